This design comes from an exercise in tuning for small area on the open sky130 flow, not from production work. The RTL was checked by simulation tests, not by an equivalence proof against the original design. Runs are listed by start time; runs that overlapped did not see each other's results, and the first one shown may already differ from the original design. The series may have gaps, and a smaller design here may also do less where the tests do not look. In runs 7 to 18 the design's own scripts or RTL, not TritonCTS, make the clock network. The clock input has no modelled driver; a real chip could not lean on it and would need a root buffer or a full tree.

--- flow/constraint.sdc ---
create_clock -name core_clock -period 10.0 [get_ports {sys_clk}]
set_input_delay 2.0000 -clock core_clock [delete_from_list [all_inputs] [get_ports {sys_clk}]]
set_output_delay 2.0000 -clock core_clock [all_outputs]
set_load 0.01 [all_outputs]
--- flow/design.v ---
`timescale 1ns / 1ps
module cs42448_adc #(
	parameter startup_frames = 76800,
	parameter startup_frames2 = 2000
)(
	input					sys_clk,
	input					sys_nrst,
	input					init_done,
	output		[15 : 0]	adc_dout_l0,
	output		[15 : 0]	adc_dout_r0,
	output		[15 : 0]	adc_dout_l1,
	output		[15 : 0]	adc_dout_r1,
	output		[15 : 0]	adc_dout_l2,
	output		[15 : 0]	adc_dout_r2,
	input					ADC_SDIN_CH0,
	input					ADC_SDIN_CH1,
	input					ADC_SDIN_CH2,
	output					ADC_SCLK,
	output					ADC_LRCK
);
	reg		[5 : 0]			adc_divider;
	wire	[3 : 0]			shift_bit;
	reg						sclk_r;
	reg						lrck_r;
	reg		[19 : 0]	startup_delay;
	reg		[15 : 0]	startup_delay2;
	reg					all_ready;
	reg					all_ready2;
	always@(posedge sys_clk)begin
		if(!sys_nrst)begin
			startup_delay <= 'd0;
			all_ready <= 1'b0;
		end else if(init_done)begin
			if(adc_divider == 'd63 && startup_delay < startup_frames)
				startup_delay <= startup_delay + 'd1;
			if(startup_delay >= startup_frames)
				all_ready <= 1'b1;
		end
	end
	always@(posedge sys_clk)begin
		if(!sys_nrst)begin
			startup_delay2 <= 'd0;
			all_ready2 <= 1'b0;
		end else if(all_ready)begin
			if(adc_divider == 'd63 && startup_delay2 < startup_frames2)
				startup_delay2 <= startup_delay2 + 'd1;
			if(startup_delay2 >= startup_frames2)
				all_ready2 <= 1'b1;
		end
	end
	always@(posedge sys_clk)begin
		if(!sys_nrst)begin
			adc_divider <= 'd0;
		end else begin
			adc_divider <= adc_divider + 'd1;
		end
	end
	always@(posedge sys_clk)begin
		if(!sys_nrst)begin
			lrck_r <= 1'b0;
		end else begin
			if(adc_divider == 'd29)
				lrck_r <= 1'b1;
			else if(adc_divider == 'd61)
				lrck_r <= 1'b0;
		end
	end
	always@(posedge sys_clk)begin
		if(!sys_nrst)begin
			sclk_r <= 1'b0;
		end else begin
			if(!adc_divider[0])
				sclk_r <= 1'b1;
			else
				sclk_r <= 1'b0;
		end
	end
	assign shift_bit = 'd15 - adc_divider[4 : 1];
	reg		[15 : 0]	adc_l_d0;
	reg		[15 : 0]	adc_r_d0;
	reg		[15 : 0]	adc_l_d1;
	reg		[15 : 0]	adc_r_d1;
	reg		[15 : 0]	adc_l_d2;
	reg		[15 : 0]	adc_r_d2;
	always@(posedge sys_clk)begin
		if(!sys_nrst)begin
			adc_l_d0 <= 'd0;
			adc_r_d0 <= 'd0;
			adc_l_d1 <= 'd0;
			adc_r_d1 <= 'd0;
			adc_l_d2 <= 'd0;
			adc_r_d2 <= 'd0;
		end else if(!adc_divider[0])begin
			if(adc_divider[5])begin
				adc_r_d0[shift_bit] <= ADC_SDIN_CH0;
				adc_r_d1[shift_bit] <= ADC_SDIN_CH1;
				adc_r_d2[shift_bit] <= ADC_SDIN_CH2;
			end else begin
				adc_l_d0[shift_bit] <= ADC_SDIN_CH0;
				adc_l_d1[shift_bit] <= ADC_SDIN_CH1;
				adc_l_d2[shift_bit] <= ADC_SDIN_CH2;
			end
		end
	end
	assign ADC_SCLK = (all_ready) ? sclk_r : 1'b0;
	assign ADC_LRCK = (all_ready) ? lrck_r : 1'b0;
	assign adc_dout_l0 = adc_l_d0;
	assign adc_dout_r0 = adc_r_d0;
	assign adc_dout_l1 = adc_l_d1;
	assign adc_dout_r1 = adc_r_d1;
	assign adc_dout_l2 = adc_l_d2;
	assign adc_dout_r2 = adc_r_d2;
endmodule
`timescale 1ns / 1ps
module cs42448_dac #(
	parameter startup_frames = 76800,
	parameter startup_frames2 = 2000
)(
	input				sys_clk,
	input				sys_nrst,
	input				init_done,
	input	[15 : 0]	dac_din_l0,
	input	[15 : 0]	dac_din_r0,
	input	[15 : 0]	dac_din_l1,
	input	[15 : 0]	dac_din_r1,
	input	[15 : 0]	dac_din_l2,
	input	[15 : 0]	dac_din_r2,
	input	[15 : 0]	dac_din_l3,
	input	[15 : 0]	dac_din_r3,
	output				DAC_SDOUT_CH0,
	output				DAC_SDOUT_CH1,
	output				DAC_SDOUT_CH2,
	output				DAC_SDOUT_CH3,
	output				DAC_SCLK,
	output				DAC_LRCK
);
	reg		[5 : 0]			dac_divider;
	wire	[3 : 0]			shift_bit;
	reg						sclk_r;
	reg						lrck_r;
	reg						sdin_r0;
	reg						sdin_r1;
	reg						sdin_r2;
	reg						sdin_r3;
	reg		[19 : 0]	startup_delay;
	reg		[15 : 0]	startup_delay2;
	reg					all_ready;
	reg					all_ready2;
	always@(posedge sys_clk)begin
		if(!sys_nrst)begin
			startup_delay <= 'd0;
			all_ready <= 1'b0;
		end else if(init_done)begin
			if(dac_divider == 'd63 && startup_delay < startup_frames)
				startup_delay <= startup_delay + 'd1;
			if(startup_delay >= startup_frames)
				all_ready <= 1'b1;
		end
	end
	always@(posedge sys_clk)begin
		if(!sys_nrst)begin
			startup_delay2 <= 'd0;
			all_ready2 <= 1'b0;
		end else if(all_ready)begin
			if(dac_divider == 'd63 && startup_delay2 < startup_frames2)
				startup_delay2 <= startup_delay2 + 'd1;
			if(startup_delay2 >= startup_frames2)
				all_ready2 <= 1'b1;
		end
	end
	always@(posedge sys_clk)begin
		if(!sys_nrst)begin
			dac_divider <= 'd0;
		end else begin
			dac_divider <= dac_divider + 'd1;
		end
	end
	always@(posedge sys_clk)begin
		if(!sys_nrst)begin
			lrck_r <= 1'b0;
		end else begin
			if(dac_divider == 'd29)
				lrck_r <= 1'b1;
			else if(dac_divider == 'd61)
				lrck_r <= 1'b0;
		end
	end
	always@(posedge sys_clk)begin
		if(!sys_nrst)begin
			sclk_r <= 1'b0;
		end else begin
			if(!dac_divider[0])
				sclk_r <= 1'b1;
			else
				sclk_r <= 1'b0;
		end
	end
	reg		[15 : 0]	dac_din_l0_r;
	reg		[15 : 0]	dac_din_r0_r;
	reg		[15 : 0]	dac_din_l1_r;
	reg		[15 : 0]	dac_din_r1_r;
	reg		[15 : 0]	dac_din_l2_r;
	reg		[15 : 0]	dac_din_r2_r;
	reg		[15 : 0]	dac_din_l3_r;
	reg		[15 : 0]	dac_din_r3_r;
	always@(posedge sys_clk)begin
		if(!sys_nrst)begin
			dac_din_l0_r <= 'd0;
			dac_din_r0_r <= 'd0;
			dac_din_l1_r <= 'd0;
			dac_din_r1_r <= 'd0;
			dac_din_l2_r <= 'd0;
			dac_din_r2_r <= 'd0;
			dac_din_l3_r <= 'd0;
			dac_din_r3_r <= 'd0;
		end else if(dac_divider == 'd61)begin
			dac_din_l0_r <= dac_din_l0;
			dac_din_r0_r <= dac_din_r0;
			dac_din_l1_r <= dac_din_l1;
			dac_din_r1_r <= dac_din_r1;
			dac_din_l2_r <= dac_din_l2;
			dac_din_r2_r <= dac_din_r2;
			dac_din_l3_r <= dac_din_l3;
			dac_din_r3_r <= dac_din_r3;
		end
	end
	assign shift_bit = 'd14 - dac_divider[4 : 1];
	always@(posedge sys_clk)begin
		if(!sys_nrst)begin
			sdin_r0 <= 1'b0;
			sdin_r1 <= 1'b0;
			sdin_r2 <= 1'b0;
			sdin_r3 <= 1'b0;
		end else if(dac_divider[0])begin
			if(dac_divider[5 : 1] >= 'd15 && dac_divider[5 : 1] < 'd31)begin
				sdin_r0 <= dac_din_r0_r[shift_bit];
				sdin_r1 <= dac_din_r1_r[shift_bit];
				sdin_r2 <= dac_din_r2_r[shift_bit];
				sdin_r3 <= dac_din_r3_r[shift_bit];
			end else begin
				sdin_r0 <= dac_din_l0_r[shift_bit];
				sdin_r1 <= dac_din_l1_r[shift_bit];
				sdin_r2 <= dac_din_l2_r[shift_bit];
				sdin_r3 <= dac_din_l3_r[shift_bit];
			end
		end
	end
	assign DAC_SCLK = (all_ready) ? sclk_r : 1'b0;
	assign DAC_LRCK = (all_ready) ? lrck_r : 1'b0;
	assign DAC_SDOUT_CH0 = (all_ready2) ? sdin_r0 : 1'b0;
	assign DAC_SDOUT_CH1 = (all_ready2) ? sdin_r1 : 1'b0;
	assign DAC_SDOUT_CH2 = (all_ready2) ? sdin_r2 : 1'b0;
	assign DAC_SDOUT_CH3 = (all_ready2) ? sdin_r3 : 1'b0;
endmodule
module cs42448_iic #(
	parameter system_clk_freq = 200000,
	parameter i2c_clk_bps = 100000,
	parameter	[0 : 0]	cs42448_a0 = 1'b1,
	parameter	[0 : 0]	cs42448_a1 = 1'b1,
	parameter	[0 : 0]	cs42448_dac0 = 1'b0,
	parameter	[0 : 0]	cs42448_dac1 = 1'b0,
	parameter	[0 : 0]	cs42448_dac2 = 1'b0,
	parameter	[0 : 0]	cs42448_dac3 = 1'b0,
	parameter	[0 : 0]	cs42448_adc0 = 1'b0,
	parameter	[0 : 0]	cs42448_adc1 = 1'b0,
	parameter	[0 : 0]	cs42448_adc2 = 1'b0
)(
	input			sys_clk,
	input 			sys_nrst,
	input			i2c_rw,
	input			i2c_start,
	output			ready,
	output			done,
	output			init_done,
	input	[6 : 0]		i2c_ptr,
	input	[7 : 0]		i2c_wr_byte,
	output	[7 : 0]		i2c_rd_byte,
	output			scl,
	input			sda_i,
	output			sda_o,
	output			sda_oe,
	output			cs_nrst,
	output			cs_mclk_rdy
);
	localparam clock_cnt_setup = (system_clk_freq * 1000) / i2c_clk_bps / 5;
	localparam limit_setup1 = clock_cnt_setup;
	localparam limit_setup2 = clock_cnt_setup*2;
	localparam limit_setup3 = clock_cnt_setup*3;
	localparam limit_setup4 = clock_cnt_setup*4;
	localparam limit_setup5 = (clock_cnt_setup*5) - 1;
	localparam cs42448_saddr = {5'b1001_0, cs42448_a1, cs42448_a0};
	localparam	wr_start			= 0,
				rd_restart			= wr_start + 1,
				wr_slave_addr		= rd_restart + 1,
				wr_pointer			= wr_slave_addr + 1,
				w_byte				= wr_pointer + 1,
				r_byte				= w_byte + 1,
				r_latch				= r_byte + 1,
				wr_stop_bit			= r_latch + 1,
				wr_end_pulse		= wr_stop_bit + 1,
				wr_end_return		= wr_end_pulse + 1,
				wr_data_bit0		= wr_end_return + 1,
				wr_data_bit1		= wr_data_bit0 + 1,
				wr_data_bit2		= wr_data_bit1 + 1,
				wr_data_bit3		= wr_data_bit2 + 1,
				wr_data_bit4		= wr_data_bit3 + 1,
				wr_data_bit5		= wr_data_bit4 + 1,
				wr_data_bit6		= wr_data_bit5 + 1,
				wr_data_bit7		= wr_data_bit6 + 1,
				r_ack_set			= wr_data_bit7 + 1,
				w_ack_get			= r_ack_set + 1,
				w_ack_check			= w_ack_get + 1;
	reg		[5 : 0]		next_stage;
	reg		[5 : 0]		store_stage;
	reg		[19 : 0]	sclk_cnt;
	reg		[19 : 0]	sclk_limit1;
	reg		[19 : 0]	sclk_limit2;
	reg		[19 : 0]	sclk_limit3;
	reg		[19 : 0]	sclk_limit4;
	reg		[19 : 0]	sclk_limit5;
	reg		[7 : 0]		tmp_r;
	reg					scl_r;
	reg					sda_r;
	wire				sda_in;
	reg					ack_r;
	reg					done_r;
	reg					io_sel_r;
	reg					ready_r;
	reg					wr_latch;
	reg					rd_latch;
	reg					addr_w;
	reg		[7 : 0]		mem_load	[21 : 0];
	initial begin
		mem_load[0] = {	cs42448_adc2, cs42448_adc1, cs42448_adc0, 
						cs42448_dac3, cs42448_dac2, cs42448_dac1, cs42448_dac0 ,1'b1};
		mem_load[1] = 8'b11_11_000_0;
		mem_load[2] = 8'b0_1_001_001;
		mem_load[3] = 8'b0_0_0_000_0_0;
		mem_load[4] = 8'b0_00_0_0_0_00;
		mem_load[5] = 8'h00;
		mem_load[6] = 8'h00;
		mem_load[7] = 8'h00;
		mem_load[8] = 8'h00;
		mem_load[9] = 8'h00;
		mem_load[10] = 8'h00;
		mem_load[11] = 8'h00;
		mem_load[12] = 8'h00;
		mem_load[13] = 8'h00;
		mem_load[14] = 8'h00;
		mem_load[15] = 8'h00;
		mem_load[16] = 8'h00;
		mem_load[17] = 8'h00;
		mem_load[18] = 8'h00;
		mem_load[19] = 8'h00;
		mem_load[20] = 8'h00;
		mem_load[21] = 8'h00;
	end
	assign sda_in = sda_i;
	assign sda_o = sda_r;
	assign sda_oe = !io_sel_r;
	assign scl = scl_r;
	reg		[3 : 0]		startup_fsm;
	reg					startup_ld;
	reg					startup_rw;
	reg					cs_nrst_r;
	reg					cs_mclk_r;
	assign cs_nrst = cs_nrst_r;
	assign cs_mclk_rdy = cs_mclk_r;
	reg		[6 : 0]		ptr_ld;
	reg		[7 : 0]		byte_ld;
	reg		[4 : 0]		mem_ptr;
	reg		[11 : 0]	stable_cnt;
	always@(posedge sys_clk)begin
		if(!sys_nrst)begin
			cs_nrst_r <= 1'b0;
			cs_mclk_r <= 1'b0;
			stable_cnt <= 'd0;
			startup_ld <= 1'b0;
			startup_rw <= 1'b0;
			startup_fsm <= 'd0;
			ptr_ld <= 7'd0;
			byte_ld <= 8'd0;
			mem_ptr <= 5'd0;
		end else begin
			case(startup_fsm)
				0: begin
					cs_nrst_r <= 1'b0;
					stable_cnt <= stable_cnt + 'd1;
					if(stable_cnt == {12{1'b1}})begin
						cs_nrst_r <= 1'b1;
						stable_cnt <= 'd0;
						startup_fsm <= startup_fsm + 'd1;
					end
				end
				1: begin
					startup_rw <= 1'b1;
					ptr_ld <= 7'd1;
					startup_ld <= 1'b1;
					if(!ready_r)
						startup_fsm <= startup_fsm + 'd1;
				end
				2: begin
					startup_ld <= 1'b0;
					if(ready_r)begin
						ptr_ld <= ptr_ld + 'd1;
						startup_fsm <= startup_fsm + 'd1;
					end
				end
				3: begin
					byte_ld <= mem_load[mem_ptr];
					startup_ld <= 1'b1;
					startup_rw <= 1'b0;
					if(!ready_r)
						startup_fsm <= startup_fsm + 'd1;
				end
				4: begin
					startup_ld <= 1'b0;
					if(ready_r)begin
						if(mem_ptr == 'd21)begin
							startup_fsm <= startup_fsm + 'd1;
							startup_rw <= 1'b0;
							ptr_ld <= 7'd1;
						end else begin
							mem_ptr <= mem_ptr + 'd1;
							ptr_ld <= ptr_ld + 'd1;
							startup_fsm <= startup_fsm - 'd1;
						end
					end
				end
				5: begin
					startup_rw <= 1'b1;
					startup_ld <= 1'b1;
					if(!ready_r)
						startup_fsm <= startup_fsm + 'd1;
				end
				6: begin
					startup_ld <= 1'b0;
					if(ready_r)begin
						if(ptr_ld == 'd21)begin
							startup_fsm <= startup_fsm + 'd1;
						end else begin
							ptr_ld <= ptr_ld + 'd1;
							startup_fsm <= startup_fsm - 'd1;
						end
					end
				end
				7: begin
					ptr_ld <= 7'd2;
					byte_ld <= {cs42448_adc2, cs42448_adc1, cs42448_adc0, 
								cs42448_dac3, cs42448_dac2, cs42448_dac1, cs42448_dac0 ,1'b0};
					stable_cnt <= stable_cnt + 'd1;
					if(stable_cnt == {6{1'b1}})begin
						startup_ld <= 1'b1;
						cs_mclk_r <= 1'b1;
					end
					startup_rw <= 1'b0;
					if(!ready_r)
						startup_fsm <= startup_fsm + 'd1;
				end
				8: begin
					startup_ld <= 1'b0;
					if(ready_r)begin
						startup_fsm <= startup_fsm + 'd1;
					end
				end
				9: begin
					mem_ptr <= i2c_ptr;
					byte_ld <= i2c_wr_byte;
				end
			endcase
		end
	end
	assign init_done = (startup_fsm == 'd9);
	reg		[7 : 0]		byte_latch;
	assign done			= done_r & init_done;
	assign ready		= ready_r & init_done;
	assign i2c_rd_byte	= byte_latch;
	reg		rd_flag;
	reg		rd_last;
	always@(posedge sys_clk)begin
		if(!sys_nrst)begin
			next_stage <= 'd0;
			store_stage <= 'd0;
			sclk_cnt <= 'd0;
			sclk_limit1 <= limit_setup1;
			sclk_limit2 <= limit_setup2;
			sclk_limit3 <= limit_setup3;
			sclk_limit4 <= limit_setup4;
			sclk_limit5 <= limit_setup5;
			tmp_r <= 8'd0;
			byte_latch <= 8'd0;
			rd_flag <= 1'b0;
			scl_r <= 1'b1;
			sda_r <= 1'b1;
			ack_r <= 1'b1;
			done_r <= 1'b0;
			io_sel_r <= 1'b0;
			ready_r <= 1'b1;
			wr_latch <= 1'b0;
			rd_latch <= 1'b0;
			addr_w <= 1'b0;
			rd_last <= 1'b0;
		end else begin
			if(i2c_start | startup_ld | (wr_latch ^ rd_latch))begin
				case(next_stage)
					wr_start: begin
						if(sclk_cnt == 0)
							if(!(wr_latch | rd_latch))begin
								rd_flag <= 1'b0;
								if(startup_ld)begin
									wr_latch <= !startup_rw;
									rd_latch <= startup_rw;
								end else begin
									wr_latch <= !i2c_rw;
									rd_latch <= i2c_rw;
								end
							end
							ready_r <= 1'b0;
						io_sel_r <= 1'b0;
						if(sclk_cnt == 0)
							scl_r <= 1'b1;
						if(sclk_cnt == sclk_limit4)
							scl_r <= 1'b0;
						if(sclk_cnt == 0)
							sda_r <= 1'b1;
						if(sclk_cnt == sclk_limit1)
							sda_r <= 1'b0;
						if(sclk_cnt == sclk_limit5)begin
							sclk_cnt <= 'd0;
							next_stage <= wr_slave_addr;
						end else begin
							sclk_cnt <= sclk_cnt + 1'b1;
						end
					end
					wr_slave_addr: begin
						if(rd_latch & rd_flag)
							tmp_r <= {cs42448_saddr, 1'b1};
						else
							tmp_r <= {cs42448_saddr, 1'b0};
						if(sclk_cnt == sclk_limit1)begin
							sclk_cnt <= 'd0;
							next_stage <= wr_data_bit0;
						end else begin
							sclk_cnt <= sclk_cnt + 1'b1;
						end
						if(rd_flag)begin
							store_stage <= r_byte;
						end else begin
							store_stage <= wr_pointer;
						end
						addr_w <= 1'b1;
						io_sel_r <= 1'b0;
					end
					wr_pointer: begin
						tmp_r <= {1'b0, ptr_ld};
						next_stage <= wr_data_bit0;
						if(rd_latch)
							store_stage <= wr_stop_bit;
						else
							store_stage <= w_byte;
						io_sel_r <= 1'b0;
					end
					w_byte: begin
						tmp_r <= byte_ld;
						next_stage <= wr_data_bit0;
						store_stage <= wr_stop_bit;
						io_sel_r <= 1'b0;
					end
					r_byte: begin
						next_stage <= wr_data_bit0;
						store_stage <= r_latch;
						rd_last <= 1'b1;
						io_sel_r <= 1'b1;
					end
					r_latch: begin
						byte_latch <= tmp_r;
						next_stage <= wr_stop_bit;
					end
					wr_stop_bit: begin
						io_sel_r <= 1'b0;
						if(sclk_cnt == 0)
							scl_r <= 1'b0;
						if(sclk_cnt == sclk_limit1)
							scl_r <= 1'b1;
						if(sclk_cnt == 0)
							sda_r <= 1'b0;
						if(sclk_cnt == sclk_limit4)
							sda_r <= 1'b1;
						if(sclk_cnt == sclk_limit5)begin
							sclk_cnt <= 'd0;
							sclk_limit1 <= limit_setup1;
							sclk_limit2 <= clock_cnt_setup << 1;
							sclk_limit3 <= (clock_cnt_setup << 1) + clock_cnt_setup;
							sclk_limit4 <= clock_cnt_setup << 2;
							sclk_limit5 <= (clock_cnt_setup << 2) + clock_cnt_setup;
							next_stage <= wr_end_pulse;
						end else
							sclk_cnt <= sclk_cnt + 1'b1;
					end
					wr_end_pulse: begin
						if(sclk_cnt == sclk_limit1)begin
							sclk_cnt <= 'd0;
							if(rd_latch & !rd_flag)begin
								next_stage <= wr_start;
								rd_flag <= 1'b1;
							end else begin
								done_r <= 1'b1;
								next_stage <= wr_end_return;
							end
						end else begin
							sclk_cnt <= sclk_cnt + 1'b1;
						end
					end
					wr_end_return: begin
						rd_flag <= 1'b0;
						done_r <= 1'b0;
						ready_r <= 1'b1;
						next_stage <= 'd0;
						wr_latch <= 1'b0;
						rd_latch <= 1'b0;
					end
					wr_data_bit0, wr_data_bit1,
					wr_data_bit2, wr_data_bit3,
					wr_data_bit4, wr_data_bit5,
					wr_data_bit6, wr_data_bit7: begin
						if(wr_latch | addr_w | (rd_latch & !rd_flag))
							sda_r <= tmp_r[wr_data_bit7-next_stage];
						else
							sda_r <= 1'b1;
						if( (sclk_cnt == sclk_limit2) && (rd_latch & rd_flag))begin
							tmp_r[wr_data_bit7-next_stage] <= sda_in;
						end
						if(sclk_cnt == 0)
							scl_r <= 1'b0;
						if(sclk_cnt == sclk_limit1)
							scl_r <= 1'b1;
						if(sclk_cnt == sclk_limit3)
							scl_r <= 1'b0;
						if(sclk_cnt == sclk_limit5)begin
							sclk_cnt <= 'd0;
							if(next_stage == wr_data_bit7)
								if(wr_latch | addr_w | (rd_latch & !rd_flag))
									next_stage <= w_ack_get;
								else
									next_stage <= r_ack_set;
							else
								next_stage <= next_stage + 1;
						end else begin
							sclk_cnt <= sclk_cnt + 1'b1;
						end
					end
					r_ack_set: begin
						io_sel_r <= 1'b0;
						sda_r <= rd_last;
						if(sclk_cnt == 0)
							scl_r <= 1'b0;
						if(sclk_cnt == sclk_limit1)
							scl_r <= 1'b1;
						if(sclk_cnt == sclk_limit3)
							scl_r <= 1'b0;
						if(sclk_cnt == sclk_limit5)begin
							sclk_cnt <= 'd0;
							rd_last <= 1'b0;
							next_stage <= store_stage;
						end else begin
							sclk_cnt <= sclk_cnt + 1'b1;
						end
					end
					w_ack_get: begin
						io_sel_r <= 1'b1;
						addr_w <= 1'b0;
						if(sclk_cnt == sclk_limit2)begin
							ack_r <= sda_in;
						end
						if(sclk_cnt == 0)
							scl_r <= 1'b0;
						if(sclk_cnt == sclk_limit1)
							scl_r <= 1'b1;
						if(sclk_cnt == sclk_limit3)
							scl_r <= 1'b0;
						if(sclk_cnt == sclk_limit5)begin
							sclk_cnt <= 'd0;
							next_stage <= w_ack_check;
						end else begin
							sclk_cnt <= sclk_cnt + 1'b1;
						end
					end
					w_ack_check: begin
						if(ack_r != 0)begin
							next_stage <= 'd0;
							ready_r <= 1'b1;
						end else begin
							next_stage <= store_stage;
						end
					end
				endcase
			end
		end
	end
endmodule
`timescale 1ns / 1ps
module cs42448 #(
	parameter clk_freq = 12288,
	parameter i2c_bps = 400000,
	parameter startup_frames = 512,
	parameter startup_frames2 = 32
)(
	input				sys_clk,
	input				sys_nrst,
	output				CS42xx8_DAC_SDOUT0,
	output				CS42xx8_DAC_SDOUT1,
	output				CS42xx8_DAC_SDOUT2,
	output				CS42xx8_DAC_SDOUT3,
	output				CS42xx8_DAC_SCLK,
	output				CS42xx8_DAC_LRCK,
	input				CS42xx8_ADC_SDIN0,
	input				CS42xx8_ADC_SDIN1,
	input				CS42xx8_ADC_SDIN2,
	output				CS42xx8_ADC_SCLK,
	output				CS42xx8_ADC_LRCK,
	output				CS42xx8_MCLK_EN,
	output				CS42xx8_SCL,
	input				CS42xx8_SDA_I,
	output				CS42xx8_SDA_O,
	output				CS42xx8_SDA_OE,
	output				CS42xx8_nRST
);
	wire	[15 : 0]	forward_w	[5 : 0];
	wire	init_done;
	wire	cs_mclk_rdy;
	assign CS42xx8_MCLK_EN = cs_mclk_rdy;
	cs42448_dac #(
		.startup_frames		(startup_frames),
		.startup_frames2	(startup_frames2)
	)cs42448_dac_u0(
		.sys_clk		(sys_clk),
		.sys_nrst		(sys_nrst),
		.init_done		(init_done),
		.dac_din_l0		(forward_w[0]),
		.dac_din_r0		(forward_w[1]),
		.dac_din_l1		(forward_w[2]),
		.dac_din_r1		(forward_w[3]),
		.dac_din_l2		(forward_w[4]),
		.dac_din_r2		(forward_w[5]),
		.dac_din_l3		(forward_w[0]),
		.dac_din_r3		(forward_w[1]),
		.DAC_SDOUT_CH0	(CS42xx8_DAC_SDOUT0),
		.DAC_SDOUT_CH1	(CS42xx8_DAC_SDOUT1),
		.DAC_SDOUT_CH2	(CS42xx8_DAC_SDOUT2),
		.DAC_SDOUT_CH3	(CS42xx8_DAC_SDOUT3),
		.DAC_LRCK		(CS42xx8_DAC_LRCK),
		.DAC_SCLK		(CS42xx8_DAC_SCLK)
	);
	cs42448_adc #(
		.startup_frames		(startup_frames),
		.startup_frames2	(startup_frames2)
	)cs42448_adc_u0(
		.sys_clk		(sys_clk),
		.sys_nrst		(sys_nrst),
		.init_done		(init_done),
		.adc_dout_l0	(forward_w[0]),
		.adc_dout_r0	(forward_w[1]),
		.adc_dout_l1	(forward_w[2]),
		.adc_dout_r1	(forward_w[3]),
		.adc_dout_l2	(forward_w[4]),
		.adc_dout_r2	(forward_w[5]),
		.ADC_SDIN_CH0	(CS42xx8_ADC_SDIN0),
		.ADC_SDIN_CH1	(CS42xx8_ADC_SDIN1),
		.ADC_SDIN_CH2	(CS42xx8_ADC_SDIN2),
		.ADC_LRCK		(CS42xx8_ADC_LRCK),
		.ADC_SCLK		(CS42xx8_ADC_SCLK)
	);
	cs42448_iic #(
		.system_clk_freq	(clk_freq),
		.i2c_clk_bps		(i2c_bps),
		.cs42448_a0			(1'b1),
		.cs42448_a1			(1'b1)
	)cs42448_u0(
		.sys_clk			(sys_clk),
		.sys_nrst			(sys_nrst),
		.i2c_rw				(1'b0),
		.i2c_start			(1'b0),
		.ready				(),
		.done				(),
		.init_done			(init_done),
		.i2c_ptr			('d0),
		.i2c_wr_byte		('d0),
		.i2c_rd_byte		(),
		.cs_mclk_rdy		(cs_mclk_rdy),
		.cs_nrst			(CS42xx8_nRST),
		.scl				(CS42xx8_SCL),
		.sda_i				(CS42xx8_SDA_I),
		.sda_o				(CS42xx8_SDA_O),
		.sda_oe				(CS42xx8_SDA_OE)
	);
endmodule
--- flow/run.sh ---
#!/bin/bash
# synth_recipe.tcl (not shown) runs the flow's synth.tcl, then flattens the netlist and writes it again
# the make line also repeats each setting of config.mk as NAME=value (left out here)
make -C /OpenROAD-flow-scripts/flow DESIGN_CONFIG=/design/flow/config.mk WORK_HOME=/design/flow/orfs CLKGATE_MAP_FILE= SYNTH_SCRIPT=/design/flow/synth_recipe.tcl finish
--- flow/config.mk ---
export PLATFORM = sky130hd
export DESIGN_NAME = cs42448
export DESIGN_NICKNAME = cs42448
export VERILOG_FILES = /design/flow/design.v
export SDC_FILE = /design/flow/constraint.sdc
export NUM_CORES = 4
export LEC_CHECK = 0
export CAP_MARGIN = 20
export CORE_MARGIN = 2
export CORE_UTILIZATION = 40
export SLEW_MARGIN = 20
==> results of run 1 <==
-- logic make-up after synthesis --
| family | Yosys count | share of synthesized area |
|---|---|---|
| multiplexers | 69 | 0.05860 |
| AO/OA/AOI/OAI | 408 | 0.1613 |
| adder cells (fa/ha/maj) | 45 | 0.03377 |
| AND/OR/NAND/NOR | 873 | 0.2460 |
| XOR/XNOR | 56 | 0.02941 |
| flip-flops | 357 | 0.4286 |
| buffers and inverters | 170 | 0.04240 |
-- layer usage --
| metal | GRT usage | part of all wire |
|---|---|---|
| met5 | 0 | 0 |
| met4 | 0.06152 | 0.026 |
| met3 | 0.03592 | 0.053 |
| met2 | 0.3011 | 0.45 |
| met1 | 0.2464 | 0.47 |
-- cell type report --
cell class	instances	area, um^2
Multi-Input combinational cell	1451	8846
Inverter	41	166.4
Timing Repair Buffer	27	262.8
Sequential cell	357	7147
Clock buffer	57	1135
Fill cell	4021	22600
Tap cell	532	665.6
Clock inverter	13	198.9
-- cell usage in the layout, fill, tap and decap left out, types with 8 or more instances in the layout --
master           Yosys  layout
mux2i_1             38      38
nor4_1              10      10
nand2_1            327     327
nor2b_1             15      15
xor2_1              35      35
nand3_1             48      47
o22ai_1             10      10
nor3_1              29      29
dfxtp_1            357     357
nand2b_1            13      13
clkdlybuf4s50_1      0      17
mux4_2              22      22
a21oi_1            158     158
and3_1              24      23
o21ai_0             49      49
a31oi_1             19      19
and2_1              55      55
or3_1               16      16
a22oi_1             74      74
clkbuf_1            96      10
a211oi_1            10      10
inv_1               39      39
mux2_2               9       9
xnor2_1             21      21
nand4_1             27      27
clkbuf_16            0      40
ha_1                45      45
nand3b_1            12      12
nor2_1             238     238
buf_4                5       8
-- through the flow --
stage | setup WS [ns] | area [um^2] | hold WS, ns | instances
detailed placement | 5.496 | 17080 | 0.4431 | 2408
global route | 5.128 | 18420 | 0.4663 | 2478
finish | 5.430 | 18420 | 0.4501 | 2478
floorplan | 6.134 | 16670 | 0.4302 | 1978
global placement | 5.535 | 17060 | 0.4357 | 2407
CTS | 5.524 | 18420 | 0.4527 | 2478
-- final timing paths --
check | end | slack, ns | depth (start not counted)
setup / recovery | cs42448_u0.tmp_r[2] | 5.43 | 14
setup reg to reg | cs42448_u0.tmp_r[2] | 5.43 | 14
hold reg to reg | cs42448_dac_u0.dac_din_r1_r[9] | 0.45 | 2
hold / removal | cs42448_dac_u0.dac_din_r1_r[9] | 0.45 | 2
-- Yosys cell counts (22+ instances only) --
library cell / n
and3_1: 24
nand4_1: 27
nor2_1: 238
mux4_2: 22
nor3_1: 29
ha_1: 45
dfxtp_1: 357
o21ai_0: 49
inv_1: 39
clkbuf_1: 96
nand2_1: 327
and2_1: 55
xor2_1: 35
a21oi_1: 158
nand3_1: 48
mux2i_1: 38
a22oi_1: 74
-- worst min-delay path, delay by kind of cell, from the launching register on --
kind	cells	cell delay (ns)
DFF	1	0.30
and+or+nand+nor	1	0.05
AOI/OAI and AO/OA	1	0.05
==> results.toml, run 1 <==
[setup_path]
path_class = "flop to flop"
crit_path_start_kind = "flop"
cp_slowest_stage_delay_ns = 0.84
cp_max_fo = 23
worstSetupStartpoint = "cs42448_u0.next_stage[2]"
crit_slowest_cell = "dfxtp_1"
critPathTopFamily = "simple AND/OR/NAND/NOR gates"
crit_buf_inv = 1
crit_required_ns = 10.48
crit_chain = "inv_1 > ha_1 > nor3_1 > a31oi_1 > nor2_1 > nand3_1 > ha_1 > or4b_1 > nor4_2 > nand3_1 > nor2_2 > nand2_1 > or4_1 > a41oi_1"
endpoint_kind = "flop"
cp_data_arrival_time_ns = 5.05
reg2reg_from = "cs42448_u0.next_stage[2]"

[clock_tree]
cts_max_path_buffers = 3
cts_tree = "yes"
cts_buffers = 40
holdBufCountCts = 0
htreeDepth = 2
cts.sinks = 357
clk_pin_slew_ns = 0.06
root_buffer = "clkbuf_16"
clk_latency_ns = 0.56
cts_setup_buffers = 0
post_cts_resized = 0

[logic_synthesis]
yosysTopAreaCellShare = 0.4286
synth_top_area_cell = "dfxtp_1"
synthArstFlopShare = 0
syn_area_mm2 = 0.01667
ys_types = 101
syn_nets = 2029
synth-edff-count = 0
ys.warnings.count = 4
ys_seq_area_frac = 0.4286
synth_ff_type = "dfxtp_1"
synth-seq-cells = 357
yosys-top-cells-area = "dfxtp_1 43%, nand2_1 7.4%, nor2_1 5.4%"
syn_avg_cell_area_um2 = 8.430
synth_cells = 1978

[worst_hold_path]
min_from = "cs42448_dac_u0.dac_din_r1_r[9]"
hp-class = "flop to flop"

[timing]
max-slew-margin-rel = 0.2515
finClkSkew_ns = 0.01516
hold_viol_final = 0
tns_ns = 0
tightest_slew_ns = 1.095
slew_violations = 0
setup_viol = 0
fmax_mhz = 218.8
post-route-period-util = 0.4570
period_needed_ns = 4.570
rsz0062_at_grt = "false"

[layout]
post-route-util = 0.4491
drive_gt1_frac = 0.07862
reg.largest.list = "cs42448_adc_u0.startup_delay x20, cs42448_dac_u0.startup_delay x20, cs42448_u0.sclk_cnt x20"
nets = 1969
syn2layout_area_growth_pct = 10.47
antenna_cells = 0

[drt]
wl_per_cell_um = 16.38
antenna_left = 0
routed_via_density = 5.511
dr.pass1.iters = 5
vias = 13660
drtIter0Drc = 1095
finalWirelength_um = 40600
drc = 0

[die]
rows = 74
io-pin-count = 19
core_mm2 = 0.04102
die_area_mm2 = 0.04334
dieHeight_um = 208.2
die_w_um = 208.2
initial_core_util = 0.4065

[run_status]
status = "finished clean"

[global_routing]
grt_max_degree = 194
grtUsageTotal = 0.1850
grt_overflow_total = 0
antenna_found_initial = 0
grt_pass1_wl_um = 66780
grt_pass1_vias = 13060

[placed_design]
io_buffers = 18
dp_hpwl_um = 26330
gp_congestion = 0.8686

[flow_run]
cap_violations = 0
Power of run 1 is not shown: the default activity estimate is doubtful for this run.
==> inputs of run 2 (changes only) <==
==> flow/design.v (replaced) <==
`timescale 1ns / 1ps
module cs42448_adc (
	input				sys_clk,
	input	[5 : 0]		ph,
	input				ADC_SDIN_CH0,
	input				ADC_SDIN_CH1,
	input				ADC_SDIN_CH2,
	output				dout0,
	output				dout1,
	output				dout2
);
	reg					hold1;
	reg		[64 : 0]	sr01;
	reg		[32 : 0]	ring2;
	reg					last0, last1, last2;
	wire	frame_end = (ph == 6'd33);
	wire	tail = (ph[5 : 1] == 5'b10000);
	always@(posedge sys_clk)begin
		hold1 <= ADC_SDIN_CH1;
		sr01 <= {sr01[63 : 0], ph[0] ? hold1 : ADC_SDIN_CH0};
		ring2 <= {ring2[31 : 0], ph[0] ? ring2[32] : ADC_SDIN_CH2};
		if(frame_end)begin
			last0 <= sr01[64];
			last1 <= sr01[63];
			last2 <= ring2[31];
		end
	end
	assign dout0 = tail ? last0 : (ph[0] ? sr01[64] : sr01[63]);
	assign dout1 = tail ? last1 : (ph[0] ? sr01[63] : sr01[62]);
	assign dout2 = tail ? last2 : (ph[0] ? ring2[31] : ring2[30]);
endmodule
`timescale 1ns / 1ps
module cs42448_dac (
	input	[5 : 0]		ph,
	input				all_ready,
	input				all_ready2,
	input				dout0,
	input				dout1,
	input				dout2,
	output				DAC_SDOUT_CH0,
	output				DAC_SDOUT_CH1,
	output				DAC_SDOUT_CH2,
	output				DAC_SDOUT_CH3,
	output				DAC_SCLK,
	output				DAC_LRCK,
	output				ADC_SCLK,
	output				ADC_LRCK
);
	wire	sclk = all_ready & ph[0];
	wire	lrck = all_ready & !ph[5];
	assign DAC_SCLK = sclk;
	assign DAC_LRCK = lrck;
	assign ADC_SCLK = sclk;
	assign ADC_LRCK = lrck;
	assign DAC_SDOUT_CH0 = all_ready2 & dout0;
	assign DAC_SDOUT_CH1 = all_ready2 & dout1;
	assign DAC_SDOUT_CH2 = all_ready2 & dout2;
	assign DAC_SDOUT_CH3 = all_ready2 & dout0;
endmodule
`timescale 1ns / 1ps
module cs42448_iic #(
	parameter startup_frames = 512,
	parameter startup_frames2 = 32
)(
	input				sys_clk,
	input				sys_nrst,
	output	[5 : 0]		ph,
	output				all_ready,
	output				all_ready2,
	output				cs_mclk_rdy,
	output				cs_nrst,
	output				scl,
	input				sda_i,
	output				sda_o,
	output				sda_oe
);
	reg		[5 : 0]		ph_r;
	always@(posedge sys_clk)begin
		if(!sys_nrst)
			ph_r <= 6'd34;
		else
			ph_r <= ph_r + 6'd1;
	end
	assign ph = ph_r;
	wire	frame_end = (ph_r == 6'd33);
	reg		[3 : 0]		fsm;
	reg		[4 : 0]		ptr;
	reg					ld;
	reg					mclk_r;
	wire				ready;
	reg		[9 : 0]		cnt;
	reg					rdy1;
	reg					rdy2;
	wire	st0 = (fsm == 4'd0);
	wire	st7 = (fsm == 4'd7);
	wire	st9 = (fsm == 4'd9);
	always@(posedge sys_clk)begin
		if(!sys_nrst)
			cnt <= 10'd0;
		else if(!(st0 | st7 | st9))
			cnt <= 10'd0;
		else if(st7 | (frame_end & !rdy2))
			cnt <= cnt + 10'd1;
	end
	always@(posedge sys_clk)begin
		if(!sys_nrst)begin
			rdy1 <= 1'b0;
			rdy2 <= 1'b0;
		end else begin
			rdy1 <= cnt[9];
			rdy2 <= cnt[9] & cnt[5];
		end
	end
	assign all_ready = rdy1;
	assign all_ready2 = rdy2;
	always@(posedge sys_clk)begin
		if(!sys_nrst)begin
			fsm <= 4'd0;
			ptr <= 5'd0;
			ld <= 1'b0;
			mclk_r <= 1'b0;
		end else begin
			case(fsm)
				4'd0: begin
					if(frame_end && cnt[5 : 0] == 6'd63)
						fsm <= 4'd1;
				end
				4'd1: begin
					ptr <= 5'd1;
					ld <= 1'b1;
					if(!ready)
						fsm <= 4'd2;
				end
				4'd2: begin
					ld <= 1'b0;
					if(ready)begin
						ptr <= ptr + 5'd1;
						fsm <= 4'd3;
					end
				end
				4'd3: begin
					ld <= 1'b1;
					if(!ready)
						fsm <= 4'd4;
				end
				4'd4: begin
					ld <= 1'b0;
					if(ready)begin
						if(ptr == 5'd23)begin
							ptr <= 5'd1;
							fsm <= 4'd5;
						end else begin
							ptr <= ptr + 5'd1;
							fsm <= 4'd3;
						end
					end
				end
				4'd5: begin
					ld <= 1'b1;
					if(!ready)
						fsm <= 4'd6;
				end
				4'd6: begin
					ld <= 1'b0;
					if(ready)begin
						if(ptr == 5'd21)
							fsm <= 4'd7;
						else begin
							ptr <= ptr + 5'd1;
							fsm <= 4'd5;
						end
					end
				end
				4'd7: begin
					ptr <= 5'd2;
					if(cnt[5 : 0] == 6'd63)begin
						ld <= 1'b1;
						mclk_r <= 1'b1;
					end
					if(!ready)
						fsm <= 4'd8;
				end
				4'd8: begin
					ld <= 1'b0;
					if(ready)
						fsm <= 4'd9;
				end
				default: ;
			endcase
		end
	end
	assign cs_nrst = !st0;
	assign cs_mclk_rdy = mclk_r;
	wire	rw = (fsm == 4'd1) | (fsm == 4'd2) | (fsm == 4'd5) | (fsm == 4'd6);
	reg		[7 : 0]		cfg_byte;
	always@(*)begin
		cfg_byte = 8'h00;
		if(fsm == 4'd3 || fsm == 4'd4)begin
			case(ptr)
				5'd2: cfg_byte = 8'h01;
				5'd3: cfg_byte = 8'hF0;
				5'd4: cfg_byte = 8'h49;
				default: cfg_byte = 8'h00;
			endcase
		end
	end
	localparam	S_START		= 5'd0,
				S_ADDR		= 5'd1,
				S_PTR		= 5'd2,
				S_WB		= 5'd3,
				S_RB		= 5'd4,
				S_RL		= 5'd5,
				S_STOP		= 5'd6,
				S_EP		= 5'd7,
				S_BIT0		= 5'd8,		 
				S_ER		= 5'd16,
				S_RACK		= 5'd17,
				S_WACK		= 5'd18,
				S_ACHK		= 5'd19;
	reg		[4 : 0]		stg;
	reg		[2 : 0]		store;		 
	reg		[4 : 0]		scnt;
	reg					first;
	reg					rdf;
	reg					wrl;
	reg					rdl;
	reg					ackr;
	reg					iosel;
	reg					scl_r;
	reg					sda_r;
	reg					ready_r;
	assign ready = ready_r;
	assign scl = scl_r;
	assign sda_o = sda_r;
	assign sda_oe = !iosel;
	wire	act = ld | wrl | rdl;
	wire	wrap5 = (scnt == (first ? 5'd29 : 5'd30));
	wire	[2 : 0]	bi = stg[2 : 0];
	reg		txbit;
	always@(*)begin
		if(store == S_PTR[2 : 0] || store == S_RB[2 : 0])begin
			case(bi)
				3'd0: txbit = 1'b1;
				3'd1: txbit = 1'b0;
				3'd2: txbit = 1'b0;
				3'd3: txbit = 1'b1;
				3'd4: txbit = 1'b0;
				3'd5: txbit = 1'b1;
				3'd6: txbit = 1'b1;
				default: txbit = rdl & rdf;
			endcase
		end else if(store == S_WB[2 : 0] || rdl)begin
			txbit = bi[2] | (bi == 3'd3) ? ptr[3'd7 - bi] : 1'b0;
		end else begin
			txbit = cfg_byte[3'd7 - bi];
		end
	end
	wire	scl_pat0 = (scnt == 5'd0) | (scnt == 5'd18);
	always@(posedge sys_clk)begin
		if(!sys_nrst)begin
			stg <= S_START;
			store <= 3'd0;
			scnt <= 5'd0;
			first <= 1'b1;
			rdf <= 1'b0;
			wrl <= 1'b0;
			rdl <= 1'b0;
			ackr <= 1'b1;
			iosel <= 1'b0;
			scl_r <= 1'b1;
			sda_r <= 1'b1;
			ready_r <= 1'b1;
		end else if(act)begin
			if(stg[3])begin
				sda_r <= txbit;
				if(scl_pat0)
					scl_r <= 1'b0;
				if(scnt == 5'd6)
					scl_r <= 1'b1;
				if(wrap5)begin
					scnt <= 5'd0;
					if(bi == 3'd7)
						stg <= (store == S_RL[2 : 0]) ? S_RACK : S_WACK;
					else
						stg <= stg + 5'd1;
				end else
					scnt <= scnt + 5'd1;
			end else begin
				case(stg)
					S_START: begin
						if(scnt == 5'd0 && !(wrl | rdl))begin
							rdf <= 1'b0;
							wrl <= !rw;
							rdl <= rw;
						end
						ready_r <= 1'b0;
						iosel <= 1'b0;
						if(scnt == 5'd0)begin
							scl_r <= 1'b1;
							sda_r <= 1'b1;
						end
						if(scnt == 5'd24)
							scl_r <= 1'b0;
						if(scnt == 5'd6)
							sda_r <= 1'b0;
						if(wrap5)begin
							scnt <= 5'd0;
							stg <= S_ADDR;
						end else
							scnt <= scnt + 5'd1;
					end
					S_ADDR: begin
						if(scnt == 5'd6)begin
							scnt <= 5'd0;
							stg <= S_BIT0;
						end else
							scnt <= scnt + 5'd1;
						store <= rdf ? S_RB[2 : 0] : S_PTR[2 : 0];
						iosel <= 1'b0;
					end
					S_PTR: begin
						stg <= S_BIT0;
						store <= rdl ? S_STOP[2 : 0] : S_WB[2 : 0];
						iosel <= 1'b0;
					end
					S_WB: begin
						stg <= S_BIT0;
						store <= S_STOP[2 : 0];
						iosel <= 1'b0;
					end
					S_RB: begin
						stg <= S_BIT0;
						store <= S_RL[2 : 0];
						iosel <= 1'b1;
					end
					S_RL: begin
						stg <= S_STOP;
					end
					S_STOP: begin
						iosel <= 1'b0;
						if(scnt == 5'd0)begin
							scl_r <= 1'b0;
							sda_r <= 1'b0;
						end
						if(scnt == 5'd6)
							scl_r <= 1'b1;
						if(scnt == 5'd24)
							sda_r <= 1'b1;
						if(wrap5)begin
							scnt <= 5'd0;
							first <= 1'b0;
							stg <= S_EP;
						end else
							scnt <= scnt + 5'd1;
					end
					S_EP: begin
						if(scnt == 5'd6)begin
							scnt <= 5'd0;
							if(rdl & !rdf)begin
								stg <= S_START;
								rdf <= 1'b1;
							end else
								stg <= S_ER;
						end else
							scnt <= scnt + 5'd1;
					end
					S_ER: begin
						rdf <= 1'b0;
						ready_r <= 1'b1;
						stg <= S_START;
						wrl <= 1'b0;
						rdl <= 1'b0;
					end
					S_RACK: begin
						iosel <= 1'b0;
						sda_r <= 1'b1;
						if(scl_pat0)
							scl_r <= 1'b0;
						if(scnt == 5'd6)
							scl_r <= 1'b1;
						if(wrap5)begin
							scnt <= 5'd0;
							stg <= {2'b00, store};
						end else
							scnt <= scnt + 5'd1;
					end
					S_WACK: begin
						iosel <= 1'b1;
						if(scnt == 5'd12)
							ackr <= sda_i;
						if(scl_pat0)
							scl_r <= 1'b0;
						if(scnt == 5'd6)
							scl_r <= 1'b1;
						if(wrap5)begin
							scnt <= 5'd0;
							stg <= S_ACHK;
						end else
							scnt <= scnt + 5'd1;
					end
					S_ACHK: begin
						if(ackr)begin
							stg <= S_START;
							ready_r <= 1'b1;
						end else
							stg <= {2'b00, store};
					end
					default: ;
				endcase
			end
		end
	end
endmodule
`timescale 1ns / 1ps
module cs42448 #(
	parameter clk_freq = 12288,
	parameter i2c_bps = 400000,
	parameter startup_frames = 512,
	parameter startup_frames2 = 32
)(
	input				sys_clk,
	input				sys_nrst,
	output				CS42xx8_DAC_SDOUT0,
	output				CS42xx8_DAC_SDOUT1,
	output				CS42xx8_DAC_SDOUT2,
	output				CS42xx8_DAC_SDOUT3,
	output				CS42xx8_DAC_SCLK,
	output				CS42xx8_DAC_LRCK,
	input				CS42xx8_ADC_SDIN0,
	input				CS42xx8_ADC_SDIN1,
	input				CS42xx8_ADC_SDIN2,
	output				CS42xx8_ADC_SCLK,
	output				CS42xx8_ADC_LRCK,
	output				CS42xx8_MCLK_EN,
	output				CS42xx8_SCL,
	input				CS42xx8_SDA_I,
	output				CS42xx8_SDA_O,
	output				CS42xx8_SDA_OE,
	output				CS42xx8_nRST
);
	wire	[5 : 0]		ph;
	wire				all_ready;
	wire				all_ready2;
	cs42448_iic #(
		.startup_frames		(startup_frames),
		.startup_frames2	(startup_frames2)
	) cs42448_u0 (
		.sys_clk		(sys_clk),
		.sys_nrst		(sys_nrst),
		.ph				(ph),
		.all_ready		(all_ready),
		.all_ready2		(all_ready2),
		.cs_mclk_rdy	(CS42xx8_MCLK_EN),
		.cs_nrst		(CS42xx8_nRST),
		.scl			(CS42xx8_SCL),
		.sda_i			(CS42xx8_SDA_I),
		.sda_o			(CS42xx8_SDA_O),
		.sda_oe			(CS42xx8_SDA_OE)
	);
	wire	dout0, dout1, dout2;
	cs42448_adc cs42448_adc_u0 (
		.sys_clk		(sys_clk),
		.ph				(ph),
		.ADC_SDIN_CH0	(CS42xx8_ADC_SDIN0),
		.ADC_SDIN_CH1	(CS42xx8_ADC_SDIN1),
		.ADC_SDIN_CH2	(CS42xx8_ADC_SDIN2),
		.dout0			(dout0),
		.dout1			(dout1),
		.dout2			(dout2)
	);
	cs42448_dac cs42448_dac_u0 (
		.ph				(ph),
		.all_ready		(all_ready),
		.all_ready2		(all_ready2),
		.dout0			(dout0),
		.dout1			(dout1),
		.dout2			(dout2),
		.DAC_SDOUT_CH0	(CS42xx8_DAC_SDOUT0),
		.DAC_SDOUT_CH1	(CS42xx8_DAC_SDOUT1),
		.DAC_SDOUT_CH2	(CS42xx8_DAC_SDOUT2),
		.DAC_SDOUT_CH3	(CS42xx8_DAC_SDOUT3),
		.DAC_SCLK		(CS42xx8_DAC_SCLK),
		.DAC_LRCK		(CS42xx8_DAC_LRCK),
		.ADC_SCLK		(CS42xx8_ADC_SCLK),
		.ADC_LRCK		(CS42xx8_ADC_LRCK)
	);
endmodule
==> run 2 against run 1 <==
Effect of this change:
- fmax up 1.3%
- hold slack worse by 0.13 ns
- synthesized area down 66%
- final cell count down 70%
- synthesized cell count down 72%
- wire length down 74%
==> results.toml, run 2 <==
[clock_tree]
root_buffer = "clkbuf_16"
cts.sinks = 153
cts_setup_buffers = 0
clk_pin_slew_ns = 0.07
cts_max_path_buffers = 2
cts_buffers = 17
htreeDepth = 4
clk_latency_ns = 0.41
post_cts_resized = 0
holdBufCountCts = 0
cts_tree = "yes"

[logic_synthesis]
synthArstFlopShare = 0
synth-seq-cells = 153
synth_top_area_cell = "dfxtp_1"
yosysTopAreaCellShare = 0.5367
yosys-top-cells-area = "dfxtp_1 54%, mux2i_1 3.8%, ha_1 3.6%"
ys_top_cells_by_count = "150 x dfxtp_1, 49 x nor2_1, 42 x nand2_1"
yosysMostFrequentCell = "dfxtp_1"
syn_area_mm2 = 0.005595
synth_cells = 551
ys.warnings.count = 2
synth_ff_type = "dfxtp_1"
ys_types = 67
ys_seq_area_frac = 0.5528
syn_nets = 573
synth-edff-count = 3
syn_avg_cell_area_um2 = 10.15

[setup_path]
endpoint_kind = "output port"
path_class = "flop to output port"
cp_max_fo = 6
crit_path_start_kind = "flop"
cp_data_arrival_time_ns = 2.51
crit_required_ns = 8.00

[drt]
routed_via_density = 5.078
vias = 3819
finalWirelength_um = 10500
drc = 0
dr.pass1.iters = 4
antenna_left = 0
wl_per_cell_um = 13.96
drtIter0Drc = 217

[die]
die_area_mm2 = 0.01495
io-pin-count = 19
core_mm2 = 0.01377
initial_core_util = 0.4062
die_w_um = 122.3
rows = 43
dieHeight_um = 122.3

[timing]
finClkSkew_ns = 0.008534
post-route-period-util = 0.4513
tns_ns = 0
fmax_mhz = 221.6
rsz0062_at_grt = "false"
hold_viol_final = 0
setup_viol = 0
period_needed_ns = 4.513
slew_violations = 0
tightest_slew_ns = 0.8706
max-slew-margin-rel = 0.4188

[layout]
regMostFlops = "cs42448_adc_u0.sr01"
mostFrequentLayoutCells = "150 x dfxtp_1, 49 x nor2_1, 42 x nand2_1"
reg.largest.list = "cs42448_adc_u0.sr01 x65, cs42448_adc_u0.ring2 x33, cs42448_u0.cnt x10"
drive_gt1_frac = 0.08042
antenna_cells = 0
nets = 581
largest_reg_flops = 65
final_common_cell = "dfxtp_1"
syn2layout_area_growth_pct = 15.97

[global_routing]
grtUsageTotal = 0.1541
grt_overflow_total = 0
grt_max_degree = 29
grt_pass1_vias = 3719
antenna_found_initial = 0
grt_pass1_wl_um = 18030

[worst_hold_path]
hp-class = "flop to flop"

[placed_design]
io_buffers = 18
dp_hpwl_um = 6873
gp_congestion = 0.8516

[flow_run]
cap_violations = 0

[run_status]
status = "finished clean"
==> run 2: final timing paths <==
kind	startpoint	end	slack [ns]	cells after the start
max	cs42448_u0.ph_r[3]	CS42xx8_DAC_SDOUT2	5.49	6
min	cs42448_adc_u0.sr01[37]	cs42448_adc_u0.sr01[38]	0.32	0
max reg2reg	cs42448_u0.stg[2]	cs42448_u0.store[2]	7.08	6
min reg2reg	cs42448_adc_u0.sr01[37]	cs42448_adc_u0.sr01[38]	0.32	0
==> run 2: layout make-up <==
class | instances | area [um^2]
clock inverter | 13 | 151.4
timing repair buffer | 19 | 187.7
fill | 1318 | 7284
inverter | 20 | 75.07
multi-input combinational | 348 | 2302
sequential | 153 | 3093
tap | 180 | 225.2
clock buffer | 19 | 454.2
==> run 2: per-stage QoR <==
stage / util / cells / cell area [um^2] / hold slack [ns] / worst slack, ns
floorplan: - / 551 / 5595 / 0.3096 / 6.410
global placement: 0.4271 / 720 / 5883 / 0.3127 / 5.984
detailed placement: 0.4271 / 720 / 5883 / 0.3121 / 5.929
CTS: 0.4711 / 752 / 6489 / 0.3238 / 5.454
global route: 0.4711 / 752 / 6489 / 0.3292 / 5.284
finish: 0.4711 / 752 / 6489 / 0.3204 / 5.487
==> run 2: critical path, cell delays in order, from the launching register on <==
cell and delay [ns]:
dfxtp_1 0.34, or4b_4 0.60, nor2_1 0.29, nand2_1 0.08, o21ai_0 0.09, and2_1 0.17, clkdlybuf4s50_1 0.54
==> run 2: metal layers <==
metal,vias up,GRT usage,routed length (um)
met3,19,0.03578,366
met4,0,0.06753,201
met2,71,0.2330,4720
met1,1792,0.2104,5207
li1,1937,-,-
met5,-,0,0
==> run 2: logic make-up (layout without fill, tap and decap cells) <==
logic type | Yosys count | after routing | share of synthesized area
simple gates | 186 | 186 | 0.1782
flops | 153 | 153 | 0.5528
compound gates | 105 | 105 | 0.1272
buf+inv | 50 | 71 | 0.03578
mux | 24 | 24 | 0.04360
xor+xnor | 17 | 17 | 0.02661
fa+ha+maj | 16 | 16 | 0.03578
Power of run 2 is not shown: the default activity estimate is doubtful for this run.
==> inputs of run 3 (changes only) <==
--- a/flow/config.mk
+++ b/flow/config.mk
@@ -9,3 +9,6 @@
 export CORE_MARGIN = 2
 export CORE_UTILIZATION = 40
+export CTS_BUF_LIST = sky130_fd_sc_hd__clkbuf_8
+export CTS_CLUSTER_DIAMETER = 100
+export CTS_CLUSTER_SIZE = 30
 export SLEW_MARGIN = 20
==> run 3 against run 2 <==
Effect of this change:
- global-route usage shrank 0.27 points
- worst setup slack lost 0.048 ns
- fmax shrank 1.0%
- count of clock-buffer cells in the layout shrank 2
- final cell count is the same
- critical path depth is the same
- via count shrank 0.47%
- utilization shrank 1.4 points
- critical path type unchanged
==> results.toml, run 3 <==
[global_routing]
grt_pass1_vias = 3651
grtUsageTotal = 0.1514
antenna_found_initial = 0
grt_max_degree = 29
grt_overflow_total = 0
grt_pass1_wl_um = 17750

[clock_tree]
cts.sinks = 153
clk_latency_ns = 0.44
holdBufCountCts = 0
root_buffer = "clkbuf_8"
clk_pin_slew_ns = 0.09
cts_max_path_buffers = 2
cts_tree = "yes"
cts_buffers = 17
post_cts_resized = 0
htreeDepth = 4
cts_setup_buffers = 0

[logic_synthesis]
syn_avg_cell_area_um2 = 10.15
ys_top_cells_by_count = "150 x dfxtp_1, 49 x nor2_1, 42 x nand2_1"
syn_nets = 573
synth-edff-count = 3
synthArstFlopShare = 0
yosysMostFrequentCell = "dfxtp_1"
yosys-top-cells-area = "dfxtp_1 54%, mux2i_1 3.8%, ha_1 3.6%"
synth-seq-cells = 153
syn_area_mm2 = 0.005595
ys.warnings.count = 2
yosysTopAreaCellShare = 0.5367
ys_seq_area_frac = 0.5528
synth_cells = 551
synth_top_area_cell = "dfxtp_1"
synth_ff_type = "dfxtp_1"
ys_types = 67

[timing]
rsz0062_at_grt = "false"
slew_violations = 0
fmax_mhz = 219.3
hold_viol_final = 0
setup_viol = 0
max-slew-margin-rel = 0.4144
tns_ns = 0
period_needed_ns = 4.561
finClkSkew_ns = 0.01870
post-route-period-util = 0.4561
tightest_slew_ns = 0.8772
fin_ws_ns = 5.439

[layout]
drive_gt1_frac = 0.08042
regMostFlops = "cs42448_adc_u0.sr01"
fillCellCount = 1344
fin_cells = 752
nets = 581
reg.largest.list = "cs42448_adc_u0.sr01 x65, cs42448_adc_u0.ring2 x33, cs42448_u0.cnt x10"
largest_reg_flops = 65
final_common_cell = "dfxtp_1"
antenna_cells = 0
mostFrequentLayoutCells = "150 x dfxtp_1, 49 x nor2_1, 42 x nand2_1"
syn2layout_area_growth_pct = 12.63

[setup_path]
reg2reg_from = "cs42448_u0.stg[2]"
endpoint_kind = "output port"
crit_chain = "or4b_4 > nor2_1 > nand2_1 > o21ai_0 > and2_1 > clkdlybuf4s50_1"
crit_required_ns = 8.00
path_class = "flop to output port"
crit_path_start_kind = "flop"
cp_max_fo = 6
reg2regPathDepth = 6
worstSetupStartpoint = "cs42448_u0.ph_r[3]"
crit_slowest_cell = "or4b_4"
cp_slowest_stage_delay_ns = 0.60
cp_data_arrival_time_ns = 2.56

[die]
io-pin-count = 19
core_mm2 = 0.01377
die_area_mm2 = 0.01495
die_w_um = 122.3
initial_core_util = 0.4062
rows = 43
dieHeight_um = 122.3

[drt]
routed_via_density = 5.055
drtIter0Drc = 240
antenna_left = 0
vias = 3801
wl_per_cell_um = 13.77
finalWirelength_um = 10350
drc = 0
dr.pass1.iters = 5

[placed_design]
gp_congestion = 0.8516
dp_slack_ns = 5.929
io_buffers = 18
dp_hpwl_um = 6873
place_inst = 720

[worst_hold_path]
hold_depth = 0
min_from = "cs42448_adc_u0.sr01[45]"
hp-class = "flop to flop"

[run_status]
status = "finished clean"

[flow_run]
cap_violations = 0
[run 3: cell families (layout without fill, tap and decap cells)]
family,after synthesis,count (layout),share of synthesized area
simple gates,186,186,0.1782
fa+ha+maj,16,16,0.03578
flops,153,153,0.5528
mux,24,24,0.04360
xor+xnor,17,17,0.02661
buf+inv,50,71,0.03578
compound gates,105,105,0.1272
[run 3: stage by stage]
| stage | utilization | cell area [um^2] | hold slack, ns |
|---|---|---|---|
| finish | 0.4576 | 6302 | 0.3253 |
| global route | 0.4576 | 6302 | 0.3301 |
| CTS | 0.4576 | 6302 | 0.3270 |
| detailed placement | 0.4271 | 5883 | 0.3121 |
| global placement | 0.4271 | 5883 | 0.3127 |
| floorplan | - | 5595 | 0.3096 |
[run 3: per-layer routing]
metal  share of wire  up-vias  global-route usage  wire length, um
met4           0.012        0             0.06609              121
met5               0        -                   0                0
met1            0.51     1808              0.2096             5261
met2            0.45       49              0.2247             4709
met3           0.025        9             0.03671              260
li1                -     1935                   -                -
[run 3: worst max-delay path: cells and delay by family, from the launching register on]
family	cells	cell delay, ns
simple gates	4	1.16
buf+inv	1	0.53
flops	1	0.34
compound gates	1	0.10
[run 3: final timing paths]
check,slack [ns],end
setup / recovery,5.44,CS42xx8_DAC_SDOUT2
hold / removal,0.33,cs42448_adc_u0.sr01[46]
setup reg to reg,7.08,cs42448_u0.store[2]
hold reg to reg,0.33,cs42448_adc_u0.sr01[46]
[run 3: cell type report]
class	count	area, um^2	share of cell area
flip-flops and latches	153	3093	0.4908
multi-input cells	348	2302	0.3653
clock buffers	17	234.0	0.03713
well taps	180	225.2	0.03574
repair buffers	19	187.7	0.02978
clock inverters	15	185.2	0.02938
inverters	20	75.07	0.01191
Power of run 3 is not shown: the default activity estimate is doubtful for this run.
==> inputs of run 4 (changes only) <==
--- a/flow/design.v
+++ b/flow/design.v
@@ -85,5 +85,4 @@
 	wire	frame_end = (ph_r == 6'd33);
 	reg		[3 : 0]		fsm;
-	reg		[4 : 0]		ptr;
 	reg					ld;
 	reg					mclk_r;
@@ -95,12 +94,24 @@
 	wire	st7 = (fsm == 4'd7);
 	wire	st9 = (fsm == 4'd9);
+	wire	last_wr = (cnt[4 : 0] == 5'd23);
+	wire	last_rd = (cnt[4 : 0] == 5'd21);
 	always@(posedge sys_clk)begin
 		if(!sys_nrst)
 			cnt <= 10'd0;
-		else if(!(st0 | st7 | st9))
-			cnt <= 10'd0;
-		else if(st7 | (frame_end & !rdy2))
-			cnt <= cnt + 10'd1;
+		else begin
+			case(fsm)
+				4'd0: if(frame_end) cnt <= cnt + 10'd1;
+				4'd1: cnt <= 10'd1;
+				4'd2: if(ready) cnt <= cnt + 10'd1;
+				4'd4: if(ready) cnt <= last_wr ? 10'd1 : cnt + 10'd1;
+				4'd6: if(ready) cnt <= last_rd ? 10'd0 : cnt + 10'd1;
+				4'd7: cnt <= cnt + 10'd1;
+				4'd8: cnt <= 10'd0;
+				4'd9: if(frame_end & !rdy2) cnt <= cnt + 10'd1;
+				default: ;
+			endcase
+		end
 	end
+	wire	[4 : 0]		ptr = (fsm[3] | st7) ? 5'd2 : cnt[4 : 0];
 	always@(posedge sys_clk)begin
 		if(!sys_nrst)begin
@@ -117,5 +128,4 @@
 		if(!sys_nrst)begin
 			fsm <= 4'd0;
-			ptr <= 5'd0;
 			ld <= 1'b0;
 			mclk_r <= 1'b0;
@@ -127,5 +137,4 @@
 				end
 				4'd1: begin
-					ptr <= 5'd1;
 					ld <= 1'b1;
 					if(!ready)
@@ -134,8 +143,6 @@
 				4'd2: begin
 					ld <= 1'b0;
-					if(ready)begin
-						ptr <= ptr + 5'd1;
+					if(ready)
 						fsm <= 4'd3;
-					end
 				end
 				4'd3: begin
@@ -146,13 +153,6 @@
 				4'd4: begin
 					ld <= 1'b0;
-					if(ready)begin
-						if(ptr == 5'd23)begin
-							ptr <= 5'd1;
-							fsm <= 4'd5;
-						end else begin
-							ptr <= ptr + 5'd1;
-							fsm <= 4'd3;
-						end
-					end
+					if(ready)
+						fsm <= last_wr ? 4'd5 : 4'd3;
 				end
 				4'd5: begin
@@ -163,15 +163,8 @@
 				4'd6: begin
 					ld <= 1'b0;
-					if(ready)begin
-						if(ptr == 5'd21)
-							fsm <= 4'd7;
-						else begin
-							ptr <= ptr + 5'd1;
-							fsm <= 4'd5;
-						end
-					end
+					if(ready)
+						fsm <= last_rd ? 4'd7 : 4'd5;
 				end
 				4'd7: begin
-					ptr <= 5'd2;
 					if(cnt[5 : 0] == 6'd63)begin
 						ld <= 1'b1;
@@ -205,4 +198,31 @@
 		end
 	end
+	cs42448_i2cm i2cm_u0 (
+		.sys_clk	(sys_clk),
+		.sys_nrst	(sys_nrst),
+		.ld			(ld),
+		.rw			(rw),
+		.ptr		(ptr),
+		.cfg_byte	(cfg_byte),
+		.ready		(ready),
+		.scl		(scl),
+		.sda_i		(sda_i),
+		.sda_o		(sda_o),
+		.sda_oe		(sda_oe)
+	);
+endmodule
+module cs42448_i2cm (
+	input				sys_clk,
+	input				sys_nrst,
+	input				ld,
+	input				rw,
+	input	[4 : 0]		ptr,
+	input	[7 : 0]		cfg_byte,
+	output				ready,
+	output				scl,
+	input				sda_i,
+	output				sda_o,
+	output				sda_oe
+);
 	localparam	S_START		= 5'd0,
 				S_ADDR		= 5'd1,
@@ -260,16 +280,13 @@
 		if(!sys_nrst)begin
 			stg <= S_START;
-			store <= 3'd0;
 			scnt <= 5'd0;
 			first <= 1'b1;
-			rdf <= 1'b0;
 			wrl <= 1'b0;
 			rdl <= 1'b0;
-			ackr <= 1'b1;
 			iosel <= 1'b0;
 			scl_r <= 1'b1;
 			sda_r <= 1'b1;
 			ready_r <= 1'b1;
-		end else if(act)begin
+		end else begin
 			if(stg[3])begin
 				sda_r <= txbit;
@@ -291,8 +308,9 @@
 						if(scnt == 5'd0 && !(wrl | rdl))begin
 							rdf <= 1'b0;
-							wrl <= !rw;
-							rdl <= rw;
+							wrl <= ld & !rw;
+							rdl <= ld & rw;
 						end
-						ready_r <= 1'b0;
+						if(act)
+							ready_r <= 1'b0;
 						iosel <= 1'b0;
 						if(scnt == 5'd0)begin
@@ -307,5 +325,5 @@
 							scnt <= 5'd0;
 							stg <= S_ADDR;
-						end else
+						end else if(act)
 							scnt <= scnt + 5'd1;
 					end
==> run 4 against run 3 <==
Effect of this change:
- worst setup slack better by 0.0097 ns
- first-iteration DRC count up 5.0%
- via count up 4.3%
- synthesized cell count down 1.3%
- die area down 1.2%
- critical path depth down 2
- non-clock buffer count unchanged
- sequential cell count down 5
- utilization up 0.50 points
- count of clock-buffer cells in the layout up 1
- global-route usage up 0.87 points
- fmax up 0.21%
==> results.toml, run 4 <==
[placed_design]
dp_hpwl_um = 7102
io_buffers = 18
gp_congestion = 0.8427
dpl_cell_area_mm2 = 0.005768

[setup_path]
path_class = "input pin to flop"
crit_path_start_kind = "input pin"
cp_data_arrival_time_ns = 4.91
endpoint_kind = "flop"
cp_slowest_stage_delay_ns = 1.07
crit_slowest_cell = "clkdlybuf4s50_1"
crit_chain = "clkdlybuf4s50_1 > clkinv_1 > or4_1 > o21ai_1"
cp_max_fo = 27
crit_required_ns = 10.36

[logic_synthesis]
yosys-top-cells-area = "dfxtp_1 51%, edfxtp_1 4.3%, a21oi_1 3.3%"
yosysTopAreaCellShare = 0.5070
synth-edff-count = 8
syn_area_mm2 = 0.005528
synth_top_area_cell = "dfxtp_1"
synth-seq-cells = 148
synth_ff_type = "dfxtp_1"
ys.warnings.count = 3
ys_top_cells_by_count = "140 x dfxtp_1, 47 x nand2_1, 37 x a21oi_1"
ys_types = 81
syn_avg_cell_area_um2 = 10.16
yosysMostFrequentCell = "dfxtp_1"
synth_cells = 544
synthArstFlopShare = 0
ys_seq_area_frac = 0.5505
syn_nets = 563

[die]
die_area_mm2 = 0.01478
dieHeight_um = 121.6
rows = 42
core_mm2 = 0.01335
die_w_um = 121.6
io-pin-count = 19
initial_core_util = 0.4141

[worst_hold_path]
hp-class = "flop to flop"

[layout]
mostFrequentLayoutCells = "140 x dfxtp_1, 47 x nand2_1, 37 x a21oi_1"
syn2layout_area_growth_pct = 11.70
final_common_cell = "dfxtp_1"
antenna_cells = 0
fillCellCount = 1287
drive_gt1_frac = 0.09464
multiInputGateArea_mm2 = 0.002242
final_area_mm2 = 0.006175
seqCellArea_mm2 = 0.003043
reg.largest.list = "cs42448_adc_u0.sr01 x65, cs42448_adc_u0.ring2 x33, cs42448_u0.cnt x10"
largest_reg_flops = 65
regMostFlops = "cs42448_adc_u0.sr01"
nets = 567

[run_status]
status = "finished clean"

[clock_tree]
cts_buffers = 17
clk_pin_slew_ns = 0.08
root_buffer = "clkbuf_8"
htreeDepth = 4
clk_latency_ns = 0.44
cts_max_path_buffers = 2
cts.sinks = 148
holdBufCountCts = 0
cts_setup_buffers = 0
post_cts_resized = 0
cts_tree = "yes"

[timing]
hold_viol_final = 0
post-route-period-util = 0.4551
max-slew-margin-rel = 0.3875
tns_ns = 0
rsz0062_at_grt = "false"
slew_violations = 0
period_needed_ns = 4.551
finClkSkew_ns = 0.01482
setup_viol = 0
fmax_mhz = 219.7
tightest_slew_ns = 0.9158

[drt]
routed_via_density = 5.387
drc = 0
wl_per_cell_um = 15.02
antenna_left = 0
finalWirelength_um = 11060
vias = 3965
drtIter0Drc = 252
dr.pass1.iters = 6

[global_routing]
grt_overflow_total = 0
grt_pass1_vias = 3827
grtUsageTotal = 0.1601
grt_max_degree = 32
antenna_found_initial = 0
grt_pass1_wl_um = 18650

[flow_run]
cap_violations = 0
## run 4: changes by cell type after synthesis, sizes merged, moves of 7 or more
cell | previous run | this run
buf | 7 | 19
nor2b | 10 | 1
a21oi | 27 | 38
nor2 | 49 | 37
clkbuf | 23 | 15
dfxtp | 150 | 140
nor3 | 17 | 7
mux2i | 21 | 6
a31oi | 2 | 9
or4 | 0 | 7
## run 4: path summary, 6_finish.rpt
| path | from | end | slack, ns | depth (start not counted) |
|---|---|---|---|---|
| max | sys_nrst | cs42448_u0.cnt[7] | 5.45 | 4 |
| min reg2reg | cs42448_adc_u0.sr01[61] | cs42448_adc_u0.sr01[62] | 0.32 | 0 |
| min | cs42448_adc_u0.sr01[61] | cs42448_adc_u0.sr01[62] | 0.32 | 0 |
| max reg2reg | cs42448_u0.i2cm_u0.stg[0] | cs42448_u0.i2cm_u0.scnt[0] | 7.30 | 7 |
## run 4: logic make-up after synthesis
family,Yosys count,synth area share
AO/OA/AOI/OAI,135,0.1680
XOR/XNOR,9,0.01426
adder cells (fa/ha/maj),13,0.02943
buffers and inverters,54,0.04391
flip-flops,148,0.5505
multiplexers,11,0.02173
AND/OR/NAND/NOR,174,0.1723
## run 4: area by class of cell
cell class	count	share of cell area
repair buffers	19	0.03040
clock buffers	18	0.04012
inverters	20	0.01216
well taps	176	0.03566
flip-flops and latches	148	0.4928
multi-input cells	342	0.3631
clock inverters	13	0.02573
## run 4: per-layer routing
| layer | up-vias | part of all wire | track usage |
|---|---|---|---|
| met5 | - | 0 | 0 |
| met4 | 0 | 0.013 | 0.07112 |
| met3 | 10 | 0.040 | 0.04635 |
| met2 | 97 | 0.46 | 0.2388 |
| met1 | 1896 | 0.49 | 0.2162 |
| li1 | 1962 | - | - |
## run 4: worst max-delay path: cells and delay by family
kind | cells | cell delay [ns]
AOI/OAI and AO/OA | 1 | 0.08
and+or+nand+nor | 1 | 0.76
buffers and inverters | 2 | 2.06
## run 4: stage by stage
step	instances	hold slack [ns]	setup slack (ns)	utilization
after global placement	705	0.3125	5.006	0.4321
after floorplan	544	0.3096	6.536	-
after CTS	736	0.3180	5.457	0.4626
after global routing	736	0.3209	5.231	0.4626
final	736	0.3193	5.449	0.4626
after detailed placement	705	0.3121	5.015	0.4321
Power of run 4 is not shown: the default activity estimate is doubtful for this run.
==> inputs of run 5 (changes only) <==
==> flow/flow/run.sh (new file) <==
#!/bin/bash
# Standard ORFS layout; only the clock tree synthesis arguments differ
# (larger sink clusters, no dummy loads).
set -euo pipefail
export CTS_ARGS="-sink_clustering_enable -repair_clock_nets -sink_clustering_size 40 -sink_clustering_max_diameter 300 -buf_list sky130_fd_sc_hd__clkbuf_16 -dont_use_dummy_load"
bash standard.sh > standard.log 2>&1
==> flow/standard.sh (new file) <==
#!/bin/bash
# synth_recipe.tcl (not shown) runs the flow's synth.tcl, then flattens the netlist and writes it again
# the make line also repeats each setting of config.mk as NAME=value (left out here)
make -C /OpenROAD-flow-scripts/flow DESIGN_CONFIG=/design/flow/config.mk WORK_HOME=/design/flow/orfs CLKGATE_MAP_FILE= SYNTH_SCRIPT=/design/flow/synth_recipe.tcl "${@:-finish}"
--- a/flow/config.mk
+++ b/flow/config.mk
@@ -9,6 +9,3 @@
 export CORE_MARGIN = 2
 export CORE_UTILIZATION = 40
-export CTS_BUF_LIST = sky130_fd_sc_hd__clkbuf_8
-export CTS_CLUSTER_DIAMETER = 100
-export CTS_CLUSTER_SIZE = 30
 export SLEW_MARGIN = 20
removed: flow/run.sh
==> run 5 against run 4 <==
Effect of this change:
- global-route usage fell by 0.080 points
- wire length is 0.95% lower
- via count decreased by 1.0%
- utilization rose by 0.14 points
- sequential share of layout area shrank 0.15 points
- die area stayed put
- non-clock buffer count is the same
- synthesized area is the same
- critical endpoint unchanged
==> results.toml, run 5 <==
[logic_synthesis]
yosysTopAreaCellShare = 0.5070
ys.warnings.count = 3
syn_nets = 563
yosysMostFrequentCell = "dfxtp_1"
synth_top_area_cell = "dfxtp_1"
syn_avg_cell_area_um2 = 10.16
synth-seq-cells = 148
synth_ff_type = "dfxtp_1"
ys_types = 81
synth_cells = 544
ys_seq_area_frac = 0.5505
yosys-top-cells-area = "dfxtp_1 51%, edfxtp_1 4.3%, a21oi_1 3.3%"
ys_top_cells_by_count = "140 x dfxtp_1, 47 x nand2_1, 37 x a21oi_1"
synthArstFlopShare = 0
syn_area_mm2 = 0.005528
synth-edff-count = 8

[setup_path]
reg2regPathDepth = 7
reg2reg_to = "cs42448_u0.i2cm_u0.scnt[0]"
path_class = "input pin to flop"
endpoint_kind = "flop"
crit_chain = "clkdlybuf4s50_1 > clkinv_1 > or4_1 > o21ai_1"
crit_slowest_cell = "clkdlybuf4s50_1"
critPathTopFamily = "buffers and inverters"
crit_path_start_kind = "input pin"
cp_slowest_stage_delay_ns = 1.07
cp_max_fo = 27
reg2reg_from = "cs42448_u0.i2cm_u0.stg[0]"
ff2ff_setup_slack_ns = 7.32
crit_required_ns = 10.33
crit_buf_inv = 2
cp_data_arrival_time_ns = 4.90
worstSetupStartpoint = "sys_nrst"

[timing]
hold_viol_final = 0
setup_viol = 0
post-route-period-util = 0.4575
tightest_slew_ns = 0.9193
max-slew-margin-rel = 0.3852
fmax_mhz = 218.6
rsz0062_at_grt = "false"
tns_ns = 0
finClkSkew_ns = 0.02132
period_needed_ns = 4.575
slew_violations = 0

[run_status]
status = "finished clean"

[placed_design]
gp_congestion = 0.8427
io_buffers = 18
dp_hpwl_um = 7102
place_inst = 705

[layout]
mostFrequentLayoutCells = "140 x dfxtp_1, 47 x nand2_1, 37 x a21oi_1"
antenna_cells = 0
nets = 567
fin_cells = 722
final_common_cell = "dfxtp_1"
multiInputGateArea_mm2 = 0.002242
reg.largest.list = "cs42448_adc_u0.sr01 x65, cs42448_adc_u0.ring2 x33, cs42448_u0.cnt x10"
syn2layout_area_growth_pct = 12.04
fillCellCount = 1282
seqCellArea_mm2 = 0.003043
regMostFlops = "cs42448_adc_u0.sr01"
largest_reg_flops = 65
drive_gt1_frac = 0.07692

[global_routing]
grt_overflow_total = 0
antenna_found_initial = 0
grt_pass1_wl_um = 18540
grt_pass1_vias = 3789
grtUsageTotal = 0.1593
grt_max_degree = 32

[clock_tree]
cts_max_path_buffers = 2
holdBufCountCts = 0
root_buffer = "clkbuf_16"
clk_latency_ns = 0.41
cts.sinks = 148
clk_pin_slew_ns = 0.06
post_cts_resized = 0
cts_tree = "yes"
cts_buffers = 17
cts_setup_buffers = 0
htreeDepth = 4

[drt]
drt-met1-wl_um = 5448
wl_per_cell_um = 15.17
drtIter0Drc = 249
highest_layer = "met4"
vias = 3925
drc = 0
dr.pass1.iters = 5
finalWirelength_um = 10950
dr_wl_met2_um = 5058
dr_wl_met3_um = 345
antenna_left = 0
routed_via_density = 5.436

[worst_hold_path]
min_from = "cs42448_adc_u0.sr01[40]"
hold_depth = 0
holdPathEnd = "cs42448_adc_u0.sr01[41]"
hp-class = "flop to flop"

[die]
initial_core_util = 0.4141
io-pin-count = 19
die_w_um = 121.6
core_mm2 = 0.01335
dieHeight_um = 121.6
rows = 42
die_area_mm2 = 0.01478

[flow_run]
cap_violations = 0
run 5: changes by cell type in the layout (fill, tap and decap cells not counted), sizes merged:
cell,change
clkinvlp,-2
bufinv,-3
clkbuf,-1
inv,-7
clkinv,-1
run 5: worst max path at each step:
stage | endpoint | slack, ns | cells past startpoint
3_3_place_gp | cs42448_u0.cnt[8] | 5.01 | 4
2_1_floorplan | CS42xx8_DAC_SDOUT3 | 6.54 | 4
4_1_cts | cs42448_u0.cnt[7] | 5.40 | 4
5_1_grt | cs42448_u0.cnt[7] | 5.17 | 4
6_report | cs42448_u0.cnt[7] | 5.43 | 4
3_5_place_dp | cs42448_u0.cnt[7] | 5.01 | 4
run 5: kinds of logic after synthesis:
group	synth area share
DFF	0.5505
AOI/OAI and AO/OA	0.1680
xor gates and xnor gates	0.01426
and+or+nand+nor	0.1723
muxes	0.02173
buffers and inverters	0.04391
adders and majority gates	0.02943
run 5: through the flow:
stage | area [um^2] | worst slack [ns] | hold WS, ns | utilization
2_1_floorplan | 5528 | 6.536 | 0.3096 | -
6_report | 6193 | 5.425 | 0.3152 | 0.4640
5_1_grt | 6193 | 5.170 | 0.3192 | 0.4640
4_1_cts | 6193 | 5.398 | 0.3127 | 0.4640
3_3_place_gp | 5768 | 5.006 | 0.3125 | 0.4321
3_5_place_dp | 5768 | 5.015 | 0.3121 | 0.4321
run 5: layer usage:
metal / track usage / up-vias
met1: 0.2162 / 1901
met2: 0.2391 / 64
li1: - / 1950
met4: 0.07615 / 0
met3: 0.03886 / 10
met5: 0 / -
run 5: area by class of cell:
class                      instances  share of cell area
tap                              176             0.03556
inverter                          20             0.01212
timing repair buffer              19             0.03030
clock buffer                      17             0.06869
sequential                       148              0.4913
multi-input combinational        342              0.3620
run 5: worst reg2reg max path: stages, from the launching register on:
cell     delay (ns)
dfxtp_1        0.43
inv_1          0.17
ha_1           0.48
nor4b_2        0.69
nand2_1        0.18
o32ai_1        0.34
nor3_1         0.11
o21a_1         0.19
Power of run 5 is not shown: the default activity estimate is doubtful for this run.
==> inputs of run 6 (changes only) <==
==> flow/flow/run.sh (replaced) <==
#!/bin/bash
# Standard ORFS layout with different knobs: clock tree without dummy
# loads, single-drive port buffers, power (area) recovery after global route.
set -euo pipefail
export CTS_ARGS="-sink_clustering_enable -repair_clock_nets -buf_list sky130_fd_sc_hd__clkbuf_8 -dont_use_dummy_load"
export BUFFER_PORTS_ARGS="-buffer_cell sky130_fd_sc_hd__buf_1"
export RECOVER_POWER=100
bash standard.sh > standard.log 2>&1
==> run 6 against run 5 <==
Effect of this change:
- wire length decreased by 1.6%
- count of clock-buffer cells in the layout did not move
- global-route usage down 0.17 points
- synthesized cell count did not move
- final cell count is 0.14% higher
- cell area decreased by 4.8%
- highest routed layer unchanged
- clock skew down 0.0012 ns
- sequential cell count is the same
- worst setup slack improved by 0.075 ns
- via count grew 0.13%
==> results.toml, run 6 <==
[logic_synthesis]
synthArstFlopShare = 0
ys_types = 81
ys_seq_area_frac = 0.5505
syn_nets = 563
synth-edff-count = 8
syn_avg_cell_area_um2 = 10.16
syn_area_mm2 = 0.005528
synth-seq-cells = 148
ys_top_cells_by_count = "140 x dfxtp_1, 47 x nand2_1, 37 x a21oi_1"
yosys-top-cells-area = "dfxtp_1 51%, edfxtp_1 4.3%, a21oi_1 3.3%"
yosysTopAreaCellShare = 0.5070
yosysMostFrequentCell = "dfxtp_1"
synth_top_area_cell = "dfxtp_1"
synth_cells = 544
synth_ff_type = "dfxtp_1"
ys.warnings.count = 3

[placed_design]
dp_hpwl_um = 7125
dpl_cell_area_mm2 = 0.005663
io_buffers = 18
gp_congestion = 0.8759
place_inst = 706
dp_slack_ns = 6.044

[die]
die_w_um = 121.6
rows = 42
initial_core_util = 0.4141
io-pin-count = 19
dieHeight_um = 121.6
core_mm2 = 0.01335
die_area_mm2 = 0.01478

[clock_tree]
holdBufCountCts = 0
post_cts_resized = 0
cts_setup_buffers = 0
cts_buffers = 17
htreeDepth = 4
cts_max_path_buffers = 2
root_buffer = "clkbuf_8"
clk_latency_ns = 0.42
clk_pin_slew_ns = 0.07
cts_tree = "yes"
cts.sinks = 148

[layout]
largest_reg_flops = 65
drive_gt1_frac = 0.07678
reg.largest.list = "cs42448_adc_u0.sr01 x65, cs42448_adc_u0.ring2 x33, cs42448_u0.cnt x10"
antenna_cells = 0
nets = 568
regMostFlops = "cs42448_adc_u0.sr01"
final_common_cell = "dfxtp_1"
final_area_mm2 = 0.005893
fin_cells = 723
mostFrequentLayoutCells = "140 x dfxtp_1, 47 x nand2_1, 37 x a21oi_1"
syn2layout_area_growth_pct = 6.609

[setup_path]
cp_max_fo = 27
cp_slowest_stage_delay_ns = 1.05
cp_data_arrival_time_ns = 4.83
critPathTopFamily = "buffers and inverters"
crit_chain = "buf_1 > clkbuf_1 > clkinv_1 > or4_1 > o21ai_0"
cp.depth = 5
crit_buf_inv = 3
ff2ff_setup_slack_ns = 7.32
crit_path_start_kind = "input pin"
crit_required_ns = 10.33
endpoint_kind = "flop"
path_class = "input pin to flop"
crit_slowest_cell = "clkinv_1"
reg2regPathDepth = 8

[global_routing]
antenna_found_initial = 0
grtUsageTotal = 0.1576
grt_overflow_total = 0
grt_pass1_vias = 3720
grt_pass1_wl_um = 18410
grt_max_degree = 28

[drt]
drc = 0
routed_via_density = 5.436
dr.pass1.iters = 5
wl_per_cell_um = 14.91
drtIter0Drc = 316
finalWirelength_um = 10780
vias = 3930
antenna_left = 0

[timing]
setup_viol = 0
rsz0062_at_grt = "false"
tightest_slew_ns = 1.188
post-route-period-util = 0.4500
hold_viol_final = 0
max-slew-margin-rel = 0.2082
slew_violations = 0
fin_ws_ns = 5.500
fmax_mhz = 222.2
finClkSkew_ns = 0.02011
period_needed_ns = 4.500
tns_ns = 0

[run_status]
status = "finished clean"

[worst_hold_path]
hp-class = "flop to flop"
hold_depth = 0

[flow_run]
cap_violations = 0
## run 6: cell families (layout without fill, tap and decap cells)
| family | after synthesis | count (layout) | share of synthesized area |
|---|---|---|---|
| and+or+nand+nor | 174 | 174 | 0.1723 |
| DFF | 148 | 148 | 0.5505 |
| adders and majority gates | 13 | 13 | 0.02943 |
| xor gates and xnor gates | 9 | 9 | 0.01426 |
| AOI/OAI and AO/OA | 135 | 135 | 0.1680 |
| buffers and inverters | 54 | 57 | 0.04391 |
| muxes | 11 | 11 | 0.02173 |
## run 6: final timing paths
| path | from | endpoint |
|---|---|---|
| worst max-delay path | sys_nrst | cs42448_u0.cnt[9] |
| worst min-delay path | cs42448_adc_u0.ring2[5] | cs42448_adc_u0.ring2[6] |
| worst min register to register | cs42448_adc_u0.ring2[5] | cs42448_adc_u0.ring2[6] |
| worst max register to register | cs42448_u0.i2cm_u0.stg[0] | cs42448_u0.i2cm_u0.scnt[4] |
## run 6: worst reg2reg max path: stages (launching register included)
cell and delay, ns:
dfxtp_1 0.59, inv_1 0.17, ha_1 0.41, nor2_1 0.21, a22oi_1 0.12, and2_4 0.22
o32ai_1 0.57, o21ai_1 0.14, a21oi_1 0.15
## run 6: metal layers
metal | track usage | routed length [um] | share of wire | vias to the layer above
met2 | 0.2374 | 4972 | 0.46 | 103
met4 | 0.06466 | 176 | 0.016 | 0
met5 | 0 | 0 | 0 | -
li1 | - | - | - | 1944
met3 | 0.04541 | 454 | 0.042 | 15
met1 | 0.2134 | 5180 | 0.48 | 1868
## run 6: area by class of cell
cell class / count / area (um^2)
fillers: 1274 / 7455
multi-input cells: 342 / 2242
clock buffers: 17 / 234.0
well taps: 176 / 220.2
flip-flops and latches: 148 / 3043
inverters: 20 / 75.07
repair buffers: 20 / 78.83
## run 6: through the flow
stage	hold slack (ns)	utilization
after global routing	0.3127	0.4415
final	0.3116	0.4415
after CTS	0.3119	0.4418
after floorplan	0.3096	-
after detailed placement	0.3121	0.4243
after global placement	0.3137	0.4243
Power of run 6 is not shown: the default activity estimate is doubtful for this run.
==> inputs of run 7 (changes only) <==
==> flow/flow/run.sh (replaced) <==
#!/bin/bash
# Own layout flow: the standard ORFS flow (standard.sh) with
#  - an area-oriented ABC mapping script in synthesis (registers unchanged),
#  - single-drive port buffers,
#  - a one-level clock tree built in the CTS step's PRE hook (optional).
set -euo pipefail
here=$(pwd)
flowdir=$here/flow

# ORFS scripts with the ABC area script replaced
rm -rf "$here/orfs_scripts"
cp -r "$FLOW_HOME/scripts" "$here/orfs_scripts"
cat > "$here/orfs_scripts/abc_area.script" <<'ABC'
strash
dc2
dch -f
map -a
topo
dnsize
ABC
export SCRIPTS_DIR=$here/orfs_scripts
export ABC_AREA=1
export BUFFER_PORTS_ARGS="-buffer_cell sky130_fd_sc_hd__buf_1"

MODE=manual
if [[ $MODE == manual ]]; then
  export MTREE_TCL=$flowdir/mtree.tcl
  export MTREE_K=${MTREE_K:-5}
  export MTREE_BUF=${MTREE_BUF:-sky130_fd_sc_hd__clkbuf_16}
  export MTREE_ROOT=${MTREE_ROOT:-sky130_fd_sc_hd__clkbuf_8}
  export PRE_CTS_TCL=$flowdir/pre_cts.tcl
else
  export CTS_ARGS="-sink_clustering_enable -repair_clock_nets -buf_list sky130_fd_sc_hd__clkbuf_8 -dont_use_dummy_load"
fi

bash standard.sh > standard.log 2>&1
==> flow/flow/mtree.tcl (new file) <==
# Manual clock tree: the clock port drives K clock buffers, each driving
# the flip-flops of one placement cluster (k-means on sink locations).
proc manual_clock_tree { K bufname {rootname ""} } {
  set block [ord::get_db_block]
  set db [ord::get_db]
  set clknet [$block findNet sys_clk]
  set sinks {}
  foreach it [$clknet getITerms] {
    set inst [$it getInst]
    set bb [$inst getBBox]
    lappend sinks [list $it [expr {([$bb xMin] + [$bb xMax]) / 2.0}] [expr {([$bb yMin] + [$bb yMax]) / 2.0}]]
  }
  set n [llength $sinks]
  # initial centers: spread along sorted x+y
  set sorted [lsort -real -index 1 $sinks]
  set cx {}; set cy {}
  for {set k 0} {$k < $K} {incr k} {
    set s [lindex $sorted [expr {int(($k + 0.5) * $n / $K)}]]
    lappend cx [lindex $s 1]; lappend cy [lindex $s 2]
  }
  set cap [expr {int(ceil(double($n) / $K)) + 2}]
  for {set iter 0} {$iter < 30} {incr iter} {
    # balanced assignment: greedy by distance with capacity
    set pairs {}
    set i 0
    foreach s $sinks {
      for {set k 0} {$k < $K} {incr k} {
        set d [expr {abs([lindex $s 1] - [lindex $cx $k]) + abs([lindex $s 2] - [lindex $cy $k])}]
        lappend pairs [list $d $i $k]
      }
      incr i
    }
    set pairs [lsort -real -index 0 $pairs]
    set assign [lrepeat $n -1]
    set cnt [lrepeat $K 0]
    foreach p $pairs {
      lassign $p d i k
      if {[lindex $assign $i] >= 0} continue
      if {[lindex $cnt $k] >= $cap} continue
      lset assign $i $k
      lset cnt $k [expr {[lindex $cnt $k] + 1}]
    }
    set sx [lrepeat $K 0.0]; set sy [lrepeat $K 0.0]
    set i 0
    foreach s $sinks {
      set k [lindex $assign $i]
      lset sx $k [expr {[lindex $sx $k] + [lindex $s 1]}]
      lset sy $k [expr {[lindex $sy $k] + [lindex $s 2]}]
      incr i
    }
    for {set k 0} {$k < $K} {incr k} {
      if {[lindex $cnt $k] > 0} {
        lset cx $k [expr {[lindex $sx $k] / [lindex $cnt $k]}]
        lset cy $k [expr {[lindex $sy $k] / [lindex $cnt $k]}]
      }
    }
  }
  set master [$db findMaster $bufname]
  set src $clknet
  if {$rootname ne ""} {
    # one root buffer between the clock port and the cluster buffers
    set rinst [odb::dbInst_create $block [$db findMaster $rootname] "clkbuf_manual_root"]
    set rnet [odb::dbNet_create $block "clknet_manual_root"]
    $rnet setSigType CLOCK
    [$rinst findITerm A] connect $clknet
    [$rinst findITerm X] connect $rnet
    set mx 0.0; set my 0.0
    foreach x $cx y $cy { set mx [expr {$mx + $x}]; set my [expr {$my + $y}] }
    $rinst setLocation [expr {int($mx / $K)}] [expr {int($my / $K)}]
    $rinst setPlacementStatus PLACED
    set src $rnet
  }
  for {set k 0} {$k < $K} {incr k} {
    set inst [odb::dbInst_create $block $master "clkbuf_manual_$k"]
    set net [odb::dbNet_create $block "clknet_manual_$k"]
    $net setSigType CLOCK
    [$inst findITerm A] connect $src
    [$inst findITerm X] connect $net
    $inst setLocation [expr {int([lindex $cx $k])}] [expr {int([lindex $cy $k])}]
    $inst setPlacementStatus PLACED
    set i 0
    foreach s $sinks {
      if {[lindex $assign $i] == $k} {
        set it [lindex $s 0]
        $it disconnect
        $it connect $net
      }
      incr i
    }
    puts "manual clock tree: buffer $k drives [lindex $cnt $k] sinks"
  }
}
==> flow/flow/pre_cts.tcl (new file) <==
# Replaces TritonCTS with a one-level clock tree: the clock port drives
# a few large clock buffers, each driving the flip-flops of one
# placement cluster (see mtree.tcl). The rest of the CTS step (legalizing,
# timing repair) runs as usual.
source $::env(MTREE_TCL)
manual_clock_tree $::env(MTREE_K) $::env(MTREE_BUF) $::env(MTREE_ROOT)
rename clock_tree_synthesis tritoncts_unused
proc clock_tree_synthesis { args } {
  puts "clock tree built by pre_cts.tcl; clock_tree_synthesis $args skipped"
}
--- a/flow/config.mk
+++ b/flow/config.mk
@@ -8,4 +8,4 @@
 export CAP_MARGIN = 20
 export CORE_MARGIN = 2
-export CORE_UTILIZATION = 40
+export CORE_UTILIZATION = 60
 export SLEW_MARGIN = 20
==> run 7 against run 6 <==
Effect of this change:
- sequential cell count did not move
- clock skew rose by 0.013 ns
- wire length fell by 16%
- utilization rose by 21 points
- register-to-register slack got worse by 0.28 ns
- critical endpoint is now CS42xx8_DAC_SDOUT1
- via count fell by 9.4%
- hold slack improved by 0.019 ns
- still clean on timing, DRC and antenna
- final cell count fell by 8.3%
- global-route usage rose by 4.7 points
- critical path depth did not move
- worst setup slack improved by 0.86 ns
- synthesized area fell by 11%
==> results.toml, run 7 <==
[setup_path]
cp_max_fo = 11
endpoint_kind = "output port"
reg2reg_from = "cs42448_u0.i2cm_u0.stg[0]"
cp_common_cell = "a21oi_1"
crit_slowest_cell = "dfxtp_1"
crit_chain = "clkinv_1 > nor2_1 > a21oi_1 > a21oi_1 > buf_1"
path_class = "flop to output port"
cp_slowest_stage_delay_ns = 0.54
crit_path_start_kind = "flop"
crit_required_ns = 8.00
cp_data_arrival_time_ns = 1.64
worstSetupStartpoint = "cs42448_u0.ph_r[0]"

[logic_synthesis]
syn_avg_cell_area_um2 = 9.214
yosysMostFrequentCell = "dfxtp_1"
ys_top_cells_by_count = "140 x dfxtp_1, 74 x nor2_1, 73 x clkinv_1"
ys_seq_area_frac = 0.6162
ys_types = 29
synth-seq-cells = 148
syn_nets = 555
synthArstFlopShare = 0
yosys-top-cells-area = "dfxtp_1 57%, nor2_1 5.6%, clkinv_1 5.5%"
synth_top_area_cell = "dfxtp_1"
synth_cells = 536
synth-edff-count = 8
yosysTopAreaCellShare = 0.5675
ys.warnings.count = 3
syn_area_mm2 = 0.004938
synth_ff_type = "dfxtp_1"

[layout]
nets = 579
regMostFlops = "cs42448_adc_u0.sr01"
fillCellCount = 676
fin_cells = 663
syn2layout_area_growth_pct = 6.537
mostFrequentLayoutCells = "140 x dfxtp_1, 74 x nor2_1, 73 x clkinv_1"
reg.largest.list = "cs42448_adc_u0.sr01 x65, cs42448_adc_u0.ring2 x33, cs42448_u0.cnt x10"
final_common_cell = "dfxtp_1"
drive_gt1_frac = 0.01254
antenna_cells = 0
post-route-util = 0.6501
largest_reg_flops = 65

[die]
io-pin-count = 19
die_w_um = 94.73
dieHeight_um = 94.73
core_mm2 = 0.008093
initial_core_util = 0.6102
rows = 33
die_area_mm2 = 0.008973

[global_routing]
antenna_found_initial = 0
grt_pass1_vias = 3273
grtUsageTotal = 0.2046
grt_max_degree = 33
grt_pass1_wl_um = 15060
grt_overflow_total = 0

[timing]
rsz0062_at_grt = "false"
tns_ns = 0
post-route-period-util = 0.3643
fin_ws_ns = 6.357
tightest_slew_ns = 0.9224
fmax_mhz = 274.5
max-slew-margin-rel = 0.3786
period_needed_ns = 3.643
slew_violations = 0
setup_viol = 0
finClkSkew_ns = 0.03325
hold_viol_final = 0

[placed_design]
gp_congestion = 0.9124
place_inst = 657
io_buffers = 18
dp_slack_ns = 6.680
dp_hpwl_um = 6326

[drt]
dr_wl_met2_um = 4008
dr_wl_met3_um = 363
finalWirelength_um = 9004
drt-met1-wl_um = 4486
drtIter0Drc = 221
wl_per_cell_um = 13.58
routed_via_density = 5.368
dr.pass1.iters = 5
drc = 0
antenna_left = 0
vias = 3559
highest_layer = "met4"

[clock_tree]
clk_pin_slew_ns = 0.12
holdBufCountCts = 0
clk_latency_ns = 0.39
cts_setup_buffers = 0
post_cts_resized = 0

[run_status]
status = "finished clean"

[flow_run]
cap_violations = 0

[worst_hold_path]
hp-class = "flop to flop"
min_from = "cs42448_adc_u0.ring2[14]"
==> run 7: cell families after synthesis <==
kind of cell	synth area share
compound gates	0.1272
xor+xnor	0.001774
fa+ha+maj	0.03294
buf+inv	0.06004
flops	0.6162
simple gates	0.1619
==> run 7: final cells by class <==
| type | instances | area [um^2] | area share |
|---|---|---|---|
| sequential | 148 | 3043 | 0.5784 |
| multi-input combinational | 312 | 1599 | 0.3039 |
| timing repair buffer | 19 | 75.07 | 0.01427 |
| tap | 105 | 131.4 | 0.02497 |
| buffer | 6 | 138.9 | 0.02640 |
| inverter | 73 | 274.0 | 0.05208 |
==> run 7: critical path: cells and delay by family, from the launching register on <==
kind | cells | cell delay [ns]
compound gates | 2 | 0.19
simple gates | 1 | 0.14
flops | 1 | 0.54
buf+inv | 2 | 0.39
==> run 7: final timing paths <==
check	to	slack [ns]	cells after the start
worst max-delay path	CS42xx8_DAC_SDOUT1	6.36	5
worst min-delay path	cs42448_adc_u0.ring2[15]	0.33	0
worst max register to register	cs42448_u0.i2cm_u0.scnt[4]	7.04	16
worst min register to register	cs42448_adc_u0.ring2[15]	0.33	0
==> run 7: through the flow <==
stage	hold WS, ns	cell area [um^2]
after CTS	0.3121	5261
after detailed placement	0.3128	5122
after global routing	0.3320	5261
after floorplan	0.3096	4938
final	0.3303	5261
after global placement	0.3116	5122
==> run 7: per-layer routing <==
layer  vias up  track usage
li1       1841            -
met1      1620       0.3006
met2        84       0.3387
met3        14      0.01676
met4         0      0.03261
met5         -            0
Power of run 7 is not shown: the default activity estimate is doubtful for this run.
==> inputs of run 8 (changes only) <==
--- a/flow/flow/run.sh
+++ b/flow/flow/run.sh
@@ -28,5 +28,5 @@
   export MTREE_K=${MTREE_K:-5}
   export MTREE_BUF=${MTREE_BUF:-sky130_fd_sc_hd__clkbuf_16}
-  export MTREE_ROOT=${MTREE_ROOT:-sky130_fd_sc_hd__clkbuf_8}
+  export MTREE_ROOT=${MTREE_ROOT:-sky130_fd_sc_hd__clkbuf_2}
   export PRE_CTS_TCL=$flowdir/pre_cts.tcl
 else
==> run 8 against run 7 <==
Effect of this change:
- still clean on timing, DRC and antenna
- synthesized cell count did not move
- critical path depth did not move
- register-to-register slack barely moved
- global-route usage did not move
- clock skew rose by 0.0030 ns
- hold slack got worse by 0.0013 ns
- fmax fell by 4.8%
- final cell count did not move
- synthesized area did not move
- die area did not move
==> results.toml, run 8 <==
[run_status]
status = "finished clean"

[logic_synthesis]
synth_cells = 536
synth_compound_area_frac = 0.1272
synthSimpleGateAreaFrac = 0.1619
muxShareOfSynthArea = 0
synthArstFlopShare = 0
synth-edff-count = 8
synth_top_family_by_area = "simple AND/OR/NAND/NOR gates"
synthAdderAreaFrac = 0.03294
synth_ff_type = "dfxtp_1"
syn_nets = 555
synth_top_area_cell = "dfxtp_1"
ys_seq_area_frac = 0.6162
yosys-top-cells-area = "dfxtp_1 57%, nor2_1 5.6%, clkinv_1 5.5%"
ys.warnings.count = 3
yosysMostFrequentCell = "dfxtp_1"
syn_avg_cell_area_um2 = 9.214
syn_area_mm2 = 0.004938
yosysTopAreaCellShare = 0.5675
synth-xor-area-share = 0.001773
ys_types = 29
synth-seq-cells = 148
ys_top_cells_by_count = "140 x dfxtp_1, 74 x nor2_1, 73 x clkinv_1"

[timing]
tightest_slew_ns = 0.9239
rsz0062_at_grt = "false"
holdWs_ns = 0.3290
fmax_mhz = 261.2
period_needed_ns = 3.829
post-route-period-util = 0.3829
fin_ws_ns = 6.171
setup_viol = 0
max-slew-margin-rel = 0.3775
slew_violations = 0
hold_viol_final = 0
tns_ns = 0
finClkSkew_ns = 0.03630

[placed_design]
place_inst = 657
io_buffers = 18
dp_hpwl_um = 6326
gp_congestion = 0.9124
dp_slack_ns = 6.680

[layout]
regMostFlops = "cs42448_adc_u0.sr01"
fillCellCount = 676
multiInputGateArea_mm2 = 0.001599
final_common_cell = "dfxtp_1"
fin_cells = 663
reg.largest.list = "cs42448_adc_u0.sr01 x65, cs42448_adc_u0.ring2 x33, cs42448_u0.cnt x10"
largest_reg_flops = 65
mostFrequentLayoutCells = "140 x dfxtp_1, 74 x nor2_1, 73 x clkinv_1"
seqCellArea_mm2 = 0.003043
drive_gt1_frac = 0.01254
antenna_cells = 0
syn2layout_area_growth_pct = 6.359
nets = 579

[setup_path]
crit_chain = "clkinv_1 > nor2_1 > a21oi_1 > a21oi_1 > buf_1"
worstSetupStartpoint = "cs42448_u0.ph_r[0]"
crit_path_start_kind = "flop"
cp_common_cell = "a21oi_1"
path_class = "flop to output port"
reg2regPathDepth = 16
crit_required_ns = 8.00
endpoint_kind = "output port"
cp_max_fo = 11
cp_slowest_stage_delay_ns = 0.54
ff2ff_setup_slack_ns = 7.03
cp_data_arrival_time_ns = 1.83
reg2reg_from = "cs42448_u0.i2cm_u0.stg[0]"
crit_slowest_cell = "dfxtp_1"

[die]
die_w_um = 94.73
dieHeight_um = 94.73
io-pin-count = 19
rows = 33
initial_core_util = 0.6102
die_area_mm2 = 0.008973
core_mm2 = 0.008093

[drt]
dr.pass1.iters = 5
wl_per_cell_um = 13.60
routed_via_density = 5.395
antenna_left = 0
vias = 3577
drc = 0
finalWirelength_um = 9014
drtIter0Drc = 212

[clock_tree]
clk_pin_slew_ns = 0.12
holdBufCountCts = 0
post_cts_resized = 0
cts_setup_buffers = 0
clk_latency_ns = 0.58

[global_routing]
grt_pass1_wl_um = 15060
grt_overflow_total = 0
grt_util_met3 = 0.01756
grt_pass1_vias = 3273
met2_usage = 0.3387
busiest_layer = "met2"
antenna_found_initial = 0
grt_max_degree = 33
grtUsageTotal = 0.2046
met1_usage = 0.3006

[flow_run]
cap_violations = 0

[worst_hold_path]
hp-class = "flop to flop"
min_from = "cs42448_adc_u0.ring2[14]"
hold_depth = 0
## run 8: cell counts after synthesis
Identical to the previous run, type by type.
## run 8: routing by layer
metal,part of all wire,routed length (um),up-vias
met1,0.50,4528,1620
met5,0,0,-
met3,0.039,352,17
met4,0.016,144,0
met2,0.44,3990,97
li1,-,-,1843
## run 8: worst paths after layout
check	end
max	CS42xx8_DAC_SDOUT1
min	cs42448_adc_u0.ring2[15]
max reg2reg	cs42448_u0.i2cm_u0.scnt[4]
min reg2reg	cs42448_adc_u0.ring2[15]
## run 8: cell type report
type                       instances  area share
buffer                             6     0.02477
inverter                          73     0.05217
multi-input combinational        312      0.3044
sequential                       148      0.5793
tap                              105     0.02501
timing repair buffer              19     0.01429
## run 8: cells by family after synthesis
family,Yosys count
XOR/XNOR,1
AND/OR/NAND/NOR,189
buffers and inverters,76
AO/OA/AOI/OAI,109
flip-flops,148
adder cells (fa/ha/maj),13
## run 8: critical path: cells and delay by family (launching register included)
family,cells,cell delay [ns]
flops,1,0.54
buf+inv,2,0.39
compound gates,2,0.19
simple gates,1,0.14
## run 8: per-stage QoR
stage                       util  cell area (um^2)
after detailed placement  0.6330              5122
final                     0.6490              5253
after floorplan                -              4938
after global placement    0.6330              5122
after CTS                 0.6490              5253
after global routing      0.6490              5253
Power of run 8 is not shown: the default activity estimate is doubtful for this run.
==> inputs of run 9 (changes only) <==
--- a/flow/design.v
+++ b/flow/design.v
@@ -84,4 +84,6 @@
 	assign ph = ph_r;
 	wire	frame_end = (ph_r == 6'd33);
+	localparam	[3 : 0]	F0 = 4'd0, F1 = 4'd1, F2 = 4'd2, F3 = 4'd3, F4 = 4'd4,
+					F5 = 4'd5, F6 = 4'd6, F7 = 4'd7, F8 = 4'd8, F9 = 4'd9;
 	reg		[3 : 0]		fsm;
 	reg					ld;
@@ -91,27 +93,26 @@
 	reg					rdy1;
 	reg					rdy2;
-	wire	st0 = (fsm == 4'd0);
-	wire	st7 = (fsm == 4'd7);
-	wire	st9 = (fsm == 4'd9);
+	wire	st0 = (fsm == F0);
+	wire	st7 = (fsm == F7);
+	wire	st9 = (fsm == F9);
 	wire	last_wr = (cnt[4 : 0] == 5'd23);
 	wire	last_rd = (cnt[4 : 0] == 5'd21);
 	always@(posedge sys_clk)begin
 		if(!sys_nrst)
-			cnt <= 10'd0;
+			cnt <= 10'd1;
 		else begin
 			case(fsm)
-				4'd0: if(frame_end) cnt <= cnt + 10'd1;
-				4'd1: cnt <= 10'd1;
-				4'd2: if(ready) cnt <= cnt + 10'd1;
-				4'd4: if(ready) cnt <= last_wr ? 10'd1 : cnt + 10'd1;
-				4'd6: if(ready) cnt <= last_rd ? 10'd0 : cnt + 10'd1;
-				4'd7: cnt <= cnt + 10'd1;
-				4'd8: cnt <= 10'd0;
-				4'd9: if(frame_end & !rdy2) cnt <= cnt + 10'd1;
+				F0: if(frame_end) cnt <= cnt + 10'd1;
+				F2: if(ready) cnt <= cnt + 10'd1;
+				F4: if(ready) cnt <= last_wr ? 10'd1 : cnt + 10'd1;
+				F6: if(ready) cnt <= last_rd ? 10'd1 : cnt + 10'd1;
+				F7: cnt <= cnt + 10'd1;
+				F8: cnt <= 10'd0;
+				F9: if(frame_end) cnt <= cnt + 10'd1;
 				default: ;
 			endcase
 		end
 	end
-	wire	[4 : 0]		ptr = (fsm[3] | st7) ? 5'd2 : cnt[4 : 0];
+	wire	[4 : 0]		ptr = (st7 | (fsm == F8) | st9) ? 5'd2 : cnt[4 : 0];
 	always@(posedge sys_clk)begin
 		if(!sys_nrst)begin
@@ -119,6 +120,6 @@
 			rdy2 <= 1'b0;
 		end else begin
-			rdy1 <= cnt[9];
-			rdy2 <= cnt[9] & cnt[5];
+			rdy1 <= rdy1 | cnt[9];
+			rdy2 <= rdy2 | (cnt[9] & cnt[5]);
 		end
 	end
@@ -127,55 +128,55 @@
 	always@(posedge sys_clk)begin
 		if(!sys_nrst)begin
-			fsm <= 4'd0;
+			fsm <= F0;
 			ld <= 1'b0;
 			mclk_r <= 1'b0;
 		end else begin
 			case(fsm)
-				4'd0: begin
-					if(frame_end && cnt[5 : 0] == 6'd63)
-						fsm <= 4'd1;
+				F0: begin
+					if(frame_end && cnt[6])
+						fsm <= F1;
 				end
-				4'd1: begin
+				F1: begin
 					ld <= 1'b1;
 					if(!ready)
-						fsm <= 4'd2;
+						fsm <= F2;
 				end
-				4'd2: begin
+				F2: begin
 					ld <= 1'b0;
 					if(ready)
-						fsm <= 4'd3;
+						fsm <= F3;
 				end
-				4'd3: begin
+				F3: begin
 					ld <= 1'b1;
 					if(!ready)
-						fsm <= 4'd4;
+						fsm <= F4;
 				end
-				4'd4: begin
+				F4: begin
 					ld <= 1'b0;
 					if(ready)
-						fsm <= last_wr ? 4'd5 : 4'd3;
+						fsm <= last_wr ? F5 : F3;
 				end
-				4'd5: begin
+				F5: begin
 					ld <= 1'b1;
 					if(!ready)
-						fsm <= 4'd6;
+						fsm <= F6;
 				end
-				4'd6: begin
+				F6: begin
 					ld <= 1'b0;
 					if(ready)
-						fsm <= last_rd ? 4'd7 : 4'd5;
+						fsm <= last_rd ? F7 : F5;
 				end
-				4'd7: begin
-					if(cnt[5 : 0] == 6'd63)begin
+				F7: begin
+					if(cnt[6])begin
 						ld <= 1'b1;
 						mclk_r <= 1'b1;
 					end
 					if(!ready)
-						fsm <= 4'd8;
+						fsm <= F8;
 				end
-				4'd8: begin
+				F8: begin
 					ld <= 1'b0;
 					if(ready)
-						fsm <= 4'd9;
+						fsm <= F9;
 				end
 				default: ;
@@ -185,9 +186,9 @@
 	assign cs_nrst = !st0;
 	assign cs_mclk_rdy = mclk_r;
-	wire	rw = (fsm == 4'd1) | (fsm == 4'd2) | (fsm == 4'd5) | (fsm == 4'd6);
+	wire	rw = (fsm == F1) | (fsm == F2) | (fsm == F5) | (fsm == F6);
 	reg		[7 : 0]		cfg_byte;
 	always@(*)begin
 		cfg_byte = 8'h00;
-		if(fsm == 4'd3 || fsm == 4'd4)begin
+		if(fsm == F3 || fsm == F4)begin
 			case(ptr)
 				5'd2: cfg_byte = 8'h01;
@@ -227,7 +228,5 @@
 	localparam	S_START		= 5'd0,
 				S_ADDR		= 5'd1,
-				S_PTR		= 5'd2,
-				S_WB		= 5'd3,
-				S_RB		= 5'd4,
+				S_NB		= 5'd2,
 				S_RL		= 5'd5,
 				S_STOP		= 5'd6,
@@ -239,5 +238,5 @@
 				S_ACHK		= 5'd19;
 	reg		[4 : 0]		stg;
-	reg		[2 : 0]		store;		 
+	reg		[1 : 0]		byt;		 
 	reg		[4 : 0]		scnt;
 	reg					first;
@@ -246,18 +245,34 @@
 	reg					rdl;
 	reg					ackr;
-	reg					iosel;
-	reg					scl_r;
 	reg					sda_r;
-	reg					ready_r;
-	assign ready = ready_r;
-	assign scl = scl_r;
-	assign sda_o = sda_r;
-	assign sda_oe = !iosel;
-	wire	act = ld | wrl | rdl;
+	wire	busy = wrl | rdl;
+	wire	act = ld | busy;
 	wire	wrap5 = (scnt == (first ? 5'd29 : 5'd30));
 	wire	[2 : 0]	bi = stg[2 : 0];
+	wire	c0 = (scnt == 5'd0);
+	wire	s_bits = stg[3];
+	wire	s_start = (stg == S_START);
+	wire	s_nb = (stg == S_NB);
+	wire	s_stop = (stg == S_STOP);
+	wire	s_ep = (stg == S_EP);
+	wire	s_er = (stg == S_ER);
+	wire	s_rack = (stg == S_RACK);
+	wire	s_wack = (stg == S_WACK);
+	wire	s_achk = (stg == S_ACHK);
+	wire	nack_restart = s_start & c0 & busy & ackr;
+	assign ready = s_start & c0 & (!busy | ackr);
+	wire	iosel = (s_wack & !c0) | s_achk | s_nb |
+					(s_bits & (byt == 2'd3)) | (s_rack & c0) |
+					nack_restart | (s_stop & c0 & (byt != 2'd3));
+	wire	scl_hi = (scnt > 5'd6) & (scnt < 5'd19);
+	assign scl = s_start ? ((scnt < 5'd25) & !nack_restart) :
+				 (s_bits | s_wack | s_rack) ? scl_hi :
+				 s_stop ? (scnt > 5'd6) :
+				 (s_ep | s_er);
+	assign sda_o = sda_r;
+	assign sda_oe = !iosel;
 	reg		txbit;
 	always@(*)begin
-		if(store == S_PTR[2 : 0] || store == S_RB[2 : 0])begin
+		if(byt == 2'd0)begin
 			case(bi)
 				3'd0: txbit = 1'b1;
@@ -270,5 +285,5 @@
 				default: txbit = rdl & rdf;
 			endcase
-		end else if(store == S_WB[2 : 0] || rdl)begin
+		end else if(byt[0])begin
 			txbit = bi[2] | (bi == 3'd3) ? ptr[3'd7 - bi] : 1'b0;
 		end else begin
@@ -276,5 +291,4 @@
 		end
 	end
-	wire	scl_pat0 = (scnt == 5'd0) | (scnt == 5'd18);
 	always@(posedge sys_clk)begin
 		if(!sys_nrst)begin
@@ -284,19 +298,12 @@
 			wrl <= 1'b0;
 			rdl <= 1'b0;
-			iosel <= 1'b0;
-			scl_r <= 1'b1;
 			sda_r <= 1'b1;
-			ready_r <= 1'b1;
 		end else begin
-			if(stg[3])begin
+			if(s_bits)begin
 				sda_r <= txbit;
-				if(scl_pat0)
-					scl_r <= 1'b0;
-				if(scnt == 5'd6)
-					scl_r <= 1'b1;
 				if(wrap5)begin
 					scnt <= 5'd0;
 					if(bi == 3'd7)
-						stg <= (store == S_RL[2 : 0]) ? S_RACK : S_WACK;
+						stg <= (byt == 2'd3) ? S_RACK : S_WACK;
 					else
 						stg <= stg + 5'd1;
@@ -306,18 +313,11 @@
 				case(stg)
 					S_START: begin
-						if(scnt == 5'd0 && !(wrl | rdl))begin
+						if(c0 && !busy)begin
 							rdf <= 1'b0;
 							wrl <= ld & !rw;
 							rdl <= ld & rw;
 						end
-						if(act)
-							ready_r <= 1'b0;
-						iosel <= 1'b0;
-						if(scnt == 5'd0)begin
-							scl_r <= 1'b1;
+						if(c0)
 							sda_r <= 1'b1;
-						end
-						if(scnt == 5'd24)
-							scl_r <= 1'b0;
 						if(scnt == 5'd6)
 							sda_r <= 1'b0;
@@ -334,21 +334,9 @@
 						end else
 							scnt <= scnt + 5'd1;
-						store <= rdf ? S_RB[2 : 0] : S_PTR[2 : 0];
-						iosel <= 1'b0;
-					end
-					S_PTR: begin
-						stg <= S_BIT0;
-						store <= rdl ? S_STOP[2 : 0] : S_WB[2 : 0];
-						iosel <= 1'b0;
+						byt <= 2'd0;
 					end
-					S_WB: begin
+					S_NB: begin
 						stg <= S_BIT0;
-						store <= S_STOP[2 : 0];
-						iosel <= 1'b0;
-					end
-					S_RB: begin
-						stg <= S_BIT0;
-						store <= S_RL[2 : 0];
-						iosel <= 1'b1;
+						byt <= (byt == 2'd0) ? {rdf, 1'b1} : 2'd2;
 					end
 					S_RL: begin
@@ -356,11 +344,6 @@
 					end
 					S_STOP: begin
-						iosel <= 1'b0;
-						if(scnt == 5'd0)begin
-							scl_r <= 1'b0;
+						if(c0)
 							sda_r <= 1'b0;
-						end
-						if(scnt == 5'd6)
-							scl_r <= 1'b1;
 						if(scnt == 5'd24)
 							sda_r <= 1'b1;
@@ -385,5 +368,4 @@
 					S_ER: begin
 						rdf <= 1'b0;
-						ready_r <= 1'b1;
 						stg <= S_START;
 						wrl <= 1'b0;
@@ -391,24 +373,14 @@
 					end
 					S_RACK: begin
-						iosel <= 1'b0;
 						sda_r <= 1'b1;
-						if(scl_pat0)
-							scl_r <= 1'b0;
-						if(scnt == 5'd6)
-							scl_r <= 1'b1;
 						if(wrap5)begin
 							scnt <= 5'd0;
-							stg <= {2'b00, store};
+							stg <= S_RL;
 						end else
 							scnt <= scnt + 5'd1;
 					end
 					S_WACK: begin
-						iosel <= 1'b1;
 						if(scnt == 5'd12)
 							ackr <= sda_i;
-						if(scl_pat0)
-							scl_r <= 1'b0;
-						if(scnt == 5'd6)
-							scl_r <= 1'b1;
 						if(wrap5)begin
 							scnt <= 5'd0;
@@ -418,9 +390,10 @@
 					end
 					S_ACHK: begin
-						if(ackr)begin
+						if(ackr)
 							stg <= S_START;
-							ready_r <= 1'b1;
-						end else
-							stg <= {2'b00, store};
+						else if(byt[1] | (byt[0] & rdl))
+							stg <= S_STOP;
+						else
+							stg <= S_NB;
 					end
 					default: ;
--- a/flow/flow/run.sh
+++ b/flow/flow/run.sh
@@ -15,5 +15,11 @@
 dc2
 dch -f
-map -a
+amap
+topo
+dnsize
+strash
+dc2
+dch -f
+amap
 topo
 dnsize
@@ -28,5 +34,5 @@
   export MTREE_K=${MTREE_K:-5}
   export MTREE_BUF=${MTREE_BUF:-sky130_fd_sc_hd__clkbuf_16}
-  export MTREE_ROOT=${MTREE_ROOT:-sky130_fd_sc_hd__clkbuf_2}
+  export MTREE_ROOT=${MTREE_ROOT:-sky130_fd_sc_hd__clkbuf_4}
   export PRE_CTS_TCL=$flowdir/pre_cts.tcl
 else
==> flow/flow/mtree.tcl (replaced) <==
# Manual clock tree: the clock port drives an optional root buffer and K
# clock buffers, each driving the flip-flops of one placement cluster.
# Clusters come from capacity-limited k-means; of several random starts
# the one with the smallest largest estimated load (pin + wire) is kept.
proc mt_cluster { sinks K seed } {
  expr {srand($seed)}
  set n [llength $sinks]
  set cx {}; set cy {}
  for {set k 0} {$k < $K} {incr k} {
    set s [lindex $sinks [expr {int(rand() * $n)}]]
    lappend cx [lindex $s 1]; lappend cy [lindex $s 2]
  }
  set cap [expr {int(ceil(double($n) / $K)) + 3}]
  for {set iter 0} {$iter < 25} {incr iter} {
    set pairs {}
    set i 0
    foreach s $sinks {
      for {set k 0} {$k < $K} {incr k} {
        lappend pairs [list [expr {abs([lindex $s 1] - [lindex $cx $k]) + abs([lindex $s 2] - [lindex $cy $k])}] $i $k]
      }
      incr i
    }
    set assign [lrepeat $n -1]
    set cnt [lrepeat $K 0]
    foreach p [lsort -real -index 0 $pairs] {
      lassign $p d i k
      if {[lindex $assign $i] >= 0 || [lindex $cnt $k] >= $cap} continue
      lset assign $i $k
      lset cnt $k [expr {[lindex $cnt $k] + 1}]
    }
    set sx [lrepeat $K 0.0]; set sy [lrepeat $K 0.0]
    set i 0
    foreach s $sinks {
      set k [lindex $assign $i]
      lset sx $k [expr {[lindex $sx $k] + [lindex $s 1]}]
      lset sy $k [expr {[lindex $sy $k] + [lindex $s 2]}]
      incr i
    }
    for {set k 0} {$k < $K} {incr k} {
      if {[lindex $cnt $k] > 0} {
        lset cx $k [expr {[lindex $sx $k] / [lindex $cnt $k]}]
        lset cy $k [expr {[lindex $sy $k] / [lindex $cnt $k]}]
      }
    }
  }
  # estimated load per cluster, fF: pins plus wire (distances in dbu)
  set load [lrepeat $K 0.0]
  set i 0
  foreach s $sinks {
    set k [lindex $assign $i]
    set d [expr {(abs([lindex $s 1] - [lindex $cx $k]) + abs([lindex $s 2] - [lindex $cy $k])) / 1000.0}]
    lset load $k [expr {[lindex $load $k] + 1.8 + 0.12 * $d}]
    incr i
  }
  set worst 0.0
  foreach l $load { if {$l > $worst} { set worst $l } }
  return [list $worst $assign $cx $cy $cnt]
}

proc manual_clock_tree { K bufname {rootname ""} {tries 40} } {
  set block [ord::get_db_block]
  set db [ord::get_db]
  set clknet [$block findNet sys_clk]
  set sinks {}
  foreach it [$clknet getITerms] {
    set bb [[$it getInst] getBBox]
    lappend sinks [list $it [expr {([$bb xMin] + [$bb xMax]) / 2.0}] [expr {([$bb yMin] + [$bb yMax]) / 2.0}]]
  }
  set best {}
  for {set t 1} {$t <= $tries} {incr t} {
    set r [mt_cluster $sinks $K $t]
    if {$best eq {} || [lindex $r 0] < [lindex $best 0]} { set best $r }
  }
  lassign $best worst assign cx cy cnt
  puts "manual clock tree: largest estimated cluster load $worst fF"
  set src $clknet
  if {$rootname ne ""} {
    set rinst [odb::dbInst_create $block [$db findMaster $rootname] "clkbuf_manual_root"]
    set rnet [odb::dbNet_create $block "clknet_manual_root"]
    $rnet setSigType CLOCK
    [$rinst findITerm A] connect $clknet
    [$rinst findITerm X] connect $rnet
    set mx 0.0; set my 0.0
    foreach x $cx y $cy { set mx [expr {$mx + $x}]; set my [expr {$my + $y}] }
    $rinst setLocation [expr {int($mx / $K)}] [expr {int($my / $K)}]
    $rinst setPlacementStatus PLACED
    set src $rnet
  }
  set master [$db findMaster $bufname]
  for {set k 0} {$k < $K} {incr k} {
    set inst [odb::dbInst_create $block $master "clkbuf_manual_$k"]
    set net [odb::dbNet_create $block "clknet_manual_$k"]
    $net setSigType CLOCK
    [$inst findITerm A] connect $src
    [$inst findITerm X] connect $net
    $inst setLocation [expr {int([lindex $cx $k])}] [expr {int([lindex $cy $k])}]
    $inst setPlacementStatus PLACED
    set i 0
    foreach s $sinks {
      if {[lindex $assign $i] == $k} {
        set it [lindex $s 0]
        $it disconnect
        $it connect $net
      }
      incr i
    }
    puts "manual clock tree: buffer $k drives [lindex $cnt $k] sinks"
  }
}
==> run 9 against run 8 <==
Effect of this change:
- sequential cell count fell by 4
- global-route usage is 0.40 points higher
- cell area decreased by 4.4%
- critical path type unchanged
- still clean on timing, DRC and antenna
- first-iteration DRC count down 34%
- fmax decreased by 15%
- clock skew down 0.026 ns
- critical path depth is 3 higher
- highest routed layer unchanged
- final cell count is 8.9% lower
==> results.toml, run 9 <==
[layout]
final_common_cell = "dfxtp_1"
regMostFlops = "cs42448_adc_u0.sr01"
nets = 523
syn2layout_area_growth_pct = 6.472
largest_reg_flops = 65
antenna_cells = 0
drive_gt1_frac = 0.01195
mostFrequentLayoutCells = "137 x dfxtp_1, 69 x nor2_1, 58 x clkinv_1"
seqCellArea_mm2 = 0.002953
fillCellCount = 602
reg.largest.list = "cs42448_adc_u0.sr01 x65, cs42448_adc_u0.ring2 x33, cs42448_u0.cnt x10"
multiInputGateArea_mm2 = 0.001524

[logic_synthesis]
synth-seq-cells = 144
synth_compound_area_frac = 0.1448
syn_avg_cell_area_um2 = 9.807
muxShareOfSynthArea = 0
ys_top_cells_by_count = "137 x dfxtp_1, 69 x nor2_1, 58 x clkinv_1"
synth-xor-area-share = 0
ys_seq_area_frac = 0.6260
synth-edff-count = 7
ys_types = 34
synthSimpleGateAreaFrac = 0.1438
synth_top_family_by_area = "compound AO/OA/AOI/OAI gates"
yosysMostFrequentCell = "dfxtp_1"
synth_cells = 481
syn_nets = 500
yosys-top-cells-area = "dfxtp_1 58%, nor2_1 5.5%, clkinv_1 4.6%"
yosysTopAreaCellShare = 0.5814
synth_ff_type = "dfxtp_1"
synthArstFlopShare = 0
synthAdderAreaFrac = 0.03448
syn_area_mm2 = 0.004717
ys.warnings.count = 3
synth_top_area_cell = "dfxtp_1"

[timing]
fmax_mhz = 220.9
setup_viol = 0
rsz0062_at_grt = "false"
post-route-period-util = 0.4526
tns_ns = 0
finClkSkew_ns = 0.009966
slew_violations = 0
period_needed_ns = 4.526
max-slew-margin-rel = 0.4099
tightest_slew_ns = 0.8760
hold_viol_final = 0

[die]
core_mm2 = 0.007687
initial_core_util = 0.6136
rows = 32
die_area_mm2 = 0.008587
dieHeight_um = 92.67
io-pin-count = 19
die_w_um = 92.67

[drt]
vias = 3368
finalWirelength_um = 8948
routed_via_density = 5.576
drtIter0Drc = 140
wl_per_cell_um = 14.81
dr.pass1.iters = 5
antenna_left = 0
drc = 0

[worst_hold_path]
hp-class = "flop to flop"

[setup_path]
crit_buf_inv = 3
crit_path_start_kind = "flop"
crit_slowest_cell = "nor4_1"
cp_max_fo = 7
crit_chain = "clkinv_1 > ha_1 > nand3_1 > nor2_1 > clkinv_1 > nor4_1 > nor4_1 > buf_1"
critPathTopFamily = "simple AND/OR/NAND/NOR gates"
crit_required_ns = 8.00
endpoint_kind = "output port"
cp_data_arrival_time_ns = 2.53
cp_slowest_stage_delay_ns = 0.41
path_class = "flop to output port"

[global_routing]
antenna_found_initial = 0
grt_overflow_total = 0
grt_pass1_vias = 3167
grt_max_degree = 32
grtUsageTotal = 0.2087
grt_pass1_wl_um = 14790

[placed_design]
gp_congestion = 0.9508
io_buffers = 18
dp_hpwl_um = 6185

[clock_tree]
clk_pin_slew_ns = 0.11
holdBufCountCts = 0
clk_latency_ns = 0.43
post_cts_resized = 0
cts_setup_buffers = 0

[run_status]
status = "finished clean"

[flow_run]
cap_violations = 0
run 9: cell types whose count changed in the layout (fill, tap and decap cells not counted), sizes merged, moves of 4 or more:
cell | previous run | this run
a211oi | 4 | 10
a21oi | 39 | 32
a31oi | 13 | 6
clkinv | 73 | 58
nand2 | 54 | 28
nand3 | 21 | 13
nor2 | 74 | 69
nor4 | 1 | 10
o21ai | 35 | 28
o221ai | 1 | 5
run 9: worst register-to-register path: stages (launching register included):
cell and delay (ns):
dfxtp_1 0.38, clkinv_1 0.14, ha_1 0.21, nand3_1 0.13, nor2_1 0.34, a32oi_1 0.24
clkinv_1 0.09, o221ai_1 0.24, a311o_1 0.40, o21ai_0 0.69, clkinv_1 0.19, o21ai_0 0.12
a21oi_1 0.05
run 9: per-stage QoR:
stage | cell area, um^2 | util | hold WS, ns | worst slack [ns] | instances
global route | 5022 | 0.6533 | 0.3344 | 5.182 | 604
detailed placement | 4890 | 0.6361 | 0.3121 | 5.922 | 598
finish | 5022 | 0.6533 | 0.3303 | 5.474 | 604
CTS | 5022 | 0.6533 | 0.3121 | 5.924 | 604
floorplan | 4717 | - | 0.3096 | 6.332 | 481
global placement | 4890 | 0.6361 | 0.3117 | 6.015 | 598
run 9: path summary, 6_finish.rpt:
kind | from | end | slack, ns | cells past startpoint
worst max-delay path | cs42448_u0.i2cm_u0.stg[1] | CS42xx8_SDA_OE | 5.47 | 8
worst min register to register | cs42448_adc_u0.sr01[55] | cs42448_adc_u0.sr01[56] | 0.33 | 0
worst max register to register | cs42448_u0.i2cm_u0.stg[1] | cs42448_u0.cnt[4] | 6.66 | 12
worst min-delay path | cs42448_adc_u0.sr01[55] | cs42448_adc_u0.sr01[56] | 0.33 | 0
run 9: final cells by class:
cell class / instances / area share
multi-input combinational: 276 / 0.3034
buffer: 6 / 0.02641
tap: 102 / 0.02541
sequential: 144 / 0.5879
timing repair buffer: 18 / 0.01345
inverter: 58 / 0.04335
run 9: routing by layer:
metal  track usage  vias up  routed length [um]
met3       0.01221       10                 392
met5             0        -                   0
li1              -     1722                   -
met2        0.3522       80                4157
met1        0.3072     1556                4296
met4       0.02941        0                 102
run 9: logic make-up after synthesis:
logic type | count (synthesis)
compound gates | 108
simple gates | 155
fa+ha+maj | 13
flops | 144
buf+inv | 61
Power of run 9 is not shown: the default activity estimate is doubtful for this run.
==> inputs of run 10 (changes only) <==
--- a/flow/design.v
+++ b/flow/design.v
@@ -242,9 +242,8 @@
 	reg					first;
 	reg					rdf;
-	reg					wrl;
-	reg					rdl;
+	reg					busy;		 
+	reg					rdl;		 
 	reg					ackr;
 	reg					sda_r;
-	wire	busy = wrl | rdl;
 	wire	act = ld | busy;
 	wire	wrap5 = (scnt == (first ? 5'd29 : 5'd30));
@@ -283,5 +282,5 @@
 				3'd5: txbit = 1'b1;
 				3'd6: txbit = 1'b1;
-				default: txbit = rdl & rdf;
+				default: txbit = rdf;
 			endcase
 		end else if(byt[0])begin
@@ -296,6 +295,5 @@
 			scnt <= 5'd0;
 			first <= 1'b1;
-			wrl <= 1'b0;
-			rdl <= 1'b0;
+			busy <= 1'b0;
 			sda_r <= 1'b1;
 		end else begin
@@ -313,8 +311,8 @@
 				case(stg)
 					S_START: begin
-						if(c0 && !busy)begin
+						if(!busy)begin
 							rdf <= 1'b0;
-							wrl <= ld & !rw;
-							rdl <= ld & rw;
+							busy <= ld;
+							rdl <= rw;
 						end
 						if(c0)
@@ -369,6 +367,5 @@
 						rdf <= 1'b0;
 						stg <= S_START;
-						wrl <= 1'b0;
-						rdl <= 1'b0;
+						busy <= 1'b0;
 					end
 					S_RACK: begin
==> run 10 against run 9 <==
Effect of this change:
- clock skew rose by 0.0024 ns
- cell area shrank 0.25%
- global-route usage down 0.50 points
- synthesized cell count fell by 0.42%
- still clean
==> results.toml, run 10 <==
[clock_tree]
holdBufCountCts = 0
clk_latency_ns = 0.44
cts_setup_buffers = 0
clk_pin_slew_ns = 0.11
post_cts_resized = 0

[timing]
tightest_slew_ns = 0.8721
finClkSkew_ns = 0.01240
tns_ns = 0
setup_viol = 0
hold_viol_final = 0
period_needed_ns = 4.666
max-slew-margin-rel = 0.4186
fmax_mhz = 214.3
rsz0062_at_grt = "false"
post-route-period-util = 0.4666
slew_violations = 0

[logic_synthesis]
synth_top_area_cell = "dfxtp_1"
ys_types = 35
yosysMostFrequentCell = "dfxtp_1"
synth_cells = 479
synthArstFlopShare = 0
ys.warnings.count = 3
yosysTopAreaCellShare = 0.5787
syn_nets = 498
ys_seq_area_frac = 0.6298
yosys-top-cells-area = "dfxtp_1 58%, nor2_1 5.8%, edfxtp_1 5.1%"
syn_area_mm2 = 0.004705
synth_ff_type = "dfxtp_1"
synth-seq-cells = 144
syn_avg_cell_area_um2 = 9.822
ys_top_cells_by_count = "136 x dfxtp_1, 73 x nor2_1, 61 x clkinv_1"
synth-edff-count = 8

[global_routing]
grt_max_degree = 33
grtUsageTotal = 0.2036
grt_pass1_vias = 3158
met2_usage = 0.3321
grt_util_met3 = 0.01709
antenna_found_initial = 0
grt_overflow_total = 0
met1_usage = 0.2977
grt_pass1_wl_um = 14520
busiest_layer = "met2"

[layout]
antenna_cells = 0
drive_gt1_frac = 0.01200
reg.largest.list = "cs42448_adc_u0.sr01 x65, cs42448_adc_u0.ring2 x33, cs42448_u0.cnt x10"
syn2layout_area_growth_pct = 6.489
final_area_mm2 = 0.005010
nets = 521
final_common_cell = "dfxtp_1"
regMostFlops = "cs42448_adc_u0.sr01"
fin_cells = 602
mostFrequentLayoutCells = "136 x dfxtp_1, 73 x nor2_1, 61 x clkinv_1"
largest_reg_flops = 65

[setup_path]
cp_data_arrival_time_ns = 2.67
crit_chain = "clkinv_1 > nand3_1 > nor2_1 > nor3_1 > clkinv_1 > o311ai_0 > o31ai_1 > buf_1"
cp_max_fo = 10
crit_required_ns = 8.00
crit_path_start_kind = "flop"
critPathTopFamily = "simple AND/OR/NAND/NOR gates"
cp_slowest_stage_delay_ns = 0.53
path_class = "flop to output port"
endpoint_kind = "output port"
crit_buf_inv = 3
crit_slowest_cell = "dfxtp_1"
cp_common_cell = "clkinv_1"

[die]
dieHeight_um = 92.55
initial_core_util = 0.6152
die_w_um = 92.55
rows = 32
io-pin-count = 19
core_mm2 = 0.007647
die_area_mm2 = 0.008566

[drt]
vias = 3339
wl_per_cell_um = 14.39
finalWirelength_um = 8663
drtIter0Drc = 164
dr.pass1.iters = 5
drc = 0
antenna_left = 0
routed_via_density = 5.547

[placed_design]
dpl_cell_area_mm2 = 0.004877
place_inst = 596
io_buffers = 18
gp_congestion = 0.9553
dp_hpwl_um = 6070

[flow_run]
cap_violations = 0

[worst_hold_path]
hp-class = "flop to flop"

[run_status]
status = "finished clean"
[run 10: area by class of cell]
class	count	area, um^2
Buffer	6	132.6
Timing Repair Buffer	18	67.56
Fill cell	620	2638
Multi-Input combinational cell	271	1490
Inverter	61	229.0
Sequential cell	144	2963
Tap cell	102	127.6
[run 10: worst paths after layout]
| path | start | endpoint | slack (ns) | cells after the start |
|---|---|---|---|---|
| min reg2reg | cs42448_adc_u0.sr01[12] | cs42448_adc_u0.sr01[13] | 0.32 | 0 |
| max reg2reg | cs42448_u0.i2cm_u0.stg[0] | cs42448_u0.cnt[6] | 6.04 | 16 |
| min | cs42448_adc_u0.sr01[12] | cs42448_adc_u0.sr01[13] | 0.32 | 0 |
| max | cs42448_u0.i2cm_u0.stg[2] | CS42xx8_SCL | 5.33 | 8 |
[run 10: worst reg2reg max path: stages, from the launching register on]
cell	delay, ns
dfxtp_1	0.38
clkinv_1	0.15
ha_1	0.21
nand3_1	0.15
nor2_1	0.21
clkinv_1	0.18
nor2_1	0.15
o21ai_0	0.20
clkinv_1	0.11
nor3_1	0.05
a221oi_1	0.52
clkinv_1	0.25
a221o_1	0.32
o21ai_0	0.58
clkinv_1	0.21
o21ai_0	0.12
a21oi_1	0.06
[run 10: per-layer routing]
metal / part of all wire / vias to the layer above
met5: 0 / -
met4: 0.021 / 0
met3: 0.043 / 13
met2: 0.45 / 88
met1: 0.49 / 1536
li1: - / 1702
[run 10: cells by family after synthesis]
family / Yosys count / share of synthesized area
AO/OA/AOI/OAI: 111 / 0.1481
adder cells (fa/ha/maj): 13 / 0.03458
buffers and inverters: 64 / 0.05346
flip-flops: 144 / 0.6298
AND/OR/NAND/NOR: 147 / 0.1340
[run 10: through the flow]
step           setup slack (ns)  hold slack (ns)  utilization
5_1_grt                   5.026           0.3380       0.6551
6_report                  5.334           0.3218       0.6551
3_5_place_dp              5.824           0.3121       0.6378
4_1_cts                   5.823           0.3121       0.6551
2_1_floorplan             6.003           0.3096            -
3_3_place_gp              5.919           0.3118       0.6378
Power of run 10 is not shown: the default activity estimate is doubtful for this run.
==> inputs of run 11 (changes only) <==
--- a/flow/design.v
+++ b/flow/design.v
@@ -85,5 +85,6 @@
 	wire	frame_end = (ph_r == 6'd33);
 	localparam	[3 : 0]	F0 = 4'd0, F1 = 4'd1, F2 = 4'd2, F3 = 4'd3, F4 = 4'd4,
-					F5 = 4'd5, F6 = 4'd6, F7 = 4'd7, F8 = 4'd8, F9 = 4'd9;
+					F5 = 4'd5, F6 = 4'd6, F7 = 4'd7, F8 = 4'd8, F9 = 4'd12,
+					F10 = 4'd13, F11 = 4'd15;
 	reg		[3 : 0]		fsm;
 	reg					ld;
@@ -91,9 +92,7 @@
 	wire				ready;
 	reg		[9 : 0]		cnt;
-	reg					rdy1;
-	reg					rdy2;
 	wire	st0 = (fsm == F0);
 	wire	st7 = (fsm == F7);
-	wire	st9 = (fsm == F9);
+	wire	st9 = fsm[3] & fsm[2];
 	wire	last_wr = (cnt[4 : 0] == 5'd23);
 	wire	last_rd = (cnt[4 : 0] == 5'd21);
@@ -109,21 +108,12 @@
 				F7: cnt <= cnt + 10'd1;
 				F8: cnt <= 10'd0;
-				F9: if(frame_end) cnt <= cnt + 10'd1;
+				F9, F10, F11: if(frame_end) cnt <= cnt + 10'd1;
 				default: ;
 			endcase
 		end
 	end
-	wire	[4 : 0]		ptr = (st7 | (fsm == F8) | st9) ? 5'd2 : cnt[4 : 0];
-	always@(posedge sys_clk)begin
-		if(!sys_nrst)begin
-			rdy1 <= 1'b0;
-			rdy2 <= 1'b0;
-		end else begin
-			rdy1 <= rdy1 | cnt[9];
-			rdy2 <= rdy2 | (cnt[9] & cnt[5]);
-		end
-	end
-	assign all_ready = rdy1;
-	assign all_ready2 = rdy2;
+	wire	[4 : 0]		ptr = (st7 | fsm[3]) ? 5'd2 : cnt[4 : 0];
+	assign all_ready = (fsm == F10) | (fsm == F11);
+	assign all_ready2 = (fsm == F11);
 	always@(posedge sys_clk)begin
 		if(!sys_nrst)begin
@@ -180,4 +170,12 @@
 						fsm <= F9;
 				end
+				F9: begin
+					if(cnt[9])
+						fsm <= F10;
+				end
+				F10: begin
+					if(cnt[5])
+						fsm <= F11;
+				end
 				default: ;
 			endcase
==> run 11 against run 10 <==
Effect of this change:
- hold slack worse by 0.0027 ns
- cell area shrank 0.57%
- via count up 2.2%
- worst setup slack got worse by 0.072 ns
- wire length down 0.69%
- global-route usage grew 0.22 points
- fmax fell by 1.5%
- synthesized area decreased by 0.61%
- sequential share of layout area fell by 0.46 points
- final cell count is 1.0% lower
- highest routed layer unchanged
- critical path type unchanged
- synthesized cell count decreased by 1.3%
- die area down 0.59%
==> results.toml, run 11 <==
[setup_path]
endpoint_kind = "output port"
path_class = "flop to output port"
crit_buf_inv = 4
crit_chain = "clkinv_1 > ha_1 > nand3_1 > nor2_1 > clkinv_1 > nor2_1 > nand3_1 > a222oi_1 > clkinv_1 > buf_1"
cp_data_arrival_time_ns = 2.74
crit_slowest_cell = "dfxtp_1"
crit_required_ns = 8.00
cp_max_fo = 9
cp_common_cell = "clkinv_1"
cp_slowest_stage_delay_ns = 0.41
crit_path_start_kind = "flop"
critPathTopFamily = "simple AND/OR/NAND/NOR gates"

[logic_synthesis]
synthAdderAreaFrac = 0.03479
synth-xor-area-share = 0
syn_nets = 492
synthSimpleGateAreaFrac = 0.1397
muxShareOfSynthArea = 0
synth_top_family_by_area = "compound AO/OA/AOI/OAI gates"
ys_seq_area_frac = 0.6251
ys.warnings.count = 3
yosys-top-cells-area = "dfxtp_1 57%, edfxtp_1 5.1%, nor2_1 5.0%"
synth-seq-cells = 142
syn_avg_cell_area_um2 = 9.885
synth_cells = 473
synthArstFlopShare = 0
yosysTopAreaCellShare = 0.5737
syn_area_mm2 = 0.004676
yosysMostFrequentCell = "dfxtp_1"
synth-edff-count = 8
ys_top_cells_by_count = "134 x dfxtp_1, 62 x nor2_1, 54 x clkinv_1"
synth_ff_type = "dfxtp_1"
synth_compound_area_frac = 0.1523
ys_types = 37
synth_top_area_cell = "dfxtp_1"

[timing]
tns_ns = 0
hold_viol_final = 0
period_needed_ns = 4.738
fmax_mhz = 211.1
setup_viol = 0
finClkSkew_ns = 0.01386
rsz0062_at_grt = "false"
fin_ws_ns = 5.262
post-route-period-util = 0.4738
max-slew-margin-rel = 0.4747
slew_violations = 0
tightest_slew_ns = 0.7798

[global_routing]
grt_pass1_wl_um = 14760
grt_overflow_total = 0
grt_pass1_vias = 3121
grtUsageTotal = 0.2058
antenna_found_initial = 0
grt_max_degree = 33

[drt]
antenna_left = 0
wl_per_cell_um = 14.43
vias = 3411
finalWirelength_um = 8603
drtIter0Drc = 208
drc = 0
routed_via_density = 5.723
dr.pass1.iters = 5

[run_status]
status = "finished clean"

[clock_tree]
clk_latency_ns = 0.45
clk_pin_slew_ns = 0.10
post_cts_resized = 0
cts_setup_buffers = 0
holdBufCountCts = 0

[layout]
post-route-util = 0.6513
largest_reg_flops = 65
fillCellCount = 618
syn2layout_area_growth_pct = 6.529
antenna_cells = 0
reg.largest.list = "cs42448_adc_u0.sr01 x65, cs42448_adc_u0.ring2 x33, cs42448_u0.cnt x10"
drive_gt1_frac = 0.01215
nets = 515
mostFrequentLayoutCells = "134 x dfxtp_1, 62 x nor2_1, 54 x clkinv_1"
final_common_cell = "dfxtp_1"
final_area_mm2 = 0.004981
regMostFlops = "cs42448_adc_u0.sr01"

[flow_run]
cap_violations = 0

[worst_hold_path]
hp-class = "flop to flop"

[placed_design]
gp_congestion = 1.037
dp_slack_ns = 5.791
dpl_cell_area_mm2 = 0.004848
dp_hpwl_um = 6127
io_buffers = 18

[die]
rows = 32
io-pin-count = 19
die_area_mm2 = 0.008515
dieHeight_um = 92.28
die_w_um = 92.28
core_mm2 = 0.007647
initial_core_util = 0.6114
[run 11: cell count changes in the layout (fill, tap and decap cells not counted), moves of 6 or more]
cell	before	now
a211oi_1	12	5
o21ai_0	34	28
nor2_1	73	62
a21oi_1	25	35
clkinv_1	61	54
[run 11: cell type report]
type                    instances  area [um^2]  share of cell area
flip-flops and latches        142         2923              0.5868
inverters                      54        202.7             0.04069
plain buffers                   6        132.6             0.02663
well taps                     102        127.6             0.02562
repair buffers                 18        67.56             0.01356
multi-input cells             274         1528              0.3067
[run 11: cells by family after synthesis]
logic type | count (synthesis)
buffers and inverters | 57
AND/OR/NAND/NOR | 147
AO/OA/AOI/OAI | 114
adder cells (fa/ha/maj) | 13
flip-flops | 142
[run 11: routing by layer]
metal / vias to the layer above / routed length [um] / GRT usage
li1: 1707 / - / -
met1: 1566 / 3957 / 0.3036
met2: 122 / 3977 / 0.3444
met3: 16 / 476 / 0.01150
met4: 0 / 192 / 0.03234
met5: - / 0 / 0
[run 11: through the flow]
stage	instances	hold WS [ns]
2_1_floorplan	473	0.3096
3_3_place_gp	590	0.3117
3_5_place_dp	590	0.3128
4_1_cts	596	0.3132
5_1_grt	596	0.3260
6_report	596	0.3191
[run 11: worst reg2reg max path: stages, from the launching register on]
cell      delay, ns
dfxtp_1        0.41
clkinv_1       0.16
ha_1           0.21
nand3_1        0.16
nor2_1         0.28
o211ai_1       0.26
a221oi_1       0.59
clkinv_1       0.26
nor2_1         0.24
nand2_1        0.10
nor3_1         0.31
and3_1         0.26
a21oi_1        0.08
a311oi_1       0.19
[run 11: path summary, 6_finish.rpt]
kind	slack, ns	startpoint	endpoint	depth (start not counted)
max	5.26	cs42448_u0.i2cm_u0.stg[0]	CS42xx8_SCL	10
min	0.32	cs42448_adc_u0.sr01[2]	cs42448_adc_u0.sr01[3]	0
max reg2reg	6.40	cs42448_u0.i2cm_u0.stg[0]	cs42448_u0.cnt[8]	13
min reg2reg	0.32	cs42448_adc_u0.sr01[2]	cs42448_adc_u0.sr01[3]	0
Power of run 11 is not shown: the default activity estimate is doubtful for this run.
==> inputs of run 12 (changes only) <==
--- a/flow/design.v
+++ b/flow/design.v
@@ -363,5 +363,4 @@
 					end
 					S_ER: begin
-						rdf <= 1'b0;
 						stg <= S_START;
 						busy <= 1'b0;
==> run 12 against run 11 <==
Effect of this change:
- critical path depth decreased by 4
- clock skew increased by 0.0085 ns
- utilization decreased by 0.16 points
- via count decreased by 1.8%
- cell area decreased by 0.25%
- first-iteration DRC count increased by 31%
==> results.toml, run 12 <==
[setup_path]
reg2reg_to = "cs42448_u0.cnt[4]"
crit_required_ns = 8.00
path_class = "flop to output port"
ff2ff_setup_slack_ns = 5.89
reg2reg_from = "cs42448_u0.i2cm_u0.stg[0]"
reg2regPathDepth = 15
cp_data_arrival_time_ns = 2.61
cp_max_fo = 11
endpoint_kind = "output port"
crit_path_start_kind = "flop"

[die]
io-pin-count = 19
die_area_mm2 = 0.008493
rows = 32
die_w_um = 92.16
initial_core_util = 0.6098
core_mm2 = 0.007647
dieHeight_um = 92.16

[layout]
syn2layout_area_growth_pct = 6.547
mostFrequentLayoutCells = "134 x dfxtp_1, 70 x nor2_1, 55 x clkinv_1"
drive_gt1_frac = 0.01222
regMostFlops = "cs42448_adc_u0.sr01"
reg.largest.list = "cs42448_adc_u0.sr01 x65, cs42448_adc_u0.ring2 x33, cs42448_u0.cnt x10"
post-route-util = 0.6497
nets = 512
final_common_cell = "dfxtp_1"
largest_reg_flops = 65
antenna_cells = 0

[logic_synthesis]
synthArstFlopShare = 0
synth-edff-count = 8
ys.warnings.count = 3
synth_cells = 470
synth-seq-cells = 142
ys_top_cells_by_count = "134 x dfxtp_1, 70 x nor2_1, 55 x clkinv_1"
syn_nets = 489
synth_ff_type = "dfxtp_1"
yosysTopAreaCellShare = 0.5753
yosysMostFrequentCell = "dfxtp_1"
syn_area_mm2 = 0.004663
syn_avg_cell_area_um2 = 9.922
ys_types = 34
yosys-top-cells-area = "dfxtp_1 58%, nor2_1 5.6%, edfxtp_1 5.2%"
ys_seq_area_frac = 0.6268
synth_top_area_cell = "dfxtp_1"

[run_status]
status = "finished clean"

[timing]
setup_viol = 0
hold_viol_final = 0
fmax_mhz = 217.0
finClkSkew_ns = 0.02233
period_needed_ns = 4.609
tns_ns = 0
slew_violations = 0
post-route-period-util = 0.4609
rsz0062_at_grt = "false"
tightest_slew_ns = 0.9660
max-slew-margin-rel = 0.3560

[global_routing]
antenna_found_initial = 0
grt_max_degree = 33
grt_pass1_wl_um = 14380
grt_overflow_total = 0
grtUsageTotal = 0.2030
grt_pass1_vias = 2984

[clock_tree]
post_cts_resized = 0
clk_latency_ns = 0.47
holdBufCountCts = 0
clk_pin_slew_ns = 0.10
cts_setup_buffers = 0

[flow_run]
cap_violations = 0

[placed_design]
gp_congestion = 0.9428
dp_hpwl_um = 6285
io_buffers = 18

[worst_hold_path]
min_from = "cs42448_adc_u0.sr01[61]"
hp-class = "flop to flop"
holdPathEnd = "cs42448_adc_u0.sr01[62]"
hold_depth = 0

[drt]
drc = 0
routed_via_density = 5.646
dr.pass1.iters = 5
wl_per_cell_um = 14.63
antenna_left = 0
vias = 3348
finalWirelength_um = 8678
drtIter0Drc = 273
run 12: cell types whose count changed in the layout (fill, tap and decap cells not counted), moves of 4 or more:
cell,change
a211oi_1,+6
nand3_1,-7
o21ai_0,-7
nor3_1,+4
a21oi_1,-6
nor2_1,+8
a31oi_1,-5
a22oi_1,+4
run 12: cells by family after synthesis:
logic type,count (synthesis),share of synthesized area
simple gates,156,0.1492
buf+inv,58,0.04910
fa+ha+maj,13,0.03488
flops,142,0.6268
compound gates,101,0.1401
run 12: worst max path at each step:
stage | endpoint | slack [ns] | from
final | CS42xx8_SCL | 5.39 | cs42448_u0.i2cm_u0.stg[2]
after global routing | CS42xx8_SDA_OE | 5.11 | cs42448_u0.i2cm_u0.stg[2]
after CTS | CS42xx8_SCL | 5.96 | cs42448_u0.i2cm_u0.stg[2]
after detailed placement | CS42xx8_SDA_OE | 5.96 | cs42448_u0.i2cm_u0.stg[2]
after global placement | CS42xx8_SDA_OE | 6.03 | cs42448_u0.i2cm_u0.stg[2]
after floorplan | CS42xx8_SCL | 6.38 | cs42448_u0.i2cm_u0.stg[1]
run 12: per-stage QoR:
step	hold WS (ns)	worst slack, ns	cell area, um^2	cells
after global placement	0.3095	6.034	4836	587
after global routing	0.3407	5.110	4969	593
after floorplan	0.3096	6.383	4663	470
after detailed placement	0.3121	5.961	4836	587
after CTS	0.3121	5.957	4969	593
final	0.3355	5.391	4969	593
run 12: worst max-delay path, cell delays in order (launching register included):
cell      delay [ns]
dfxtp_1         0.52
clkinv_1        0.35
nor3_1          0.64
clkinv_1        0.21
a31oi_1         0.18
o31ai_1         0.11
buf_1           0.14
run 12: layout make-up:
type                            instances  area (um^2)
Sequential cell                       142         2923
Fill cell                             610         2679
Multi-Input combinational cell        270         1511
Inverter                               55        206.4
Buffer                                  6        132.6
Tap cell                              102        127.6
Timing Repair Buffer                   18        67.56
run 12: routing by layer:
layer	GRT usage	up-vias	share of wire
met5	0	-	0
met4	0.02488	0	0.012
met1	0.3189	1549	0.51
met2	0.3168	101	0.43
met3	0.01643	12	0.052
li1	-	1686	-
Power of run 12 is not shown: the default activity estimate is doubtful for this run.
==> inputs of run 13 (changes only) <==
--- a/flow/design.v
+++ b/flow/design.v
@@ -288,22 +288,44 @@
 		end
 	end
+	wire	s_addr = (stg == S_ADDR);
+	wire	s_rl = (stg == S_RL);
+	wire	c6 = (scnt == 5'd6);
+	wire	seg_end = ((s_bits | s_start | s_stop | s_rack | s_wack) & wrap5) |
+					  ((s_addr | s_ep) & c6);
+	wire	counting = s_bits | (s_start & act) | s_addr | s_stop | s_ep |
+					   s_rack | s_wack;
+	always@(posedge sys_clk)begin
+		if(!sys_nrst || seg_end || !counting)
+			scnt <= 5'd0;
+		else
+			scnt <= scnt + 5'd1;
+	end
+	always@(posedge sys_clk)begin
+		if(!sys_nrst)
+			sda_r <= 1'b1;
+		else if(s_bits)
+			sda_r <= txbit;
+		else if(s_start)
+			sda_r <= (scnt < 5'd6);
+		else if(s_stop)
+			sda_r <= (scnt > 5'd23);
+		else if(s_rack | s_rl | s_ep | s_er)
+			sda_r <= 1'b1;
+		else if(s_addr)
+			sda_r <= 1'b0;
+	end
 	always@(posedge sys_clk)begin
 		if(!sys_nrst)begin
 			stg <= S_START;
-			scnt <= 5'd0;
 			first <= 1'b1;
 			busy <= 1'b0;
-			sda_r <= 1'b1;
 		end else begin
 			if(s_bits)begin
-				sda_r <= txbit;
 				if(wrap5)begin
-					scnt <= 5'd0;
 					if(bi == 3'd7)
 						stg <= (byt == 2'd3) ? S_RACK : S_WACK;
 					else
 						stg <= stg + 5'd1;
-				end else
-					scnt <= scnt + 5'd1;
+				end
 			end else begin
 				case(stg)
@@ -314,20 +336,10 @@
 							rdl <= rw;
 						end
-						if(c0)
-							sda_r <= 1'b1;
-						if(scnt == 5'd6)
-							sda_r <= 1'b0;
-						if(wrap5)begin
-							scnt <= 5'd0;
+						if(wrap5)
 							stg <= S_ADDR;
-						end else if(act)
-							scnt <= scnt + 5'd1;
 					end
 					S_ADDR: begin
-						if(scnt == 5'd6)begin
-							scnt <= 5'd0;
+						if(c6)
 							stg <= S_BIT0;
-						end else
-							scnt <= scnt + 5'd1;
 						byt <= 2'd0;
 					end
@@ -340,18 +352,11 @@
 					end
 					S_STOP: begin
-						if(c0)
-							sda_r <= 1'b0;
-						if(scnt == 5'd24)
-							sda_r <= 1'b1;
 						if(wrap5)begin
-							scnt <= 5'd0;
 							first <= 1'b0;
 							stg <= S_EP;
-						end else
-							scnt <= scnt + 5'd1;
+						end
 					end
 					S_EP: begin
-						if(scnt == 5'd6)begin
-							scnt <= 5'd0;
+						if(c6)begin
 							if(rdl & !rdf)begin
 								stg <= S_START;
@@ -359,6 +364,5 @@
 							end else
 								stg <= S_ER;
-						end else
-							scnt <= scnt + 5'd1;
+						end
 					end
 					S_ER: begin
@@ -367,19 +371,12 @@
 					end
 					S_RACK: begin
-						sda_r <= 1'b1;
-						if(wrap5)begin
-							scnt <= 5'd0;
+						if(wrap5)
 							stg <= S_RL;
-						end else
-							scnt <= scnt + 5'd1;
 					end
 					S_WACK: begin
 						if(scnt == 5'd12)
 							ackr <= sda_i;
-						if(wrap5)begin
-							scnt <= 5'd0;
+						if(wrap5)
 							stg <= S_ACHK;
-						end else
-							scnt <= scnt + 5'd1;
 					end
 					S_ACHK: begin
==> run 13 against run 12 <==
Effect of this change:
- utilization is 0.23 points higher
- critical path depth is 2 higher
- critical path type unchanged
- via count is 0.45% lower
- critical endpoint unchanged
- die area is 0.21% higher
- final cell count is 0.34% higher
- wire length is 6.0% higher
- highest routed layer unchanged
- largest cell class unchanged
- clock skew is 0.0019 ns lower
- synthesized area is 0.21% higher
- first-iteration DRC count is 14% lower
==> results.toml, run 13 <==
[run_status]
status = "finished clean"

[drt]
finalWirelength_um = 9198
antenna_left = 0
vias = 3333
wl_per_cell_um = 15.46
routed_via_density = 5.602
dr.pass1.iters = 5
drc = 0
drtIter0Drc = 236

[logic_synthesis]
synth_cells = 471
ys_top_cells_by_count = "134 x dfxtp_1, 73 x nor2_1, 53 x clkinv_1"
syn_area_mm2 = 0.004673
ys_types = 40
yosysTopAreaCellShare = 0.5740
synth_ff_type = "dfxtp_1"
synth_top_area_cell = "dfxtp_1"
yosys-top-cells-area = "dfxtp_1 57%, nor2_1 5.9%, edfxtp_1 5.1%"
synth-edff-count = 8
syn_nets = 490
yosysMostFrequentCell = "dfxtp_1"
ys_seq_area_frac = 0.6254
syn_avg_cell_area_um2 = 9.922
synthArstFlopShare = 0
ys.warnings.count = 3
synth-seq-cells = 142

[layout]
reg.largest.list = "cs42448_adc_u0.sr01 x65, cs42448_adc_u0.ring2 x33, cs42448_u0.cnt x10"
regMostFlops = "cs42448_adc_u0.sr01"
drive_gt1_frac = 0.01420
final_common_cell = "dfxtp_1"
mostFrequentLayoutCells = "134 x dfxtp_1, 73 x nor2_1, 53 x clkinv_1"
syn2layout_area_growth_pct = 6.693
nets = 514
largest_reg_flops = 65
antenna_cells = 0

[global_routing]
grt_pass1_wl_um = 15480
grt_pass1_vias = 3089
grt_overflow_total = 0
grtUsageTotal = 0.2217
antenna_found_initial = 0
grt_max_degree = 33

[die]
die_area_mm2 = 0.008511
dieHeight_um = 92.26
rows = 32
io-pin-count = 19
core_mm2 = 0.007647
initial_core_util = 0.6111
die_w_um = 92.26

[clock_tree]
clk_latency_ns = 0.47
clk_pin_slew_ns = 0.11
post_cts_resized = 0
holdBufCountCts = 0
cts_setup_buffers = 0

[placed_design]
gp_congestion = 0.9184
dp_hpwl_um = 6672
io_buffers = 18
dp_slack_ns = 5.777

[timing]
finClkSkew_ns = 0.02042
hold_viol_final = 0
slew_violations = 0
fmax_mhz = 210.2
post-route-period-util = 0.4758
max-slew-margin-rel = 0.4066
period_needed_ns = 4.758
rsz0062_at_grt = "false"
fin_ws_ns = 5.242
setup_viol = 0
tightest_slew_ns = 0.8786
tns_ns = 0

[flow_run]
cap_violations = 0

[setup_path]
crit_chain = "ha_1 > clkinv_1 > nor3_1 > clkinv_1 > o21ai_0 > nor2_1 > o32ai_1 > buf_1"
cp_common_cell = "clkinv_1"
crit_required_ns = 8.00
endpoint_kind = "output port"
path_class = "flop to output port"
cp_data_arrival_time_ns = 2.76
crit_slowest_cell = "dfxtp_1"
cp_slowest_stage_delay_ns = 0.53
crit_path_start_kind = "flop"
cp_max_fo = 10

[worst_hold_path]
hp-class = "flop to flop"
==> run 13: worst max-delay path, delay by kind of cell, from the launching register on <==
family	cells	cell delay, ns
and+or+nand+nor	2	0.60
buffers and inverters	3	0.59
DFF	1	0.53
AOI/OAI and AO/OA	2	0.34
adders and majority gates	1	0.25
==> run 13: routing by layer <==
metal | GRT usage | vias to the layer above | part of all wire
met5 | 0 | - | 0
met4 | 0.04478 | 0 | 0.024
met3 | 0.01808 | 24 | 0.048
met2 | 0.3548 | 107 | 0.45
met1 | 0.3328 | 1514 | 0.48
li1 | - | 1688 | -
==> run 13: cell families (layout without fill, tap and decap cells) <==
group | after synthesis | count (layout) | share of synthesized area
and+or+nand+nor | 158 | 158 | 0.1502
DFF | 142 | 142 | 0.6254
AOI/OAI and AO/OA | 102 | 102 | 0.1422
buffers and inverters | 56 | 78 | 0.04739
adders and majority gates | 13 | 13 | 0.03481
==> run 13: metrics by stage <==
stage / util / hold slack [ns] / cell area (um^2) / std cells
2_1_floorplan: - / 0.3096 / 4673 / 471
3_3_place_gp: 0.6347 / 0.3095 / 4853 / 589
3_5_place_dp: 0.6347 / 0.3121 / 4853 / 589
4_1_cts: 0.6520 / 0.3121 / 4986 / 595
5_1_grt: 0.6520 / 0.3346 / 4986 / 595
6_report: 0.6520 / 0.3246 / 4986 / 595
==> run 13: layout make-up <==
cell class / instances / area [um^2]
fillers: 630 / 2661
flip-flops and latches: 142 / 2923
well taps: 102 / 127.6
multi-input cells: 273 / 1529
inverters: 53 / 198.9
plain buffers: 6 / 132.6
repair buffers: 19 / 75.07
==> run 13: final timing paths <==
path	startpoint	endpoint	slack [ns]	cells past startpoint
setup / recovery	cs42448_u0.i2cm_u0.stg[0]	CS42xx8_SCL	5.24	8
hold / removal	cs42448_adc_u0.sr01[30]	cs42448_adc_u0.sr01[31]	0.32	0
setup reg to reg	cs42448_u0.i2cm_u0.stg[0]	cs42448_u0.cnt[6]	5.68	15
hold reg to reg	cs42448_adc_u0.sr01[30]	cs42448_adc_u0.sr01[31]	0.32	0
Power of run 13 is not shown: the default activity estimate is doubtful for this run.
==> inputs of run 14 (changes only) <==
==> flow/design.v: back to that of run 12 <==
==> flow/flow/run.sh (replaced) <==
#!/bin/bash
# Own layout flow: the standard ORFS flow (standard.sh) with
#  - an area-oriented ABC mapping script in synthesis (registers unchanged),
#  - single-drive port buffers,
#  - a one-level clock tree built in the CTS step's PRE hook.
set -euo pipefail
here=$(pwd)
flowdir=$here/flow

# ORFS scripts with the ABC area script replaced
rm -rf "$here/orfs_scripts"
cp -r "$FLOW_HOME/scripts" "$here/orfs_scripts"
cat > "$here/orfs_scripts/abc_area.script" <<'ABC'
strash
dc2
dch -f
amap
topo
dnsize
strash
dc2
dch -f
amap
topo
dnsize
ABC
export SCRIPTS_DIR=$here/orfs_scripts
export ABC_AREA=1
export BUFFER_PORTS_ARGS="-buffer_cell sky130_fd_sc_hd__buf_1"

export MTREE_TCL=$flowdir/mtree.tcl
export MTREE_K=4
export MTREE_BUF=sky130_fd_sc_hd__clkbuf_16
export MTREE_ROOT=""
export PRE_CTS_TCL=$flowdir/pre_cts.tcl

bash standard.sh > standard.log 2>&1
==> run 14 against run 13 <==
Effect of this change:
- final cell count fell by 0.67%
- largest cell class unchanged
- global-route usage fell by 1.7 points
- synthesized cell count fell by 0.21%
- die area fell by 0.21%
==> results.toml, run 14 <==
[run_status]
status = "finished clean"

[clock_tree]
cts_setup_buffers = 0
post_cts_resized = 0
clk_latency_ns = 0.18
holdBufCountCts = 0
clk_pin_slew_ns = 0.12

[layout]
antenna_cells = 0
final_common_cell = "dfxtp_1"
reg.largest.list = "cs42448_adc_u0.sr01 x65, cs42448_adc_u0.ring2 x33, cs42448_u0.cnt x10"
mostFrequentLayoutCells = "134 x dfxtp_1, 70 x nor2_1, 55 x clkinv_1"
multiInputGateArea_mm2 = 0.001511
drive_gt1_frac = 0.008180
fillCellCount = 615
syn2layout_area_growth_pct = 5.849
nets = 510
regMostFlops = "cs42448_adc_u0.sr01"
largest_reg_flops = 65
seqCellArea_mm2 = 0.002923

[timing]
rsz0062_at_grt = "false"
holdWs_ns = 0.3383
setup_viol = 0
post-route-period-util = 0.4314
tightest_slew_ns = 0.9771
period_needed_ns = 4.314
hold_viol_final = 0
max-slew-margin-rel = 0.3486
finClkSkew_ns = 0.01062
fmax_mhz = 231.8
slew_violations = 0
tns_ns = 0

[die]
die_w_um = 92.16
rows = 32
die_area_mm2 = 0.008493
core_mm2 = 0.007647
dieHeight_um = 92.16
initial_core_util = 0.6098
io-pin-count = 19

[drt]
vias = 3319
routed_via_density = 5.616
dr.pass1.iters = 7
antenna_left = 0
wl_per_cell_um = 14.78
drtIter0Drc = 309
drc = 0
finalWirelength_um = 8736

[global_routing]
grt_max_degree = 40
antenna_found_initial = 0
grt_overflow_total = 0
grt_pass1_vias = 3009
grt_pass1_wl_um = 14480
grtUsageTotal = 0.2051

[setup_path]
crit_required_ns = 8.00
crit_path_start_kind = "flop"
crit_slowest_cell = "nor3_1"
cp_slowest_stage_delay_ns = 0.63
cp_data_arrival_time_ns = 2.31
cp_max_fo = 11
path_class = "flop to output port"
cp_common_cell = "clkinv_1"
endpoint_kind = "output port"
crit_chain = "clkinv_1 > nor3_1 > clkinv_1 > a31oi_1 > o31ai_1 > buf_1"

[logic_synthesis]
ys_top_cells_by_count = "134 x dfxtp_1, 70 x nor2_1, 55 x clkinv_1"
syn_nets = 489
muxShareOfSynthArea = 0
ys_seq_area_frac = 0.6268
syn_area_mm2 = 0.004663
synthArstFlopShare = 0
synth-edff-count = 8
synth-xor-area-share = 0
synth_compound_area_frac = 0.1401
synth-seq-cells = 142
yosysMostFrequentCell = "dfxtp_1"
ys.warnings.count = 3
ys_types = 34
yosys-top-cells-area = "dfxtp_1 58%, nor2_1 5.6%, edfxtp_1 5.2%"
synth_cells = 470
synth_ff_type = "dfxtp_1"
synth_top_family_by_area = "simple AND/OR/NAND/NOR gates"
syn_avg_cell_area_um2 = 9.922
synthAdderAreaFrac = 0.03488
synth_top_area_cell = "dfxtp_1"
yosysTopAreaCellShare = 0.5753
synthSimpleGateAreaFrac = 0.1492

[placed_design]
dp_hpwl_um = 6285
gp_congestion = 0.9428
io_buffers = 18

[worst_hold_path]
hp-class = "flop to flop"

[flow_run]
cap_violations = 0
-- run 14: cell count changes after synthesis, sizes merged, moves of 3 or more --
cell and change:
a22oi +4, a31oi -3, nand4 +3, nor2 -3
-- run 14: kinds of logic (layout without fill, tap and decap cells) --
family / count (synthesis) / count (layout)
adder cells (fa/ha/maj): 13 / 13
AND/OR/NAND/NOR: 156 / 156
AO/OA/AOI/OAI: 101 / 101
flip-flops: 142 / 142
buffers and inverters: 58 / 77
-- run 14: final cells by class --
cell class / count / area share
Tap cell: 102 / 0.02586
Timing Repair Buffer: 18 / 0.01369
Sequential cell: 142 / 0.5921
Inverter: 55 / 0.04183
Buffer: 4 / 0.02028
Multi-Input combinational cell: 270 / 0.3062
-- run 14: metrics by stage --
step,std cells,setup WS [ns],instance area (um^2),util
5_1_grt,591,5.416,4936,0.6455
3_3_place_gp,587,6.034,4836,0.6324
6_report,591,5.686,4936,0.6455
2_1_floorplan,470,6.383,4663,-
4_1_cts,591,5.957,4936,0.6455
3_5_place_dp,587,5.961,4836,0.6324
-- run 14: worst paths after layout --
check	end	cells past startpoint	slack (ns)	from
worst max-delay path	CS42xx8_SCL	6	5.69	cs42448_u0.i2cm_u0.stg[2]
worst min-delay path	cs42448_adc_u0.ring2[6]	0	0.34	cs42448_adc_u0.ring2[5]
worst max register to register	cs42448_u0.cnt[4]	15	5.94	cs42448_u0.i2cm_u0.stg[0]
worst min register to register	cs42448_adc_u0.ring2[6]	0	0.34	cs42448_adc_u0.ring2[5]
-- run 14: per-layer routing --
metal / global-route usage / vias to the layer above / wire length (um)
li1: - / 1672 / -
met2: 0.3352 / 100 / 3858
met1: 0.3163 / 1541 / 4389
met4: 0.01866 / 0 / 63
met3: 0.009860 / 6 / 424
met5: 0 / - / 0
-- run 14: critical path: cells and delay by family, from the launching register on --
kind            cells  cell delay, ns
flops               1            0.52
compound gates      2            0.28
buf+inv             3            0.69
simple gates        1            0.63
Power of run 14 is not shown: the default activity estimate is doubtful for this run.
==> inputs of run 15 (changes only) <==
--- a/flow/config.mk
+++ b/flow/config.mk
@@ -9,3 +9,4 @@
 export CORE_MARGIN = 2
 export CORE_UTILIZATION = 60
+export PLACE_DENSITY = 0.75
 export SLEW_MARGIN = 20
==> run 15 against run 14 <==
Effect of this change:
- still clean
- via count decreased by 0.15%
- global-route usage increased by 1.3 points
- sequential cell count unchanged
- register-to-register slack got worse by 0.02 ns
==> results.toml, run 15 <==
[placed_design]
gp_congestion = 0.9169
io_buffers = 18
dp_hpwl_um = 6628

[setup_path]
worstSetupEndpoint = "CS42xx8_SCL"
path_class = "flop to output port"
worstSetupStartpoint = "cs42448_u0.i2cm_u0.stg[2]"
crit_required_ns = 8.00
reg2reg_from = "cs42448_u0.i2cm_u0.stg[1]"
crit_path_start_kind = "flop"
endpoint_kind = "output port"
reg2reg_to = "cs42448_u0.cnt[7]"
ff2ff_setup_slack_ns = 5.92
reg2regPathDepth = 15
cp_data_arrival_time_ns = 2.25
cp_max_fo = 11

[layout]
nets = 510
drive_gt1_frac = 0.008180
syn2layout_area_growth_pct = 5.849
final_common_cell = "dfxtp_1"
regMostFlops = "cs42448_adc_u0.sr01"
largest_reg_flops = 65
seqCellArea_mm2 = 0.002923
reg.largest.list = "cs42448_adc_u0.sr01 x65, cs42448_adc_u0.ring2 x33, cs42448_u0.cnt x10"
multiInputGateArea_mm2 = 0.001511
fillCellCount = 616
mostFrequentLayoutCells = "134 x dfxtp_1, 70 x nor2_1, 55 x clkinv_1"
antenna_cells = 0

[die]
initial_core_util = 0.6098
core_mm2 = 0.007647
die_area_mm2 = 0.008493
dieHeight_um = 92.16
die_w_um = 92.16
io-pin-count = 19
rows = 32

[logic_synthesis]
ys.warnings.count = 3
syn_avg_cell_area_um2 = 9.922
synth_ff_type = "dfxtp_1"
synth_cells = 470
ys_seq_area_frac = 0.6268
syn_area_mm2 = 0.004663
synthArstFlopShare = 0
ys_types = 34
synth-edff-count = 8
yosysMostFrequentCell = "dfxtp_1"
yosys-top-cells-area = "dfxtp_1 58%, nor2_1 5.6%, edfxtp_1 5.2%"
syn_nets = 489
ys_top_cells_by_count = "134 x dfxtp_1, 70 x nor2_1, 55 x clkinv_1"
synth-seq-cells = 142
yosysTopAreaCellShare = 0.5753
synth_top_area_cell = "dfxtp_1"

[worst_hold_path]
hp-class = "flop to flop"

[clock_tree]
post_cts_resized = 0
clk_latency_ns = 0.18
cts_setup_buffers = 0
clk_pin_slew_ns = 0.12
holdBufCountCts = 0

[drt]
drt-met1-wl_um = 4574
drc = 0
routed_via_density = 5.607
wl_per_cell_um = 15.43
drtIter0Drc = 204
vias = 3314
finalWirelength_um = 9117
highest_layer = "met4"
antenna_left = 0
dr_wl_met3_um = 465
dr.pass1.iters = 6
dr_wl_met2_um = 3973

[global_routing]
grt_overflow_total = 0
grt_pass1_vias = 3121
grtUsageTotal = 0.2181
grt_pass1_wl_um = 15160
grt_max_degree = 40
antenna_found_initial = 0

[timing]
period_needed_ns = 4.250
rsz0062_at_grt = "false"
slew_violations = 0
setup_viol = 0
tns_ns = 0
max-slew-margin-rel = 0.4713
post-route-period-util = 0.4250
fmax_mhz = 235.3
tightest_slew_ns = 0.7930
hold_viol_final = 0
finClkSkew_ns = 0.01969

[flow_run]
cap_violations = 0

[run_status]
status = "finished clean"
==> run 15: cell counts in the layout (fill, tap and decap cells not counted) <==
No cell type changed its count.
==> run 15: layer usage <==
layer,global-route usage,vias to the layer above
met5,0,-
met2,0.3431,111
met1,0.3389,1507
met3,0.01561,10
met4,0.03358,0
li1,-,1686
==> run 15: worst min-delay path by stage <==
stage / startpoint / end / slack, ns / cells past startpoint
2_1_floorplan: cs42448_adc_u0.ring2[9] / cs42448_adc_u0.ring2[10] / 0.31 / 0
3_3_place_gp: cs42448_adc_u0.ring2[29] / cs42448_adc_u0.ring2[30] / 0.31 / 0
3_5_place_dp: cs42448_adc_u0.sr01[0] / cs42448_adc_u0.sr01[1] / 0.31 / 0
4_1_cts: cs42448_adc_u0.sr01[9] / cs42448_adc_u0.sr01[10] / 0.31 / 0
5_1_grt: cs42448_adc_u0.sr01[61] / cs42448_adc_u0.sr01[62] / 0.34 / 0
6_report: cs42448_adc_u0.sr01[61] / cs42448_adc_u0.sr01[62] / 0.33 / 0
==> run 15: worst max-delay path: stages, from the launching register on <==
cell and delay (ns):
dfxtp_1 0.52, clkinv_1 0.33, nor3_1 0.63, or2_0 0.25, a31oi_1 0.11, o31ai_1 0.07
buf_1 0.17
==> run 15: cell families (layout without fill, tap and decap cells) <==
family / after synthesis / count (layout) / synth area share
fa+ha+maj: 13 / 13 / 0.03488
buf+inv: 58 / 77 / 0.04910
simple gates: 156 / 156 / 0.1492
flops: 142 / 142 / 0.6268
compound gates: 101 / 101 / 0.1401
==> run 15: cell type report <==
class                      count  share of cell area
buffer                         4             0.02028
timing repair buffer          18             0.01369
multi-input combinational    270              0.3062
tap                          102             0.02586
inverter                      55             0.04183
sequential                   142              0.5921
==> run 15: metrics by stage <==
stage	std cells	setup WS (ns)	utilization	hold WS, ns	cell area (um^2)
finish	591	5.750	0.6455	0.3271	4936
global route	591	5.516	0.6455	0.3414	4936
CTS	591	5.968	0.6455	0.3121	4936
detailed placement	587	6.008	0.6324	0.3121	4836
global placement	587	6.062	0.6324	0.3102	4836
floorplan	470	6.383	-	0.3096	4663
Power of run 15 is not shown: the default activity estimate is doubtful for this run.
==> inputs of run 16 (changes only) <==
--- a/flow/config.mk
+++ b/flow/config.mk
@@ -8,5 +8,5 @@
 export CAP_MARGIN = 20
 export CORE_MARGIN = 2
-export CORE_UTILIZATION = 60
-export PLACE_DENSITY = 0.75
+export CORE_UTILIZATION = 70
+export PLACE_DENSITY = 0.8
 export SLEW_MARGIN = 20
==> run 16 against run 15 <==
Effect of this change:
- register-to-register slack got worse by 0.57 ns
- via count increased by 7.5%
- global-route usage increased by 5.9 points
- sequential share of layout area increased by 0.38 points
- sequential cell count unchanged
- die area decreased by 14%
- wire length increased by 11%
- clock skew decreased by 0.0063 ns
- hold slack improved by 0.0083 ns
- fmax decreased by 8.5%
- largest cell class unchanged
- highest routed layer unchanged
==> results.toml, run 16 <==
[global_routing]
grt_pass1_vias = 3248
grt_overflow_total = 0
grt_max_degree = 40
antenna_found_initial = 0
grtUsageTotal = 0.2774
grt_pass1_wl_um = 16340

[logic_synthesis]
synth_ff_type = "dfxtp_1"
yosys-top-cells-area = "dfxtp_1 58%, nor2_1 5.6%, edfxtp_1 5.2%"
yosysMostFrequentCell = "dfxtp_1"
syn_nets = 489
yosysTopAreaCellShare = 0.5753
ys.warnings.count = 3
ys_seq_area_frac = 0.6268
synth-edff-count = 8
ys_types = 34
syn_avg_cell_area_um2 = 9.922
synth-seq-cells = 142
synth_top_area_cell = "dfxtp_1"
synth_cells = 470
ys_top_cells_by_count = "134 x dfxtp_1, 70 x nor2_1, 55 x clkinv_1"
synthArstFlopShare = 0
syn_area_mm2 = 0.004663

[setup_path]
reg2regPathDepth = 15
cp.depth = 15
reg2reg_from = "cs42448_u0.i2cm_u0.stg[1]"
cp_data_arrival_time_ns = 4.71
cp_slowest_stage_delay_ns = 0.76
crit_path_start_kind = "flop"
critPathTopFamily = "compound AO/OA/AOI/OAI gates"
ff2ff_setup_slack_ns = 5.35
cp_max_fo = 7
crit_buf_inv = 4
path_class = "flop to flop"
worstSetupStartpoint = "cs42448_u0.i2cm_u0.stg[1]"
worstSetupEndpoint = "cs42448_u0.cnt[4]"
reg2reg_to = "cs42448_u0.cnt[4]"
crit_chain = "clkinv_1 > ha_1 > clkinv_1 > nor3_1 > nand2_1 > nor2_1 > o21ai_0 > a221oi_1 > clkinv_1 > a31oi_1 > o21ai_0 > o21ai_0 > clkinv_1 > o21ai_0 > a21oi_1"
crit_slowest_cell = "o21ai_0"
crit_required_ns = 10.06
endpoint_kind = "flop"

[layout]
seqCellArea_mm2 = 0.002923
final_area_mm2 = 0.004905
drive_gt1_frac = 0.008180
mostFrequentLayoutCells = "134 x dfxtp_1, 70 x nor2_1, 55 x clkinv_1"
antenna_cells = 0
fillCellCount = 410
reg.largest.list = "cs42448_adc_u0.sr01 x65, cs42448_adc_u0.ring2 x33, cs42448_u0.cnt x10"
largest_reg_flops = 65
syn2layout_area_growth_pct = 5.178
fin_cells = 566
regMostFlops = "cs42448_adc_u0.sr01"
nets = 510
multiInputGateArea_mm2 = 0.001511
final_common_cell = "dfxtp_1"

[run_status]
status = "finished clean"

[drt]
dr.pass1.iters = 6
wl_per_cell_um = 17.94
antenna_left = 0
drc = 0
drtIter0Drc = 331
routed_via_density = 6.297
finalWirelength_um = 10150
vias = 3564

[worst_hold_path]
hp-class = "flop to flop"
hold_depth = 0

[placed_design]
gp_congestion = 0.8950
io_buffers = 18
dpl_cell_area_mm2 = 0.004805
place_inst = 562
dp_hpwl_um = 7047

[clock_tree]
post_cts_resized = 0
holdBufCountCts = 0
clk_pin_slew_ns = 0.12
cts_setup_buffers = 0
clk_latency_ns = 0.18

[timing]
slew_violations = 0
tightest_slew_ns = 1.006
setup_viol = 0
hold_viol_final = 0
rsz0062_at_grt = "false"
fmax_mhz = 215.2
finClkSkew_ns = 0.01337
max-slew-margin-rel = 0.3294
post-route-period-util = 0.4646
tns_ns = 0
period_needed_ns = 4.646

[die]
initial_core_util = 0.7302
io-pin-count = 19
die_w_um = 85.62
rows = 29
die_area_mm2 = 0.007331
core_mm2 = 0.006386
dieHeight_um = 85.62

[flow_run]
cap_violations = 0
## run 16: cell counts after synthesis
No cell type changed its count.
## run 16: cells by family (layout without fill, tap and decap cells)
group / Yosys count / in the layout / share of synthesized area
simple gates: 156 / 156 / 0.1492
fa+ha+maj: 13 / 13 / 0.03488
flops: 142 / 142 / 0.6268
buf+inv: 58 / 77 / 0.04910
compound gates: 101 / 101 / 0.1401
## run 16: layout make-up
class / count / area share
flip-flops and latches: 142 / 0.5959
multi-input cells: 270 / 0.3082
repair buffers: 18 / 0.01378
plain buffers: 4 / 0.02041
inverters: 55 / 0.04209
well taps: 77 / 0.01964
## run 16: metrics by stage
stage,hold WS (ns),util,setup WS (ns)
after floorplan,0.3096,-,6.383
after global placement,0.3096,0.7524,5.991
after detailed placement,0.3121,0.7524,5.790
after CTS,0.3121,0.7680,5.624
after global routing,0.3390,0.7680,5.094
final,0.3354,0.7680,5.354
## run 16: how the worst min path moves through the flow
stage / start / to / slack (ns)
floorplan: cs42448_adc_u0.ring2[9] / cs42448_adc_u0.ring2[10] / 0.31
global placement: cs42448_adc_u0.ring2[20] / cs42448_adc_u0.ring2[21] / 0.31
detailed placement: cs42448_adc_u0.sr01[41] / cs42448_adc_u0.sr01[42] / 0.31
CTS: cs42448_adc_u0.sr01[34] / cs42448_adc_u0.sr01[35] / 0.31
global route: cs42448_adc_u0.sr01[61] / cs42448_adc_u0.sr01[62] / 0.34
finish: cs42448_adc_u0.sr01[61] / cs42448_adc_u0.sr01[62] / 0.34
## run 16: worst register-to-register path, stage by stage (launching register included)
cell	delay (ns)
dfxtp_1	0.42
clkinv_1	0.14
ha_1	0.19
clkinv_1	0.11
nor3_1	0.27
nand2_1	0.21
nor2_1	0.20
o21ai_0	0.21
a221oi_1	0.74
clkinv_1	0.38
a31oi_1	0.22
o21ai_0	0.14
o21ai_0	0.76
clkinv_1	0.30
o21ai_0	0.18
a21oi_1	0.07
## run 16: routing by layer
| layer | up-vias | global-route usage | wire length [um] |
|---|---|---|---|
| met4 | 0 | 0.04618 | 147 |
| met5 | - | 0 | 0 |
| li1 | 1684 | - | - |
| met2 | 213 | 0.4659 | 4871 |
| met3 | 17 | 0.03561 | 892 |
| met1 | 1650 | 0.3954 | 4240 |
Power of run 16 is not shown: the default activity estimate is doubtful for this run.
==> inputs of run 17 (changes only) <==
--- a/flow/design.v
+++ b/flow/design.v
@@ -224,15 +224,15 @@
 	output				sda_oe
 );
-	localparam	S_START		= 5'd0,
-				S_ADDR		= 5'd1,
-				S_NB		= 5'd2,
-				S_RL		= 5'd5,
-				S_STOP		= 5'd6,
-				S_EP		= 5'd7,
-				S_BIT0		= 5'd8,		 
+	localparam	S_START		= 5'd18,
+				S_ADDR		= 5'd2,
+				S_NB		= 5'd6,
+				S_RL		= 5'd23,
+				S_STOP		= 5'd0,
+				S_EP		= 5'd1,
 				S_ER		= 5'd16,
-				S_RACK		= 5'd17,
-				S_WACK		= 5'd18,
-				S_ACHK		= 5'd19;
+				S_RACK		= 5'd20,
+				S_WACK		= 5'd5,
+				S_ACHK		= 5'd4,
+				S_BIT0		= 5'd8;		 
 	reg		[4 : 0]		stg;
 	reg		[1 : 0]		byt;		 
--- a/flow/flow/run.sh
+++ b/flow/flow/run.sh
@@ -30,7 +30,7 @@
 
 export MTREE_TCL=$flowdir/mtree.tcl
-export MTREE_K=4
 export MTREE_BUF=sky130_fd_sc_hd__clkbuf_16
-export MTREE_ROOT=""
+export MTREE_ROOT=sky130_fd_sc_hd__clkbuf_4
+export MTREE_MAX_SLEW=0.122
 export PRE_CTS_TCL=$flowdir/pre_cts.tcl
 
--- a/flow/flow/mtree.tcl
+++ b/flow/flow/mtree.tcl
@@ -108,2 +108,39 @@
   }
 }
+
+# Undo manual_clock_tree: flip-flops back on the clock port's net, the
+# buffers and their nets removed.
+proc manual_clock_tree_undo { } {
+  set block [ord::get_db_block]
+  set clknet [$block findNet sys_clk]
+  foreach inst [$block getInsts] {
+    if {![string match "clkbuf_manual_*" [$inst getName]]} continue
+    set onet [[$inst findITerm X] getNet]
+    foreach it [$onet getITerms] {
+      if {[$it getInst] eq $inst} continue
+      if {[string match "clkbuf_manual_*" [[$it getInst] getName]]} {
+        $it disconnect
+        continue
+      }
+      $it disconnect
+      $it connect $clknet
+    }
+  }
+  foreach inst [$block getInsts] {
+    if {![string match "clkbuf_manual_*" [$inst getName]]} continue
+    set onet [[$inst findITerm X] getNet]
+    odb::dbInst_destroy $inst
+    odb::dbNet_destroy $onet
+  }
+}
+
+# Worst slew at a flip-flop clock pin, from placement parasitics.
+proc manual_clock_tree_worst_slew { } {
+  estimate_parasitics -placement
+  set worst 0.0
+  foreach pin [get_pins -hier */CLK] {
+    set s [get_property $pin slew_max]
+    if {$s > $worst} { set worst $s }
+  }
+  return $worst
+}
==> flow/flow/pre_cts.tcl (replaced) <==
source $::env(MTREE_TCL)
manual_clock_tree 4 $::env(MTREE_BUF) ""
detailed_placement
set_propagated_clock [all_clocks]
set mt_worst [manual_clock_tree_worst_slew]
puts "manual clock tree: 4 buffers, worst estimated clock-pin slew $mt_worst"
if {$mt_worst > $::env(MTREE_MAX_SLEW)} {
  manual_clock_tree_undo
  manual_clock_tree 5 $::env(MTREE_BUF) $::env(MTREE_ROOT)
  detailed_placement
  set mt_worst [manual_clock_tree_worst_slew]
  puts "manual clock tree: 5 buffers and a root, worst estimated clock-pin slew $mt_worst"
}
unset_propagated_clock [all_clocks]
rename clock_tree_synthesis tritoncts_unused
proc clock_tree_synthesis { args } {
  puts "clock tree built by pre_cts.tcl; clock_tree_synthesis $args skipped"
}
--- a/flow/config.mk
+++ b/flow/config.mk
@@ -8,5 +8,4 @@
 export CAP_MARGIN = 20
 export CORE_MARGIN = 2
-export CORE_UTILIZATION = 70
-export PLACE_DENSITY = 0.8
+export CORE_UTILIZATION = 60
 export SLEW_MARGIN = 20
==> run 17 against run 16 <==
Effect of this change:
- critical path depth decreased by 7
- synthesized area decreased by 0.38%
- fmax decreased by 2.0%
- final cell count increased by 5.1%
- sequential share of layout area decreased by 0.56 points
- cell area increased by 0.94%
- register-to-register slack improved by 0.54 ns
- utilization decreased by 12 points
- first-iteration DRC count decreased by 55%
- clock skew decreased by 0.0016 ns
- synthesized cell count increased by 0.43%
- global-route usage decreased by 5.2 points
- largest cell class unchanged
==> results.toml, run 17 <==
[run_status]
status = "finished clean"

[logic_synthesis]
synth-seq-cells = 142
synthArstFlopShare = 0
synth_top_area_cell = "dfxtp_1"
ys.warnings.count = 3
ys_seq_area_frac = 0.6291
ys_types = 34
synth-edff-count = 8
ys_top_cells_by_count = "134 x dfxtp_1, 72 x nor2_1, 56 x clkinv_1"
yosysTopAreaCellShare = 0.5774
yosysMostFrequentCell = "dfxtp_1"
synth_cells = 472
syn_area_mm2 = 0.004646
synth_ff_type = "dfxtp_1"
syn_nets = 489
syn_avg_cell_area_um2 = 9.843
yosys-top-cells-area = "dfxtp_1 58%, nor2_1 5.8%, edfxtp_1 5.2%"

[timing]
fmax_mhz = 211.0
fin_ws_ns = 5.261
period_needed_ns = 4.739
setup_viol = 0
post-route-period-util = 0.4739
hold_viol_final = 0
tightest_slew_ns = 0.8307
slew_violations = 0
tns_ns = 0
finClkSkew_ns = 0.01181
max-slew-margin-rel = 0.4404
rsz0062_at_grt = "false"
holdWs_ns = 0.3352

[clock_tree]
holdBufCountCts = 0
clk_pin_slew_ns = 0.10
clk_latency_ns = 0.45
post_cts_resized = 0
cts_setup_buffers = 0

[setup_path]
crit_path_start_kind = "flop"
reg2regPathDepth = 13
reg2reg_to = "cs42448_u0.cnt[6]"
cp_data_arrival_time_ns = 2.74
cp_slowest_stage_delay_ns = 0.50
path_class = "flop to output port"
endpoint_kind = "output port"
worstSetupStartpoint = "cs42448_u0.i2cm_u0.stg[0]"
crit_chain = "clkinv_1 > ha_1 > clkinv_1 > nor3_1 > clkinv_1 > nor3_1 > a2111oi_0 > buf_1"
crit_required_ns = 8.00
critPathTopFamily = "simple AND/OR/NAND/NOR gates"
crit_slowest_cell = "nor3_1"
crit_buf_inv = 4
cp_common_cell = "clkinv_1"
ff2ff_setup_slack_ns = 5.89
cp_max_fo = 7
reg2reg_from = "cs42448_u0.i2cm_u0.stg[0]"

[drt]
antenna_left = 0
drc = 0
finalWirelength_um = 9509
wl_per_cell_um = 15.98
vias = 3368
drtIter0Drc = 150
routed_via_density = 5.661
dr.pass1.iters = 5

[global_routing]
grt_pass1_wl_um = 15570
grt_overflow_total = 0
antenna_found_initial = 0
grt_pass1_vias = 3176
grt_max_degree = 33
grtUsageTotal = 0.2252

[layout]
regMostFlops = "cs42448_adc_u0.sr01"
mostFrequentLayoutCells = "134 x dfxtp_1, 72 x nor2_1, 56 x clkinv_1"
antenna_cells = 0
seqCellArea_mm2 = 0.002923
nets = 512
reg.largest.list = "cs42448_adc_u0.sr01 x65, cs42448_adc_u0.ring2 x33, cs42448_u0.cnt x10"
final_common_cell = "dfxtp_1"
fillCellCount = 595
multiInputGateArea_mm2 = 0.001490
largest_reg_flops = 65
drive_gt1_frac = 0.01217
syn2layout_area_growth_pct = 6.572

[die]
die_w_um = 92.00
die_area_mm2 = 0.008463
dieHeight_um = 92.00
initial_core_util = 0.6107
rows = 32
core_mm2 = 0.007607
io-pin-count = 19

[placed_design]
gp_congestion = 0.8882
dp_slack_ns = 5.805
io_buffers = 18
dp_hpwl_um = 6596

[worst_hold_path]
holdPathEnd = "cs42448_adc_u0.ring2[4]"
min_from = "cs42448_adc_u0.ring2[3]"
hold_depth = 0
hp-class = "flop to flop"

[flow_run]
cap_violations = 0
run 17: changes by cell type in the layout (fill, tap and decap cells not counted), moves of 3 or more:
| cell | delta |
|---|---|
| a31oi_1 | +5 |
| a21oi_1 | -8 |
| o21ai_0 | +6 |
| or3_1 | -3 |
| a311oi_1 | -3 |
| a221oi_1 | -3 |
| a22oi_1 | -3 |
| nand2_1 | +6 |
run 17: kinds of logic after synthesis:
logic type | Yosys count | synth area share
and+or+nand+nor | 157 | 0.1468
DFF | 142 | 0.6291
AOI/OAI and AO/OA | 103 | 0.1444
buffers and inverters | 59 | 0.05009
adders and majority gates | 11 | 0.02963
run 17: worst max-delay path by stage:
stage	cells past startpoint	slack, ns	endpoint
floorplan	9	5.99	CS42xx8_SDA_OE
global placement	8	5.85	CS42xx8_SCL
detailed placement	8	5.81	CS42xx8_SDA_OE
CTS	8	5.79	CS42xx8_SDA_OE
global route	8	5.02	CS42xx8_SDA_OE
finish	8	5.26	CS42xx8_SDA_OE
run 17: cell type report:
type / instances / share of cell area
Buffer: 6 / 0.02679
Inverter: 56 / 0.04246
Multi-Input combinational cell: 271 / 0.3010
Sequential cell: 142 / 0.5903
Tap cell: 102 / 0.02578
Timing Repair Buffer: 18 / 0.01365
run 17: metal layers:
metal,vias to the layer above,global-route usage,routed length (um)
met5,-,0,0
met4,0,0.03483,155
met3,16,0.01315,294
met2,95,0.3891,4539
met1,1564,0.3216,4520
li1,1693,-,-
run 17: worst reg2reg max path, stage by stage, from the launching register on:
cell	delay (ns)
dfxtp_1	0.40
clkinv_1	0.14
ha_1	0.21
clkinv_1	0.12
nor3_1	0.50
clkinv_1	0.35
a211oi_1	0.47
o21ai_0	0.38
a31oi_1	0.25
o21ai_0	0.12
o21ai_0	0.66
clkinv_1	0.22
o21ai_0	0.13
a21oi_1	0.05
run 17: per-stage QoR:
stage | utilization | instances | instance area [um^2]
floorplan | - | 472 | 4646
global placement | 0.6334 | 589 | 4818
detailed placement | 0.6334 | 589 | 4818
CTS | 0.6508 | 595 | 4951
global route | 0.6508 | 595 | 4951
finish | 0.6508 | 595 | 4951
Power of run 17 is not shown: the default activity estimate is doubtful for this run.
==> inputs of run 18 (changes only) <==
--- a/flow/design.v
+++ b/flow/design.v
@@ -224,15 +224,15 @@
 	output				sda_oe
 );
-	localparam	S_START		= 5'd18,
-				S_ADDR		= 5'd2,
-				S_NB		= 5'd6,
-				S_RL		= 5'd23,
-				S_STOP		= 5'd0,
-				S_EP		= 5'd1,
+	localparam	S_START		= 5'd0,
+				S_ADDR		= 5'd1,
+				S_NB		= 5'd2,
+				S_RL		= 5'd5,
+				S_STOP		= 5'd6,
+				S_EP		= 5'd7,
+				S_BIT0		= 5'd8,		 
 				S_ER		= 5'd16,
-				S_RACK		= 5'd20,
-				S_WACK		= 5'd5,
-				S_ACHK		= 5'd4,
-				S_BIT0		= 5'd8;		 
+				S_RACK		= 5'd17,
+				S_WACK		= 5'd18,
+				S_ACHK		= 5'd19;
 	reg		[4 : 0]		stg;
 	reg		[1 : 0]		byt;		 
==> run 18 against run 17 <==
Effect of this change:
- still clean on timing, DRC and antenna
- fmax up 9.8%
- wire length is 8.1% lower
- final cell count decreased by 0.67%
- synthesized area up 0.38%
- critical path depth down 2
- register-to-register slack better by 0.05 ns
- die area rose by 0.36%
- cell area down 0.30%
- synthesized cell count is 0.42% lower
- worst setup slack improved by 0.42 ns
- hold slack better by 0.0032 ns
==> results.toml, run 18 <==
[logic_synthesis]
synth_cells = 470
syn_nets = 489
synth_top_area_cell = "dfxtp_1"
synth_ff_type = "dfxtp_1"
synth-seq-cells = 142
yosysMostFrequentCell = "dfxtp_1"
ys.warnings.count = 3
ys_top_cells_by_count = "134 x dfxtp_1, 70 x nor2_1, 55 x clkinv_1"
synthArstFlopShare = 0
yosys-top-cells-area = "dfxtp_1 58%, nor2_1 5.6%, edfxtp_1 5.2%"
syn_avg_cell_area_um2 = 9.922
ys_seq_area_frac = 0.6268
synth-edff-count = 8
ys_types = 34
syn_area_mm2 = 0.004663
yosysTopAreaCellShare = 0.5753

[timing]
fmax_mhz = 231.8
slew_violations = 0
setup_viol = 0
period_needed_ns = 4.314
hold_viol_final = 0
finClkSkew_ns = 0.01062
tns_ns = 0
post-route-period-util = 0.4314
max-slew-margin-rel = 0.3486
rsz0062_at_grt = "false"
tightest_slew_ns = 0.9771

[die]
initial_core_util = 0.6098
core_mm2 = 0.007647
die_w_um = 92.16
die_area_mm2 = 0.008493
dieHeight_um = 92.16
io-pin-count = 19
rows = 32

[setup_path]
reg2reg_from = "cs42448_u0.i2cm_u0.stg[0]"
crit_chain = "clkinv_1 > nor3_1 > clkinv_1 > a31oi_1 > o31ai_1 > buf_1"
cp_common_cell = "clkinv_1"
crit_buf_inv = 3
cp_slowest_stage_delay_ns = 0.63
critPathTopFamily = "buffers and inverters"
crit_path_start_kind = "flop"
cp_data_arrival_time_ns = 2.31
crit_slowest_cell = "nor3_1"
endpoint_kind = "output port"
cp_max_fo = 11
reg2reg_to = "cs42448_u0.cnt[4]"
crit_required_ns = 8.00
ff2ff_setup_slack_ns = 5.94
path_class = "flop to output port"
reg2regPathDepth = 15

[layout]
regMostFlops = "cs42448_adc_u0.sr01"
post-route-util = 0.6455
final_area_mm2 = 0.004936
nets = 510
syn2layout_area_growth_pct = 5.849
mostFrequentLayoutCells = "134 x dfxtp_1, 70 x nor2_1, 55 x clkinv_1"
final_common_cell = "dfxtp_1"
drive_gt1_frac = 0.008180
antenna_cells = 0
fillCellCount = 615
reg.largest.list = "cs42448_adc_u0.sr01 x65, cs42448_adc_u0.ring2 x33, cs42448_u0.cnt x10"
largest_reg_flops = 65

[drt]
drc = 0
routed_via_density = 5.616
vias = 3319
antenna_left = 0
finalWirelength_um = 8736
dr.pass1.iters = 7
drtIter0Drc = 309
wl_per_cell_um = 14.78

[global_routing]
grtUsageTotal = 0.2051
grt_pass1_wl_um = 14480
grt_pass1_vias = 3009
grt_overflow_total = 0
antenna_found_initial = 0
grt_max_degree = 40

[placed_design]
gp_congestion = 0.9428
dp_hpwl_um = 6285
io_buffers = 18
dpl_cell_area_mm2 = 0.004836

[clock_tree]
clk_pin_slew_ns = 0.12
holdBufCountCts = 0
clk_latency_ns = 0.18
post_cts_resized = 0
cts_setup_buffers = 0

[worst_hold_path]
hold_depth = 0
hp-class = "flop to flop"
min_from = "cs42448_adc_u0.ring2[5]"
holdPathEnd = "cs42448_adc_u0.ring2[6]"

[flow_run]
cap_violations = 0

[run_status]
status = "finished clean"
## run 18: worst max path at each step
stage	endpoint	depth (start not counted)	slack [ns]	startpoint
final	CS42xx8_SCL	6	5.69	cs42448_u0.i2cm_u0.stg[2]
after floorplan	CS42xx8_SCL	8	6.38	cs42448_u0.i2cm_u0.stg[1]
after detailed placement	CS42xx8_SDA_OE	6	5.96	cs42448_u0.i2cm_u0.stg[2]
after global placement	CS42xx8_SDA_OE	6	6.03	cs42448_u0.i2cm_u0.stg[2]
after CTS	CS42xx8_SCL	6	5.96	cs42448_u0.i2cm_u0.stg[2]
after global routing	CS42xx8_SDA_OE	7	5.42	cs42448_u0.i2cm_u0.stg[2]
## run 18: through the flow
stage	hold slack (ns)	cells	worst slack, ns
after floorplan	0.3096	470	6.383
after global placement	0.3095	587	6.034
after detailed placement	0.3121	587	5.961
after CTS	0.3121	591	5.957
after global routing	0.3423	591	5.416
final	0.3383	591	5.686
## run 18: cell families (layout without fill, tap and decap cells)
family | after synthesis | after routing | share of synthesized area
buffers and inverters | 58 | 77 | 0.04910
adder cells (fa/ha/maj) | 13 | 13 | 0.03488
flip-flops | 142 | 142 | 0.6268
AND/OR/NAND/NOR | 156 | 156 | 0.1492
AO/OA/AOI/OAI | 101 | 101 | 0.1401
## run 18: area by class of cell
type / instances / area (um^2) / share of cell area
multi-input cells: 270 / 1511 / 0.3062
plain buffers: 4 / 100.1 / 0.02028
well taps: 102 / 127.6 / 0.02586
repair buffers: 18 / 67.56 / 0.01369
inverters: 55 / 206.4 / 0.04183
flip-flops and latches: 142 / 2923 / 0.5921
## run 18: layer usage
metal / vias up / track usage / wire, um / part of all wire
met1: 1541 / 0.3163 / 4389 / 0.50
li1: 1672 / - / - / -
met3: 6 / 0.009860 / 424 / 0.049
met4: 0 / 0.01866 / 63 / 0.0072
met5: - / 0 / 0 / 0
met2: 100 / 0.3352 / 3858 / 0.44
Power of run 18 is not shown: the default activity estimate is doubtful for this run.

[static timing again, ports no longer ideal]
The flow's constraints put no driver on any port. The routed layouts listed below were extracted and timed again, unchanged, in two steps.
Step 1 sets driving cells, clkbuf_16 on the clock port and buf_2 on the other inputs (assumed; they add their load-dependent delay and slew).
Step 2 adds t to the input delays and takes it off the output delays; t is the mean of the earliest and latest rising clock arrival at the registers after step 1. Input paths then give back, and output paths get back, about the clock's delay inside the block.
a / b / c = ideal / step 1 / step 2; a / b = the first two.
run | t (ns) | setup slack, ns | hold WS [ns]
run 1 | 0.604 | 5.430 / 5.430 / 5.430 | 0.450 / 0.450 / 0.450
run 2 | 0.446 | 5.487 / 5.450 / 5.895 | 0.320 / 0.320 / 0.320
run 3 | 0.463 | 5.439 / 5.405 / 5.868 | 0.325 / 0.325 / 0.325
run 4 | 0.464 | 5.449 / 5.455 / 4.991 | 0.319 / 0.319 / 0.319
run 5 | 0.432 | 5.425 / 5.433 / 5.001 | 0.315 / 0.315 / 0.315
run 6 | 0.440 | 5.500 / 5.509 / 5.070 | 0.312 / 0.312 / 0.312
run 7 | 0.407 | 6.357 / 6.328 / 6.707 | 0.330 / 0.330 / 0.330
run 8 | 0.589 | 6.171 / 6.146 / 6.706 | 0.329 / 0.329 / 0.329
run 9 | 0.458 | 5.474 / 5.446 / 5.904 | 0.330 / 0.330 / 0.330
run 10 | 0.464 | 5.334 / 5.309 / 5.772 | 0.322 / 0.322 / 0.322
run 11 | 0.473 | 5.262 / 5.233 / 5.706 | 0.319 / 0.319 / 0.319
run 12 | 0.488 | 5.391 / 5.362 / 5.850 | 0.335 / 0.335 / 0.335
run 13 | 0.485 | 5.242 / 5.213 / 5.681 | 0.325 / 0.325 / 0.325
run 14 | 0.249 | 5.686 / 5.611 / 5.860 | 0.338 / 0.338 / 0.338
run 15 | 0.250 | 5.750 / 5.674 / 5.919 | 0.327 / 0.327 / 0.327
run 16 | 0.249 | 5.354 / 5.354 / 5.354 | 0.335 / 0.335 / 0.335
run 17 | 0.473 | 5.261 / 5.237 / 5.710 | 0.335 / 0.335 / 0.335
run 18 | 0.249 | 5.686 / 5.611 / 5.860 | 0.338 / 0.338 / 0.338
After both steps every run listed still meets setup and hold. For run 4, which loses most, drivers alone change the setup slack by +0.006 ns; drivers and shift together by -0.458 ns.
